Background: an optimization exercise with open tools, aiming at small area. Do not read the settings as production practice. Where RTL was checked, it was by simulation tests only, not by an equivalence proof against the original. Runs are listed by start time; runs that overlapped did not see each other's results, and the first one shown may already differ from the original design. Not every run is shown, and edits may drop behaviour that the tests do not exercise. For run 3, only the layout was checked, not whether the RTL still works.

**flow/config.mk**
```make
export PLATFORM = sky130hd
export DESIGN_NAME = v_top
export DESIGN_NICKNAME = v_top
export VERILOG_FILES = /design/flow/design.v
export SDC_FILE = /design/flow/constraint.sdc
export NUM_CORES = 8
export LEC_CHECK = 0
export CAP_MARGIN = 20
export CORE_MARGIN = 2
export CORE_UTILIZATION = 40
export SLEW_MARGIN = 20
```
**flow/constraint.sdc**
```tcl
create_clock -name core_clock -period 12.0 [get_ports {hclk}]
set_input_delay 2.4000 -clock core_clock [delete_from_list [all_inputs] [get_ports {hclk}]]
set_output_delay 2.4000 -clock core_clock [all_outputs]
set_load 0.01 [all_outputs]
```
**flow/design.v**
```verilog
package ahb_lite;
  parameter [1:0] AHB_IDLE   = 2'b00,
                  AHB_BUSY   = 2'b01,
                  AHB_NONSEQ = 2'b10,
                  AHB_SEQ    = 2'b11;
  parameter [2:0] AHB_B8    = 3'b000,
                  AHB_B16   = 3'b001,
                  AHB_B32   = 3'b010,
                  AHB_B64   = 3'b011,
                  AHB_B128  = 3'b100, 
                  AHB_B256  = 3'b101, 
                  AHB_B512  = 3'b110,
                  AHB_B1024 = 3'b111,
                  AHB_BYTE  = AHB_B8,
                  AHB_HWORD = AHB_B16,
                  AHB_WORD  = AHB_B32,
                  AHB_DWORD = AHB_B64;
  parameter [2:0] AHB_SINGLE = 3'b000,
                  AHB_INCR   = 3'b001,
                  AHB_WRAP4  = 3'b010,
                  AHB_INCR4  = 3'b011,
                  AHB_WRAP8  = 3'b100,
                  AHB_INCR8  = 3'b101,
                  AHB_WRAP16 = 3'b110,
                  AHB_INCR16 = 3'b111;
  parameter [3:0] AHB_OPCODE         = 4'b0000,
                  AHB_DATA           = 4'b0001,
                  AHB_USER           = 4'b0000,
                  AHB_PRIVILEGED     = 4'b0010,
                  AHB_NON_BUFFERABLE = 4'b0000,
                  AHB_BUFFERABLE     = 4'b0100,
                  AHB_NON_CACHEABLE  = 4'b0000,
                  AHB_CACHEABLE      = 4'b1000;
  parameter       AHB_OKAY  = 1'b0,
                  AHB_ERROR = 1'b1;
endpackage
module v_arbiter #(
  parameter CH = 8)
(
  input  logic [CH-1:0] r_i,
  input  logic [CH-1:0][1:0] p_i,
  output logic [$clog2(CH)-1:0] c_o,
  output logic ready);
  always_comb begin c_o = '0;
    for (int j=0; j<4; j++)
      for (int i=0; i<CH; i++) 
         if (r_i[CH-i-1] & p_i[CH-i-1]==j) 
            c_o = CH-i-1;
  end
  assign ready = |r_i;
endmodule
module v_rux #(
  parameter CHANNEL_NUM = 8,
  parameter REQUEST_WIDTH = 16)
(
  input  logic [CHANNEL_NUM-1:0][$clog2(REQUEST_WIDTH)-1:0] rmux_i,
  input  logic [CHANNEL_NUM-1:0][$clog2(REQUEST_WIDTH)-1:0] wmux_i,
  input  logic [REQUEST_WIDTH-1:0] rreq_i,
  input  logic [REQUEST_WIDTH-1:0] wreq_i,
  output logic [REQUEST_WIDTH-1:0] rack_o,
  output logic [REQUEST_WIDTH-1:0] wack_o,
  output logic [CHANNEL_NUM-1:0] ch_rreq_o,
  output logic [CHANNEL_NUM-1:0] ch_wreq_o, 
  input  logic [CHANNEL_NUM-1:0] ch_rack_i,
  input  logic [CHANNEL_NUM-1:0] ch_wack_i); 
  logic [REQUEST_WIDTH-1:0][CHANNEL_NUM-1:0] m_rack;
  logic [REQUEST_WIDTH-1:0][CHANNEL_NUM-1:0] m_wack;
  genvar i,j;
  generate 
    for (i=0; i <CHANNEL_NUM; i++) begin: ireq_gen
      assign ch_rreq_o[i] = rreq_i[rmux_i[i]];
      assign ch_wreq_o[i] = wreq_i[wmux_i[i]];
    end 
    for (i=0; i <CHANNEL_NUM; i++) begin: mack_ch_gen
      for (j=0; j<REQUEST_WIDTH; j++) begin: mack_rq_gen
        assign m_rack[j][i] = rmux_i[i]==j ? ch_rack_i[i] : '0;
        assign m_wack[j][i] = wmux_i[i]==j ? ch_wack_i[i] : '0;
    end end 
    for (j=0; j<REQUEST_WIDTH; j++) begin: oack_rq_gen
      assign rack_o[j] = |m_rack[j];
      assign wack_o[j] = |m_wack[j];
    end 
  endgenerate
endmodule
module v_fifo #(
  parameter DATA_WIDTH = 32,
  parameter BUFFER_SIZE = 2,
  parameter HEAD = 2)
(
  input  logic  clk,
  input  logic  areset,
  input  logic [DATA_WIDTH-1:0]  data_i,
  input  logic                   read_i,
  input  logic                   write_i,
  output logic [DATA_WIDTH-1:0]  data_o);
  logic [DATA_WIDTH-1:0] memory [BUFFER_SIZE];
  logic [$clog2(BUFFER_SIZE)-1:0] num, num_next;
  logic [$clog2(BUFFER_SIZE)-1:0] read_ptr, write_ptr;
  logic [$clog2(BUFFER_SIZE)-1:0] read_ptr_next, write_ptr_next;
  logic full_next, empty_next, ready_next;
  logic full_o,empty_o,ready_o;
  always @(posedge clk or negedge areset)
    if (~areset) begin
      num <= '0;
      read_ptr <= '0;
      write_ptr <= '0;
      full_o <= '0;
      empty_o <= '1;
      ready_o <= '1;
    end
    else begin
      num <= num_next;
      read_ptr <= read_ptr_next;
      write_ptr <= write_ptr_next;
      full_o <= full_next;
      empty_o <= empty_next;
      ready_o <= ready_next;
    end
  always @(posedge clk or negedge areset)
    if (~areset) begin
      for (int i=0; i<BUFFER_SIZE; i++)
        memory[i] <= '0;
    end
    else if ((~read_i & write_i & ~full_o) | (read_i & write_i))
      memory[write_ptr] <= data_i;
  always_comb begin data_o = memory[read_ptr];
    if (read_i & ~write_i & ~empty_o) begin
      read_ptr_next = inc_pointer(read_ptr);
      write_ptr_next = write_ptr;
      full_next = '0;
      empty_next = (read_ptr_next == write_ptr);
      num_next = num-1;
    end
    else if (~read_i & write_i & ~full_o) begin
      read_ptr_next = read_ptr;
      write_ptr_next = inc_pointer(write_ptr);
      full_next = (write_ptr_next == read_ptr);
      empty_next = '0; 
      num_next = num+1;
    end
    else if (read_i & write_i & ~empty_o) begin
      read_ptr_next = inc_pointer(read_ptr);      
      write_ptr_next = inc_pointer(write_ptr);
      full_next = full_o;       
      empty_next = empty_o; 
      num_next = num;
    end
    else begin
      read_ptr_next = read_ptr;      
      write_ptr_next = write_ptr;
      full_next = full_o;       
      empty_next = empty_o; 
      num_next = num;      
    end  
  end
  always_comb begin
    if (num > num_next & num < HEAD) 
      ready_next = '1;
    else if (num < num_next & num_next > BUFFER_SIZE - HEAD) 
      ready_next = '0; 
    else ready_next = ready_o;  
  end
  function automatic logic [$clog2(BUFFER_SIZE)-1:0] inc_pointer(
    input logic [$clog2(BUFFER_SIZE)-1:0] pointer);
    inc_pointer = (pointer == BUFFER_SIZE-1) ? '0 : pointer + 1'b1;
  endfunction
endmodule
module v_ch_fifo #(
  parameter BUFFER_SIZE = 2)
(
  input  logic  clk,
  input  logic  areset,
  input  logic  en,
  input  logic [31:0] data_i,
  input  logic        read_i,
  input  logic        write_i,
  output logic [31:0] data_o,
  input  logic  [1:0] size_i,
  input  logic  [1:0] offset_i);
  logic [3:0] rd_en;
  logic [3:0] wr_en;
  logic [3:0][7:0] wr_data;
  logic [3:0][7:0] rd_data;
  logic [3:0][7:0] data_to_buffer;
  logic [3:0][7:0] data_from_buffer;
  logic [1:0] w_count, r_count;
  logic [2:0] n_lanes;
  genvar i;
  generate for (i=0; i<4; i++) begin : data_gen
    assign wr_data[i] = data_i[8*(i+1)-1:8*i];
    always @(posedge clk or negedge areset)
      if (~areset) data_o[8*(i+1)-1:8*i] <= '0;
      else if (en & read_i) 
        data_o[8*(i+1)-1:8*i] <= rd_data[i];
  end endgenerate
  always @(posedge clk or negedge areset)
    if (~areset) begin
      r_count <= '0;
      w_count <= '0;
    end
    else begin
      if (read_i) r_count <= r_count+2**size_i;
      if (write_i) w_count <= w_count+2**size_i;  
    end 
  always_comb
    case (size_i)
      2'd0:    n_lanes = 3'd1;
      2'd1:    n_lanes = 3'd2;
      2'd2:    n_lanes = 3'd4;
      default: n_lanes = 3'd0;
    endcase
  always_comb begin  
    rd_data = '0;
    rd_en = '0;
    wr_en = '0;
    data_to_buffer = '0;
    for (int k=0; k<4; k++)
      if (k < n_lanes) begin
        wr_en[2'(w_count+k)] = write_i;
        data_to_buffer[2'(w_count+k)] = wr_data[2'(offset_i+k)];
        rd_en[2'(r_count+k)] = read_i;
        rd_data[2'(offset_i+k)] = data_from_buffer[2'(r_count+k)];
      end
  end
  generate for (i =0; i<4; i++) begin : byte_fifos
    v_fifo #(8,BUFFER_SIZE)
    byte_fifo (
      .clk(clk),
      .areset(areset),
      .data_i(data_to_buffer[i]),
      .read_i(rd_en[i]),
      .write_i(wr_en[i]),
      .data_o(data_from_buffer[i]));  
  end endgenerate
endmodule
module v_channel #(
  parameter BUFFER_SIZE = 4)
(
  input  logic        clk,
  input  logic        areset,
  input  logic        en,
  input  logic        ch_enable_i,
  input  logic        ch_rd_mode_i, 
  input  logic        ch_wr_mode_i,
  input  logic        ch_rd_incr_i,  
  input  logic        ch_wr_incr_i,
  input  logic  [1:0] ch_rd_size_i,  
  input  logic  [1:0] ch_wr_size_i, 
  input  logic  [2:0] ch_rd_bsize_i,  
  input  logic  [2:0] ch_wr_bsize_i,  
  input  logic        ch_rack_en_i,  
  input  logic        ch_wack_en_i,
  input  logic [31:0] ch_data_len_i, 
  input  logic [31:0] ch_rd_addr_i,   
  input  logic [31:0] ch_wr_addr_i,
  input  logic        read_request_i,
  input  logic        write_request_i,
  input  logic        i_last_i,
  input  logic        i_last_write_i,
  input  logic        i_next_i,
  input  logic        i_resp_i,
  output logic        rush_read_o,
  output logic        rush_write_o,
  output logic [31:0] i_rd_addr_o,
  output logic [31:0] i_wr_addr_o, 
  output logic  [$clog2(4*BUFFER_SIZE):0] i_lenght_o,
  output logic  [1:0] i_size_o,
  output logic        i_incr_o,   
  output logic        i_mode_o,
  output logic        i_flow_o,
  output logic [31:0] i_rd_data_o, 
  input  logic [31:0] i_wr_data_i,
  input  logic  [1:0] i_buf_size_i,
  input  logic  [1:0] i_buf_offset_i,
  input  logic        i_read_i,
  input  logic        i_write_i,
  output logic        ch_error_o,
  output logic        ch_bus_error_o, 
  output logic        ch_interrupt_o,  
  input  logic        ch_rreq_i,
  input  logic        ch_wreq_i,
  output logic        ch_rack_o,
  output logic        ch_wack_o,
  output logic        ready);
  typedef enum {
    IDLE,
    READ,
    WRITE,
    WAIT_ACK_READ,
    WAIT_LAST_READ,
    WAIT_ACK_WRITE,
    WAIT_LAST_WRITE,
    LAST,
    BUS_ERROR} fsm_state;
  fsm_state state;
  logic [31:0] r_count, w_count;
  logic [32:0] l_count;
  assign rush_read_o = state == READ;
  assign rush_write_o = state == WRITE;
  always @(posedge clk or negedge areset)
    if (~areset) begin
      state <= IDLE;
      i_rd_addr_o <= '0;
      i_wr_addr_o <= '0;
      i_lenght_o <= '0;
      i_size_o <= '0;
      i_mode_o <= '0; 
      i_incr_o <= '0;
      r_count <= '0; 
      w_count <= '0;
      l_count <= '0;
      ch_bus_error_o <= '0;
      ch_interrupt_o <= '0;
    end
    else case (state)
      IDLE: begin 
        if (ch_enable_i) begin 
          state <= READ;
          i_rd_addr_o <= ch_rd_addr_i;
          i_wr_addr_o <= ch_wr_addr_i;
          i_incr_o <= ch_rd_incr_i;
          i_mode_o <= '0;
          i_size_o <= ch_rd_size_i; 
          i_lenght_o <= 2**ch_rd_bsize_i;
        end 
      end
      READ: begin
        if (i_resp_i) state <= BUS_ERROR;
        else begin
          if (i_next_i) begin
            r_count <= r_count + 2**ch_rd_bsize_i;
            i_rd_addr_o <= ch_rd_incr_i ? 
            i_rd_addr_o + 2**ch_rd_bsize_i : i_rd_addr_o; 
            if (ch_wr_bsize_i>=ch_rd_bsize_i) begin
              if (r_count>=2**ch_wr_bsize_i-2**ch_rd_bsize_i) begin
                if (ch_rack_en_i & ~ch_rd_mode_i) 
                  state <= WAIT_LAST_READ;
                else state <= WRITE;
                i_incr_o <= ch_wr_incr_i;
                i_mode_o <= '1;
                i_size_o <= ch_wr_size_i;
                i_lenght_o <= 2**ch_wr_bsize_i;
              end
              else if (ch_rack_en_i & ~ch_rd_mode_i)
                state <= WAIT_LAST_READ;
            end
            else begin
              if (ch_rack_en_i & ~ch_rd_mode_i) 
                state <= WAIT_LAST_READ;
              else state <= WRITE;
              i_incr_o <= ch_wr_incr_i;
              i_mode_o <= '1;
              i_size_o <= ch_wr_size_i;
              i_lenght_o <= 2**ch_wr_bsize_i;
            end 
          end 
        end   
      end    
      WAIT_LAST_READ: begin
        if (i_resp_i) state <= BUS_ERROR;
        if (i_last_i) begin
          state <= WAIT_ACK_READ;
        end
      end
      WAIT_ACK_READ: begin
        if (i_next_i) state <= BUS_ERROR;
        if (~ch_rreq_i) begin
          if (ch_wr_bsize_i>=ch_rd_bsize_i)
            if (r_count>=2**ch_wr_bsize_i) begin
              state <= WRITE;
            end 
            else state <= READ;
          else begin
            state <= WRITE;
          end
        end 
      end
      WRITE: begin
        if (i_resp_i) state <= BUS_ERROR;
        else begin
          if (i_next_i) begin
            if (l_count ==  ch_data_len_i-2**ch_wr_bsize_i+1) 
              state <= LAST;
            else begin
              i_wr_addr_o <= ch_wr_incr_i ? 
              i_wr_addr_o + 2**ch_wr_bsize_i : i_wr_addr_o;  
              i_mode_o <= '1;
              i_size_o <= ch_wr_size_i;
              i_incr_o <= ch_wr_incr_i;
              w_count <= w_count + 2**ch_wr_bsize_i;
              l_count <= l_count + 2**ch_wr_bsize_i;
              i_lenght_o <= 2**ch_wr_bsize_i;
              if (ch_wack_en_i & ~ch_wr_mode_i) begin
                state <= WAIT_LAST_WRITE;
                i_mode_o <= '0;
              end
              else if (w_count >= r_count-2**ch_wr_bsize_i | w_count >= r_count) begin
                  state <= READ;
                  r_count <= '0;
                  w_count <= '0;
                  i_mode_o <= '0;
                  i_size_o <= ch_rd_size_i;
                  i_incr_o <= ch_rd_incr_i; 
                  i_lenght_o <= 2**ch_rd_bsize_i;
              end 
            end
          end  
        end
      end
      WAIT_LAST_WRITE: begin
        if (i_resp_i) state <= BUS_ERROR;
        if (i_last_write_i) begin
          state <= WAIT_ACK_WRITE;
        end 
      end
      WAIT_ACK_WRITE: begin
        if (i_resp_i) state <= BUS_ERROR;
        if (~ch_wreq_i) begin       
          if (l_count == ch_data_len_i+1)
            state <= LAST;
          else begin
            if (w_count >= r_count) begin
              state <= READ;
              r_count <= '0;
              w_count <= '0;
              i_mode_o <= '0;
              i_size_o <= ch_rd_size_i;
              i_incr_o <= ch_rd_incr_i; 
              i_lenght_o <= 2**ch_rd_bsize_i;
            end
            else begin
              state <= WRITE;
              i_mode_o <= '1;
            end
          end  
        end
      end
      LAST: begin
        if (i_resp_i) state <= BUS_ERROR;
        if (i_last_write_i) begin
          ch_interrupt_o <= '1;
          state <= IDLE;
        end
      end 
      BUS_ERROR: begin
        ch_bus_error_o <= '1;
        state <= IDLE;
      end  
    endcase
  v_ch_fifo #(
    BUFFER_SIZE)
  channel_fifo (
    .clk(clk),
    .areset(areset),
    .en(en),
    .data_i(i_wr_data_i),
    .read_i(i_read_i),
    .write_i(i_write_i),
    .data_o(i_rd_data_o),
    .size_i(i_buf_size_i),
    .offset_i(i_buf_offset_i));  
  assign ch_rack_o = state == WAIT_LAST_READ ? i_last_i : '0;
  assign ch_wack_o = (state == WAIT_LAST_WRITE | state == LAST )? i_last_write_i : '0;
  assign ready = state == IDLE;
  assign ch_error_o = state == BUS_ERROR;
endmodule
module v_engine #(
  parameter CHANNEL_NUM  = 4,
  parameter REQUEST_LINE = 4,
  parameter BUFFER_SIZE  = 4)
(
  input  logic clk,
  input  logic areset,
  input  logic cg_te,
  input  logic [CHANNEL_NUM-1:0]       ch_enable_i, 
  input  logic [CHANNEL_NUM-1:0] [1:0] ch_prior_i,
  input  logic [CHANNEL_NUM-1:0]       ch_rd_mode_i, 
  input  logic [CHANNEL_NUM-1:0]       ch_wr_mode_i,
  input  logic [CHANNEL_NUM-1:0]       ch_rd_incr_i,  
  input  logic [CHANNEL_NUM-1:0]       ch_wr_incr_i,
  input  logic [CHANNEL_NUM-1:0] [1:0] ch_rd_size_i,  
  input  logic [CHANNEL_NUM-1:0] [1:0] ch_wr_size_i, 
  input  logic [CHANNEL_NUM-1:0] [2:0] ch_rd_bsize_i,  
  input  logic [CHANNEL_NUM-1:0] [2:0] ch_wr_bsize_i, 
  input  logic [CHANNEL_NUM-1:0]
      [$clog2(REQUEST_LINE)-1:0]       ch_rreq_sel_i, 
  input  logic [CHANNEL_NUM-1:0]
      [$clog2(REQUEST_LINE)-1:0]       ch_wreq_sel_i,
  input  logic [CHANNEL_NUM-1:0]       ch_rack_en_i,  
  input  logic [CHANNEL_NUM-1:0]       ch_wack_en_i,
  input  logic [CHANNEL_NUM-1:0][31:0] ch_data_len_i, 
  input  logic [CHANNEL_NUM-1:0][31:0] ch_rd_addr_i,   
  input  logic [CHANNEL_NUM-1:0][31:0] ch_wr_addr_i,
  output logic [CHANNEL_NUM-1:0]       ch_ready_o,
  output logic [CHANNEL_NUM-1:0]       ch_bus_error_o, 
  output logic                         grq_o,
  output logic [CHANNEL_NUM-1:0]       irq_o,  
  input  logic [REQUEST_LINE-1:0]      rreq_i,
  input  logic [REQUEST_LINE-1:0]      wreq_i,
  output logic [REQUEST_LINE-1:0]      rack_o,
  output logic [REQUEST_LINE-1:0]      wack_o,   
  input  logic                         i_next_i,
  input  logic                         i_last_i,
  input  logic                         i_last_write_i,
  input  logic                         i_resp_i,  
  output logic                         i_valid_o,  
  output logic                  [31:0] i_rd_addr_o,
  output logic                  [31:0] i_wr_addr_o, 
  output logic [$clog2(4*BUFFER_SIZE):0] i_lenght_o,
  output logic                   [1:0] i_size_o,
  output logic                         i_incr_o,
  output logic                         i_mode_o,
  input  logic                         i_ready_i,
  input  logic                         i_hready_i,
  output logic                  [31:0] i_rd_data_o, 
  input  logic                  [31:0] i_wr_data_i,
  input  logic                   [1:0] i_buf_size_i,
  input  logic                   [1:0] i_buf_offset_i,
  input  logic                         i_read_i,
  input  logic                         i_write_i,
  output logic                         race,
  output logic                         ready);
  logic [CHANNEL_NUM-1:0]      rreq;
  logic [CHANNEL_NUM-1:0]      wreq;
  logic [CHANNEL_NUM-1:0]       rack;
  logic [CHANNEL_NUM-1:0]       wack;
  logic [CHANNEL_NUM-1:0][31:0] i_rd_addr;
  logic [CHANNEL_NUM-1:0][31:0] i_wr_addr; 
  logic [CHANNEL_NUM-1:0][$clog2(4*BUFFER_SIZE):0] i_lenght;
  logic [CHANNEL_NUM-1:0] [1:0] i_size;
  logic [CHANNEL_NUM-1:0]       i_incr;
  logic [CHANNEL_NUM-1:0]       i_mode;
  logic [CHANNEL_NUM-1:0][31:0] i_rd_data; 
  logic [CHANNEL_NUM-1:0]       rush_read;
  logic [CHANNEL_NUM-1:0]       rush_write;
  logic [CHANNEL_NUM-1:0]       read_request;
  logic [CHANNEL_NUM-1:0]       write_request;
  logic [$clog2(CHANNEL_NUM)-1:0] read_channel;
  logic [$clog2(CHANNEL_NUM)-1:0] write_channel;
  logic [CHANNEL_NUM-1:0]         channel_error;
  logic [$clog2(CHANNEL_NUM)-1:0] channel_select;
  logic [$clog2(CHANNEL_NUM)-1:0] channel_select_next;
  logic [$clog2(CHANNEL_NUM)-1:0] channel_select_last;
  logic [$clog2(CHANNEL_NUM)-1:0] channel_select_last_write;
  logic race_i;
  logic channel_init;
  logic read_ready_from_arbiter;
  logic write_ready_from_arbiter; 
  typedef enum {
    IDLE,
    WAIT_REQUEST,
    HANDLING_REQUEST} fsm_state;
  fsm_state state;
  assign channel_select = 
    write_ready_from_arbiter ? 
    write_channel : read_channel;
  always @(posedge clk) if (|ch_enable_i) begin
    if (channel_init) channel_select_next <= channel_select;
    if (channel_init) channel_select_last <= channel_select;
    if (channel_init) channel_select_last_write <= channel_select;
    if (race)
      if (i_last_i | i_valid_o) channel_select_next <= channel_select;
    if (i_next_i) channel_select_last <= channel_select_next;
    if (i_last_write_i) channel_select_last_write <= channel_select_next;
  end
  assign race = race_i & (state != IDLE); 
  assign race_i = write_ready_from_arbiter | read_ready_from_arbiter;
  always @(posedge clk or negedge areset)
    if (~areset) begin
      state <= IDLE;
      channel_init <= '0;
      i_valid_o <= '0;
      grq_o <= '0;
    end 
    else case (state)
      IDLE: begin
        grq_o <= '0;
        if (|ch_enable_i) begin
          state <=  WAIT_REQUEST;
          channel_init <= '1;
        end
      end
      WAIT_REQUEST: begin
        channel_init <= '0;
        if (|ch_enable_i) begin
          if (race_i & i_ready_i) begin
            channel_init <= '0;
            i_valid_o <= '1;
            state <= HANDLING_REQUEST;
          end
        end else begin
          grq_o <= '1;
          state <= IDLE;
        end 
      end
      HANDLING_REQUEST: begin
        i_valid_o <= '0;
        if (|ch_enable_i) begin 
          if (i_hready_i) begin  
            if (i_resp_i) state <= IDLE;
            else if (~race_i)
              state <=  WAIT_REQUEST;
          end  
        end 
        else if (i_ready_i) begin
          grq_o <= '1;
          state <= IDLE;
        end 
      end
    endcase
  genvar i;
  generate for (i=0; i<CHANNEL_NUM; i++) begin : channels
    v_channel #(BUFFER_SIZE)
    v_channel (
      .clk(clk),
      .areset(areset & ch_enable_i[i]),
      .en(ch_enable_i[i] | cg_te),
      .ch_enable_i(ch_enable_i[i]),
      .ch_rd_mode_i(ch_rd_mode_i[i]), 
      .ch_wr_mode_i(ch_wr_mode_i[i]),
      .ch_rd_incr_i(ch_rd_incr_i[i]),  
      .ch_wr_incr_i(ch_wr_incr_i[i]),
      .ch_rd_size_i(ch_rd_size_i[i]),  
      .ch_wr_size_i(ch_wr_size_i[i]),  
      .ch_rd_bsize_i(ch_rd_bsize_i[i]),  
      .ch_wr_bsize_i(ch_wr_bsize_i[i]), 
      .ch_rack_en_i(ch_rack_en_i[i]),  
      .ch_wack_en_i(ch_wack_en_i[i]),
      .ch_data_len_i(ch_data_len_i[i]), 
      .ch_rd_addr_i(ch_rd_addr_i[i]),   
      .ch_wr_addr_i(ch_wr_addr_i[i]),
      .read_request_i(read_request[i]),
      .write_request_i(write_request[i]),
      .i_last_i(i_last_i & i==channel_select_next),
      .i_last_write_i(i_last_write_i),
      .i_next_i(i_next_i & i==channel_select_next),
      .i_resp_i(i_resp_i & i==channel_select_last),
      .rush_read_o(rush_read[i]),
      .rush_write_o(rush_write[i]),
      .i_rd_addr_o(i_rd_addr[i]),
      .i_wr_addr_o(i_wr_addr[i]), 
      .i_lenght_o(i_lenght[i]),
      .i_size_o(i_size[i]),
      .i_incr_o(i_incr[i]),
      .i_mode_o(i_mode[i]),
      .i_rd_data_o(i_rd_data[i]), 
      .i_wr_data_i(i_wr_data_i),
      .i_buf_size_i(i_buf_size_i),
      .i_buf_offset_i(i_buf_offset_i),
      .i_read_i(i_read_i & i==channel_select_next),
      .i_write_i(i_write_i & i==channel_select_next),
      .ch_interrupt_o(irq_o[i]),
      .ch_rreq_i(rreq[i]),
      .ch_wreq_i(wreq[i]),
      .ch_rack_o(rack[i]),
      .ch_wack_o(wack[i]),
      .ch_error_o(channel_error[i]), 
      .ch_bus_error_o(ch_bus_error_o[i]),         
      .ready(ch_ready_o[i]));
  end endgenerate
  assign i_rd_data_o = i_rd_data[channel_select_last];
  assign i_rd_addr_o = i_rd_addr[channel_select];
  assign i_wr_addr_o = i_wr_addr[channel_select];
  assign i_lenght_o = i_lenght[channel_select];
  assign i_size_o = i_size[channel_select];
  assign i_incr_o = i_incr[channel_select];
  assign i_mode_o = i_mode[channel_select];
  v_arbiter #(CHANNEL_NUM)
  read_arbiter (
    .r_i(read_request & ch_enable_i),
    .p_i(ch_prior_i), 
    .c_o(read_channel),
    .ready(read_ready_from_arbiter));
  v_arbiter #(CHANNEL_NUM)
  write_arbiter (
    .r_i(write_request & ch_enable_i),
    .p_i(ch_prior_i),
    .c_o(write_channel),
    .ready(write_ready_from_arbiter));
  v_rux #(CHANNEL_NUM, REQUEST_LINE)
  v_rux (
    .rmux_i(ch_rreq_sel_i),
    .wmux_i(ch_wreq_sel_i),
    .rreq_i(rreq_i),
    .wreq_i(wreq_i),
    .wack_o(wack_o),
    .rack_o(rack_o),
    .ch_rreq_o(rreq),
    .ch_wreq_o(wreq), 
    .ch_rack_i(rack),
    .ch_wack_i(wack)); 
  logic [CHANNEL_NUM-1:0] req_mask;
  always_comb begin
    read_request = '0;
    write_request = '0; 
    req_mask = '0;
    for (int i=0; i<CHANNEL_NUM; i++) begin
      req_mask[i] = i_last_i & (channel_select_next==i);  
      read_request[i] = rreq[i] & rush_read[i] & ~req_mask[i]; 
      write_request[i] = wreq[i] & rush_write[i] & ~req_mask[i]; 
      if (ch_rd_mode_i[i]) read_request[i] = rush_read[i] & ~req_mask[i];
      if (ch_wr_mode_i[i]) write_request[i] = rush_write[i] & ~req_mask[i];
  end end
  assign ready = state == IDLE;
endmodule
module v_control #(
  parameter CHANNEL_NUM   = 8,
  parameter REQUEST_LINE  = 4,
  parameter AHB_ADDR_SIZE = 32,
  parameter AHB_DATA_SIZE = 32)
(
  input  logic clk,
  input  logic areset,
  input  logic     [AHB_ADDR_SIZE-1:0] c_ad_i,
  input  logic                         c_we_i,
  input  logic                         c_cs_i,
  input  logic     [AHB_DATA_SIZE-1:0] c_wd_i,
  output logic     [AHB_DATA_SIZE-1:0] c_rd_o,
  output logic [CHANNEL_NUM-1:0]       ch_enable_o, 
  output logic [CHANNEL_NUM-1:0] [1:0] ch_prior_o,
  output logic [CHANNEL_NUM-1:0]       ch_rd_mode_o, 
  output logic [CHANNEL_NUM-1:0]       ch_wr_mode_o,
  output logic [CHANNEL_NUM-1:0]       ch_rd_incr_o,  
  output logic [CHANNEL_NUM-1:0]       ch_wr_incr_o,
  output logic [CHANNEL_NUM-1:0] [1:0] ch_rd_size_o,  
  output logic [CHANNEL_NUM-1:0] [1:0] ch_wr_size_o, 
  output logic [CHANNEL_NUM-1:0] [2:0] ch_rd_bsize_o,  
  output logic [CHANNEL_NUM-1:0] [2:0] ch_wr_bsize_o, 
  output logic [CHANNEL_NUM-1:0]
      [$clog2(REQUEST_LINE)-1:0]       ch_rreq_sel_o, 
  output logic [CHANNEL_NUM-1:0]
      [$clog2(REQUEST_LINE)-1:0]       ch_wreq_sel_o,
  output logic [CHANNEL_NUM-1:0]       ch_rack_en_o,  
  output logic [CHANNEL_NUM-1:0]       ch_wack_en_o,
  output logic [CHANNEL_NUM-1:0][31:0] ch_data_len_o, 
  output logic [CHANNEL_NUM-1:0][31:0] ch_rd_addr_o,   
  output logic [CHANNEL_NUM-1:0][31:0] ch_wr_addr_o,
  input  logic [CHANNEL_NUM-1:0]       ch_ready_i,
  output logic                         erq_o,
  output logic                         grq_o,
  output logic [CHANNEL_NUM-1:0]       irq_o,
  input  logic [CHANNEL_NUM-1:0]       ch_bus_errors_i,
  input  logic [CHANNEL_NUM-1:0]       ch_interrupt_i,  
  input  logic                         ch_g_interrupt_i);
  logic      grq_en, irq_en, erq_en;
  logic [CHANNEL_NUM-1:0] bus_error;
  logic [CHANNEL_NUM-1:0] ch_irq_ena;
  always @(posedge clk or negedge areset)
    if (~areset) begin
      erq_o         <= '0;
      grq_o         <= '0;
      irq_o         <= '0; 
      erq_en        <= '1;
      grq_en        <= '1;
      irq_en        <= '0; 
      bus_error     <= '0;
      ch_enable_o   <= '0;
      ch_prior_o    <= '0;
      ch_rd_mode_o  <= '0;
      ch_wr_mode_o  <= '0;
      ch_rd_incr_o  <= '0;  
      ch_wr_incr_o  <= '0;
      ch_rd_size_o  <= '0;  
      ch_wr_size_o  <= '0; 
      ch_rd_bsize_o <= '0;  
      ch_wr_bsize_o <= '0; 
      ch_rreq_sel_o <= '0;
      ch_wreq_sel_o <= '0;
      ch_rack_en_o  <= '0;
      ch_wack_en_o  <= '0;
      ch_irq_ena    <= '0;
    end
    else begin    
        for (int i=0; i <CHANNEL_NUM; i++) begin 
          if (ch_bus_errors_i[i]) begin
            bus_error[i] <= '1;
            if (erq_en) erq_o <= '1;
          end
          if (ch_interrupt_i[i]| 
              ch_bus_errors_i[i]) ch_enable_o[i] <= '0;
          if (ch_interrupt_i[i]&ch_irq_ena[i]) irq_o[i] <= '1;
          if (c_cs_i & c_we_i) begin
            for (int i=0; i <CHANNEL_NUM; i++) begin
              if (c_ad_i == 16*i+12) begin
                {ch_irq_ena[i],
                 ch_wack_en_o[i], 
                 ch_rack_en_o[i],
                 ch_wreq_sel_o[i],
                 ch_rreq_sel_o[i], 
                 ch_wr_bsize_o[i], 
                 ch_rd_bsize_o[i], 
                 ch_wr_size_o[i], 
                 ch_rd_size_o[i], 
                 ch_wr_incr_o[i],  
                 ch_rd_incr_o[i],  
                 ch_wr_mode_o[i],  
                 ch_rd_mode_o[i], 
                 ch_prior_o[i]}   
                 <= c_wd_i[AHB_DATA_SIZE-1:1];  
                if (c_wd_i[0])
                  if (ch_ready_i[i]) begin
                    ch_enable_o[i] <= '1;
                    {bus_error[i]} <= '0;
                  end 
                  else ch_enable_o[i] <= '0; 
                else ch_enable_o[i] <= '0;
              end  
              if (c_ad_i == 16*CHANNEL_NUM+0)
                if (c_wd_i[i] == '1) irq_o[i] <= '0;      
            end
          end
        end
        if (ch_g_interrupt_i & grq_en) grq_o <= '1;  
        if (c_cs_i & c_we_i) begin
          if (c_ad_i == 16*CHANNEL_NUM) begin  
            if (c_wd_i[CHANNEL_NUM+0] == '1 & 
                c_wd_i[CHANNEL_NUM+1] == '1) {grq_o,erq_o} <= '0;            
            if (c_wd_i[CHANNEL_NUM+0] == '1) grq_o  <= '0;            
            if (c_wd_i[CHANNEL_NUM+1] == '1) erq_o  <= '0;
            if (c_wd_i[CHANNEL_NUM+2] == '0) grq_en <= '0;
            if (c_wd_i[CHANNEL_NUM+2] == '1) grq_en <= '1; 
            if (c_wd_i[CHANNEL_NUM+3] == '0) erq_en <= '0;
            if (c_wd_i[CHANNEL_NUM+3] == '1) erq_en <= '1; 
            if (c_wd_i[CHANNEL_NUM+2] == '0&
                   c_wd_i[CHANNEL_NUM+3] == '0) {grq_en,erq_en} <= '0;
            if (c_wd_i[CHANNEL_NUM+2] == '1&
                   c_wd_i[CHANNEL_NUM+3] == '1) {grq_en,erq_en} <= '1;
          end     
        end         
      end
  always @(posedge clk)
    if (areset & c_cs_i & c_we_i)
      for (int i=0; i <CHANNEL_NUM; i++) begin
        if (c_ad_i == 16*i+0) 
          {ch_wr_addr_o[i]} <= c_wd_i;
        if (c_ad_i == 16*i+4) 
          {ch_rd_addr_o[i]} <= c_wd_i;
        if (c_ad_i == 16*i+8) 
          {ch_data_len_o[i]} <= c_wd_i;
      end
  always_comb begin c_rd_o = '0;
    if (c_cs_i & ~c_we_i) if (c_ad_i == 16*CHANNEL_NUM)    
      c_rd_o =  {{(AHB_DATA_SIZE-3*CHANNEL_NUM){1'b0}},bus_error,irq_o,ch_ready_i}; end
endmodule
import ahb_lite::*;
module v_ahb_slave #(
  parameter AHB_SLAVE_VOL = 64,
  parameter AHB_ADDR_SIZE = 32,
  parameter AHB_DATA_SIZE = 32)
(
  input  logic                     hclk,
  input  logic                     hresetn,
  input  logic                     s_hsel_i,
  input  logic [AHB_ADDR_SIZE-1:0] s_haddr_i,
  input  logic [AHB_DATA_SIZE-1:0] s_hwdata_i,
  output logic [AHB_DATA_SIZE-1:0] s_hrdata_o,
  input  logic                     s_hwrite_i,
  input  logic               [2:0] s_hsize_i,
  input  logic               [2:0] s_hburst_i,
  input  logic               [3:0] s_hprot_i,
  input  logic               [1:0] s_htrans_i,
  input  logic                     s_hmastlock_i ,
  output logic                     s_hreadyout_o, 
  input  logic                     s_hready_i, 
  output logic                     s_hresp_o,
  output logic [AHB_ADDR_SIZE-1:0] c_ad_o,
  output logic                     c_we_o,
  output logic                     c_cs_o,
  output logic [AHB_DATA_SIZE-1:0] c_wd_o,
  input  logic [AHB_DATA_SIZE-1:0] c_rd_i,
  input  logic                     flow_ready_i);
  localparam LAW = $clog2(AHB_SLAVE_VOL);
  logic we;
  logic [AHB_DATA_SIZE-1:0] data;
  logic [LAW-1:0] waddr;
  assign data = s_hwdata_i[AHB_DATA_SIZE-1:0];
  always @(posedge hclk)
    if (s_hready_i & s_hsel_i & (s_htrans_i != AHB_BUSY) & (s_htrans_i != AHB_IDLE)) begin
      we <= s_hwrite_i;
      waddr <= s_haddr_i[LAW-1:0];
    end
  assign c_ad_o = waddr;
  assign c_we_o = we;
  assign c_wd_o = data;
  assign s_hrdata_o = {c_rd_i};
  typedef enum logic [0:0] {IDLE, ERROR} fsm_state;
  fsm_state state;
  always @(posedge hclk or negedge hresetn) 
    if (~hresetn) begin 
      state <= IDLE;
      s_hreadyout_o <= '1;
      s_hresp_o <= AHB_OKAY;
      c_cs_o <= '0;
    end
    else case (state)
      IDLE: begin
        s_hresp_o <= AHB_OKAY;
        s_hreadyout_o <= '1;
        c_cs_o <= '0;
        if (s_hsel_i & s_htrans_i[1] & s_hready_i) begin
          c_cs_o <= '1;
          if (s_hsize_i!=AHB_WORD) begin
            c_cs_o <= '0;
            state <= ERROR;
            s_hresp_o <= AHB_ERROR;
            s_hreadyout_o <= '0;
          end
        end          
      end
      ERROR: begin
        c_cs_o <= '0;
        s_hreadyout_o <= '1;
        state <= IDLE;
      end
    endcase
endmodule
import ahb_lite::*;
module v_ahb_master #(
  parameter AHB_ADDR_SIZE  = 32,
  parameter AHB_DATA_SIZE  = 32,
  parameter BUFFER_SIZE = 4) 
(
  input  logic                     hclk,
  input  logic                     hresetn,
  output logic                     m_hsel_o,
  output logic [AHB_ADDR_SIZE-1:0] m_haddr_o,
  output logic [AHB_DATA_SIZE-1:0] m_hwdata_o,
  input  logic [AHB_DATA_SIZE-1:0] m_hrdata_i,
  output logic                     m_hwrite_o,
  output logic               [2:0] m_hsize_o,
  output logic               [2:0] m_hburst_o,
  output logic               [3:0] m_hprot_o,
  output logic               [1:0] m_htrans_o,
  output logic                     m_hmastlock_o ,
  input  logic                     m_hready_i, 
  input  logic                     m_hresp_i,
  output logic                     i_last_o,
  output logic                     i_last_write_o,
  output logic                     i_next_o,
  input  logic                     i_valid_i,   
  input  logic              [31:0] i_rd_addr_i,
  input  logic              [31:0] i_wr_addr_i, 
  input  logic [$clog2(4*BUFFER_SIZE):0] i_lenght_i,
  input  logic               [1:0] i_size_i,
  input  logic                     i_incr_i,
  input  logic                     i_mode_i,
  input  logic              [31:0] i_rd_data_i, 
  output logic              [31:0] i_wr_data_o,
  output logic               [1:0] i_buf_size_o,
  output logic               [1:0] i_buf_offset_o,
  output logic                     i_read_o,
  output logic                     i_write_o,
  input  logic                     channel_enable, 
  input  logic                     race,
  output logic                     ready);
  assign m_hprot_o = '0;
  assign m_hburst_o = '0;
  assign m_hmastlock_o = '0;
  logic write_last_f, i_last_write;
  assign i_last_write_o = write_last_f | i_last_write; 
  typedef enum {
    IDLE,
    READ_INIT,
    READ_NEXT,
    WRITE_INIT,
    WRITE_NEXT, 
    WAIT_LAST} fsm_state;
  fsm_state state;
  logic       t_incr_s;
  logic [$clog2(4*BUFFER_SIZE):0] t_count;
  logic [$clog2(4*BUFFER_SIZE):0] t_lenght_s;
  logic m_hsel_a;
  always_comb begin
    i_next_o = '0;
    if (m_hready_i) begin
      if (state == READ_INIT) i_next_o = '1;
      if (state == WRITE_INIT) i_next_o = '1;
    end
  end
  always @(posedge hclk or negedge hresetn)
    if (~hresetn) begin
      state <= IDLE;
      m_haddr_o <= '0;
      m_hsel_a <= '0;
      m_htrans_o <= AHB_IDLE;
      m_hsize_o <= '0;
      m_hwrite_o <= '0;
      t_count <= '0;
      t_incr_s <= '0;
      t_lenght_s <= '0; 
      write_last_f <= '0;
    end
    else case (state)
      IDLE: begin
        if (m_hresp_i) begin
          state <= IDLE;
          m_haddr_o <= '0;
          m_hsel_a <= '0;
          m_htrans_o <= AHB_IDLE;
          m_hsize_o <= '0;
          m_hwrite_o <= '0;
          write_last_f <= '0;
        end 
        else begin
          if (i_valid_i & channel_enable) begin 
            if (i_mode_i) begin
              state <= WRITE_INIT;
              m_htrans_o <= AHB_NONSEQ;
              m_hsel_a <= '1;
              m_hwrite_o <= '1;
              m_haddr_o <= i_wr_addr_i;
              m_hsize_o <= i_size_i; 
              t_count <= '0;
              t_incr_s <= i_incr_i;
              t_lenght_s <= i_lenght_i; 
            end
            else begin
              state <= READ_INIT;  
              m_htrans_o <= AHB_NONSEQ;
              m_hsel_a <= '1;
              m_haddr_o <= i_rd_addr_i;
              m_hsize_o <= i_size_i; 
              t_count <= '0;
              t_incr_s <= i_incr_i;
              t_lenght_s <= i_lenght_i; 
            end  
          end
        end
      end
      READ_INIT: begin
        write_last_f <= '0;
        if (m_hresp_i) begin
          state <= IDLE;
          m_haddr_o <= '0;
          m_hsel_a <= '0;
          m_htrans_o <= AHB_IDLE;
          m_hsize_o <= '0;
          m_hwrite_o <= '0;
        end 
        else if (m_hready_i) begin
          state <= READ_NEXT;
          if (t_lenght_s>2**m_hsize_o)
            m_haddr_o <= t_incr_s? m_haddr_o+2**m_hsize_o: m_haddr_o;
          if (t_lenght_s == 2**m_hsize_o) m_hsel_a <= '0;
        end
      end 
      READ_NEXT: begin
        if (m_hresp_i) begin
          state <= IDLE;
          m_haddr_o <= '0;
          m_hsel_a <= '0;
          m_htrans_o <= AHB_IDLE;
          m_hsize_o <= '0;
          m_hwrite_o <= '0;
        end 
        else if (m_hready_i) begin
          if (t_count < t_lenght_s-2**m_hsize_o) begin    
            t_count <= t_count+2**m_hsize_o; 
            if (t_count < t_lenght_s-2*2**m_hsize_o) begin   
              m_haddr_o <= t_incr_s ? t_count < t_lenght_s-2*2**m_hsize_o ? 
              m_haddr_o+2**m_hsize_o: m_haddr_o : m_haddr_o;
            end 
            else begin
              m_hsel_a<='0;
              m_htrans_o<=AHB_IDLE; 
            end
          end
          else begin
            m_hsel_a<='0;
            m_htrans_o<=AHB_IDLE;  
            if (race) begin
              if (i_mode_i) begin
                state <= WRITE_INIT;
                m_htrans_o <= AHB_NONSEQ;
                m_hsel_a <= '1;
                m_hwrite_o <= '1;
                m_haddr_o <= i_wr_addr_i;
                m_hsize_o <= i_size_i; 
                t_count <= '0;
                t_incr_s <= i_incr_i;
                t_lenght_s <= i_lenght_i; 
              end
              else begin
                state <= READ_INIT;
                m_htrans_o <= AHB_NONSEQ;
                m_hsel_a <= '1;
                m_haddr_o <= i_rd_addr_i;
                m_hsize_o <= i_size_i; 
                t_count <= '0;
                t_incr_s <= i_incr_i;
                t_lenght_s <= i_lenght_i; 
              end
            end else state <= IDLE;
          end        
        end
      end
      WRITE_INIT: begin
        write_last_f <= '0;
        if (m_hresp_i) begin
          state <= IDLE;
          m_haddr_o <= '0;
          m_hsel_a <= '0;
          m_htrans_o <= AHB_IDLE;
          m_hsize_o <= '0;
          m_hwrite_o <= '0;
        end 
        else 
          if (m_hready_i) begin
            state <= WRITE_NEXT;
            if (t_lenght_s>2**m_hsize_o) begin
              m_haddr_o <= t_incr_s? 
              m_haddr_o+2**m_hsize_o: m_haddr_o;
              t_count <= t_count+2**m_hsize_o;
            end 
            if (t_lenght_s == 2**m_hsize_o) begin
              m_hsel_a <= '0;
              m_hwrite_o <= '0;
            end  
          end
      end
      WRITE_NEXT: begin
        if (m_hresp_i) begin
          state <= IDLE;
          m_haddr_o <= '0;
          m_hsel_a <= '0;
          m_htrans_o <= AHB_IDLE;
          m_hsize_o <= '0;
          m_hwrite_o <= '0;
        end 
        else if (m_hready_i) begin
          if (t_count < t_lenght_s-2**m_hsize_o) begin    
            t_count <= t_count+2**m_hsize_o; 
            m_haddr_o <= t_incr_s ? 
            m_haddr_o+2**m_hsize_o : m_haddr_o;
          end
          else begin
            m_hsel_a<='0;
            m_hwrite_o<='0;
            m_htrans_o<=AHB_IDLE;  
            if (race) begin
              if (i_mode_i) begin
                write_last_f <= '1;
                state <= WRITE_INIT;
                m_htrans_o <= AHB_NONSEQ;
                m_hsel_a <= '1;
                m_hwrite_o <= '1;
                m_haddr_o <= i_wr_addr_i;
                m_hsize_o <= i_size_i; 
                t_count <= '0;
                t_incr_s <= i_incr_i;
                t_lenght_s <= i_lenght_i; 
              end
              else begin
                write_last_f <= '1;
                state <= READ_INIT;  
                m_htrans_o <= AHB_NONSEQ;
                m_hsel_a <= '1;
                m_haddr_o <= i_rd_addr_i;
                m_hsize_o <= i_size_i; 
                t_count <= '0;
                t_incr_s <= i_incr_i;
                t_lenght_s <= i_lenght_i; 
              end
            end
            else state <= WAIT_LAST;
          end
        end
      end
      WAIT_LAST: begin
        if (m_hready_i) state <= IDLE;
      end
    endcase
  assign m_hsel_o = channel_enable ? m_hsel_a : '0;
  logic [1:0] i_buf_size_s;
  logic [1:0] i_buf_offset_s;
  always @(posedge hclk)
    if (m_hsel_a & m_hready_i)
      i_buf_offset_s <= m_haddr_o;
  assign i_buf_size_o = m_hsize_o;
  always @(posedge hclk or negedge hresetn)
    if (~hresetn) i_buf_size_s <= '0;
    else if (m_hsel_a & m_hwrite_o & m_hready_i) i_buf_size_s <= i_buf_size_o;
  assign i_buf_offset_o = i_write_o ? i_buf_offset_s : m_haddr_o;
  always_comb begin
    i_wr_data_o = '0;
    i_write_o = '0;
    i_read_o = '0;
    i_last_o = '0;
    i_last_write = '0;
    m_hwdata_o = '0;
    if (state == READ_NEXT & m_hready_i) begin
      i_write_o = '1;
      if (t_count == t_lenght_s-2**m_hsize_o) 
        i_last_o = '1;
      case (m_hsize_o) 
        0: case (i_buf_offset_s[1:0])
             0: i_wr_data_o[7:0] = m_hrdata_i[7:0]; 
             1: i_wr_data_o[15:8] = m_hrdata_i[15:8];
             2: i_wr_data_o[23:16] = m_hrdata_i[23:16];
             3: i_wr_data_o[31:24] = m_hrdata_i[31:24];
           endcase
        1: case (i_buf_offset_s[1])
             0: i_wr_data_o[15:0] = m_hrdata_i[15:0]; 
             1: i_wr_data_o[31:16] = m_hrdata_i[31:16];
           endcase
        2: i_wr_data_o = m_hrdata_i;
      endcase
    end
    if ((state == WRITE_NEXT | state == WRITE_INIT) 
        & m_hready_i & m_hsel_a) i_read_o = '1;
    if (state == WRITE_NEXT & m_hready_i) begin
      if (t_count == t_lenght_s-2**m_hsize_o) 
        i_last_o = '1;
    end
    if (state == WAIT_LAST & m_hready_i) begin
      if (t_count == t_lenght_s-2**m_hsize_o) 
        i_last_write = '1;
    end
    case (i_buf_size_s) 
      0: case (i_buf_offset_s[1:0])
           0: m_hwdata_o[7:0] = i_rd_data_i[7:0]; 
           1: m_hwdata_o[15:8] = i_rd_data_i[15:8];
           2: m_hwdata_o[23:16] = i_rd_data_i[23:16];
           3: m_hwdata_o[31:24] = i_rd_data_i[31:24];
         endcase
      1: case (i_buf_offset_s[1])
           0: m_hwdata_o[15:0] = i_rd_data_i[15:0];
           1: m_hwdata_o[31:16] = i_rd_data_i[31:16];
         endcase
      2: m_hwdata_o = i_rd_data_i;
    endcase
  end
  assign ready = state == IDLE;
endmodule
module v_top #(
  parameter CHANNEL_NUM    = 8,
  parameter REQUEST_LINE   = 16,
  parameter CHANNEL_DEPTH  = 4,
  parameter AHB_ADDR_SIZE  = 32,
  parameter AHB_DATA_SIZE  = 32) 
(
  input  logic                     hclk,
  input  logic                     hresetn,
  input  logic                     cg_te,
  output logic                     m_hsel_o,
  output logic [AHB_ADDR_SIZE-1:0] m_haddr_o,
  output logic [AHB_DATA_SIZE-1:0] m_hwdata_o,
  input  logic [AHB_DATA_SIZE-1:0] m_hrdata_i,
  output logic                     m_hwrite_o,
  output logic               [2:0] m_hsize_o,
  output logic               [2:0] m_hburst_o,
  output logic               [3:0] m_hprot_o,
  output logic               [1:0] m_htrans_o,
  output logic                     m_hmastlock_o,
  input  logic                     m_hready_i, 
  input  logic                     m_hresp_i,
  input  logic                     s_hsel_i,
  input  logic [AHB_ADDR_SIZE-1:0] s_haddr_i,
  input  logic [AHB_DATA_SIZE-1:0] s_hwdata_i,
  output logic [AHB_DATA_SIZE-1:0] s_hrdata_o,
  input  logic                     s_hwrite_i,
  input  logic               [2:0] s_hsize_i,
  input  logic               [2:0] s_hburst_i,
  input  logic               [3:0] s_hprot_i,
  input  logic               [1:0] s_htrans_i,
  input  logic                     s_hmastlock_i ,
  output logic                     s_hreadyout_o, 
  input  logic                     s_hready_i, 
  output logic                     s_hresp_o,
  output logic                     grq_o,
  output logic                     erq_o, 
  output logic   [CHANNEL_NUM-1:0] irq_o,  
  input  logic  [REQUEST_LINE-1:0] rreq_i,
  input  logic  [REQUEST_LINE-1:0] wreq_i,
  output logic  [REQUEST_LINE-1:0] rack_o,
  output logic  [REQUEST_LINE-1:0] wack_o,
  output logic                     ready);
  logic                         channel_race;
  logic [CHANNEL_NUM-1:0]       ch_enable; 
  logic [CHANNEL_NUM-1:0] [1:0] ch_prior;
  logic [CHANNEL_NUM-1:0]       ch_rd_mode; 
  logic [CHANNEL_NUM-1:0]       ch_wr_mode;
  logic [CHANNEL_NUM-1:0]       ch_rd_incr;  
  logic [CHANNEL_NUM-1:0]       ch_wr_incr;
  logic [CHANNEL_NUM-1:0] [1:0] ch_rd_size;  
  logic [CHANNEL_NUM-1:0] [1:0] ch_wr_size; 
  logic [CHANNEL_NUM-1:0] [2:0] ch_rd_bsize;  
  logic [CHANNEL_NUM-1:0] [2:0] ch_wr_bsize;  
  logic [CHANNEL_NUM-1:0]
  [$clog2(REQUEST_LINE)-1:0]    ch_rreq_sel;
  logic [CHANNEL_NUM-1:0]
  [$clog2(REQUEST_LINE)-1:0]    ch_wreq_sel;
  logic [CHANNEL_NUM-1:0]       ch_rack_en;  
  logic [CHANNEL_NUM-1:0]       ch_wack_en;
  logic [CHANNEL_NUM-1:0][31:0] ch_data_len; 
  logic [CHANNEL_NUM-1:0][31:0] ch_rd_addr;   
  logic [CHANNEL_NUM-1:0][31:0] ch_wr_addr;
  logic [CHANNEL_NUM-1:0]       ch_ready;
  logic [CHANNEL_NUM-1:0]       ch_bus_error;
  logic [CHANNEL_NUM-1:0]       ch_irq;
  logic                         ch_grq;
  logic                         i_next;
  logic                         i_last;
  logic                         i_last_write;
  logic                         i_valid;  
  logic                  [31:0] i_rd_addr;
  logic                  [31:0] i_wr_addr; 
  logic [$clog2(4*CHANNEL_DEPTH):0] i_lenght;
  logic                   [1:0] i_size;
  logic                         i_incr;  
  logic                         i_mode;
  logic                  [31:0] i_wr_data; 
  logic                  [31:0] i_rd_data;
  logic                   [1:0] i_buf_size;
  logic                   [1:0] i_buf_offset;
  logic                         i_read;
  logic                         i_write;
  logic                   [8:0] c_ad;
  logic                         c_we, 
                                c_cs;
  logic     [AHB_DATA_SIZE-1:0] c_wd, 
                                c_rd;
  logic ready_from_master, ready_from_engine;
  v_ahb_slave #(16*(CHANNEL_NUM+1),9,AHB_DATA_SIZE)
  v_ahb_slave (
    .hclk(hclk),
    .hresetn(hresetn),
    .s_hsel_i(s_hsel_i),
    .s_haddr_i(s_haddr_i),
    .s_hwdata_i(s_hwdata_i),
    .s_hrdata_o(s_hrdata_o),
    .s_hwrite_i(s_hwrite_i),
    .s_hsize_i(s_hsize_i),
    .s_hburst_i(s_hburst_i),
    .s_hprot_i(s_hprot_i),
    .s_htrans_i(s_htrans_i),
    .s_hmastlock_i(s_hmastlock_i),
    .s_hreadyout_o(s_hreadyout_o), 
    .s_hready_i(s_hready_i), 
    .s_hresp_o(s_hresp_o),
    .c_ad_o(c_ad),
    .c_we_o(c_we),
    .c_cs_o(c_cs),
    .c_wd_o(c_wd),
    .c_rd_i(c_rd),
    .flow_ready_i());
  v_control #(
    CHANNEL_NUM,
    REQUEST_LINE,
    AHB_ADDR_SIZE,
    AHB_DATA_SIZE)
  v_control(
    .clk(hclk),
    .areset(hresetn),
    .c_ad_i(c_ad),
    .c_we_i(c_we),
    .c_cs_i(c_cs),
    .c_wd_i(c_wd),
    .c_rd_o(c_rd),
    .ch_enable_o(ch_enable), 
    .ch_prior_o(ch_prior),
    .ch_rd_mode_o(ch_rd_mode), 
    .ch_wr_mode_o(ch_wr_mode),
    .ch_rd_incr_o(ch_rd_incr),  
    .ch_wr_incr_o(ch_wr_incr),
    .ch_rd_size_o(ch_rd_size),  
    .ch_wr_size_o(ch_wr_size), 
    .ch_rd_bsize_o(ch_rd_bsize),  
    .ch_wr_bsize_o(ch_wr_bsize),
    .ch_rreq_sel_o(ch_rreq_sel),
    .ch_wreq_sel_o(ch_wreq_sel),
    .ch_rack_en_o(ch_rack_en),  
    .ch_wack_en_o(ch_wack_en),
    .ch_data_len_o(ch_data_len), 
    .ch_rd_addr_o(ch_rd_addr),   
    .ch_wr_addr_o(ch_wr_addr),
    .ch_ready_i(ch_ready),
    .erq_o(erq_o),
    .grq_o(grq_o),
    .irq_o(irq_o),
    .ch_bus_errors_i(ch_bus_error),
    .ch_interrupt_i(ch_irq),
    .ch_g_interrupt_i(ch_grq));
  v_engine #(
    CHANNEL_NUM,
    REQUEST_LINE,
    CHANNEL_DEPTH)
  v_engine (
    .clk(hclk),
    .areset(hresetn),
    .cg_te(cg_te),
    .ch_enable_i(ch_enable), 
    .ch_prior_i(ch_prior),
    .ch_rd_mode_i(ch_rd_mode), 
    .ch_wr_mode_i(ch_wr_mode),
    .ch_rd_incr_i(ch_rd_incr),  
    .ch_wr_incr_i(ch_wr_incr),
    .ch_rd_size_i(ch_rd_size),  
    .ch_wr_size_i(ch_wr_size), 
    .ch_rd_bsize_i(ch_rd_bsize),  
    .ch_wr_bsize_i(ch_wr_bsize),  
    .ch_rreq_sel_i(ch_rreq_sel),
    .ch_wreq_sel_i(ch_wreq_sel),
    .ch_rack_en_i(ch_rack_en),  
    .ch_wack_en_i(ch_wack_en),
    .ch_data_len_i(ch_data_len), 
    .ch_rd_addr_i(ch_rd_addr),   
    .ch_wr_addr_i(ch_wr_addr),
    .ch_ready_o(ch_ready),
    .ch_bus_error_o(ch_bus_error),      
    .grq_o(ch_grq),
    .irq_o(ch_irq),  
    .rreq_i(rreq_i),
    .wreq_i(wreq_i),
    .rack_o(rack_o),
    .wack_o(wack_o),
    .i_next_i(i_next),
    .i_last_i(i_last),
    .i_last_write_i(i_last_write),
    .i_valid_o(i_valid),  
    .i_rd_addr_o(i_rd_addr),
    .i_wr_addr_o(i_wr_addr), 
    .i_lenght_o(i_lenght),
    .i_size_o(i_size),
    .i_incr_o(i_incr),
    .i_mode_o(i_mode),
    .i_hready_i(m_hready_i),
    .i_ready_i(ready_from_master),
    .i_rd_data_o(i_rd_data), 
    .i_wr_data_i(i_wr_data),
    .i_buf_size_i(i_buf_size),
    .i_buf_offset_i(i_buf_offset),
    .i_read_i(i_read),
    .i_write_i(i_write),
    .i_resp_i(m_hresp_i),
    .race(channel_race), 
    .ready(ready_from_engine));
  v_ahb_master #(
    AHB_ADDR_SIZE,
    AHB_DATA_SIZE,
    CHANNEL_DEPTH) 
  v_ahb_master (
    .hclk(hclk),
    .hresetn(hresetn),
    .m_hsel_o(m_hsel_o),
    .m_haddr_o(m_haddr_o),
    .m_hwdata_o(m_hwdata_o),
    .m_hrdata_i(m_hrdata_i),
    .m_hwrite_o(m_hwrite_o),
    .m_hsize_o(m_hsize_o),
    .m_hburst_o(m_hburst_o),
    .m_hprot_o(m_hprot_o),
    .m_htrans_o(m_htrans_o),
    .m_hmastlock_o(m_hmastlock_o),
    .m_hready_i(m_hready_i), 
    .m_hresp_i(m_hresp_i),
    .i_next_o(i_next),
    .i_last_o(i_last),
    .i_last_write_o(i_last_write),
    .i_valid_i(i_valid),  
    .i_rd_addr_i(i_rd_addr),
    .i_wr_addr_i(i_wr_addr), 
    .i_lenght_i(i_lenght),
    .i_size_i(i_size),
    .i_incr_i(i_incr),
    .i_mode_i(i_mode),
    .i_rd_data_i(i_rd_data), 
    .i_wr_data_o(i_wr_data),
    .i_buf_size_o(i_buf_size),
    .i_buf_offset_o(i_buf_offset),
    .i_read_o(i_read),
    .i_write_o(i_write),
    .channel_enable(|ch_enable), 
    .race(channel_race),
    .ready(ready_from_master));
  assign ready = &ch_ready &ready_from_master &ready_from_engine;
endmodule
```
**flow/run.sh**
```bash
#!/bin/bash
# synth_recipe.tcl (not shown) runs the flow's synth.tcl, then flattens the netlist and writes it again
# the make line also repeats each setting of config.mk as NAME=value (left out here)
make -C /OpenROAD-flow-scripts/flow DESIGN_CONFIG=/design/flow/config.mk WORK_HOME=/design/flow/orfs CLKGATE_MAP_FILE= SYNTH_SCRIPT=/design/flow/synth_recipe.tcl finish
```
==> run notes, run 1 <==
* **cell with the most instances after synthesis** dfrtp_1
* **result of the run** complete, no violations
* **start-to-end type of the worst setup path** flop to output port
* **Final setup violation count** 0
* **clock slew at the register clock pins of the worst setup and hold paths** 0.06 ns
* **cells along the critical path** inv_1, ha_4, ha_1, inv_1, fa_1, a21o_1, a21oi_1, ha_1, ha_1, nand4_1, or4_1, o21bai_1, buf_4, nor2_1, nand3_1, nor3_1, inv_1, o31ai_1, a221oi_1, o311ai_0, clkdlybuf4s50_1
* **library cell occupying the most area in the post-synthesis netlist** dfrtp_1
* **number of vias in the routed layout** 261000
* **slew of the pin with the lowest slew margin** 1.33 ns
* **WP data arrival** 8.63 ns
* **final estimated routing congestion in global placement** 1.03
* **number of global-route vias before repair** 245000
* **share of cells above drive strength 1** 0.0775
* **sinks on the clock net** 4228
* **Pins Over Slew Limit** 0
* **reg-to-reg setup timing slack** 2.05 ns
* **maximum number of buffers from clock root to sink** 4
* **number of top-level pins** 305
* **insertion delay to the later sink of the worst-skew pair** 1.12 ns
* **number of synthesized register bits** 4228
* **Mapped Cells** 32100
* **capturing element type of the critical path** output port
* **Worst R2R Start** v_ahb_master.m_hsize_o[0]
* **width of the die** 855 um
* **worst flop-to-flop path endpoint** v_ahb_master.m_haddr_o[30]
* **startpoint types** flop
* **clock tree from TritonCTS** yes
* **final standard cell utilization of the core** 0.444
* **worst hold slack** 0.368 ns
* **TritonCTS buffer count** 523
* **Hold Crit Endpoint** v_engine.channels[1].v_channel.state[16]
* **first-pass GRT wire length** 1730 mm
* **WL per Instance** 29.0 um
* **EDFF count, synth** 785
* **share of synthesized flip-flops with an asynchronous set or reset** 0.814
* **Routed Wire Length** 1210 mm
* **half-perimeter wire length of the detailed placement result** 876 mm
* **Rel. slew slack** 0.107
* **leading register cell type out of synthesis** dfrtp_1
* **count of warnings emitted by yosys** 11
* **global router's overall resource usage** 0.318
* **number of distinct standard cells referenced by the synthesized netlist** 125
* **final hold violations** 0
* **Synth top area share** 0.294
* **buffer cell driving the clock tree root** clkbuf_16
* **most instantiated cells after synthesis** dfrtp_1, nand2_1, a21oi_1
* **Synth Cell Area** 290000 um2
* **Routed Antenna Nets** 0
* **pin count of the biggest net entering global routing** 158
* **aggregate global routing overflow** 0
* **critical path data required time** 9.60 ns
* **Layout Cell Area excl Fill** 321000 um2
* **Final Critical Period** 11.03 ns
* **drc violations** 0
* **largest stage delay on the critical path** 0.83 ns
* **Post-layout nets** 33900
* **f_max** 90.6 MHz
* **CTS Hold Buffers Added** 0
* **via density per instance** 6.26
* **drt pass-1 iters** 14
* **CTS H-tree lvls** 6
* **worst-path cell with the longest stage delay** nor3_1
* **CP max FO** 6
* **cells resized by post-CTS repair** 0
* **Floorplan Core Area** 722000 um2
* **critical hold path startpoint** v_engine.channels[1].v_channel.state[16]
* **part of the Yosys area used for sequential elements** 0.379
* **setup repair after global routing missed its margin** no
* **cell area after placement** 302000 um2
* **hold depth** 0
* **postcts setup bufs** 0
* **cells taking the most area after synthesis** dfrtp_1, ha_1, edfxtp_1, a21oi_1, nand2_1
* **Initial Util** 0.401
* **DIE HEIGHT** 855 um
* **Max-cap violations** 0
* **floorplan die area** 731000 um2
* **r2r worst-path depth** 25
* **worst clock skew on the final layout** 0.0558 ns
* **number of port buffers** 253
* **classification of the worst-slack hold path** flop to flop
* **share of the clock period used by the worst path** 0.919
* **number of antenna violations at the first check in global routing** 129
* **placement row count** 312
* **mean instance size in the synthesized netlist** 9.02 um2
* **relative area change from synthesis to final layout** 10.7%
* **DRT iter0 DRCs** 33500
[worst max-delay path, delay by kind of cell, from the launching register on]
family	cells	cell delay (ns)
compound gates	6	1.11
fa+ha+maj	5	1.66
buf+inv	5	1.37
flops	1	0.46
simple gates	5	2.92
[per-layer routing]
metal | GRT usage | share of wire | vias up
met5 | 0.00400 | 0.00035 | -
met2 | 0.475 | 0.43 | 13800
met1 | 0.404 | 0.39 | 128000
li1 | - | - | 116000
met3 | 0.0849 | 0.10 | 3433
met4 | 0.213 | 0.078 | 35
[cell families (layout without fill, tap and decap cells)]
| kind of cell | count (synthesis) | after routing | synth area share |
|---|---|---|---|
| AO/OA/AOI/OAI | 8894 | 8894 | 0.194 |
| XOR/XNOR | 1743 | 1743 | 0.0527 |
| adder cells (fa/ha/maj) | 2235 | 2235 | 0.0985 |
| buffers and inverters | 3550 | 3366 | 0.0472 |
| flip-flops | 4228 | 4228 | 0.379 |
| multiplexers | 1733 | 1733 | 0.0681 |
| other | 1 | 185 | 0.0000129 |
| AND/OR/NAND/NOR | 9712 | 9712 | 0.160 |
[layout by cell type, fill, tap and decap left out, types with 736 or more instances in the layout]
master    synthesis  layout
mux2i_1        1104    1086
inv_1          1628    1627
dfrtp_1        3408    3408
edfxtp_1        785     785
xnor2_1        1259    1259
nand2_1        3004    2994
o21ai_0        2175    2170
nor2_1         2397    2333
nand3_1         857     854
ha_1           2156    2148
a21oi_1        2453    2446
o22ai_1         738     736
[cell type report]
| type | count | area, um2 |
|---|---|---|
| Sequential cell | 4228 | 110000 |
| Multi-Input combinational cell | 24300 | 168000 |
| Antenna cell | 167 | 418 |
| Clock buffer | 727 | 15000 |
| Inverter | 1643 | 6170 |
| Clock inverter | 217 | 2850 |
| Fill cell | 69400 | 401000 |
| Timing Repair Buffer | 779 | 6740 |
| Tap cell | 9577 | 12000 |
[worst max path at each step]
stage                                          from                                            end
after floorplan                             hresetn  v_engine.channels[4].v_channel.ch_bus_error_o
after global placement                   m_hready_i                                      rack_o[0]
after detailed placement                 m_hready_i                     v_ahb_master.m_haddr_o[28]
after CTS                 v_ahb_master.m_hsize_o[0]                                      rack_o[0]
after global routing      v_ahb_master.m_hsize_o[0]                                      rack_o[0]
final                     v_ahb_master.m_hsize_o[0]                                      rack_o[0]
[per-stage QoR]
stage          setup TNS, ns  setup slack [ns]  instances
2_1_floorplan       -4814.90             -3.10      32100
3_3_place_gp               0              1.96      40500
3_5_place_dp               0              1.92      40500
4_1_cts                    0              1.10      41500
5_1_grt                    0             0.943      41500
6_report                   0             0.967      41700
Power of run 1 is not shown: the default activity estimate is doubtful for this run.
==> run 2: changes to the inputs <==
--- a/flow/design.v
+++ b/flow/design.v
@@ -59,3 +59,2 @@
   input  logic [REQUEST_WIDTH-1:0] wreq_i,
-  output logic [REQUEST_WIDTH-1:0] rack_o,
   output logic [REQUEST_WIDTH-1:0] wack_o,
@@ -63,180 +62,58 @@
   output logic [CHANNEL_NUM-1:0] ch_wreq_o, 
-  input  logic [CHANNEL_NUM-1:0] ch_rack_i,
   input  logic [CHANNEL_NUM-1:0] ch_wack_i); 
-  logic [REQUEST_WIDTH-1:0][CHANNEL_NUM-1:0] m_rack;
-  logic [REQUEST_WIDTH-1:0][CHANNEL_NUM-1:0] m_wack;
-  genvar i,j;
-  generate 
-    for (i=0; i <CHANNEL_NUM; i++) begin: ireq_gen
-      assign ch_rreq_o[i] = rreq_i[rmux_i[i]];
-      assign ch_wreq_o[i] = wreq_i[wmux_i[i]];
-    end 
-    for (i=0; i <CHANNEL_NUM; i++) begin: mack_ch_gen
-      for (j=0; j<REQUEST_WIDTH; j++) begin: mack_rq_gen
-        assign m_rack[j][i] = rmux_i[i]==j ? ch_rack_i[i] : '0;
-        assign m_wack[j][i] = wmux_i[i]==j ? ch_wack_i[i] : '0;
-    end end 
-    for (j=0; j<REQUEST_WIDTH; j++) begin: oack_rq_gen
-      assign rack_o[j] = |m_rack[j];
-      assign wack_o[j] = |m_wack[j];
-    end 
-  endgenerate
+  always_comb begin
+    wack_o = '0;
+    for (int i=0; i<CHANNEL_NUM; i++) begin
+      ch_rreq_o[i] = rreq_i[rmux_i[i]];
+      ch_wreq_o[i] = wreq_i[wmux_i[i]];
+      if (ch_wack_i[i]) wack_o[wmux_i[i]] = 1'b1;
+    end
+  end
 endmodule
-module v_fifo #(
-  parameter DATA_WIDTH = 32,
-  parameter BUFFER_SIZE = 2,
-  parameter HEAD = 2)
-(
-  input  logic  clk,
-  input  logic  areset,
-  input  logic [DATA_WIDTH-1:0]  data_i,
-  input  logic                   read_i,
-  input  logic                   write_i,
-  output logic [DATA_WIDTH-1:0]  data_o);
-  logic [DATA_WIDTH-1:0] memory [BUFFER_SIZE];
-  logic [$clog2(BUFFER_SIZE)-1:0] num, num_next;
-  logic [$clog2(BUFFER_SIZE)-1:0] read_ptr, write_ptr;
-  logic [$clog2(BUFFER_SIZE)-1:0] read_ptr_next, write_ptr_next;
-  logic full_next, empty_next, ready_next;
-  logic full_o,empty_o,ready_o;
+module v_fifo (
+  input  logic       clk,
+  input  logic       areset,
+  input  logic [7:0] data_i,
+  input  logic       read_i,
+  input  logic       write_i,
+  output logic [7:0] data_o,
+  output logic       valid_o);
+  logic [7:0] memory [4];
+  logic [1:0] read_ptr, write_ptr;
+  logic full, empty, wrapped;
+  logic do_write, do_read;
+  assign do_write = write_i & ~full;
+  assign do_read  = read_i & ~empty;
   always @(posedge clk or negedge areset)
     if (~areset) begin
-      num <= '0;
       read_ptr <= '0;
       write_ptr <= '0;
-      full_o <= '0;
-      empty_o <= '1;
-      ready_o <= '1;
+      full <= '0;
+      empty <= '1;
+      wrapped <= '0;
     end
     else begin
-      num <= num_next;
-      read_ptr <= read_ptr_next;
-      write_ptr <= write_ptr_next;
-      full_o <= full_next;
-      empty_o <= empty_next;
-      ready_o <= ready_next;
-    end
-  always @(posedge clk or negedge areset)
-    if (~areset) begin
-      for (int i=0; i<BUFFER_SIZE; i++)
-        memory[i] <= '0;
-    end
-    else if ((~read_i & write_i & ~full_o) | (read_i & write_i))
-      memory[write_ptr] <= data_i;
-  always_comb begin data_o = memory[read_ptr];
-    if (read_i & ~write_i & ~empty_o) begin
-      read_ptr_next = inc_pointer(read_ptr);
-      write_ptr_next = write_ptr;
-      full_next = '0;
-      empty_next = (read_ptr_next == write_ptr);
-      num_next = num-1;
-    end
-    else if (~read_i & write_i & ~full_o) begin
-      read_ptr_next = read_ptr;
-      write_ptr_next = inc_pointer(write_ptr);
-      full_next = (write_ptr_next == read_ptr);
-      empty_next = '0; 
-      num_next = num+1;
-    end
-    else if (read_i & write_i & ~empty_o) begin
-      read_ptr_next = inc_pointer(read_ptr);      
-      write_ptr_next = inc_pointer(write_ptr);
-      full_next = full_o;       
-      empty_next = empty_o; 
-      num_next = num;
+      if (do_write) begin
+        write_ptr <= write_ptr + 2'd1;
+        full <= (2'(write_ptr + 2'd1) == read_ptr);
+        empty <= '0;
+        if (write_ptr == 2'd3) wrapped <= '1;
+      end
+      if (do_read) begin
+        read_ptr <= read_ptr + 2'd1;
+        empty <= (2'(read_ptr + 2'd1) == write_ptr);
+        full <= '0;
+      end
     end
-    else begin
-      read_ptr_next = read_ptr;      
-      write_ptr_next = write_ptr;
-      full_next = full_o;       
-      empty_next = empty_o; 
-      num_next = num;      
-    end  
-  end
-  always_comb begin
-    if (num > num_next & num < HEAD) 
-      ready_next = '1;
-    else if (num < num_next & num_next > BUFFER_SIZE - HEAD) 
-      ready_next = '0; 
-    else ready_next = ready_o;  
-  end
-  function automatic logic [$clog2(BUFFER_SIZE)-1:0] inc_pointer(
-    input logic [$clog2(BUFFER_SIZE)-1:0] pointer);
-    inc_pointer = (pointer == BUFFER_SIZE-1) ? '0 : pointer + 1'b1;
-  endfunction
-endmodule
-module v_ch_fifo #(
-  parameter BUFFER_SIZE = 2)
-(
-  input  logic  clk,
-  input  logic  areset,
-  input  logic  en,
-  input  logic [31:0] data_i,
-  input  logic        read_i,
-  input  logic        write_i,
-  output logic [31:0] data_o,
-  input  logic  [1:0] size_i,
-  input  logic  [1:0] offset_i);
-  logic [3:0] rd_en;
-  logic [3:0] wr_en;
-  logic [3:0][7:0] wr_data;
-  logic [3:0][7:0] rd_data;
-  logic [3:0][7:0] data_to_buffer;
-  logic [3:0][7:0] data_from_buffer;
-  logic [1:0] w_count, r_count;
-  logic [2:0] n_lanes;
   genvar i;
-  generate for (i=0; i<4; i++) begin : data_gen
-    assign wr_data[i] = data_i[8*(i+1)-1:8*i];
-    always @(posedge clk or negedge areset)
-      if (~areset) data_o[8*(i+1)-1:8*i] <= '0;
-      else if (en & read_i) 
-        data_o[8*(i+1)-1:8*i] <= rd_data[i];
-  end endgenerate
-  always @(posedge clk or negedge areset)
-    if (~areset) begin
-      r_count <= '0;
-      w_count <= '0;
-    end
-    else begin
-      if (read_i) r_count <= r_count+2**size_i;
-      if (write_i) w_count <= w_count+2**size_i;  
-    end 
-  always_comb
-    case (size_i)
-      2'd0:    n_lanes = 3'd1;
-      2'd1:    n_lanes = 3'd2;
-      2'd2:    n_lanes = 3'd4;
-      default: n_lanes = 3'd0;
-    endcase
-  always_comb begin  
-    rd_data = '0;
-    rd_en = '0;
-    wr_en = '0;
-    data_to_buffer = '0;
-    for (int k=0; k<4; k++)
-      if (k < n_lanes) begin
-        wr_en[2'(w_count+k)] = write_i;
-        data_to_buffer[2'(w_count+k)] = wr_data[2'(offset_i+k)];
-        rd_en[2'(r_count+k)] = read_i;
-        rd_data[2'(offset_i+k)] = data_from_buffer[2'(r_count+k)];
-      end
-  end
-  generate for (i =0; i<4; i++) begin : byte_fifos
-    v_fifo #(8,BUFFER_SIZE)
-    byte_fifo (
-      .clk(clk),
-      .areset(areset),
-      .data_i(data_to_buffer[i]),
-      .read_i(rd_en[i]),
-      .write_i(wr_en[i]),
-      .data_o(data_from_buffer[i]));  
+  generate for (i=0; i<4; i++) begin : mem
+    always @(posedge clk)
+      if (do_write & write_ptr == i) memory[i] <= data_i;
   end endgenerate
+  assign valid_o = wrapped | ~empty;
+  assign data_o = memory[read_ptr];
 endmodule
-module v_channel #(
-  parameter BUFFER_SIZE = 4)
-(
+module v_channel (
   input  logic        clk,
   input  logic        areset,
-  input  logic        en,
   input  logic        ch_enable_i,
@@ -255,4 +132,3 @@
   input  logic [31:0] ch_wr_addr_i,
-  input  logic        read_request_i,
-  input  logic        write_request_i,
+  input  logic        sel_i,
   input  logic        i_last_i,
@@ -261,2 +137,13 @@
   input  logic        i_resp_i,
+  input  logic [31:0] g_rd_addr_next_i,
+  input  logic [31:0] g_wr_addr_next_i,
+  input  logic [32:0] g_l_next_i,
+  input  logic        g_l_last_i,
+  input  logic  [7:0] g_r_next_i,
+  input  logic  [7:0] g_w_next_i,
+  input  logic        g_w_done_i,
+  input  logic        g_r_full_i,
+  input  logic        g_wb_ge_rb_i,
+  input  logic  [1:0] g_fr_next_i,
+  input  logic  [1:0] g_fw_next_i,
   output logic        rush_read_o,
@@ -265,3 +152,3 @@
   output logic [31:0] i_wr_addr_o, 
-  output logic  [$clog2(4*BUFFER_SIZE):0] i_lenght_o,
+  output logic  [4:0] i_lenght_o,
   output logic  [1:0] i_size_o,
@@ -269,10 +156,14 @@
   output logic        i_mode_o,
-  output logic        i_flow_o,
-  output logic [31:0] i_rd_data_o, 
-  input  logic [31:0] i_wr_data_i,
-  input  logic  [1:0] i_buf_size_i,
-  input  logic  [1:0] i_buf_offset_i,
+  output logic  [7:0] r_count_o,
+  output logic  [7:0] w_count_o,
+  output logic [32:0] l_count_o,
   input  logic        i_read_i,
   input  logic        i_write_i,
-  output logic        ch_error_o,
+  input  logic  [3:0] g_rd_lanes_i,
+  input  logic  [3:0] g_wr_lanes_i,
+  input  logic [31:0] g_wr_data_i,
+  output logic  [1:0] f_r_count_o,
+  output logic  [1:0] f_w_count_o,
+  output logic [31:0] f_data_o,
+  output logic  [3:0] f_valid_o,
   output logic        ch_bus_error_o, 
@@ -281,6 +172,6 @@
   input  logic        ch_wreq_i,
-  output logic        ch_rack_o,
-  output logic        ch_wack_o,
+  output logic        rack_state_o,
+  output logic        wack_state_o,
   output logic        ready);
-  typedef enum {
+  typedef enum logic [3:0] {
     IDLE,
@@ -295,4 +186,15 @@
   fsm_state state;
-  logic [31:0] r_count, w_count;
-  logic [32:0] l_count;
+  logic  [7:0] r_count, w_count;
+  logic [32:0] l_m;
+  logic  [4:0] rb_len, wb_len;
+  logic  [7:0] wb;
+  logic        next, last;
+  assign next = i_next_i & sel_i;
+  assign last = i_last_i & sel_i;
+  assign rb_len = 5'(8'd1 << ch_rd_bsize_i);
+  assign wb_len = 5'(8'd1 << ch_wr_bsize_i);
+  assign wb = 8'd1 << ch_wr_bsize_i;
+  assign r_count_o = r_count;
+  assign w_count_o = w_count;
+  assign l_count_o = l_m;
   assign rush_read_o = state == READ;
@@ -310,3 +212,3 @@
       w_count <= '0;
-      l_count <= '0;
+      l_m <= '1;
       ch_bus_error_o <= '0;
@@ -323,3 +225,3 @@
           i_size_o <= ch_rd_size_i; 
-          i_lenght_o <= 2**ch_rd_bsize_i;
+          i_lenght_o <= rb_len;
         end 
@@ -328,30 +230,16 @@
         if (i_resp_i) state <= BUS_ERROR;
-        else begin
-          if (i_next_i) begin
-            r_count <= r_count + 2**ch_rd_bsize_i;
-            i_rd_addr_o <= ch_rd_incr_i ? 
-            i_rd_addr_o + 2**ch_rd_bsize_i : i_rd_addr_o; 
-            if (ch_wr_bsize_i>=ch_rd_bsize_i) begin
-              if (r_count>=2**ch_wr_bsize_i-2**ch_rd_bsize_i) begin
-                if (ch_rack_en_i & ~ch_rd_mode_i) 
-                  state <= WAIT_LAST_READ;
-                else state <= WRITE;
-                i_incr_o <= ch_wr_incr_i;
-                i_mode_o <= '1;
-                i_size_o <= ch_wr_size_i;
-                i_lenght_o <= 2**ch_wr_bsize_i;
-              end
-              else if (ch_rack_en_i & ~ch_rd_mode_i)
-                state <= WAIT_LAST_READ;
-            end
-            else begin
-              if (ch_rack_en_i & ~ch_rd_mode_i) 
-                state <= WAIT_LAST_READ;
-              else state <= WRITE;
-              i_incr_o <= ch_wr_incr_i;
-              i_mode_o <= '1;
-              i_size_o <= ch_wr_size_i;
-              i_lenght_o <= 2**ch_wr_bsize_i;
-            end 
-          end 
+        else if (next) begin
+          r_count <= g_r_next_i;
+          if (ch_rd_incr_i) i_rd_addr_o <= g_rd_addr_next_i;
+          if (~g_wb_ge_rb_i | g_r_full_i) begin
+            if (ch_rack_en_i & ~ch_rd_mode_i) 
+              state <= WAIT_LAST_READ;
+            else state <= WRITE;
+            i_incr_o <= ch_wr_incr_i;
+            i_mode_o <= '1;
+            i_size_o <= ch_wr_size_i;
+            i_lenght_o <= wb_len;
+          end
+          else if (ch_rack_en_i & ~ch_rd_mode_i)
+            state <= WAIT_LAST_READ;
         end   
@@ -360,17 +248,11 @@
         if (i_resp_i) state <= BUS_ERROR;
-        if (i_last_i) begin
-          state <= WAIT_ACK_READ;
-        end
+        if (last) state <= WAIT_ACK_READ;
       end
       WAIT_ACK_READ: begin
-        if (i_next_i) state <= BUS_ERROR;
+        if (next) state <= BUS_ERROR;
         if (~ch_rreq_i) begin
-          if (ch_wr_bsize_i>=ch_rd_bsize_i)
-            if (r_count>=2**ch_wr_bsize_i) begin
-              state <= WRITE;
-            end 
-            else state <= READ;
-          else begin
+          if (ch_wr_bsize_i >= ch_rd_bsize_i && {1'b0, r_count} < {1'b0, wb})
+            state <= READ;
+          else
             state <= WRITE;
-          end
         end 
@@ -379,30 +261,27 @@
         if (i_resp_i) state <= BUS_ERROR;
-        else begin
-          if (i_next_i) begin
-            if (l_count ==  ch_data_len_i-2**ch_wr_bsize_i+1) 
-              state <= LAST;
-            else begin
-              i_wr_addr_o <= ch_wr_incr_i ? 
-              i_wr_addr_o + 2**ch_wr_bsize_i : i_wr_addr_o;  
-              i_mode_o <= '1;
-              i_size_o <= ch_wr_size_i;
-              i_incr_o <= ch_wr_incr_i;
-              w_count <= w_count + 2**ch_wr_bsize_i;
-              l_count <= l_count + 2**ch_wr_bsize_i;
-              i_lenght_o <= 2**ch_wr_bsize_i;
-              if (ch_wack_en_i & ~ch_wr_mode_i) begin
-                state <= WAIT_LAST_WRITE;
-                i_mode_o <= '0;
-              end
-              else if (w_count >= r_count-2**ch_wr_bsize_i | w_count >= r_count) begin
-                  state <= READ;
-                  r_count <= '0;
-                  w_count <= '0;
-                  i_mode_o <= '0;
-                  i_size_o <= ch_rd_size_i;
-                  i_incr_o <= ch_rd_incr_i; 
-                  i_lenght_o <= 2**ch_rd_bsize_i;
-              end 
+        else if (next) begin
+          if (g_l_last_i) 
+            state <= LAST;
+          else begin
+            if (ch_wr_incr_i) i_wr_addr_o <= g_wr_addr_next_i;
+            i_mode_o <= '1;
+            i_size_o <= ch_wr_size_i;
+            i_incr_o <= ch_wr_incr_i;
+            w_count <= g_w_next_i;
+            l_m <= g_l_next_i;
+            i_lenght_o <= wb_len;
+            if (ch_wack_en_i & ~ch_wr_mode_i) begin
+              state <= WAIT_LAST_WRITE;
+              i_mode_o <= '0;
             end
-          end  
+            else if (g_w_done_i) begin
+              state <= READ;
+              r_count <= '0;
+              w_count <= '0;
+              i_mode_o <= '0;
+              i_size_o <= ch_rd_size_i;
+              i_incr_o <= ch_rd_incr_i; 
+              i_lenght_o <= rb_len;
+            end 
+          end
         end
@@ -411,5 +290,3 @@
         if (i_resp_i) state <= BUS_ERROR;
-        if (i_last_write_i) begin
-          state <= WAIT_ACK_WRITE;
-        end 
+        if (i_last_write_i) state <= WAIT_ACK_WRITE;
       end
@@ -418,19 +295,17 @@
         if (~ch_wreq_i) begin       
-          if (l_count == ch_data_len_i+1)
+          if (l_m == {1'b0, ch_data_len_i})
             state <= LAST;
+          else if (w_count >= r_count) begin
+            state <= READ;
+            r_count <= '0;
+            w_count <= '0;
+            i_mode_o <= '0;
+            i_size_o <= ch_rd_size_i;
+            i_incr_o <= ch_rd_incr_i; 
+            i_lenght_o <= rb_len;
+          end
           else begin
-            if (w_count >= r_count) begin
-              state <= READ;
-              r_count <= '0;
-              w_count <= '0;
-              i_mode_o <= '0;
-              i_size_o <= ch_rd_size_i;
-              i_incr_o <= ch_rd_incr_i; 
-              i_lenght_o <= 2**ch_rd_bsize_i;
-            end
-            else begin
-              state <= WRITE;
-              i_mode_o <= '1;
-            end
-          end  
+            state <= WRITE;
+            i_mode_o <= '1;
+          end
         end
@@ -448,23 +323,37 @@
       end  
+      default: ;
     endcase
-  v_ch_fifo #(
-    BUFFER_SIZE)
-  channel_fifo (
-    .clk(clk),
-    .areset(areset),
-    .en(en),
-    .data_i(i_wr_data_i),
-    .read_i(i_read_i),
-    .write_i(i_write_i),
-    .data_o(i_rd_data_o),
-    .size_i(i_buf_size_i),
-    .offset_i(i_buf_offset_i));  
-  assign ch_rack_o = state == WAIT_LAST_READ ? i_last_i : '0;
-  assign ch_wack_o = (state == WAIT_LAST_WRITE | state == LAST )? i_last_write_i : '0;
+  assign rack_state_o = state == WAIT_LAST_READ;
+  assign wack_state_o = state == WAIT_LAST_WRITE | state == LAST;
   assign ready = state == IDLE;
-  assign ch_error_o = state == BUS_ERROR;
+  logic [1:0] f_r_count, f_w_count;
+  logic rd, wr;
+  assign rd = i_read_i & sel_i;
+  assign wr = i_write_i & sel_i;
+  assign f_r_count_o = f_r_count;
+  assign f_w_count_o = f_w_count;
+  always @(posedge clk or negedge areset)
+    if (~areset) begin
+      f_r_count <= '0;
+      f_w_count <= '0;
+    end
+    else begin
+      if (rd) f_r_count <= g_fr_next_i;
+      if (wr) f_w_count <= g_fw_next_i;
+    end 
+  genvar i;
+  generate for (i=0; i<4; i++) begin : byte_fifos
+    v_fifo byte_fifo (
+      .clk(clk),
+      .areset(areset),
+      .data_i(g_wr_data_i[8*i+:8]),
+      .read_i(rd & g_rd_lanes_i[i]),
+      .write_i(wr & g_wr_lanes_i[i]),
+      .data_o(f_data_o[8*i+:8]),
+      .valid_o(f_valid_o[i]));
+  end endgenerate
 endmodule
 module v_engine #(
-  parameter CHANNEL_NUM  = 4,
-  parameter REQUEST_LINE = 4,
+  parameter CHANNEL_NUM  = 8,
+  parameter REQUEST_LINE = 16,
   parameter BUFFER_SIZE  = 4)
@@ -522,9 +411,10 @@
   output logic                         ready);
+  localparam CW = $clog2(CHANNEL_NUM);
   logic [CHANNEL_NUM-1:0]      rreq;
   logic [CHANNEL_NUM-1:0]      wreq;
-  logic [CHANNEL_NUM-1:0]       rack;
-  logic [CHANNEL_NUM-1:0]       wack;
+  logic [CHANNEL_NUM-1:0]      rack_state;
+  logic [CHANNEL_NUM-1:0]      wack_state;
   logic [CHANNEL_NUM-1:0][31:0] i_rd_addr;
   logic [CHANNEL_NUM-1:0][31:0] i_wr_addr; 
-  logic [CHANNEL_NUM-1:0][$clog2(4*BUFFER_SIZE):0] i_lenght;
+  logic [CHANNEL_NUM-1:0][4:0]  i_lenght;
   logic [CHANNEL_NUM-1:0] [1:0] i_size;
@@ -532,3 +422,9 @@
   logic [CHANNEL_NUM-1:0]       i_mode;
-  logic [CHANNEL_NUM-1:0][31:0] i_rd_data; 
+  logic [CHANNEL_NUM-1:0] [7:0] r_count;
+  logic [CHANNEL_NUM-1:0] [7:0] w_count;
+  logic [CHANNEL_NUM-1:0][32:0] l_count;
+  logic [CHANNEL_NUM-1:0] [1:0] f_r_count;
+  logic [CHANNEL_NUM-1:0] [1:0] f_w_count;
+  logic [CHANNEL_NUM-1:0][31:0] f_data;
+  logic [CHANNEL_NUM-1:0] [3:0] f_valid;
   logic [CHANNEL_NUM-1:0]       rush_read;
@@ -537,9 +433,9 @@
   logic [CHANNEL_NUM-1:0]       write_request;
-  logic [$clog2(CHANNEL_NUM)-1:0] read_channel;
-  logic [$clog2(CHANNEL_NUM)-1:0] write_channel;
-  logic [CHANNEL_NUM-1:0]         channel_error;
-  logic [$clog2(CHANNEL_NUM)-1:0] channel_select;
-  logic [$clog2(CHANNEL_NUM)-1:0] channel_select_next;
-  logic [$clog2(CHANNEL_NUM)-1:0] channel_select_last;
-  logic [$clog2(CHANNEL_NUM)-1:0] channel_select_last_write;
+  logic [CW-1:0] read_channel;
+  logic [CW-1:0] write_channel;
+  logic [CW-1:0] channel_select;
+  logic [CW-1:0] channel_select_next;
+  logic [CW-1:0] channel_select_last;
+  logic [CW-1:0] channel_select_last_write;
+  logic [CHANNEL_NUM-1:0] sel;
   logic race_i;
@@ -548,3 +444,3 @@
   logic write_ready_from_arbiter; 
-  typedef enum {
+  typedef enum logic [1:0] {
     IDLE,
@@ -609,10 +505,100 @@
       end
+      default: ;
+    endcase
+  always_comb
+    for (int i=0; i<CHANNEL_NUM; i++) sel[i] = channel_select_next == i;
+  logic [31:0] g_rd_addr, g_wr_addr, g_len;
+  logic [32:0] g_l;
+  logic  [7:0] g_r, g_w;
+  logic  [2:0] g_rbs, g_wbs;
+  logic  [1:0] g_fr, g_fw;
+  logic [31:0] g_fdata;
+  logic  [3:0] g_fvalid;
+  always_comb begin
+    g_rd_addr = '0; g_wr_addr = '0; g_len = '0; g_l = '0; g_r = '0; g_w = '0;
+    g_rbs = '0; g_wbs = '0; g_fr = '0; g_fw = '0; g_fdata = '0; g_fvalid = '0;
+    for (int i=0; i<CHANNEL_NUM; i++) if (sel[i]) begin
+      g_rd_addr = g_rd_addr | i_rd_addr[i];
+      g_wr_addr = g_wr_addr | i_wr_addr[i];
+      g_len     = g_len     | ch_data_len_i[i];
+      g_l       = g_l       | l_count[i];
+      g_r       = g_r       | r_count[i];
+      g_w       = g_w       | w_count[i];
+      g_rbs     = g_rbs     | ch_rd_bsize_i[i];
+      g_wbs     = g_wbs     | ch_wr_bsize_i[i];
+      g_fr      = g_fr      | f_r_count[i];
+      g_fw      = g_fw      | f_w_count[i];
+      g_fdata   = g_fdata   | f_data[i];
+      g_fvalid  = g_fvalid  | f_valid[i];
+    end
+  end
+  logic  [7:0] g_rb, g_wb;
+  logic [31:0] g_rd_addr_next, g_wr_addr_next;
+  logic [32:0] g_l_next;
+  logic        g_l_last;
+  logic  [7:0] g_r_next, g_w_next;
+  logic        g_w_done, g_r_full, g_wb_ge_rb;
+  assign g_rb = 8'd1 << g_rbs;
+  assign g_wb = 8'd1 << g_wbs;
+  assign g_rd_addr_next = g_rd_addr + 32'(g_rb);
+  assign g_wr_addr_next = g_wr_addr + 32'(g_wb);
+  assign g_l_next = g_l + 33'(g_wb);
+  assign g_l_last = g_l_next == {1'b0, g_len};
+  assign g_r_next = g_r + g_rb;
+  assign g_w_next = g_w + g_wb;
+  assign g_wb_ge_rb = g_wbs >= g_rbs;
+  assign g_r_full = {1'b0, g_r} >= {1'b0, g_wb} - {1'b0, g_rb};
+  assign g_w_done = ({1'b0, g_r} >= {1'b0, g_wb}) ? ({1'b0, g_w} + {1'b0, g_wb} >= {1'b0, g_r})
+                                                  : (g_w >= g_r);
+  logic [3:0] lane_mask;
+  logic [1:0] lane_step;
+  logic [1:0] w_rot, r_rot;
+  logic [3:0] g_rd_lanes, g_wr_lanes;
+  logic [3:0][7:0] g_wr_data, wr_bytes;
+  logic [1:0] g_fr_next, g_fw_next;
+  always_comb
+    case (i_buf_size_i)
+      2'd0:    begin lane_mask = 4'b0001; lane_step = 2'd1; end
+      2'd1:    begin lane_mask = 4'b0011; lane_step = 2'd2; end
+      2'd2:    begin lane_mask = 4'b1111; lane_step = 2'd0; end
+      default: begin lane_mask = 4'b0000; lane_step = 2'd0; end
     endcase
+  assign wr_bytes = i_wr_data_i;
+  assign w_rot = 2'(i_buf_offset_i - g_fw);
+  assign r_rot = 2'(g_fr - i_buf_offset_i);
+  assign g_fr_next = 2'(g_fr + lane_step);
+  assign g_fw_next = 2'(g_fw + lane_step);
+  always_comb
+    for (int j=0; j<4; j++) begin
+      g_wr_lanes[j] = lane_mask[2'(j - g_fw)];
+      g_rd_lanes[j] = lane_mask[2'(j - g_fr)];
+      g_wr_data[j] = wr_bytes[2'(j + w_rot)];
+    end
+  logic [31:0] d_data;
+  logic [CW-1:0] d_owner;
+  logic d_valid;
+  always @(posedge clk or negedge areset)
+    if (~areset) begin
+      d_valid <= '0;
+    end
+    else if (i_read_i) begin
+      d_valid <= ch_enable_i[channel_select_next];
+    end
+    else if (~ch_enable_i[d_owner]) begin
+      d_valid <= '0;
+    end
+  always @(posedge clk)
+    if (i_read_i) begin
+      d_owner <= channel_select_next;
+      for (int j=0; j<4; j++)
+        d_data[8*j+:8] <= (lane_mask[2'(j - i_buf_offset_i)] & g_fvalid[2'(j + r_rot)]) ?
+                          g_fdata[8*(2'(j + r_rot))+:8] : 8'd0;
+    end
+  assign i_rd_data_o = (d_valid & ch_enable_i[d_owner] & d_owner == channel_select_last) ?
+                       d_data : '0;
   genvar i;
   generate for (i=0; i<CHANNEL_NUM; i++) begin : channels
-    v_channel #(BUFFER_SIZE)
-    v_channel (
+    v_channel v_channel (
       .clk(clk),
       .areset(areset & ch_enable_i[i]),
-      .en(ch_enable_i[i] | cg_te),
       .ch_enable_i(ch_enable_i[i]),
@@ -631,8 +617,18 @@
       .ch_wr_addr_i(ch_wr_addr_i[i]),
-      .read_request_i(read_request[i]),
-      .write_request_i(write_request[i]),
-      .i_last_i(i_last_i & i==channel_select_next),
+      .sel_i(sel[i]),
+      .i_last_i(i_last_i),
       .i_last_write_i(i_last_write_i),
-      .i_next_i(i_next_i & i==channel_select_next),
+      .i_next_i(i_next_i),
       .i_resp_i(i_resp_i & i==channel_select_last),
+      .g_rd_addr_next_i(g_rd_addr_next),
+      .g_wr_addr_next_i(g_wr_addr_next),
+      .g_l_next_i(g_l_next),
+      .g_l_last_i(g_l_last),
+      .g_r_next_i(g_r_next),
+      .g_w_next_i(g_w_next),
+      .g_w_done_i(g_w_done),
+      .g_r_full_i(g_r_full),
+      .g_wb_ge_rb_i(g_wb_ge_rb),
+      .g_fr_next_i(g_fr_next),
+      .g_fw_next_i(g_fw_next),
       .rush_read_o(rush_read[i]),
@@ -645,8 +641,15 @@
       .i_mode_o(i_mode[i]),
-      .i_rd_data_o(i_rd_data[i]), 
-      .i_wr_data_i(i_wr_data_i),
-      .i_buf_size_i(i_buf_size_i),
-      .i_buf_offset_i(i_buf_offset_i),
-      .i_read_i(i_read_i & i==channel_select_next),
-      .i_write_i(i_write_i & i==channel_select_next),
+      .r_count_o(r_count[i]),
+      .w_count_o(w_count[i]),
+      .l_count_o(l_count[i]),
+      .i_read_i(i_read_i),
+      .i_write_i(i_write_i),
+      .g_rd_lanes_i(g_rd_lanes),
+      .g_wr_lanes_i(g_wr_lanes),
+      .g_wr_data_i(g_wr_data),
+      .f_r_count_o(f_r_count[i]),
+      .f_w_count_o(f_w_count[i]),
+      .f_data_o(f_data[i]),
+      .f_valid_o(f_valid[i]),
+      .ch_bus_error_o(ch_bus_error_o[i]),
       .ch_interrupt_o(irq_o[i]),
@@ -654,9 +657,6 @@
       .ch_wreq_i(wreq[i]),
-      .ch_rack_o(rack[i]),
-      .ch_wack_o(wack[i]),
-      .ch_error_o(channel_error[i]), 
-      .ch_bus_error_o(ch_bus_error_o[i]),         
+      .rack_state_o(rack_state[i]),
+      .wack_state_o(wack_state[i]),
       .ready(ch_ready_o[i]));
   end endgenerate
-  assign i_rd_data_o = i_rd_data[channel_select_last];
   assign i_rd_addr_o = i_rd_addr[channel_select];
@@ -686,7 +686,14 @@
     .wack_o(wack_o),
-    .rack_o(rack_o),
     .ch_rreq_o(rreq),
     .ch_wreq_o(wreq), 
-    .ch_rack_i(rack),
-    .ch_wack_i(wack)); 
+    .ch_wack_i(wack_state & {CHANNEL_NUM{i_last_write_i}})); 
+  logic [$clog2(REQUEST_LINE)-1:0] g_rsel;
+  always_comb begin
+    g_rsel = '0;
+    for (int i=0; i<CHANNEL_NUM; i++) if (sel[i]) g_rsel = g_rsel | ch_rreq_sel_i[i];
+  end
+  always_comb begin
+    rack_o = '0;
+    if (i_last_i & |(rack_state & sel)) rack_o[g_rsel] = 1'b1;
+  end
   logic [CHANNEL_NUM-1:0] req_mask;
@@ -697,3 +704,3 @@
     for (int i=0; i<CHANNEL_NUM; i++) begin
-      req_mask[i] = i_last_i & (channel_select_next==i);  
+      req_mask[i] = i_last_i & sel[i];  
       read_request[i] = rreq[i] & rush_read[i] & ~req_mask[i]; 
@@ -757,16 +764,2 @@
       ch_enable_o   <= '0;
-      ch_prior_o    <= '0;
-      ch_rd_mode_o  <= '0;
-      ch_wr_mode_o  <= '0;
-      ch_rd_incr_o  <= '0;  
-      ch_wr_incr_o  <= '0;
-      ch_rd_size_o  <= '0;  
-      ch_wr_size_o  <= '0; 
-      ch_rd_bsize_o <= '0;  
-      ch_wr_bsize_o <= '0; 
-      ch_rreq_sel_o <= '0;
-      ch_wreq_sel_o <= '0;
-      ch_rack_en_o  <= '0;
-      ch_wack_en_o  <= '0;
-      ch_irq_ena    <= '0;
     end
@@ -784,17 +777,2 @@
               if (c_ad_i == 16*i+12) begin
-                {ch_irq_ena[i],
-                 ch_wack_en_o[i], 
-                 ch_rack_en_o[i],
-                 ch_wreq_sel_o[i],
-                 ch_rreq_sel_o[i], 
-                 ch_wr_bsize_o[i], 
-                 ch_rd_bsize_o[i], 
-                 ch_wr_size_o[i], 
-                 ch_rd_size_o[i], 
-                 ch_wr_incr_o[i],  
-                 ch_rd_incr_o[i],  
-                 ch_wr_mode_o[i],  
-                 ch_rd_mode_o[i], 
-                 ch_prior_o[i]}   
-                 <= c_wd_i[AHB_DATA_SIZE-1:1];  
                 if (c_wd_i[0])
@@ -831,2 +809,21 @@
   always @(posedge clk)
+    if (c_cs_i & c_we_i)
+      for (int i=0; i <CHANNEL_NUM; i++)
+        if (c_ad_i == 16*i+12)
+          {ch_irq_ena[i],
+           ch_wack_en_o[i], 
+           ch_rack_en_o[i],
+           ch_wreq_sel_o[i],
+           ch_rreq_sel_o[i], 
+           ch_wr_bsize_o[i], 
+           ch_rd_bsize_o[i], 
+           ch_wr_size_o[i], 
+           ch_rd_size_o[i], 
+           ch_wr_incr_o[i],  
+           ch_rd_incr_o[i],  
+           ch_wr_mode_o[i],  
+           ch_rd_mode_o[i], 
+           ch_prior_o[i]}   
+           <= c_wd_i[AHB_DATA_SIZE-1:1];  
+  always @(posedge clk)
     if (areset & c_cs_i & c_we_i)
==> run notes, run 2 <==
* **setup repair after global routing missed its margin** no
* **classification of the worst-slack hold path** flop to flop
* **clock slew at the register clock pins of the worst setup and hold paths** 0.06 ns, about the same
* **via density per instance** 6.24, -0.32%
* **Mapped Cells** 14900, -54%
* **placement row count** 239, -23%
* **DRT iter0 DRCs** 18500, -45%
* **worst clock skew on the final layout** 0.0642 ns, +0.00836 ns
* **WL per Instance** 32.4 um, +12%
* **count of warnings emitted by yosys** 11, unchanged
* **DIE HEIGHT** 657 um, -23%
* **slew of the pin with the lowest slew margin** 1.29 ns, -0.0396 ns
* **Final Critical Period** 10.59 ns, -0.447 ns
* **CTS Hold Buffers Added** 0, unchanged
* **share of cells above drive strength 1** 0.153, +0.0759
* **met1 capacity usage during global routing** 0.394, -0.00931
* **number of antenna violations at the first check in global routing** 49, -62%
* **clock tree from TritonCTS** yes
* **f_max** 94.5 MHz, +4.2%
* **final estimated routing congestion in global placement** 1.01, -2.3%
* **final hold violations** 0, unchanged
* **global router's overall resource usage** 0.305, -0.0134
* **TritonCTS buffer count** 371, -29%
* **largest register by flop count** v_engine.channels.v_channel.byte_fifos.byte_fifo.memory
* **number of port buffers** 252, -0.40%
* **Pins Over Slew Limit** 0, unchanged
* **CP Buf/Inv Count** 4, -1
* **Final setup violation count** 0, unchanged
* **mean instance size in the synthesized netlist** 11.5 um2, +27%
* **EDFF count, synth** 2060, +160%
* **crit-path leading delay family** simple AND/OR/NAND/NOR gates
* **Synth Cell Area** 171000 um2, -41%
* **Routed Wire Length** 680 mm, -44%
* **most instantiated cells after synthesis** edfxtp_1, nand2_1, nor2_1
* **Worst R2R Start** v_engine.channel_select_next[0]
* **cells taking the most area after synthesis** edfxtp_1, dfrtp_1, mux2_2, dfstp_2, ha_1
* **Initial Util** 0.402, +0.00105
* **aggregate global routing overflow** 0, unchanged
* **worst flop-to-flop path endpoint** v_engine.channels[2].v_channel.w_count[5]
* **Floorplan Core Area** 424000 um2, -41%
* **startpoint types** flop
* **max reg flops** 1024
* **buffer cell driving the clock tree root** clkbuf_16
* **Total Neg Setup Slack** 0 ns, unchanged
* **sinks on the clock net** 3432, -19%
* **r2r worst-path depth** 24, -4.0%
* **commonest non-fill, non-tap cell in the layout** edfxtp_1
* **hold depth** 1, +1
* **first-pass GRT wire length** 948 mm, -45%
* **most frequent cells in the layout** edfxtp_1, nand2_1, nor2_1
* **CP max FO** 36, +30
* **share of the clock period used by the worst path** 0.882, -0.0372
* **Rel. slew slack** 0.138, +0.0314
* **cell with the most instances after synthesis** edfxtp_1
* **maximum number of buffers from clock root to sink** 4, unchanged
* **worst hold slack** 0.458 ns, +0.0899 ns
* **registers with the most flip-flops** v_engine.channels.v_channel.byte_fifos.byte_fifo.memory: 1024 flops, v_engine.channels.v_channel.l_m: 264 flops
* **start-to-end type of the worst setup path** flop to flop
* **Max-cap violations** 0, unchanged
* **floorplan die area** 432000 um2, -41%
* **cells resized by post-CTS repair** 0, unchanged
* **number of top-level pins** 305, unchanged
* **fillcell total** 38800, -44%
* **pin count of the biggest net entering global routing** 140, -11%
* **part of the Yosys area used for sequential elements** 0.566, +0.187
* **critical path data required time** 12.88 ns, +3.28 ns
* **Layout Cell Area excl Fill** 193000 um2, -40%
* **worst-path cell with the longest stage delay** nor2_1
* **CTS H-tree lvls** 5, -1
* **WP data arrival** 11.46 ns, +2.83 ns
* **Post-layout nets** 15700, -54%
* **largest stage delay on the critical path** 0.97 ns, +0.14 ns
* **leading register cell type out of synthesis** edfxtp_1
* **insertion delay to the later sink of the worst-skew pair** 1.01 ns, -0.11 ns
* **share of synthesized flip-flops with an asynchronous set or reset** 0.400, -0.415
* **width of the die** 657 um, -23%
* **result of the run** complete, no violations
* **reg-to-reg setup timing slack** 1.41 ns, -0.64 ns
* **Routed Antenna Nets** 0, unchanged
* **number of distinct standard cells referenced by the synthesized netlist** 127, +1.6%
* **postcts setup bufs** 0, unchanged
* **library cell occupying the most area in the post-synthesis netlist** edfxtp_1
* **GR Util met3** 0.0840, -0.000859
* **Global Route met2 Usage** 0.463, -0.0119
* **capturing element type of the critical path** flop
* **relative area change from synthesis to final layout** 12.9%
* **drt pass-1 iters** 9, -5
* **busiest metal layer after global routing** met2
* **cell area after placement** 180000 um2, -40%
* **Synth top area share** 0.362, +0.0679
* **number of synthesized register bits** 3432, -19%
* **number of global-route vias before repair** 125000, -49%
* **half-perimeter wire length of the detailed placement result** 450 mm, -49%
* **drc violations** 0, unchanged
* **cells along the critical path** buf_4, and3_4, a22oi_1, and4_1, inv_1, nand2_1, nor2_1, ha_1, a21oi_1, o21bai_1, a21oi_1, o21bai_1, a21oi_1, nand4bb_1, xor2_1, xor2_1, nor4_1, nand4_1, nor3_4, buf_4, nor3_4, buf_4, o21ai_2, mux2_2
* **number of vias in the routed layout** 131000, -50%
-- run 2: cell count changes after synthesis, sizes merged, moves of 559 or more --
cell / before / now
dfrtp: 3408 / 1073
nand2: 3004 / 1367
ha: 2156 / 555
a21oi: 2453 / 981
o21ai: 2235 / 910
edfxtp: 785 / 2060
inv: 1639 / 440
nor2: 2400 / 1249
xnor2: 1259 / 337
clkbuf: 1586 / 674
mux2i: 1112 / 257
a21o: 670 / 59
nand3: 857 / 291
o22ai: 739 / 180
-- run 2: kinds of logic after synthesis --
logic type | after synthesis | share of synthesized area
compound gates | 3602 | 0.137
xor+xnor | 596 | 0.0307
simple gates | 4246 | 0.117
other cells | 1 | 0.0000220
mux | 1081 | 0.0760
buf+inv | 1357 | 0.0321
flops | 3432 | 0.566
fa+ha+maj | 566 | 0.0420
-- run 2: cell type report --
cell class	instances	area [um2]	area share
Clock inverter	179	1890	0.00982
Tap cell	5663	7090	0.0368
Multi-Input combinational cell	10100	69900	0.363
Sequential cell	3432	96600	0.501
Antenna cell	31	77.6	0.000403
Clock buffer	510	10400	0.0538
Timing Repair Buffer	585	5110	0.0265
Inverter	441	1660	0.00859
-- run 2: worst max-delay path by stage --
stage	startpoint	end	slack, ns	cells past startpoint
6_report	v_engine.channel_select_next[0]	v_engine.channels[2].v_channel.w_count[5]	1.41	24
4_1_cts	v_ahb_master.m_hsize_o[1]	v_ahb_master.m_haddr_o[28]	1.92	25
2_1_floorplan	v_engine.channel_select_next[0]	v_engine.channels[3].v_channel.w_count[0]	3.38	38
3_5_place_dp	m_hready_i	v_ahb_master.m_haddr_o[28]	1.62	18
3_3_place_gp	m_hready_i	v_ahb_master.m_haddr_o[3]	1.57	16
5_1_grt	v_ahb_master.m_hsize_o[1]	v_ahb_master.m_haddr_o[29]	1.35	26
-- run 2: metal layers --
layer  share of wire  vias up
met2            0.44     7738
li1                -    55400
met1            0.39    65700
met3            0.11     1799
met5         0.00034        -
met4           0.063       36
-- run 2: per-stage QoR --
step / worst slack [ns] / std cells / util
after floorplan: 3.38 / 14900 / -
after global placement: 1.57 / 20200 / 0.425
after detailed placement: 1.62 / 20200 / 0.425
after CTS: 1.92 / 20900 / 0.454
after global routing: 1.35 / 20900 / 0.454
final: 1.41 / 21000 / 0.454
Power of run 2 is not shown: the default activity estimate is doubtful for this run.
==> run 3: changes to the inputs <==
--- a/flow/design.v
+++ b/flow/design.v
@@ -63,10 +63,16 @@
   input  logic [CHANNEL_NUM-1:0] ch_wack_i); 
-  always_comb begin
-    wack_o = '0;
-    for (int i=0; i<CHANNEL_NUM; i++) begin
-      ch_rreq_o[i] = rreq_i[rmux_i[i]];
-      ch_wreq_o[i] = wreq_i[wmux_i[i]];
-      if (ch_wack_i[i]) wack_o[wmux_i[i]] = 1'b1;
-    end
-  end
+  genvar i, j;
+  generate 
+    for (i=0; i <CHANNEL_NUM; i++) begin: ireq_gen
+      assign ch_rreq_o[i] = rreq_i[rmux_i[i]];
+      assign ch_wreq_o[i] = wreq_i[wmux_i[i]];
+    end 
+    for (j=0; j<REQUEST_WIDTH; j++) begin: oack_gen
+      logic [CHANNEL_NUM-1:0] hit;
+      for (i=0; i <CHANNEL_NUM; i++) begin: ch_gen
+        assign hit[i] = ch_wack_i[i] & (wmux_i[i] == j);
+      end
+      assign wack_o[j] = |hit;
+    end 
+  endgenerate
 endmodule
@@ -78,2 +84,3 @@
   input  logic       write_i,
+  input  logic       sel_i,
   output logic [7:0] data_o,
@@ -82,3 +89,7 @@
   logic [1:0] read_ptr, write_ptr;
-  logic full, empty, wrapped;
+  logic last_write, wrapped;
+  logic same, full, empty;
+  assign same  = read_ptr == write_ptr;
+  assign full  = same & last_write;
+  assign empty = same & ~last_write;
   logic do_write, do_read;
@@ -90,4 +101,3 @@
       write_ptr <= '0;
-      full <= '0;
-      empty <= '1;
+      last_write <= '0;
       wrapped <= '0;
@@ -96,11 +106,9 @@
       if (do_write) begin
-        write_ptr <= write_ptr + 2'd1;
-        full <= (2'(write_ptr + 2'd1) == read_ptr);
-        empty <= '0;
-        if (write_ptr == 2'd3) wrapped <= '1;
+        write_ptr <= {write_ptr[0], ~write_ptr[1]};
+        last_write <= '1;
+        if (write_ptr == 2'b10) wrapped <= '1;
       end
       if (do_read) begin
-        read_ptr <= read_ptr + 2'd1;
-        empty <= (2'(read_ptr + 2'd1) == write_ptr);
-        full <= '0;
+        read_ptr <= {read_ptr[0], ~read_ptr[1]};
+        last_write <= '0;
       end
@@ -113,3 +121,7 @@
   assign valid_o = wrapped | ~empty;
-  assign data_o = memory[read_ptr];
+  always_comb begin
+    data_o = '0;
+    for (int e=0; e<4; e++)
+      if (sel_i & read_ptr == e) data_o = data_o | memory[e];
+  end
 endmodule
@@ -137,8 +149,7 @@
   input  logic        i_resp_i,
-  input  logic [31:0] g_rd_addr_next_i,
-  input  logic [31:0] g_wr_addr_next_i,
+  input  logic [31:0] g_addr_next_i,
   input  logic [32:0] g_l_next_i,
   input  logic        g_l_last_i,
-  input  logic  [7:0] g_r_next_i,
-  input  logic  [7:0] g_w_next_i,
+  input  logic  [8:0] g_d_next_i,
+  input  logic        g_r_ge_wb_next_i,
   input  logic        g_w_done_i,
@@ -152,3 +163,3 @@
   output logic [31:0] i_wr_addr_o, 
-  output logic  [4:0] i_lenght_o,
+  output logic  [2:0] i_bsize_o,
   output logic  [1:0] i_size_o,
@@ -156,4 +167,4 @@
   output logic        i_mode_o,
-  output logic  [7:0] r_count_o,
-  output logic  [7:0] w_count_o,
+  output logic  [8:0] d_count_o,
+  output logic        r_ge_wb_o,
   output logic [32:0] l_count_o,
@@ -174,2 +185,3 @@
   output logic        wack_state_o,
+  output logic        loaded_o,
   output logic        ready);
@@ -186,15 +198,16 @@
   fsm_state state;
-  logic  [7:0] r_count, w_count;
+  logic  [8:0] d_count;
+  logic        r_ge_wb;
   logic [32:0] l_m;
-  logic  [4:0] rb_len, wb_len;
   logic  [7:0] wb;
-  logic        next, last;
+  logic        next, last, fresh, start;
   assign next = i_next_i & sel_i;
   assign last = i_last_i & sel_i;
-  assign rb_len = 5'(8'd1 << ch_rd_bsize_i);
-  assign wb_len = 5'(8'd1 << ch_wr_bsize_i);
+  assign fresh = ~ch_interrupt_o & ~ch_bus_error_o;
+  assign start = state == IDLE & ch_enable_i;
   assign wb = 8'd1 << ch_wr_bsize_i;
-  assign r_count_o = r_count;
-  assign w_count_o = w_count;
+  assign d_count_o = d_count;
+  assign r_ge_wb_o = r_ge_wb;
   assign l_count_o = l_m;
+  assign loaded_o = state != IDLE | ~fresh;
   assign rush_read_o = state == READ;
@@ -204,11 +217,2 @@
       state <= IDLE;
-      i_rd_addr_o <= '0;
-      i_wr_addr_o <= '0;
-      i_lenght_o <= '0;
-      i_size_o <= '0;
-      i_mode_o <= '0; 
-      i_incr_o <= '0;
-      r_count <= '0; 
-      w_count <= '0;
-      l_m <= '1;
       ch_bus_error_o <= '0;
@@ -217,13 +221,4 @@
     else case (state)
-      IDLE: begin 
-        if (ch_enable_i) begin 
-          state <= READ;
-          i_rd_addr_o <= ch_rd_addr_i;
-          i_wr_addr_o <= ch_wr_addr_i;
-          i_incr_o <= ch_rd_incr_i;
-          i_mode_o <= '0;
-          i_size_o <= ch_rd_size_i; 
-          i_lenght_o <= rb_len;
-        end 
-      end
+      IDLE: 
+        if (ch_enable_i) state <= READ;
       READ: begin
@@ -231,4 +226,2 @@
         else if (next) begin
-          r_count <= g_r_next_i;
-          if (ch_rd_incr_i) i_rd_addr_o <= g_rd_addr_next_i;
           if (~g_wb_ge_rb_i | g_r_full_i) begin
@@ -237,6 +230,2 @@
             else state <= WRITE;
-            i_incr_o <= ch_wr_incr_i;
-            i_mode_o <= '1;
-            i_size_o <= ch_wr_size_i;
-            i_lenght_o <= wb_len;
           end
@@ -253,3 +242,3 @@
         if (~ch_rreq_i) begin
-          if (ch_wr_bsize_i >= ch_rd_bsize_i && {1'b0, r_count} < {1'b0, wb})
+          if (ch_wr_bsize_i >= ch_rd_bsize_i && ~r_ge_wb)
             state <= READ;
@@ -264,24 +253,6 @@
             state <= LAST;
-          else begin
-            if (ch_wr_incr_i) i_wr_addr_o <= g_wr_addr_next_i;
-            i_mode_o <= '1;
-            i_size_o <= ch_wr_size_i;
-            i_incr_o <= ch_wr_incr_i;
-            w_count <= g_w_next_i;
-            l_m <= g_l_next_i;
-            i_lenght_o <= wb_len;
-            if (ch_wack_en_i & ~ch_wr_mode_i) begin
-              state <= WAIT_LAST_WRITE;
-              i_mode_o <= '0;
-            end
-            else if (g_w_done_i) begin
-              state <= READ;
-              r_count <= '0;
-              w_count <= '0;
-              i_mode_o <= '0;
-              i_size_o <= ch_rd_size_i;
-              i_incr_o <= ch_rd_incr_i; 
-              i_lenght_o <= rb_len;
-            end 
-          end
+          else if (ch_wack_en_i & ~ch_wr_mode_i)
+            state <= WAIT_LAST_WRITE;
+          else if (g_w_done_i)
+            state <= READ;
         end
@@ -297,15 +268,6 @@
             state <= LAST;
-          else if (w_count >= r_count) begin
+          else if (w_ge_r)
             state <= READ;
-            r_count <= '0;
-            w_count <= '0;
-            i_mode_o <= '0;
-            i_size_o <= ch_rd_size_i;
-            i_incr_o <= ch_rd_incr_i; 
-            i_lenght_o <= rb_len;
-          end
-          else begin
+          else
             state <= WRITE;
-            i_mode_o <= '1;
-          end
         end
@@ -325,2 +287,46 @@
     endcase
+  logic rd_next, wr_next, wr_last, to_read_w, to_read_a, ack_w, to_write_r;
+  logic w_ge_r;
+  assign w_ge_r = d_count[8] | d_count == '0;
+  assign rd_next   = state == READ & ~i_resp_i & next;
+  assign wr_next   = state == WRITE & ~i_resp_i & next;
+  assign wr_last   = wr_next & g_l_last_i;
+  assign to_read_w = wr_next & ~g_l_last_i & ~(ch_wack_en_i & ~ch_wr_mode_i) & g_w_done_i;
+  assign ack_w     = state == WAIT_ACK_WRITE & ~ch_wreq_i & l_m != {1'b0, ch_data_len_i};
+  assign to_read_a = ack_w & w_ge_r;
+  assign to_write_r = rd_next & (~g_wb_ge_rb_i | g_r_full_i);
+  always @(posedge clk) begin
+    if (start) begin
+      i_rd_addr_o <= ch_rd_addr_i;
+      i_wr_addr_o <= ch_wr_addr_i;
+    end
+    if (rd_next & ch_rd_incr_i) i_rd_addr_o <= g_addr_next_i;
+    if (wr_next & ~g_l_last_i & ch_wr_incr_i) i_wr_addr_o <= g_addr_next_i;
+    if (start) l_m <= '1;
+    if (wr_next & ~g_l_last_i) l_m <= g_l_next_i;
+    if (rd_next) begin
+      d_count <= g_d_next_i;
+      r_ge_wb <= g_r_ge_wb_next_i;
+    end
+    if (wr_next & ~g_l_last_i) d_count <= g_d_next_i;
+    if (start | to_read_w | to_read_a) begin
+      d_count <= '0;
+      r_ge_wb <= '0;
+    end
+    if (start | to_read_w | to_read_a) begin
+      i_incr_o <= ch_rd_incr_i;
+      i_size_o <= ch_rd_size_i; 
+      i_bsize_o <= ch_rd_bsize_i;
+    end
+    if (to_write_r | (wr_next & ~g_l_last_i & ~to_read_w)) begin
+      i_incr_o <= ch_wr_incr_i;
+      i_size_o <= ch_wr_size_i;
+      i_bsize_o <= ch_wr_bsize_i;
+    end
+    if (start | to_read_w | to_read_a | (wr_next & ~g_l_last_i & ch_wack_en_i & ~ch_wr_mode_i))
+      i_mode_o <= '0;
+    if (to_write_r | (wr_next & ~g_l_last_i & ~(ch_wack_en_i & ~ch_wr_mode_i) & ~g_w_done_i) |
+        (ack_w & ~w_ge_r))
+      i_mode_o <= '1;
+  end
   assign rack_state_o = state == WAIT_LAST_READ;
@@ -351,2 +357,3 @@
       .write_i(wr & g_wr_lanes_i[i]),
+      .sel_i(sel_i),
       .data_o(f_data_o[8*i+:8]),
@@ -418,3 +425,4 @@
   logic [CHANNEL_NUM-1:0][31:0] i_wr_addr; 
-  logic [CHANNEL_NUM-1:0][4:0]  i_lenght;
+  logic [CHANNEL_NUM-1:0][2:0]  i_bsize;
+  logic [CHANNEL_NUM-1:0]       loaded;
   logic [CHANNEL_NUM-1:0] [1:0] i_size;
@@ -422,4 +430,4 @@
   logic [CHANNEL_NUM-1:0]       i_mode;
-  logic [CHANNEL_NUM-1:0] [7:0] r_count;
-  logic [CHANNEL_NUM-1:0] [7:0] w_count;
+  logic [CHANNEL_NUM-1:0] [8:0] d_count;
+  logic [CHANNEL_NUM-1:0]       r_ge_wb;
   logic [CHANNEL_NUM-1:0][32:0] l_count;
@@ -509,5 +517,6 @@
     for (int i=0; i<CHANNEL_NUM; i++) sel[i] = channel_select_next == i;
-  logic [31:0] g_rd_addr, g_wr_addr, g_len;
+  logic [31:0] g_addr, g_len;
   logic [32:0] g_l;
-  logic  [7:0] g_r, g_w;
+  logic  [8:0] g_d;
+  logic        g_read, g_rge;
   logic  [2:0] g_rbs, g_wbs;
@@ -517,11 +526,12 @@
   always_comb begin
-    g_rd_addr = '0; g_wr_addr = '0; g_len = '0; g_l = '0; g_r = '0; g_w = '0;
+    g_addr = '0; g_len = '0; g_l = '0; g_d = '0; g_read = '0; g_rge = '0;
     g_rbs = '0; g_wbs = '0; g_fr = '0; g_fw = '0; g_fdata = '0; g_fvalid = '0;
+    for (int i=0; i<CHANNEL_NUM; i++) g_fdata = g_fdata | f_data[i];
     for (int i=0; i<CHANNEL_NUM; i++) if (sel[i]) begin
-      g_rd_addr = g_rd_addr | i_rd_addr[i];
-      g_wr_addr = g_wr_addr | i_wr_addr[i];
+      g_addr    = g_addr    | (rush_read[i] ? i_rd_addr[i] : i_wr_addr[i]);
+      g_read    = g_read    | rush_read[i];
       g_len     = g_len     | ch_data_len_i[i];
       g_l       = g_l       | l_count[i];
-      g_r       = g_r       | r_count[i];
-      g_w       = g_w       | w_count[i];
+      g_d       = g_d       | d_count[i];
+      g_rge     = g_rge     | r_ge_wb[i];
       g_rbs     = g_rbs     | ch_rd_bsize_i[i];
@@ -530,3 +540,2 @@
       g_fw      = g_fw      | f_w_count[i];
-      g_fdata   = g_fdata   | f_data[i];
       g_fvalid  = g_fvalid  | f_valid[i];
@@ -535,19 +544,18 @@
   logic  [7:0] g_rb, g_wb;
-  logic [31:0] g_rd_addr_next, g_wr_addr_next;
+  logic [31:0] g_addr_next;
   logic [32:0] g_l_next;
   logic        g_l_last;
-  logic  [7:0] g_r_next, g_w_next;
-  logic        g_w_done, g_r_full, g_wb_ge_rb;
+  logic  [8:0] g_d_next, g_r_next;
+  logic        g_w_done, g_r_full, g_wb_ge_rb, g_rge_next;
   assign g_rb = 8'd1 << g_rbs;
   assign g_wb = 8'd1 << g_wbs;
-  assign g_rd_addr_next = g_rd_addr + 32'(g_rb);
-  assign g_wr_addr_next = g_wr_addr + 32'(g_wb);
+  assign g_addr_next = g_addr + 32'(g_read ? g_rb : g_wb);
   assign g_l_next = g_l + 33'(g_wb);
   assign g_l_last = g_l_next == {1'b0, g_len};
-  assign g_r_next = g_r + g_rb;
-  assign g_w_next = g_w + g_wb;
+  assign g_r_next = g_d + {1'b0, g_rb};
+  assign g_d_next = g_read ? g_r_next : g_d - {1'b0, g_wb};
+  assign g_rge_next = g_r_next >= {1'b0, g_wb};
   assign g_wb_ge_rb = g_wbs >= g_rbs;
-  assign g_r_full = {1'b0, g_r} >= {1'b0, g_wb} - {1'b0, g_rb};
-  assign g_w_done = ({1'b0, g_r} >= {1'b0, g_wb}) ? ({1'b0, g_w} + {1'b0, g_wb} >= {1'b0, g_r})
-                                                  : (g_w >= g_r);
+  assign g_r_full = g_d >= {1'b0, g_wb} - {1'b0, g_rb};
+  assign g_w_done = g_rge ? ($signed(g_d) <= $signed({1'b0, g_wb})) : ($signed(g_d) <= 0);
   logic [3:0] lane_mask;
@@ -576,2 +584,10 @@
     end
+  logic [3:0] hw_mask;
+  always_comb
+    case (i_buf_size_i)
+      2'd0:    hw_mask = 4'b0001 << i_buf_offset_i;
+      2'd1:    hw_mask = i_buf_offset_i[1] ? 4'b1100 : 4'b0011;
+      2'd2:    hw_mask = 4'b1111;
+      default: hw_mask = 4'b0000;
+    endcase
   logic [31:0] d_data;
@@ -593,3 +609,3 @@
       for (int j=0; j<4; j++)
-        d_data[8*j+:8] <= (lane_mask[2'(j - i_buf_offset_i)] & g_fvalid[2'(j + r_rot)]) ?
+        d_data[8*j+:8] <= (lane_mask[2'(j - i_buf_offset_i)] & hw_mask[j] & g_fvalid[2'(j + r_rot)]) ?
                           g_fdata[8*(2'(j + r_rot))+:8] : 8'd0;
@@ -622,8 +638,7 @@
       .i_resp_i(i_resp_i & i==channel_select_last),
-      .g_rd_addr_next_i(g_rd_addr_next),
-      .g_wr_addr_next_i(g_wr_addr_next),
+      .g_addr_next_i(g_addr_next),
       .g_l_next_i(g_l_next),
       .g_l_last_i(g_l_last),
-      .g_r_next_i(g_r_next),
-      .g_w_next_i(g_w_next),
+      .g_d_next_i(g_d_next),
+      .g_r_ge_wb_next_i(g_rge_next),
       .g_w_done_i(g_w_done),
@@ -637,3 +652,3 @@
       .i_wr_addr_o(i_wr_addr[i]), 
-      .i_lenght_o(i_lenght[i]),
+      .i_bsize_o(i_bsize[i]),
       .i_size_o(i_size[i]),
@@ -641,4 +656,4 @@
       .i_mode_o(i_mode[i]),
-      .r_count_o(r_count[i]),
-      .w_count_o(w_count[i]),
+      .d_count_o(d_count[i]),
+      .r_ge_wb_o(r_ge_wb[i]),
       .l_count_o(l_count[i]),
@@ -659,10 +674,14 @@
       .wack_state_o(wack_state[i]),
+      .loaded_o(loaded[i]),
       .ready(ch_ready_o[i]));
   end endgenerate
-  assign i_rd_addr_o = i_rd_addr[channel_select];
-  assign i_wr_addr_o = i_wr_addr[channel_select];
-  assign i_lenght_o = i_lenght[channel_select];
-  assign i_size_o = i_size[channel_select];
-  assign i_incr_o = i_incr[channel_select];
-  assign i_mode_o = i_mode[channel_select];
+  logic cs_loaded;
+  assign cs_loaded = loaded[channel_select];
+  assign i_rd_addr_o = ~cs_loaded ? '0 :
+                       i_mode[channel_select] ? i_wr_addr[channel_select] : i_rd_addr[channel_select];
+  assign i_wr_addr_o = i_rd_addr_o;
+  assign i_lenght_o = cs_loaded ? 5'(8'd1 << i_bsize[channel_select]) : '0;
+  assign i_size_o = cs_loaded ? i_size[channel_select] : '0;
+  assign i_incr_o = cs_loaded & i_incr[channel_select];
+  assign i_mode_o = cs_loaded & i_mode[channel_select];
   v_arbiter #(CHANNEL_NUM)
@@ -1170,3 +1189,2 @@
   assign m_hsel_o = channel_enable ? m_hsel_a : '0;
-  logic [1:0] i_buf_size_s;
   logic [1:0] i_buf_offset_s;
@@ -1176,5 +1194,2 @@
   assign i_buf_size_o = m_hsize_o;
-  always @(posedge hclk or negedge hresetn)
-    if (~hresetn) i_buf_size_s <= '0;
-    else if (m_hsel_a & m_hwrite_o & m_hready_i) i_buf_size_s <= i_buf_size_o;
   assign i_buf_offset_o = i_write_o ? i_buf_offset_s : m_haddr_o;
@@ -1215,15 +1230,3 @@
     end
-    case (i_buf_size_s) 
-      0: case (i_buf_offset_s[1:0])
-           0: m_hwdata_o[7:0] = i_rd_data_i[7:0]; 
-           1: m_hwdata_o[15:8] = i_rd_data_i[15:8];
-           2: m_hwdata_o[23:16] = i_rd_data_i[23:16];
-           3: m_hwdata_o[31:24] = i_rd_data_i[31:24];
-         endcase
-      1: case (i_buf_offset_s[1])
-           0: m_hwdata_o[15:0] = i_rd_data_i[15:0];
-           1: m_hwdata_o[31:16] = i_rd_data_i[31:16];
-         endcase
-      2: m_hwdata_o = i_rd_data_i;
-    endcase
+    m_hwdata_o = i_rd_data_i;
   end
--- a/flow/config.mk
+++ b/flow/config.mk
@@ -10,2 +10,3 @@
 export CORE_UTILIZATION = 40
+export CTS_BUF_LIST = sky130_fd_sc_hd__clkbuf_4
 export SLEW_MARGIN = 20
==> run notes, run 3 <==
* **cell with the most instances after synthesis** edfxtp_1
* **Max-cap violations** 0, unchanged
* **Pins Over Slew Limit** 0, unchanged
* **classification of the worst-slack hold path** flop to flop
* **Crit path top cell by count** ha_1
* **buffer cell driving the clock tree root** clkbuf_4
* **placement row count** 228, -4.6%
* **Worst R2R Start** v_engine.channel_select_next[0]
* **share of the clock period used by the worst path** 0.932, +0.0495
* **start-to-end type of the worst setup path** flop to output port
* **sinks on the clock net** 3334, -2.9%
* **Final setup violation count** 0, unchanged
* **DIE HEIGHT** 627 um, -4.6%
* **share of synthesized flip-flops with an asynchronous set or reset** 0.109, -0.291
* **clock slew at the register clock pins of the worst setup and hold paths** 0.07 ns, about the same
* **Initial Util** 0.402, about the same
* **most instantiated cells after synthesis** edfxtp_1, nand2_1, nor2_1
* **final standard cell utilization of the core** 0.461, +0.00676
* **worst flop-to-flop path endpoint** v_engine.channels[5].v_channel.i_wr_addr_o[23]
* **cells resized by post-CTS repair** 0, unchanged
* **floorplan die area** 393000 um2, -9.1%
* **via density per instance** 6.39, +2.4%
* **drt pass-1 iters** 6, -3
* **worst-path cell with the longest stage delay** ha_1
* **drc violations** 0, unchanged
* **r2r worst-path depth** 23, -4.2%
* **capture point of the critical path** wack_o[9]
* **CP max FO** 28, -22%
* **CTS Hold Buffers Added** 0, unchanged
* **number of vias in the routed layout** 120000, -8.1%
* **insertion delay to the later sink of the worst-skew pair** 1.79 ns, +0.78 ns
* **result of the run** complete, no violations
* **half-perimeter wire length of the detailed placement result** 432 mm, -4.0%
* **DRT iter0 DRCs** 18500, -0.11%
* **WP data arrival** 8.78 ns, -2.68 ns
* **capturing element type of the critical path** output port
* **startpoint types** flop
* **commonest non-fill, non-tap cell in the layout** edfxtp_1
* **EDFF count, synth** 2884, +40%
* **max reg flops** 1024, unchanged
* **critical hold path startpoint** v_ahb_slave.state
* **cells taking the most area after synthesis** edfxtp_1, dfrtp_1, mux2_2, mux2i_1, nand2_1
* **leading register cell type out of synthesis** edfxtp_1
* **TritonCTS buffer count** 863, +130%
* **Total Neg Setup Slack** 0 ns, unchanged
* **Rel. slew slack** 0.114, -0.0239
* **cells along the critical path** ha_1, clkinv_1, ha_1, a21oi_1, inv_1, a21oi_1, ha_1, ha_1, nand2_1, nor3_1, a41oi_2, buf_4, nor2_1, nand3_1, o22ai_1, a2111oi_0, o21ai_0, clkdlybuf4s50_1
* **most frequent cells in the layout** edfxtp_1, clkbuf_4, nand2_1
* **setup repair after global routing missed its margin** no
* **slew of the pin with the lowest slew margin** 1.32 ns, +0.0285 ns
* **registers with the most flip-flops** v_engine.channels.v_channel.byte_fifos.byte_fifo.memory: 1024 flops, v_engine.channels.v_channel.l_m: 264 flops
* **Floorplan Core Area** 386000 um2, -9.0%
* **mean instance size in the synthesized netlist** 13.0 um2, +13%
* **number of distinct standard cells referenced by the synthesized netlist** 103, -19%
* **WL per Instance** 35.3 um, +8.8%
* **Post-layout nets** 13200, -16%
* **Routed Antenna Nets** 0, unchanged
* **number of synthesized register bits** 3334, -2.9%
* **relative area change from synthesis to final layout** 14.7%
* **Routed Wire Length** 663 mm, -2.4%
* **first-pass GRT wire length** 899 mm, -5.1%
* **largest register by flop count** v_engine.channels.v_channel.byte_fifos.byte_fifo.memory
* **share of cells above drive strength 1** 0.219, +0.0653
* **largest stage delay on the critical path** 0.72 ns, -0.25 ns
* **number of top-level pins** 305, unchanged
* **final estimated routing congestion in global placement** 0.991, -1.7%
* **critical path data required time** 9.60 ns, -3.28 ns
* **number of port buffers** 252, unchanged
* **number of antenna violations at the first check in global routing** 51, +4.1%
* **f_max** 89.4 MHz, -5.3%
* **clock tree from TritonCTS** yes
* **Mapped Cells** 11900, -20%
* **library cell occupying the most area in the post-synthesis netlist** edfxtp_1
* **Synth top area share** 0.558, +0.196
* **launch point of the worst path** v_ahb_master.m_hsize_o[1]
* **aggregate global routing overflow** 0, unchanged
* **Synth Cell Area** 155000 um2, -9.1%
* **number of global-route vias before repair** 115000, -7.4%
* **CTS H-tree lvls** 6, +1
* **part of the Yosys area used for sequential elements** 0.628, +0.0624
* **Final Critical Period** 11.18 ns, +0.594 ns
* **worst clock skew on the final layout** 0.213 ns, +0.148 ns
* **pin count of the biggest net entering global routing** 89, -36%
* **final hold violations** 0, unchanged
* **global router's overall resource usage** 0.328, +0.0229
* **width of the die** 627 um, -4.6%
* **maximum number of buffers from clock root to sink** 4, unchanged
* **count of warnings emitted by yosys** 10, -1
* **reg-to-reg setup timing slack** 1.81 ns, +0.40 ns
* **postcts setup bufs** 0, unchanged
run 3: cell type report:
class | count | area [um2]
Antenna cell | 45 | 113
Clock buffer | 1302 | 9770
Clock inverter | 242 | 1410
Fill cell | 34700 | 208000
Inverter | 224 | 841
Multi-Input combinational cell | 7774 | 55800
Sequential cell | 3334 | 97400
Tap cell | 5175 | 6470
Timing Repair Buffer | 699 | 6000
run 3: worst min path at each step:
stage,end,slack (ns),cells past startpoint
finish,v_ahb_slave.c_cs_o,0.46,1
global route,flop,0.48,1
CTS,v_ahb_slave.c_cs_o,0.46,1
detailed placement,v_ahb_slave.c_cs_o,0.45,1
global placement,flop,0.45,1
floorplan,v_engine.d_owner[2],0.42,0
run 3: worst max-delay path, delay by kind of cell, from the launching register on:
family,cells,cell delay [ns]
flops,1,0.53
compound gates,6,1.15
fa+ha+maj,4,1.79
simple gates,4,1.88
buf+inv,4,1.66
run 3: per-layer routing:
metal	share of wire	GRT usage	vias to the layer above	wire (um)
met4	0.076	0.211	28	50200
met1	0.36	0.407	59700	239000
met2	0.44	0.502	9446	292000
met3	0.12	0.0919	2190	81900
met5	0.00028	0	-	188
li1	-	-	48700	-
run 3: metrics by stage:
step	cell area, um2	setup slack, ns	hold WS, ns	cells
6_report	178000	0.820	0.465	18800
2_1_floorplan	155000	1.87	0.424	11900
4_1_cts	178000	0.815	0.461	18700
3_3_place_gp	166000	2.09	0.451	17200
3_5_place_dp	166000	1.99	0.450	17200
5_1_grt	178000	0.300	0.484	18800
run 3: kinds of logic (layout without fill, tap and decap cells):
| kind of cell | after synthesis | in the layout | share of synthesized area |
|---|---|---|---|
| adder cells (fa/ha/maj) | 138 | 138 | 0.0116 |
| flip-flops | 3334 | 3334 | 0.628 |
| AO/OA/AOI/OAI | 2442 | 2442 | 0.109 |
| buffers and inverters | 834 | 2467 | 0.0216 |
| other | 1 | 63 | 0.0000242 |
| XOR/XNOR | 458 | 458 | 0.0266 |
| multiplexers | 1290 | 1290 | 0.0955 |
| AND/OR/NAND/NOR | 3428 | 3428 | 0.107 |
Power of run 3 is not shown: the default activity estimate is doubtful for this run.
==> run 4: changes to the inputs <==
--- a/flow/design.v
+++ b/flow/design.v
@@ -559,3 +559,3 @@
   assign g_r_full = g_d >= {1'b0, g_wb} - {1'b0, g_rb};
-  assign g_w_done = g_rge ? ($signed(g_d) <= $signed({1'b0, g_wb})) : ($signed(g_d) <= 0);
+  assign g_w_done = g_d[8] | (g_rge ? g_d[7:0] <= g_wb : g_d[7:0] == '0);
   logic [3:0] lane_mask;
--- a/flow/config.mk
+++ b/flow/config.mk
@@ -10,3 +10,2 @@
 export CORE_UTILIZATION = 40
-export CTS_BUF_LIST = sky130_fd_sc_hd__clkbuf_4
 export SLEW_MARGIN = 20
==> run notes, run 4 <==
* **result of the run** complete, no violations
* **aggregate global routing overflow** 0, unchanged
* **registers with the most flip-flops** v_engine.channels.v_channel.byte_fifos.byte_fifo.memory: 1024 flops, v_engine.channels.v_channel.l_m: 264 flops
* **clock slew at the register clock pins of the worst setup and hold paths** 0.06 ns, about the same
* **Max-cap violations** 0, unchanged
* **Total Neg Setup Slack** 0 ns, unchanged
* **DRT iter0 DRCs** 17100, -7.4%
* **drc violations** 0, unchanged
* **leading register cell type out of synthesis** edfxtp_1
* **Rel. slew slack** 0.135, +0.0210
* **number of antenna violations at the first check in global routing** 37, -27%
* **sinks on the clock net** 3334, unchanged
* **placement row count** 229, +0.44%
* **postcts setup bufs** 0, unchanged
* **floorplan die area** 395000 um2, +0.48%
* **startpoint types** flop
* **Synth Cell Area** 156000 um2, +0.48%
* **cells resized by post-CTS repair** 0, unchanged
* **buffer cell driving the clock tree root** clkbuf_16
* **reg-to-reg setup timing slack** 2.25 ns, +0.44 ns
* **CTS Hold Buffers Added** 0, unchanged
* **capture point of the critical path** wack_o[0]
* **maximum number of buffers from clock root to sink** 4, unchanged
* **f_max** 100 MHz, +12%
* **worst clock skew on the final layout** 0.118 ns, -0.0948 ns
* **most instantiated cells after synthesis** edfxtp_1, nand2_1, nor2_1
* **number of global-route vias before repair** 109000, -5.6%
* **Pins Over Slew Limit** 0, unchanged
* **share of synthesized flip-flops with an asynchronous set or reset** 0.109, unchanged
* **final estimated routing congestion in global placement** 0.950, -4.2%
* **largest register by flop count** v_engine.channels.v_channel.byte_fifos.byte_fifo.memory
* **start-to-end type of the worst setup path** flop to output port
* **slew of the pin with the lowest slew margin** 1.29 ns, -0.0301 ns
* **WP data arrival** 7.59 ns, -1.19 ns
* **number of port buffers** 252, unchanged
* **global router's overall resource usage** 0.308, -0.0193
* **max reg flops** 1024, unchanged
* **first-pass GRT wire length** 860 mm, -4.3%
* **CTS H-tree lvls** 5, -1
* **library cell occupying the most area in the post-synthesis netlist** edfxtp_1
* **Routed Antenna Nets** 0, unchanged
* **TritonCTS buffer count** 363, -58%
* **insertion delay to the later sink of the worst-skew pair** 1.03 ns, -0.76 ns
* **EDFF count, synth** 2884, unchanged
* **width of the die** 628 um, +0.24%
* **part of the Yosys area used for sequential elements** 0.625, -0.00301
* **cells along the critical path** inv_1, ha_1, ha_1, inv_1, fa_1, a21o_1, a21oi_1, ha_1, ha_1, and4b_1, nand4_1, nor2_1, a31o_2, buf_4, and3_1, or3b_2, nor3_1, a221oi_1, nand3_1, clkdlybuf4s50_1
* **Final setup violation count** 0, unchanged
* **pin count of the biggest net entering global routing** 88, -1.1%
* **commonest non-fill, non-tap cell in the layout** edfxtp_1
* **fillcell total** 34400, -0.71%
* **classification of the worst-slack hold path** flop to flop
* **most frequent cells in the layout** edfxtp_1, nand2_1, mux2i_1
* **number of distinct standard cells referenced by the synthesized netlist** 134, +30%
* **Synth top area share** 0.556, -0.00268
* **count of warnings emitted by yosys** 10, unchanged
* **DIE HEIGHT** 628 um, +0.24%
* **r2r worst-path depth** 26, +13%
* **Crit path top cell by count** ha_1
* **number of synthesized register bits** 3334, unchanged
* **via density per instance** 6.37, -0.30%
* **cell with the most instances after synthesis** edfxtp_1
* **relative area change from synthesis to final layout** 14.2%
* **capturing element type of the critical path** output port
* **Floorplan Core Area** 389000 um2, +0.66%
* **number of vias in the routed layout** 114000, -5.3%
* **share of the clock period used by the worst path** 0.832, -0.0993
* **launch point of the worst path** v_ahb_master.m_hsize_o[0]
* **mean instance size in the synthesized netlist** 13.1 um2, +0.36%
* **CP max FO** 13, -54%
* **Final Critical Period** 9.99 ns, -1.19 ns
* **largest stage delay on the critical path** 0.62 ns, -0.10 ns
* **worst-path cell with the longest stage delay** ha_1
* **cells taking the most area after synthesis** edfxtp_1, dfrtp_1, mux2i_1, mux2_2, nand2_1
* **half-perimeter wire length of the detailed placement result** 418 mm, -3.3%
* **clock tree from TritonCTS** yes
* **WL per Instance** 35.3 um, +0.11%
* **drt pass-1 iters** 6, unchanged
* **number of top-level pins** 305, unchanged
* **Initial Util** 0.401, -0.000717
* **final standard cell utilization of the core** 0.458, -0.00257
* **setup repair after global routing missed its margin** no
* **Worst R2R Start** v_engine.channel_select_next[0]
* **critical path data required time** 9.60 ns, about the same
* **Post-layout nets** 12600, -4.3%
* **Routed Wire Length** 630 mm, -5.0%
* **share of cells above drive strength 1** 0.156, -0.0624
* **final hold violations** 0, unchanged
* **Mapped Cells** 11900, +0.12%
* **worst flop-to-flop path endpoint** v_engine.channels[3].v_channel.i_wr_addr_o[1]
## run 4: layout make-up
cell class	count	area [um2]	area share
Inverter	221	831	0.00467
Clock inverter	191	1830	0.0103
Clock buffer	476	9870	0.0554
Timing Repair Buffer	636	5380	0.0302
Tap cell	5197	6500	0.0365
Sequential cell	3334	97400	0.547
Multi-Input combinational cell	7772	56200	0.315
Antenna cell	17	42.5	0.000239
## run 4: layer usage
| layer | wire length, um | global-route usage |
|---|---|---|
| met5 | 133 | 0 |
| met4 | 40700 | 0.168 |
| met3 | 68200 | 0.0680 |
| met2 | 287000 | 0.486 |
| met1 | 235000 | 0.396 |
## run 4: how the worst min path moves through the flow
stage / slack (ns) / to / cells past startpoint / startpoint
2_1_floorplan: 0.43 / flop / 2 / flop
3_3_place_gp: 0.44 / flop / 1 / flop
3_5_place_dp: 0.44 / flop / 1 / flop
4_1_cts: 0.46 / flop / 1 / flop
5_1_grt: 0.48 / flop / 1 / flop
6_report: 0.46 / flop / 1 / flop
## run 4: cells by family (layout without fill, tap and decap cells)
group           count (synthesis)  count (layout)  synth area share
simple gates                 3507            3507             0.109
flops                        3334            3334             0.625
compound gates               2329            2329             0.105
mux                          1328            1328            0.0999
buf+inv                       850            1524            0.0236
xor+xnor                      451             451            0.0263
fa+ha+maj                     139             139            0.0116
other cells                     1              35         0.0000241
## run 4: stage by stage
step	hold slack [ns]	cells	setup WS, ns	instance area [um2]
finish	0.460	17800	2.01	178000
CTS	0.460	17800	2.05	178000
global route	0.482	17800	1.73	178000
floorplan	0.428	12000	2.19	156000
global placement	0.443	17200	2.55	166000
detailed placement	0.444	17200	2.50	166000
## run 4: worst max-delay path, delay by kind of cell, from the launching register on
kind	cells	cell delay (ns)
AOI/OAI and AO/OA	4	0.94
adders and majority gates	5	1.93
DFF	1	0.46
buffers and inverters	4	1.08
and+or+nand+nor	7	2.25
Power of run 4 is not shown: the default activity estimate is doubtful for this run.
==> run 5: changes to the inputs <==
--- a/flow/config.mk
+++ b/flow/config.mk
@@ -9,3 +9,3 @@
 export CORE_MARGIN = 2
-export CORE_UTILIZATION = 40
+export CORE_UTILIZATION = 65
 export SLEW_MARGIN = 20
==> run notes, run 5 <==
* **CP max FO** 25, +12
* **Crit path top cell by count** buf_4
* **most frequent cells in the layout** edfxtp_1, nand2_1, mux2i_1
* **first-pass GRT wire length** 824 mm, -4.2%
* **leading register cell type out of synthesis** edfxtp_1
* **pin count of the biggest net entering global routing** 96, +9.1%
* **setup repair after global routing missed its margin** no
* **number of global-route vias before repair** 113000, +3.9%
* **start-to-end type of the worst setup path** flop to flop
* **registers with the most flip-flops** v_engine.channels.v_channel.byte_fifos.byte_fifo.memory: 1024 flops, v_engine.channels.v_channel.l_m: 264 flops
* **Routed Antenna Nets** 0, unchanged
* **placement row count** 179, -22%
* **largest register by flop count** v_engine.channels.v_channel.byte_fifos.byte_fifo.memory
* **number of port buffers** 252, unchanged
* **number of top-level pins** 305, unchanged
* **commonest non-fill, non-tap cell in the layout** edfxtp_1
* **maximum number of buffers from clock root to sink** 4, unchanged
* **Post-layout nets** 12600, -0.38%
* **cells resized by post-CTS repair** 0, unchanged
* **number of antenna violations at the first check in global routing** 32, -14%
* **insertion delay to the later sink of the worst-skew pair** 1.02 ns, about the same
* **worst flop-to-flop path endpoint** v_engine.channels[3].v_channel.i_wr_addr_o[1]
* **r2r worst-path depth** 25, -3.8%
* **Routed Wire Length** 597 mm, -5.3%
* **final hold violations** 0, unchanged
* **capturing element type of the critical path** flop
* **final estimated routing congestion in global placement** 1.05, +10%
* **DRT iter0 DRCs** 20800, +22%
* **TritonCTS buffer count** 348, -4.1%
* **hold depth** 1, unchanged
* **postcts setup bufs** 0, unchanged
* **half-perimeter wire length of the detailed placement result** 380 mm, -9.0%
* **Initial Util** 0.655, +0.254
* **floorplan die area** 244000 um2, -38%
* **mean instance size in the synthesized netlist** 13.1 um2, unchanged
* **Synth top area share** 0.556, unchanged
* **slew of the pin with the lowest slew margin** 1.29 ns, +0.00244 ns
* **Final setup violation count** 0, unchanged
* **CTS Hold Buffers Added** 0, unchanged
* **width of the die** 494 um, -21%
* **WL per Instance** 38.0 um, +7.4%
* **sinks on the clock net** 3334, unchanged
* **part of the Yosys area used for sequential elements** 0.625, unchanged
* **drc violations** 0, unchanged
* **classification of the worst-slack hold path** flop to flop
* **Max-cap violations** 0, unchanged
* **cells taking the most area after synthesis** edfxtp_1, dfrtp_1, mux2i_1, mux2_2, nand2_1
* **clock slew at the register clock pins of the worst setup and hold paths** 0.06 ns, about the same
* **count of placed standard cells including taps** 15100, -12%
* **result of the run** complete, no violations
* **number of synthesized register bits** 3334, unchanged
* **fillcell total** 15100, -56%
* **count of warnings emitted by yosys** 10, unchanged
* **Floorplan Core Area** 238000 um2, -39%
* **launch point of the worst path** v_engine.channel_select_next[2]
* **EDFF count, synth** 2884, unchanged
* **worst-path cell with the longest stage delay** edfxtp_1
* **CTS H-tree lvls** 5, unchanged
* **Final Critical Period** 10.43 ns, +0.445 ns
* **clock tree from TritonCTS** yes
* **library cell occupying the most area in the post-synthesis netlist** edfxtp_1
* **f_max** 95.8 MHz, -4.3%
* **number of vias in the routed layout** 118000, +3.7%
* **Total Neg Setup Slack** 0 ns, unchanged
* **via density per instance** 7.49, +18%
* **global router's overall resource usage** 0.482, +0.174
* **Mapped Cells** 11900, unchanged
* **WP data arrival** 11.15 ns, +3.56 ns
* **number of distinct standard cells referenced by the synthesized netlist** 134, unchanged
* **aggregate global routing overflow** 0, unchanged
* **DIE HEIGHT** 494 um, -21%
* **largest stage delay on the critical path** 1.18 ns, +0.56 ns
* **buffer cell driving the clock tree root** clkbuf_16
* **drt pass-1 iters** 10, +4
* **Rel. slew slack** 0.116, -0.0191
* **Post-Layout Cell Count** 15700, -12%
* **relative area change from synthesis to final layout** 11.9%
* **max reg flops** 1024, unchanged
* **reg-to-reg setup timing slack** 1.57 ns, -0.68 ns
* **share of the clock period used by the worst path** 0.869, +0.0371
* **share of cells above drive strength 1** 0.151, -0.00494
* **most instantiated cells after synthesis** edfxtp_1, nand2_1, nor2_1
* **startpoint types** flop
* **cell with the most instances after synthesis** edfxtp_1
* **Pins Over Slew Limit** 0, unchanged
* **share of synthesized flip-flops with an asynchronous set or reset** 0.109, unchanged
* **worst clock skew on the final layout** 0.102 ns, -0.0158 ns
* **Worst R2R Start** v_engine.channel_select_next[2]
* **Synth Cell Area** 156000 um2, unchanged
* **critical path data required time** 12.71 ns, +3.11 ns
## run 5: critical path, delay by kind of cell, from the launching register on
kind	cells	cell delay [ns]
buffers and inverters	5	1.90
XOR/XNOR	1	0.67
adder cells (fa/ha/maj)	2	0.66
AND/OR/NAND/NOR	9	3.30
flip-flops	1	1.18
multiplexers	2	0.75
AO/OA/AOI/OAI	6	1.61
## run 5: cell type report
cell class / count / area, um2 / area share
Tap cell: 3167 / 3960 / 0.0227
Antenna cell: 23 / 57.6 / 0.000330
Clock inverter: 183 / 1600 / 0.00917
Clock buffer: 434 / 9240 / 0.0530
Multi-Input combinational cell: 7772 / 56100 / 0.322
Timing Repair Buffer: 603 / 5170 / 0.0296
Inverter: 221 / 831 / 0.00476
Sequential cell: 3334 / 97400 / 0.559
## run 5: stage by stage
step	cell area, um2	hold slack (ns)	utilization	setup slack, ns
final	174000	0.463	0.733	1.57
after global routing	174000	0.485	0.732	1.57
after CTS	174000	0.465	0.731	2.11
after detailed placement	163000	0.451	0.686	2.25
after global placement	163000	0.447	0.685	2.36
after floorplan	156000	0.428	-	2.19
## run 5: cells by family after synthesis
group | count (synthesis) | share of synthesized area
and+or+nand+nor | 3507 | 0.109
adders and majority gates | 139 | 0.0116
muxes | 1328 | 0.0999
buffers and inverters | 850 | 0.0236
AOI/OAI and AO/OA | 2329 | 0.105
other | 1 | 0.0000241
DFF | 3334 | 0.625
xor gates and xnor gates | 451 | 0.0263
## run 5: metal layers
metal  vias up  global-route usage  wire [um]  share of wire
li1      46600                   -          -              -
met1     57200               0.595     192000           0.32
met2     11100               0.716     258000           0.43
met3      2899               0.157      91900           0.15
met4        14               0.354      55200          0.092
met5         -                   0         99        0.00017
## run 5: worst max-delay path by stage
| stage | to | depth (start not counted) |
|---|---|---|
| finish | v_engine.channels[3].v_channel.i_wr_addr_o[1] | 25 |
| global route | v_engine.channels[6].v_channel.i_bsize_o[2] | 27 |
| CTS | wack_o[0] | 17 |
| detailed placement | v_engine.channels[6].v_channel.i_size_o[0] | 27 |
| global placement | v_engine.channels[3].v_channel.i_wr_addr_o[0] | 24 |
| floorplan | v_engine.channels[1].v_channel.l_m[0] | 39 |
Power of run 5 is not shown: the default activity estimate is doubtful for this run.
==> run 6: changes to the inputs <==
==> flow/flow/run.sh (new file) <==
#!/bin/bash
# The standard layout (standard.sh), with clock tree synthesis told not to
# add dummy loads. make's output goes to standard.log; ORFS keeps each step's
# log under orfs/logs.
set -euo pipefail
export CTS_ARGS="-sink_clustering_enable -repair_clock_nets -dont_use_dummy_load"
bash standard.sh > standard.log 2>&1
==> flow/standard.sh (new file) <==
#!/bin/bash
# synth_recipe.tcl (not shown) runs the flow's synth.tcl, then flattens the netlist and writes it again
# the make line also repeats each setting of config.mk as NAME=value (left out here)
make -C /OpenROAD-flow-scripts/flow DESIGN_CONFIG=/design/flow/config.mk WORK_HOME=/design/flow/orfs CLKGATE_MAP_FILE= SYNTH_SCRIPT=/design/flow/synth_recipe.tcl "${@:-finish}"
--- a/flow/config.mk
+++ b/flow/config.mk
@@ -9,3 +9,3 @@
 export CORE_MARGIN = 2
-export CORE_UTILIZATION = 65
+export CORE_UTILIZATION = 40
 export SLEW_MARGIN = 20
removed: flow/run.sh
==> run notes, run 6 <==
* **result of the run** complete, no violations
* **number of global-route vias before repair** 108000, -4.2%
* **Routed Wire Length** 629 mm, +5.4%
* **final estimated routing congestion in global placement** 0.950, -9.1%
* **largest stage delay on the critical path** 0.62 ns, -0.56 ns
* **worst-path cell with the longest stage delay** ha_1
* **critical hold path startpoint** v_control.ch_rd_addr_o[8]
* **via density per instance** 6.45, -14%
* **half-perimeter wire length of the detailed placement result** 418 mm, +9.9%
* **Routed Antenna Nets** 0, unchanged
* **Synth Cell Area** 156000 um2, unchanged
* **largest register by flop count** v_engine.channels.v_channel.byte_fifos.byte_fifo.memory
* **count of placed standard cells including taps** 17200, +14%
* **cell with the most instances after synthesis** edfxtp_1
* **sinks on the clock net** 3334, unchanged
* **EDFF count, synth** 2884, unchanged
* **worst hold slack** 0.453 ns, -0.00987 ns
* **Multi-input gate area** 56200 um2, +0.12%
* **critical path data required time** 9.60 ns, -3.11 ns
* **start-to-end type of the worst setup path** flop to output port
* **capturing element type of the critical path** output port
* **capture point of the critical path** wack_o[0]
* **width of the die** 628 um, +27%
* **Total Neg Setup Slack** 0 ns, unchanged
* **CTS Hold Buffers Added** 0, unchanged
* **share of cells above drive strength 1** 0.147, -0.00443
* **Final Critical Period** 9.94 ns, -0.494 ns
* **CP max FO** 13, -48%
* **part of the Yosys area used for sequential elements** 0.625, unchanged
* **number of synthesized register bits** 3334, unchanged
* **final hold violations** 0, unchanged
* **DIE HEIGHT** 628 um, +27%
* **CTS H-tree lvls** 5, unchanged
* **fillcell total** 34600, +130%
* **Mapped Cells** 11900, unchanged
* **WL per Instance** 35.9 um, -5.5%
* **number of vias in the routed layout** 113000, -4.0%
* **r2r worst-path depth** 26, +4.0%
* **classification of the worst-slack hold path** flop to flop
* **cells along the critical path** inv_1, ha_1, ha_1, inv_1, fa_1, a21o_1, a21oi_1, ha_1, ha_1, and4b_1, nand4_1, nor2_1, a31o_2, buf_4, and3_1, or3b_2, nor3_1, a221oi_1, nand3_1, clkdlybuf4s50_1
* **placement row count** 229, +28%
* **commonest non-fill, non-tap cell in the layout** edfxtp_1
* **TritonCTS buffer count** 363, +4.3%
* **cells taking the most area after synthesis** edfxtp_1, dfrtp_1, mux2i_1, mux2_2, nand2_1
* **share of the clock period used by the worst path** 0.828, -0.0412
* **registers with the most flip-flops** v_engine.channels.v_channel.byte_fifos.byte_fifo.memory: 1024 flops, v_engine.channels.v_channel.l_m: 264 flops
* **aggregate global routing overflow** 0, unchanged
* **DRT iter0 DRCs** 17100, -18%
* **Initial Util** 0.401, -0.254
* **Floorplan Core Area** 389000 um2, +63%
* **sequential standard cell area** 97400 um2, unchanged
* **leading register cell type out of synthesis** edfxtp_1
* **worst flop-to-flop path endpoint** v_engine.channels[3].v_channel.i_wr_addr_o[1]
* **clock slew at the register clock pins of the worst setup and hold paths** 0.06 ns, about the same
* **clock tree from TritonCTS** yes
* **WP data arrival** 7.54 ns, -3.61 ns
* **slew of the pin with the lowest slew margin** 1.26 ns, -0.0338 ns
* **startpoint types** flop
* **share of synthesized flip-flops with an asynchronous set or reset** 0.109, unchanged
* **drt pass-1 iters** 8, -2
* **library cell occupying the most area in the post-synthesis netlist** edfxtp_1
* **number of port buffers** 252, unchanged
* **count of warnings emitted by yosys** 10, unchanged
* **setup repair after global routing missed its margin** no
* **maximum number of buffers from clock root to sink** 4, unchanged
* **Post-layout nets** 12600, +0.38%
* **worst clock skew on the final layout** 0.124 ns, +0.0221 ns
* **f_max** 101 MHz, +5.0%
* **CP Buf/Inv Count** 4, -1
* **Synth top area share** 0.556, unchanged
* **global router's overall resource usage** 0.308, -0.174
* **number of top-level pins** 305, unchanged
* **mean instance size in the synthesized netlist** 13.1 um2, unchanged
* **launch point of the worst path** v_ahb_master.m_hsize_o[0]
* **crit-path leading delay family** simple AND/OR/NAND/NOR gates
* **relative area change from synthesis to final layout** 12.6%
* **floorplan die area** 395000 um2, +62%
* **most instantiated cells after synthesis** edfxtp_1, nand2_1, nor2_1
* **postcts setup bufs** 0, unchanged
* **Max-cap violations** 0, unchanged
* **Worst path depth** 20, -20%
* **cells resized by post-CTS repair** 0, unchanged
* **number of antenna violations at the first check in global routing** 39, +22%
* **Final setup violation count** 0, unchanged
* **Crit path top cell by count** ha_1
* **pin count of the biggest net entering global routing** 88, -8.3%
* **Worst R2R Start** v_engine.channel_select_next[0]
* **Post-Layout Cell Count** 17500, +11%
* **number of distinct standard cells referenced by the synthesized netlist** 134, unchanged
* **Rel. slew slack** 0.156, +0.0402
* **buffer cell driving the clock tree root** clkbuf_16
* **reg-to-reg setup timing slack** 2.26 ns, +0.69 ns
* **Pins Over Slew Limit** 0, unchanged
* **max reg flops** 1024, unchanged
* **drc violations** 0, unchanged
* **most frequent cells in the layout** edfxtp_1, nand2_1, mux2i_1
* **insertion delay to the later sink of the worst-skew pair** 1.01 ns, about the same
* **first-pass GRT wire length** 858 mm, +4.1%
[run 6: layout make-up]
cell class              instances  share of cell area
inverters                     221             0.00474
repair buffers                636              0.0307
well taps                    5197              0.0371
diodes                         16            0.000228
flip-flops and latches       3334               0.555
clock buffers                 363              0.0518
multi-input cells            7772               0.320
[run 6: worst min-delay path by stage]
| stage | end | slack (ns) | depth (start not counted) |
|---|---|---|---|
| finish | v_engine.channels[0].v_channel.i_rd_addr_o[8] | 0.45 | 2 |
| global route | flop | 0.48 | 1 |
| CTS | flop | 0.46 | 1 |
| detailed placement | flop | 0.44 | 1 |
| global placement | flop | 0.44 | 1 |
| floorplan | flop | 0.43 | 2 |
[run 6: routing by layer]
metal / track usage / wire [um] / vias up
met5: 0 / 110 / -
met4: 0.166 / 40000 / 16
li1: - / - / 46400
met2: 0.487 / 287000 / 7523
met3: 0.0668 / 69000 / 1653
met1: 0.395 / 234000 / 57500
[run 6: logic make-up after synthesis]
group / Yosys count / share of synthesized area
AO/OA/AOI/OAI: 2329 / 0.105
XOR/XNOR: 451 / 0.0263
multiplexers: 1328 / 0.0999
buffers and inverters: 850 / 0.0236
AND/OR/NAND/NOR: 3507 / 0.109
flip-flops: 3334 / 0.625
other: 1 / 0.0000241
adder cells (fa/ha/maj): 139 / 0.0116
[run 6: per-stage QoR]
step	util	area (um2)	setup WS, ns
6_report	0.452	175000	2.06
3_5_place_dp	0.428	166000	2.50
3_3_place_gp	0.427	166000	2.55
2_1_floorplan	-	156000	2.19
4_1_cts	0.451	175000	2.07
5_1_grt	0.451	175000	1.76
[run 6: tightest hold or removal path, stage by stage (launching register included)]
cell and delay [ns]:
edfxtp_1 0.32, nand2_1 0.04, o21ai_0 0.05
Power of run 6 is not shown: the default activity estimate is doubtful for this run.
==> run 7: changes to the inputs <==
==> flow/flow/run.sh (replaced) <==
#!/bin/bash
# The standard layout (standard.sh), with clock tree synthesis told not to
# add dummy loads and given its buffer and sink clustering. make's output goes
# to standard.log; ORFS keeps each step's log under orfs/logs.
set -euo pipefail
export CTS_ARGS="-sink_clustering_enable -repair_clock_nets -dont_use_dummy_load -buf_list sky130_fd_sc_hd__clkbuf_8 -sink_clustering_size 12 -sink_clustering_max_diameter 80"
bash standard.sh > standard.log 2>&1
--- a/flow/config.mk
+++ b/flow/config.mk
@@ -9,3 +9,3 @@
 export CORE_MARGIN = 2
-export CORE_UTILIZATION = 40
+export CORE_UTILIZATION = 65
 export SLEW_MARGIN = 20
==> run notes, run 7 <==
* **result of the run** complete, no violations
* **pin count of the biggest net entering global routing** 96, +9.1%
* **count of warnings emitted by yosys** 10, unchanged
* **WP data arrival** 11.13 ns, +3.59 ns
* **share of synthesized flip-flops with an asynchronous set or reset** 0.109, unchanged
* **post-placement setup slack** 2.25 ns, -0.255 ns
* **number of vias in the routed layout** 116000, +2.4%
* **share of cells above drive strength 1** 0.142, -0.00497
* **clock slew at the register clock pins of the worst setup and hold paths** 0.08 ns, +0.02 ns
* **sequential standard cell area** 97400 um2, unchanged
* **postcts setup bufs** 0, unchanged
* **start-to-end type of the worst setup path** flop to flop
* **part of the Yosys area used for sequential elements** 0.625, unchanged
* **EDFF count, synth** 2884, unchanged
* **worst clock skew on the final layout** 0.121 ns, -0.00362 ns
* **max reg flops** 1024, unchanged
* **startpoint types** flop
* **Worst R2R Start** v_engine.channel_select_next[2]
* **drc violations** 0, unchanged
* **share of the clock period used by the worst path** 0.863, +0.0352
* **placement row count** 179, -22%
* **worst hold slack** 0.472 ns, +0.0185 ns
* **setup repair after global routing missed its margin** no
* **number of antenna violations at the first check in global routing** 34, -13%
* **critical path data required time** 12.77 ns, +3.17 ns
* **slew of the pin with the lowest slew margin** 1.23 ns, -0.0206 ns
* **classification of the worst-slack hold path** flop to flop
* **library cell occupying the most area in the post-synthesis netlist** edfxtp_1
* **CP max FO** 40, +27
* **global router's overall resource usage** 0.475, +0.167
* **Initial Util** 0.655, +0.254
* **Synth Cell Area** 156000 um2, unchanged
* **f_max** 96.5 MHz, -4.1%
* **Max-cap violations** 0, unchanged
* **width of the die** 494 um, -21%
* **Mapped Cells** 11900, unchanged
* **TritonCTS buffer count** 329, -9.4%
* **via density per instance** 7.50, +16%
* **capturing element type of the critical path** flop
* **number of top-level pins** 305, unchanged
* **cells resized by post-CTS repair** 0, unchanged
* **DRT iter0 DRCs** 20800, +22%
* **most instantiated cells after synthesis** edfxtp_1, nand2_1, nor2_1
* **clock tree from TritonCTS** yes
* **number of synthesized register bits** 3334, unchanged
* **most frequent cells in the layout** edfxtp_1, nand2_1, mux2i_1
* **WL per Instance** 38.0 um, +5.8%
* **launch point of the worst path** v_engine.channel_select_next[2]
* **cells taking the most area after synthesis** edfxtp_1, dfrtp_1, mux2i_1, mux2_2, nand2_1
* **Floorplan Core Area** 238000 um2, -39%
* **insertion delay to the later sink of the worst-skew pair** 1.17 ns, +0.16 ns
* **Post-layout nets** 12500, -0.55%
* **mean instance size in the synthesized netlist** 13.1 um2, unchanged
* **fillcell total** 16100, -54%
* **first-pass GRT wire length** 811 mm, -5.5%
* **buffer cell driving the clock tree root** clkbuf_8
* **leading register cell type out of synthesis** edfxtp_1
* **Synth top area share** 0.556, unchanged
* **drt pass-1 iters** 9, +1
* **aggregate global routing overflow** 0, unchanged
* **worst-case setup margin in the final layout** 1.64 ns, -0.422 ns
* **half-perimeter wire length of the detailed placement result** 380 mm, -9.0%
* **final hold violations** 0, unchanged
* **number of distinct standard cells referenced by the synthesized netlist** 134, unchanged
* **relative area change from synthesis to final layout** 7.84%
* **Rel. slew slack** 0.153, -0.00285
* **Final Critical Period** 10.36 ns, +0.422 ns
* **maximum number of buffers from clock root to sink** 4, unchanged
* **cell with the most instances after synthesis** edfxtp_1
* **Multi-input gate area** 56100 um2, -0.12%
* **number of global-route vias before repair** 111000, +2.5%
* **CTS H-tree lvls** 5, unchanged
* **Final setup violation count** 0, unchanged
* **Routed Antenna Nets** 0, unchanged
* **registers with the most flip-flops** v_engine.channels.v_channel.byte_fifos.byte_fifo.memory: 1024 flops, v_engine.channels.v_channel.l_m: 264 flops
* **number of port buffers** 252, unchanged
* **DIE HEIGHT** 494 um, -21%
* **sinks on the clock net** 3334, unchanged
* **commonest non-fill, non-tap cell in the layout** edfxtp_1
* **largest register by flop count** v_engine.channels.v_channel.byte_fifos.byte_fifo.memory
* **floorplan die area** 244000 um2, -38%
* **Routed Wire Length** 587 mm, -6.8%
* **count of placed standard cells including taps** 15100, -12%
* **Total Neg Setup Slack** 0 ns, unchanged
* **final estimated routing congestion in global placement** 1.05, +10%
* **Post-Layout Cell Count** 15500, -12%
* **Pins Over Slew Limit** 0, unchanged
* **CTS Hold Buffers Added** 0, unchanged
## run 7: final cells by class
| type | instances | area share |
|---|---|---|
| Clock buffer | 329 | 0.0269 |
| Sequential cell | 3334 | 0.580 |
| Multi-Input combinational cell | 7772 | 0.334 |
| Antenna cell | 26 | 0.000387 |
| Inverter | 221 | 0.00494 |
| Timing Repair Buffer | 601 | 0.0306 |
| Tap cell | 3167 | 0.0236 |
## run 7: worst max-delay path, stage by stage (launching register included)
cell	delay [ns]
edfxtp_1	1.19
buf_4	0.56
nor3b_4	0.09
buf_4	0.30
a221oi_1	0.57
nand2_1	0.15
inv_1	0.27
ha_1	0.23
inv_1	0.07
fa_1	0.42
nor2b_1	0.13
o21ai_0	0.11
a21oi_1	0.21
o21a_1	0.36
o2111ai_2	0.37
nor4_1	0.60
xor2_1	0.69
o2111ai_1	0.26
nand4b_1	0.24
and4bb_2	0.86
buf_4	0.44
nor4_4	0.08
buf_4	0.39
nand2_1	0.17
nand3_1	0.51
a211o_1	0.68
## run 7: worst paths after layout
check,to,slack (ns),depth (start not counted)
worst max-delay path,v_engine.channels[6].v_channel.i_bsize_o[0],1.64,25
worst min-delay path,flop,0.47,1
max in group asynchronous,async pin,8.61,3
worst max register to register,v_engine.channels[6].v_channel.i_bsize_o[0],1.64,25
min in group asynchronous,v_engine.channels[0].v_channel.ch_bus_error_o,0.66,1
worst min register to register,flop,0.47,1
## run 7: per-layer routing
metal / global-route usage / share of wire / vias up
met5: 0.00822 / 0.00064 / -
met4: 0.339 / 0.089 / 20
met3: 0.159 / 0.15 / 2682
met2: 0.700 / 0.43 / 10700
met1: 0.590 / 0.32 / 56300
li1: - / - / 46200
## run 7: metrics by stage
step	util	instance area [um2]
after global placement	0.685	163000
after detailed placement	0.686	163000
after global routing	0.706	168000
after CTS	0.705	168000
after floorplan	-	156000
final	0.706	168000
## run 7: logic make-up (layout without fill, tap and decap cells)
| family | Yosys count | count (layout) | share of synthesized area |
|---|---|---|---|
| adder cells (fa/ha/maj) | 139 | 139 | 0.0116 |
| AND/OR/NAND/NOR | 3507 | 3507 | 0.109 |
| multiplexers | 1328 | 1328 | 0.0999 |
| buffers and inverters | 850 | 1151 | 0.0236 |
| AO/OA/AOI/OAI | 2329 | 2329 | 0.105 |
| XOR/XNOR | 451 | 451 | 0.0263 |
| other | 1 | 44 | 0.0000241 |
| flip-flops | 3334 | 3334 | 0.625 |
Power of run 7 is not shown: the default activity estimate is doubtful for this run.
==> run 8: changes to the inputs <==
==> flow/flow/run.sh (replaced) <==
#!/bin/bash
# The standard layout (standard.sh), with clock tree synthesis told not to
# add dummy loads and given its buffer and sink clustering. make's output goes
# to standard.log; ORFS keeps each step's log under orfs/logs.
set -euo pipefail
export CTS_ARGS="-sink_clustering_enable -repair_clock_nets -dont_use_dummy_load -buf_list sky130_fd_sc_hd__clkbuf_16 -sink_clustering_size 24 -sink_clustering_max_diameter 120"
bash standard.sh > standard.log 2>&1
==> run notes, run 8 <==
* **hold depth** 1, unchanged
* **insertion delay to the later sink of the worst-skew pair** 0.92 ns, -0.25 ns
* **number of top-level pins** 305, unchanged
* **buffer cell driving the clock tree root** clkbuf_16
* **most instantiated cells after synthesis** edfxtp_1, nand2_1, nor2_1
* **f_max** 96.4 MHz, -0.11%
* **sinks on the clock net** 3334, unchanged
* **cells resized by post-CTS repair** 0, unchanged
* **WL per Instance** 38.3 um, +0.94%
* **Initial Util** 0.655, unchanged
* **placement row count** 179, unchanged
* **final estimated routing congestion in global placement** 1.05, unchanged
* **Post-layout nets** 12400, -1.4%
* **DIE HEIGHT** 494 um, unchanged
* **Routed Antenna Nets** 0, unchanged
* **clock slew at the register clock pins of the worst setup and hold paths** 0.10 ns, +0.02 ns
* **most frequent cells in the layout** edfxtp_1, nand2_1, mux2i_1
* **worst flop-to-flop path endpoint** v_engine.channels[6].v_channel.i_bsize_o[1]
* **Floorplan Core Area** 238000 um2, unchanged
* **Worst R2R Start** v_engine.channel_select_next[2]
* **share of synthesized flip-flops with an asynchronous set or reset** 0.109, unchanged
* **Synth Cell Area** 156000 um2, unchanged
* **post-placement setup slack** 2.25 ns, unchanged
* **maximum number of buffers from clock root to sink** 3, -1
* **Routed Wire Length** 585 mm, -0.23%
* **registers with the most flip-flops** v_engine.channels.v_channel.byte_fifos.byte_fifo.memory: 1024 flops, v_engine.channels.v_channel.l_m: 264 flops
* **via density per instance** 7.54, +0.56%
* **result of the run** complete, no violations
* **pin count of the biggest net entering global routing** 96, unchanged
* **share of cells above drive strength 1** 0.130, -0.0124
* **DRT iter0 DRCs** 20800, +0.13%
* **EDFF count, synth** 2884, unchanged
* **part of the Yosys area used for sequential elements** 0.625, unchanged
* **number of vias in the routed layout** 115000, -0.61%
* **share of the clock period used by the worst path** 0.864, +0.000989
* **met1 capacity usage during global routing** 0.588, -0.00196
* **cell with the most instances after synthesis** edfxtp_1
* **CP max FO** 40, unchanged
* **Final Critical Period** 10.37 ns, +0.0119 ns
* **Pins Over Slew Limit** 0, unchanged
* **CTS Hold Buffers Added** 0, unchanged
* **reg-to-reg setup timing slack** 1.63 ns, about the same
* **setup repair after global routing missed its margin** no
* **worst-case setup margin in the final layout** 1.63 ns, -0.0119 ns
* **Final setup violation count** 0, unchanged
* **CTS H-tree lvls** 4, -1
* **postcts setup bufs** 0, unchanged
* **count of placed standard cells including taps** 15100, unchanged
* **number of distinct standard cells referenced by the synthesized netlist** 134, unchanged
* **WP data arrival** 10.94 ns, -0.19 ns
* **relative area change from synthesis to final layout** 7.42%
* **final standard cell utilization of the core** 0.703, -0.00275
* **leading register cell type out of synthesis** edfxtp_1
* **final hold violations** 0, unchanged
* **Total Neg Setup Slack** 0 ns, unchanged
* **count of warnings emitted by yosys** 10, unchanged
* **first-pass GRT wire length** 807 mm, -0.43%
* **largest register by flop count** v_engine.channels.v_channel.byte_fifos.byte_fifo.memory
* **number of port buffers** 252, unchanged
* **global router's overall resource usage** 0.473, -0.00168
* **floorplan die area** 244000 um2, unchanged
* **slew of the pin with the lowest slew margin** 1.32 ns, +0.0814 ns
* **library cell occupying the most area in the post-synthesis netlist** edfxtp_1
* **start-to-end type of the worst setup path** flop to flop
* **Post-Layout Cell Count** 15300, -1.2%
* **fillcell total** 16100, +0.031%
* **busiest metal layer after global routing** met2
* **drt pass-1 iters** 10, +1
* **classification of the worst-slack hold path** flop to flop
* **Synth top area share** 0.556, unchanged
* **capturing element type of the critical path** flop
* **Rel. slew slack** 0.105, -0.0481
* **max reg flops** 1024, unchanged
* **Max-cap violations** 0, unchanged
* **drc violations** 0, unchanged
* **commonest non-fill, non-tap cell in the layout** edfxtp_1
* **half-perimeter wire length of the detailed placement result** 380 mm, unchanged
* **number of antenna violations at the first check in global routing** 36, +5.9%
* **clock tree from TritonCTS** yes
* **cells taking the most area after synthesis** edfxtp_1, dfrtp_1, mux2i_1, mux2_2, nand2_1
* **Mapped Cells** 11900, unchanged
* **Global Route met2 Usage** 0.702, +0.00150
* **worst clock skew on the final layout** 0.0879 ns, -0.0326 ns
* **number of global-route vias before repair** 110000, -0.97%
* **mean instance size in the synthesized netlist** 13.1 um2, unchanged
* **aggregate global routing overflow** 0, unchanged
* **width of the die** 494 um, unchanged
* **startpoint types** flop
* **r2r worst-path depth** 27, +8.0%
* **TritonCTS buffer count** 156, -53%
* **number of synthesized register bits** 3334, unchanged
* **critical path data required time** 12.56 ns, -0.21 ns
* **GR Util met3** 0.153, -0.00593
-- run 8: worst max-delay path by stage --
| stage | start | endpoint | slack (ns) | cells past startpoint |
|---|---|---|---|---|
| 6_report | v_engine.channel_select_next[2] | v_engine.channels[6].v_channel.i_bsize_o[1] | 1.63 | 27 |
| 2_1_floorplan | v_engine.channel_select_next[0] | v_engine.channels[1].v_channel.l_m[0] | 2.19 | 39 |
| 3_5_place_dp | v_engine.channel_select_next[2] | v_engine.channels[6].v_channel.i_size_o[0] | 2.25 | 27 |
| 4_1_cts | v_ahb_master.m_hsize_o[1] | wack_o[0] | 2.17 | 17 |
| 5_1_grt | v_engine.channel_select_next[2] | v_engine.channels[6].v_channel.i_bsize_o[0] | 1.57 | 27 |
| 3_3_place_gp | v_engine.channel_select_next[2] | v_engine.channels[3].v_channel.i_wr_addr_o[0] | 2.36 | 24 |
-- run 8: critical path, cell delays in order, from the launching register on --
cell       delay [ns]
edfxtp_1         1.18
buf_4            0.45
nor2b_4          0.06
buf_4            0.25
a221oi_1         0.34
o21ai_0          0.29
nor2_1           0.20
nand2_1          0.10
inv_1            0.27
ha_1             0.23
inv_1            0.07
fa_1             0.42
nor2b_1          0.13
o21ai_0          0.12
a21oi_1          0.21
o21a_1           0.36
o2111ai_2        0.39
nor4_1           0.61
xor2_1           0.68
o2111ai_1        0.26
nand4b_1         0.24
and4bb_2         0.88
buf_4            0.44
nor4_4           0.08
buf_4            0.41
nand2_1          0.18
nand3_1          0.50
a211o_1          0.66
-- run 8: stage by stage --
step	instance area [um2]	hold WS, ns
floorplan	156000	0.428
global placement	163000	0.447
detailed placement	163000	0.451
CTS	167000	0.474
global route	167000	0.493
finish	167000	0.475
-- run 8: kinds of logic (layout without fill, tap and decap cells) --
kind of cell             count (synthesis)  in the layout  share of synthesized area
AND/OR/NAND/NOR                       3507           3507                      0.109
flip-flops                            3334           3334                      0.625
AO/OA/AOI/OAI                         2329           2329                      0.105
multiplexers                          1328           1328                     0.0999
buffers and inverters                  850            978                     0.0236
XOR/XNOR                               451            451                     0.0263
adder cells (fa/ha/maj)                139            139                     0.0116
other                                    1             37                  0.0000241
-- run 8: metal layers --
layer  up-vias  share of wire
li1      45900              -
met1     56200           0.32
met2     10500           0.44
met3      2565           0.15
met4        32          0.089
met5         -        0.00058
-- run 8: final cells by class --
cell class | instances | area (um2) | share of cell area
flip-flops and latches | 3334 | 97400 | 0.582
multi-input cells | 7772 | 56100 | 0.335
repair buffers | 601 | 5140 | 0.0307
well taps | 3167 | 3960 | 0.0237
clock buffers | 156 | 3900 | 0.0233
inverters | 221 | 831 | 0.00496
diodes | 19 | 47.5 | 0.000284
Power of run 8 is not shown: the default activity estimate is doubtful for this run.
==> run 9: changes to the inputs <==
==> flow/flow/run.sh (replaced) <==
#!/bin/bash
# Layout flow: the standard flow (standard.sh) with these changes.
#  2. Clock tree synthesis adds no dummy loads, and uses clkbuf_8 buffers on
#     sink clusters of 12.
#  3. The buffers that placement puts on every input and output port are
#     buf_2 cells.
# Each tool's output goes to a log file of its own in this folder.
set -uo pipefail
R=orfs/results/sky130hd/v_top/base
YOSYS=$FLOW_HOME/../tools/install/yosys/bin/yosys
YABC=$FLOW_HOME/../tools/install/yosys/bin/yosys-abc
LIB=$FLOW_HOME/platforms/sky130hd/lib/sky130_fd_sc_hd__tt_025C_1v80.lib
export BUFFER_PORTS_ARGS="-buffer_cell sky130_fd_sc_hd__buf_2"
export CTS_ARGS="-sink_clustering_enable -repair_clock_nets -dont_use_dummy_load -buf_list sky130_fd_sc_hd__clkbuf_8 -sink_clustering_size 12 -sink_clustering_max_diameter 80"

bash standard.sh synth > synth.log 2>&1 || exit 1
cp $R/1_2_yosys.v standard_netlist.v

DU=""
for c in probe_p_8 probec_p_8 lpflow_bleeder_1 lpflow_clkbufkapwr_1 lpflow_clkbufkapwr_16 \
  lpflow_clkbufkapwr_2 lpflow_clkbufkapwr_4 lpflow_clkbufkapwr_8 lpflow_clkinvkapwr_1 \
  lpflow_clkinvkapwr_16 lpflow_clkinvkapwr_2 lpflow_clkinvkapwr_4 lpflow_clkinvkapwr_8 \
  lpflow_decapkapwr_12 lpflow_decapkapwr_3 lpflow_decapkapwr_4 lpflow_decapkapwr_6 \
  lpflow_decapkapwr_8 lpflow_inputiso0n_1 lpflow_inputiso0p_1 lpflow_inputiso1n_1 \
  lpflow_inputiso1p_1 lpflow_inputisolatch_1 lpflow_isobufsrc_1 lpflow_isobufsrc_16 \
  lpflow_isobufsrc_2 lpflow_isobufsrc_4 lpflow_isobufsrc_8 lpflow_isobufsrckapwr_16 \
  lpflow_lsbuf_lh_hl_isowell_tap_1 lpflow_lsbuf_lh_hl_isowell_tap_2 \
  lpflow_lsbuf_lh_hl_isowell_tap_4 lpflow_lsbuf_lh_isowell_4 lpflow_lsbuf_lh_isowell_tap_1 \
  lpflow_lsbuf_lh_isowell_tap_2 lpflow_lsbuf_lh_isowell_tap_4; do
  DU="$DU -dont_use sky130_fd_sc_hd__$c"
done

cat > remap.ys <<EOT
read_liberty -ignore_miss_func $LIB
read_verilog standard_netlist.v
hierarchy -top v_top
setattr -mod -set keep_hierarchy 1 sky130_fd_sc_hd__df* sky130_fd_sc_hd__edf* sky130_fd_sc_hd__sdf* sky130_fd_sc_hd__sedf* sky130_fd_sc_hd__dl*
flatten
blackbox sky130_fd_sc_hd__*
delete t:\$scopeinfo
opt -purge
abc -script flow/area.abc -liberty $LIB $DU
opt_clean -purge
setundef -zero
hilomap -singleton -hicell sky130_fd_sc_hd__conb_1 HI -locell sky130_fd_sc_hd__conb_1 LO
insbuf -buf sky130_fd_sc_hd__buf_4 A X
splitnets
opt_clean -purge
stat -liberty $LIB
write_verilog -noattr -noexpr -nohex -nodec remapped_netlist.v
EOT
$YOSYS -s remap.ys > remap.log 2>&1

ok=0
if [[ -s remapped_netlist.v ]]; then
  python3 flow/cutff.py standard_netlist.v gold_cut.v > cut.log 2>&1 &&
  python3 flow/cutff.py remapped_netlist.v gate_cut.v >> cut.log 2>&1 &&
  cat > equiv.ys <<EOT &&
read_liberty -ignore_miss_func $LIB
read_verilog gold_cut.v
rename v_top gold
read_verilog gate_cut.v
rename v_top gate
hierarchy -check
flatten gold gate
delete t:\$scopeinfo
opt_clean
miter -equiv -flatten gold gate miter
hierarchy -top miter
opt -fast
techmap
aigmap
write_aiger miter.aig
EOT
  $YOSYS -s equiv.ys > equiv.log 2>&1 &&
  $YABC -c "read_aiger miter.aig; strash; iprove" > iprove.log 2>&1 &&
  grep -q "UNSATISFIABLE" iprove.log && ok=1
fi
if [[ $ok == 1 ]]; then
  echo "remapped netlist proven equal; using it" > remap_result.log
  cp remapped_netlist.v $R/1_2_yosys.v
else
  echo "remapped netlist not proven equal; using the standard netlist" > remap_result.log
fi
rm -f gold_cut.v gate_cut.v miter.aig

bash standard.sh > standard.log 2>&1
==> flow/flow/area.abc (new file) <==
&get -n
&st
&deepsyn -T 120
&dch -f
&nf -a -R 1000
&st
&syn2
&dch -f
&nf -a -R 1000
&put
topo
==> flow/flow/cutff.py (new file) <==
#!/usr/bin/env python3
"""Cut the flip-flops out of a mapped netlist: each flip-flop's Q becomes a top
input and each of its input pins a top output, named after the instance, so two
netlists with the same flip-flops can be compared as combinational logic."""
import re, sys
src, dst = sys.argv[1], sys.argv[2]
t = open(src).read()
m = re.search(r'module\s+v_top\s*\((.*?)\);', t, re.S)
body_start = m.end()
end = t.index('endmodule', body_start)
body = t[body_start:end]
inst_re = re.compile(r'\n(\s*)(sky130_fd_sc_hd__\w+)\s+(\\\S+|\S+)\s*\((.*?)\);', re.S)
newports = []
decls = []
assigns = []
def ident(s):
    s = re.sub(r'[^A-Za-z0-9_]', '_', s)
    return s
out = []
pos = 0
for mm in inst_re.finditer(body):
    cell, name, pins = mm.group(2), mm.group(3), mm.group(4)
    if not re.match(r'sky130_fd_sc_hd__(df|edf|sdf|sedf|dl)', cell):
        continue
    out.append(body[pos:mm.start()])
    pos = mm.end()
    base = ident(name.lstrip('\\'))
    for p, n in re.findall(r'\.(\w+)\(([^()]*)\)', pins):
        n = n.strip()
        if not n:
            continue
        if p in ('Q', 'Q_N'):
            pn = 'q__' + base + '__' + p
            newports.append(pn); decls.append(f'  input {pn};')
            assigns.append(f'  assign {n} = {pn};')
        else:
            pn = 'd__' + base + '__' + p
            newports.append(pn); decls.append(f'  output {pn};')
            assigns.append(f'  assign {pn} = {n} ;')
out.append(body[pos:])
ports = m.group(1).strip()
res = t[:m.start()] + 'module v_top(' + ports + ', ' + ', '.join(newports) + ');\n' + \
      '\n'.join(decls) + '\n' + ''.join(out) + '\n'.join(assigns) + '\n' + t[end:]
open(dst, 'w').write(res)
--- a/flow/config.mk
+++ b/flow/config.mk
@@ -9,3 +9,3 @@
 export CORE_MARGIN = 2
-export CORE_UTILIZATION = 65
+export CORE_UTILIZATION = 55
 export SLEW_MARGIN = 20
==> run notes, run 9 <==
* **slew of the pin with the lowest slew margin** 1.33 ns, +0.0146 ns
* **Post-layout nets** 12300, -0.23%
* **Layout Cell Area excl Fill** 158000 um2, -5.7%
* **drt pass-1 iters** 14, +4
* **start-to-end type of the worst setup path** flop to flop
* **WL per Instance** 40.1 um, +4.7%
* **Final setup violation count** 0, unchanged
* **max reg flops** 1024, unchanged
* **placement row count** 186, +3.9%
* **postcts setup bufs** 0, unchanged
* **final hold violations** 0, unchanged
* **Routed Antenna Nets** 0, unchanged
* **number of port buffers** 252, unchanged
* **final estimated routing congestion in global placement** 1.08, +3.4%
* **cells resized by post-CTS repair** 0, unchanged
* **maximum number of buffers from clock root to sink** 4, +1
* **startpoint types** flop
* **CP max FO** 35, -13%
* **result of the run** complete, no violations
* **clock slew at the register clock pins of the worst setup and hold paths** 0.08 ns, -0.02 ns
* **r2r worst-path depth** 39, +44%
* **Synth Cell Area** 142000 um2, -8.7%
* **insertion delay to the later sink of the worst-skew pair** 1.05 ns, +0.13 ns
* **worst flop-to-flop path endpoint** v_engine.channels[6].v_channel.l_m[3]
* **worst-path cell with the longest stage delay** edfxtp_1
* **capture point of the critical path** v_engine.channels[6].v_channel.l_m[3]
* **aggregate global routing overflow** 0, unchanged
* **capturing element type of the critical path** flop
* **Rel. slew slack** 0.0952, -0.00990
* **most frequent cells in the layout** edfxtp_1, nand2_1, nor2_1
* **CTS H-tree lvls** 5, +1
* **Max-cap violations** 0, unchanged
* **pin count of the biggest net entering global routing** 66, -31%
* **drc violations** 0, unchanged
* **cell area after placement** 153000 um2, -6.3%
* **TritonCTS buffer count** 324, +110%
* **first-pass GRT wire length** 849 mm, +5.2%
* **Pins Over Slew Limit** 0, unchanged
* **WP data arrival** 11.92 ns, +0.98 ns
* **setup repair after global routing missed its margin** no
* **CTS Hold Buffers Added** 0, unchanged
* **number of top-level pins** 305, unchanged
* **relative area change from synthesis to final layout** 10.9%
* **number of global-route vias before repair** 108000, -2.1%
* **Routed Wire Length** 628 mm, +7.2%
* **Mapped Cells** 11100, -6.8%
* **final standard cell utilization of the core** 0.614, -0.0890
* **via density per instance** 7.42, -1.6%
* **Final Critical Period** 11.30 ns, +0.931 ns
* **share of cells above drive strength 1** 0.116, -0.0135
* **sinks on the clock net** 3334, unchanged
* **buffer cell driving the clock tree root** clkbuf_8
* **worst clock skew on the final layout** 0.123 ns, +0.0355 ns
* **mean instance size in the synthesized netlist** 12.8 um2, -2.0%
* **clock tree from TritonCTS** yes
* **Floorplan Core Area** 257000 um2, +7.9%
* **f_max** 88.5 MHz, -8.2%
* **Worst R2R Start** v_engine.channel_select_next[2]
* **DIE HEIGHT** 513 um, +3.8%
* **number of antenna violations at the first check in global routing** 60, +67%
* **number of vias in the routed layout** 116000, +0.84%
* **share of the clock period used by the worst path** 0.942, +0.0776
* **launch point of the worst path** v_engine.channel_select_next[2]
* **DRT iter0 DRCs** 24100, +16%
* **width of the die** 513 um, +3.8%
* **critical path data required time** 12.62 ns, +0.06 ns
* **reg-to-reg setup timing slack** 0.70 ns, -0.93 ns
* **Initial Util** 0.554, -0.101
* **commonest non-fill, non-tap cell in the layout** edfxtp_1
* **registers with the most flip-flops** v_engine.channels.v_channel.byte_fifos.byte_fifo.memory: 1024 flops, v_engine.channels.v_channel.l_m: 264 flops
* **half-perimeter wire length of the detailed placement result** 423 mm, +11%
* **largest stage delay on the critical path** 0.88 ns, -0.30 ns
* **largest register by flop count** v_engine.channels.v_channel.byte_fifos.byte_fifo.memory
* **global router's overall resource usage** 0.467, -0.00588
* **count of warnings emitted by yosys** 10, unchanged
* **floorplan die area** 263000 um2, +7.8%
* **classification of the worst-slack hold path** flop to async pin
* **Crit path top cell by count** buf_4
## run 9: cell type report
type | instances | area, um2
Sequential cell | 3334 | 97400
Inverter | 372 | 1400
Timing Repair Buffer | 793 | 5530
Fill cell | 20100 | 99100
Multi-Input combinational cell | 7372 | 44600
Tap cell | 3384 | 4230
Antenna cell | 62 | 155
Clock buffer | 324 | 4460
## run 9: worst min path at each step
| stage | startpoint | to | slack, ns | cells past startpoint |
|---|---|---|---|---|
| detailed placement | v_control.ch_enable_o[5] | v_engine.channels[5].v_channel.ch_bus_error_o | 0.41 | 2 |
| global route | v_control.ch_enable_o[5] | v_engine.channels[5].v_channel.state[2] | 0.38 | 2 |
| global placement | v_control.ch_enable_o[5] | v_engine.channels[5].v_channel.ch_bus_error_o | 0.41 | 2 |
| floorplan | v_ahb_slave.state | v_ahb_slave.c_cs_o | 0.43 | 1 |
| CTS | v_control.ch_enable_o[1] | v_engine.channels[1].v_channel.state[3] | 0.36 | 2 |
| finish | v_control.ch_enable_o[5] | v_engine.channels[5].v_channel.state[0] | 0.37 | 2 |
## run 9: per-stage QoR
| step | hold slack, ns | worst slack, ns | setup TNS, ns | instances |
|---|---|---|---|---|
| after floorplan | 0.433 | -0.0435 | -1.24 | 11100 |
| after global placement | 0.408 | 0.832 | 0 | 15200 |
| after CTS | 0.363 | 1.16 | 0 | 15600 |
| final | 0.369 | 0.696 | 0 | 15600 |
| after global routing | 0.376 | 0.675 | 0 | 15600 |
| after detailed placement | 0.414 | 0.817 | 0 | 15300 |
## run 9: critical path: cells and delay by family (launching register included)
| family | cells | cell delay [ns] |
|---|---|---|
| buffers and inverters | 6 | 2.05 |
| XOR/XNOR | 1 | 0.21 |
| flip-flops | 1 | 0.88 |
| AO/OA/AOI/OAI | 7 | 1.97 |
| adder cells (fa/ha/maj) | 2 | 0.69 |
| AND/OR/NAND/NOR | 23 | 4.93 |
## run 9: per-layer routing
layer	global-route usage	part of all wire
met2	0.674	0.42
met4	0.325	0.087
met1	0.595	0.33
met5	0	0.00029
met3	0.159	0.16
Power of run 9 is not shown: the default activity estimate is doubtful for this run.
==> run 10: changes to the inputs <==
==> flow/flow/area.abc (replaced) <==
&get -n
&st
&deepsyn -T 300
&dch -f
&nf -a -R 1000
&st
&syn2
&dch -f
&nf -a -R 1000
&put
topo
--- a/flow/config.mk
+++ b/flow/config.mk
@@ -10,2 +10,3 @@
 export CORE_UTILIZATION = 55
+export SETUP_SLACK_MARGIN = 0.4
 export SLEW_MARGIN = 20
==> run notes, run 10 <==
* **via density per instance** 7.53, +1.4%
* **Pins Over Slew Limit** 0, unchanged
* **sinks on the clock net** 3334, unchanged
* **first-pass GRT wire length** 886 mm, +4.3%
* **largest register by flop count** v_engine.channels.v_channel.byte_fifos.byte_fifo.memory
* **start-to-end type of the worst setup path** flop to flop
* **Final setup violation count** 0, unchanged
* **CTS H-tree lvls** 5, unchanged
* **global router's overall resource usage** 0.491, +0.0237
* **WP data arrival** 11.73 ns, -0.19 ns
* **Post-layout nets** 12400, +0.38%
* **clock tree from TritonCTS** yes
* **floorplan die area** 263000 um2, about the same
* **critical path data required time** 12.84 ns, +0.22 ns
* **Initial Util** 0.553, about the same
* **startpoint types** flop
* **clock slew at the register clock pins of the worst setup and hold paths** 0.09 ns, about the same
* **half-perimeter wire length of the detailed placement result** 447 mm, +5.8%
* **most frequent cells in the layout** edfxtp_1, nand2_1, nor2_1
* **number of antenna violations at the first check in global routing** 70, +17%
* **postcts setup bufs** 0, unchanged
* **drc violations** 0, unchanged
* **width of the die** 513 um, about the same
* **relative area change from synthesis to final layout** 11.2%
* **commonest non-fill, non-tap cell in the layout** edfxtp_1
* **share of the clock period used by the worst path** 0.908, -0.0341
* **Crit path top cell by count** nand2b_1
* **f_max** 91.8 MHz, +3.8%
* **result of the run** complete, no violations
* **placement row count** 186, unchanged
* **CTS Hold Buffers Added** 0, unchanged
* **count of warnings emitted by yosys** 10, unchanged
* **drt pass-1 iters** 14, unchanged
* **number of vias in the routed layout** 118000, +1.6%
* **classification of the worst-slack hold path** flop to flop
* **setup repair after global routing missed its margin** no
* **insertion delay to the later sink of the worst-skew pair** 1.15 ns, +0.10 ns
* **Routed Wire Length** 661 mm, +5.3%
* **CP max FO** 16, -54%
* **Max-cap violations** 0, unchanged
* **WL per Instance** 42.1 um, +5.0%
* **Total Neg Setup Slack** 0 ns, unchanged
* **final estimated routing congestion in global placement** 1.08, about the same
* **Synth Cell Area** 142000 um2, about the same
* **DRT iter0 DRCs** 26000, +7.7%
* **worst clock skew on the final layout** 0.0942 ns, -0.0292 ns
* **buffer cell driving the clock tree root** clkbuf_8
* **Routed Antenna Nets** 0, unchanged
* **final hold violations** 0, unchanged
* **maximum number of buffers from clock root to sink** 4, unchanged
* **Mapped Cells** 11100, +0.20%
* **number of port buffers** 252, unchanged
* **worst-path cell with the longest stage delay** or3_1
* **aggregate global routing overflow** 0, unchanged
* **number of top-level pins** 305, unchanged
* **Final Critical Period** 10.89 ns, -0.409 ns
* **max reg flops** 1024, unchanged
* **DIE HEIGHT** 513 um, about the same
* **number of global-route vias before repair** 110000, +1.7%
* **slew of the pin with the lowest slew margin** 1.31 ns, -0.0160 ns
* **Rel. slew slack** 0.123, +0.0282
* **cells resized by post-CTS repair** 0, unchanged
* **TritonCTS buffer count** 319, -1.5%
* **fillcell total** 20200, +0.41%
* **largest stage delay on the critical path** 0.80 ns, -0.08 ns
* **mean instance size in the synthesized netlist** 12.8 um2, -0.15%
* **pin count of the biggest net entering global routing** 66, unchanged
* **share of cells above drive strength 1** 0.115, -0.00151
* **capturing element type of the critical path** flop
* **registers with the most flip-flops** v_engine.channels.v_channel.byte_fifos.byte_fifo.memory: 1024 flops, v_engine.channels.v_channel.l_m: 264 flops
* **Floorplan Core Area** 257000 um2, about the same
## run 10: stage by stage
stage	utilization	hold slack [ns]	cell area [um2]	instances	setup WS (ns)
after global placement	0.597	0.446	153000	15300	1.16
after global routing	0.615	0.490	158000	15700	1.03
final	0.615	0.475	158000	15700	1.11
after floorplan	-	0.433	142000	11200	0.309
after detailed placement	0.597	0.457	154000	15300	1.02
after CTS	0.614	0.455	158000	15600	1.86
## run 10: path summary, 6_finish.rpt
kind / startpoint / end / slack, ns / depth (start not counted)
worst max-delay path: v_engine.channels[4].v_channel.state[3] / v_engine.channels[7].v_channel.i_rd_addr_o[31] / 1.11 / 42
worst min-delay path: flop / flop / 0.47 / 1
worst max register to register: v_engine.channels[4].v_channel.state[3] / v_engine.channels[7].v_channel.i_rd_addr_o[31] / 1.11 / 42
worst min register to register: flop / flop / 0.47 / 1
max in group asynchronous: hresetn / async pin / 8.28 / 4
min in group asynchronous: v_control.ch_enable_o[7] / v_engine.channels[7].v_channel.state[0] / 0.51 / 1
## run 10: area by class of cell
| class | count | area, um2 | share of cell area |
|---|---|---|---|
| diodes | 51 | 128 | 0.000806 |
| clock buffers | 319 | 4390 | 0.0277 |
| inverters | 415 | 1560 | 0.00984 |
| multi-input cells | 7351 | 44200 | 0.280 |
| flip-flops and latches | 3334 | 97400 | 0.616 |
| well taps | 3384 | 4230 | 0.0268 |
| repair buffers | 823 | 6270 | 0.0396 |
## run 10: critical path: cells and delay by family, from the launching register on
family / cells / cell delay, ns
AOI/OAI and AO/OA: 8 / 1.94
xor gates and xnor gates: 1 / 0.14
adders and majority gates: 1 / 0.20
buffers and inverters: 4 / 0.79
DFF: 1 / 0.66
and+or+nand+nor: 28 / 6.84
## run 10: per-layer routing
layer	GRT usage	routed length, um
met1	0.607	213000
met2	0.691	269000
met3	0.193	112000
met4	0.377	66600
met5	0.00493	370
Power of run 10 is not shown: the default activity estimate is doubtful for this run.
==> run 11: changes to the inputs <==
==> flow/flow/area.abc (replaced) <==
&get -n
&st
&deepsyn -T 120
&dch -f
&nf -a -R 1000
&st
&syn2
&dch -f
&nf -a -R 1000
&put
topo
==> run notes, run 11 <==
* **result of the run** complete, no violations
* **Mapped Cells** 11200, +0.43%
* **pin count of the biggest net entering global routing** 77, +17%
* **Post-layout nets** 12400, unchanged
* **maximum number of buffers from clock root to sink** 4, unchanged
* **share of cells above drive strength 1** 0.114, -0.00106
* **Rel. slew slack** 0.0579, -0.0656
* **classification of the worst-slack hold path** flop to async pin
* **clock tree from TritonCTS** yes
* **CTS H-tree lvls** 5, unchanged
* **width of the die** 514 um, +0.21%
* **share of the clock period used by the worst path** 0.938, +0.0300
* **first-pass GRT wire length** 850 mm, -4.0%
* **number of top-level pins** 305, unchanged
* **most frequent cells in the layout** edfxtp_1, nand2_1, nor2_1
* **fillcell total** 20100, -0.35%
* **floorplan die area** 264000 um2, +0.42%
* **crit-path leading delay family** simple AND/OR/NAND/NOR gates
* **half-perimeter wire length of the detailed placement result** 426 mm, -4.7%
* **Final Critical Period** 11.26 ns, +0.360 ns
* **DRT iter0 DRCs** 23800, -8.4%
* **largest register by flop count** v_engine.channels.v_channel.byte_fifos.byte_fifo.memory
* **via density per instance** 7.41, -1.5%
* **DIE HEIGHT** 514 um, +0.21%
* **final estimated routing congestion in global placement** 1.10, +1.7%
* **largest stage delay on the critical path** 0.55 ns, -0.25 ns
* **WL per Instance** 40.2 um, -4.6%
* **critical path data required time** 12.83 ns, about the same
* **drc violations** 0, unchanged
* **drt pass-1 iters** 13, -1
* **sinks on the clock net** 3334, unchanged
* **clock slew at the register clock pins of the worst setup and hold paths** 0.09 ns, about the same
* **commonest non-fill, non-tap cell in the layout** edfxtp_1
* **final hold violations** 0, unchanged
* **number of antenna violations at the first check in global routing** 41, -41%
* **TritonCTS buffer count** 319, unchanged
* **registers with the most flip-flops** v_engine.channels.v_channel.byte_fifos.byte_fifo.memory: 1024 flops, v_engine.channels.v_channel.l_m: 264 flops
* **aggregate global routing overflow** 0, unchanged
* **mean instance size in the synthesized netlist** 12.8 um2, about the same
* **Pins Over Slew Limit** 0, unchanged
* **number of vias in the routed layout** 116000, -1.5%
* **worst-path cell with the longest stage delay** a221oi_2
* **Routed Antenna Nets** 0, unchanged
* **insertion delay to the later sink of the worst-skew pair** 1.19 ns, +0.04 ns
* **Initial Util** 0.552, -0.00164
* **WP data arrival** 12.08 ns, +0.35 ns
* **count of warnings emitted by yosys** 10, unchanged
* **worst clock skew on the final layout** 0.177 ns, +0.0829 ns
* **number of global-route vias before repair** 107000, -2.4%
* **startpoint types** flop
* **Final setup violation count** 0, unchanged
* **f_max** 88.8 MHz, -3.2%
* **Crit path top cell by count** nand2b_1
* **CP Buf/Inv Count** 5, +1
* **relative area change from synthesis to final layout** 10.7%
* **placement row count** 187, +0.54%
* **Max-cap violations** 0, unchanged
* **buffer cell driving the clock tree root** clkbuf_8
* **start-to-end type of the worst setup path** flop to flop
* **slew of the pin with the lowest slew margin** 1.40 ns, +0.0836 ns
* **global router's overall resource usage** 0.467, -0.0242
* **Total Neg Setup Slack** 0 ns, unchanged
* **Routed Wire Length** 631 mm, -4.5%
* **CP max FO** 76, +60
* **Synth Cell Area** 143000 um2, +0.42%
* **capturing element type of the critical path** flop
* **reg-to-reg setup timing slack** 0.74 ns, -0.36 ns
* **number of port buffers** 252, unchanged
* **setup repair after global routing missed its margin** no
* **Floorplan Core Area** 259000 um2, +0.72%
* **max reg flops** 1024, unchanged
## run 11: cell count changes in the layout (fill, tap and decap cells not counted), sizes merged, moves of 14 or more
cell	change
nand2b	-14
clkinv	+33
nor2	+17
a21oi	+63
a222oi	-43
a22o	+16
mux2i	+55
nand3	+19
o21ai	-34
buf	-51
nand2	-71
and4	-20
xor2	+24
a22oi	+28
## run 11: final cells by class
type / count / area [um2] / area share
antenna: 48 / 120 / 0.000759
timing repair buffer: 774 / 5430 / 0.0343
multi-input combinational: 7366 / 45000 / 0.284
tap: 3402 / 4260 / 0.0269
sequential: 3334 / 97400 / 0.616
inverter: 449 / 1690 / 0.0106
clock buffer: 319 / 4390 / 0.0277
## run 11: repair_timing
item / 4_1_cts / 5_1_grt
buffers inserted: 0 / 7
hold buffers: 0 / 0
setup endpoints to repair: 0 / 702
resized for setup: 0 / 10
## run 11: worst paths after layout
kind | from | end | cells after the start
worst max-delay path | v_engine.channel_select_next[1] | v_engine.channels[5].v_channel.i_rd_addr_o[31] | 45
worst min-delay path | v_control.ch_enable_o[7] | v_engine.channels[7].v_channel.state[0] | 1
worst max register to register | v_engine.channel_select_next[1] | v_engine.channels[5].v_channel.i_rd_addr_o[31] | 45
worst min register to register | v_control.ch_enable_o[7] | v_engine.channels[7].v_channel.state[0] | 1
max in group asynchronous | hresetn | v_engine.channels[6].v_channel.f_w_count[1] | 4
min in group core_clock | v_control.ch_rd_size_o[14] | v_engine.channels[7].v_channel.i_size_o[0] | 1
## run 11: routing by layer
metal / part of all wire / global-route usage
met2: 0.42 / 0.668
met4: 0.090 / 0.337
met1: 0.33 / 0.594
met5: 0.00042 / 0
met3: 0.16 / 0.158
## run 11: metrics by stage
step | std cells | utilization | hold WS, ns | worst slack [ns] | cell area (um2)
detailed placement | 15300 | 0.592 | 0.454 | 0.858 | 153000
global placement | 15300 | 0.592 | 0.449 | 0.979 | 153000
CTS | 15600 | 0.609 | 0.430 | 0.704 | 158000
floorplan | 11200 | - | 0.433 | 0.455 | 143000
global route | 15700 | 0.611 | 0.468 | 0.471 | 158000
finish | 15700 | 0.611 | 0.459 | 0.745 | 158000
Power of run 11 is not shown: the default activity estimate is doubtful for this run.
==> run 12: changes to the inputs <==
--- a/flow/config.mk
+++ b/flow/config.mk
@@ -10,2 +10,3 @@
 export CORE_UTILIZATION = 55
+export GPL_TIMING_DRIVEN = 0
 export SETUP_SLACK_MARGIN = 0.4
==> run notes, run 12 <==
* **largest register by flop count** v_engine.channels.v_channel.byte_fifos.byte_fifo.memory
* **drc violations** 0, unchanged
* **TritonCTS buffer count** 332, +4.1%
* **max reg flops** 1024, unchanged
* **Hold Crit Endpoint** v_engine.channels[5].v_channel.i_rd_addr_o[13]
* **final estimated routing congestion in global placement** 1.07, -2.9%
* **mean instance size in the synthesized netlist** 12.8 um2, unchanged
* **Routed Antenna Nets** 0, unchanged
* **registers with the most flip-flops** v_engine.channels.v_channel.byte_fifos.byte_fifo.memory: 1024 flops, v_engine.channels.v_channel.l_m: 264 flops
* **first-pass GRT wire length** 869 mm, +2.1%
* **count of warnings emitted by yosys** 10, unchanged
* **commonest non-fill, non-tap cell in the layout** edfxtp_1
* **pin count of the biggest net entering global routing** 67, -13%
* **setup repair after global routing missed its margin** yes
* **WL per Instance** 41.1 um, +2.1%
* **number of antenna violations at the first check in global routing** 51, +24%
* **clock tree from TritonCTS** yes
* **number of top-level pins** 305, unchanged
* **capturing element type of the critical path** flop
* **post-placement setup slack** -2.57 ns, -3.43 ns
* **floorplan die area** 264000 um2, unchanged
* **half-perimeter wire length of the detailed placement result** 453 mm, +6.3%
* **Crit path top cell by count** nor2_1
* **Post-Layout Cell Count** 15700, +0.22%
* **width of the die** 514 um, unchanged
* **hold depth** 2
* **share of the clock period used by the worst path** 0.971, +0.0326
* **classification of the worst-slack hold path** flop to flop
* **clock slew at the register clock pins of the worst setup and hold paths** 0.08 ns, about the same
* **Rel. slew slack** 0.0429, -0.0150
* **sinks on the clock net** 3334, unchanged
* **worst flop-to-flop path endpoint** v_engine.channels[0].v_channel.i_wr_addr_o[22]
* **share of cells above drive strength 1** 0.135, +0.0217
* **buffer cell driving the clock tree root** clkbuf_8
* **number of vias in the routed layout** 118000, +1.2%
* **maximum number of buffers from clock root to sink** 4, unchanged
* **DRT iter0 DRCs** 22500, -5.4%
* **reg-to-reg setup timing slack** 0.35 ns, -0.39 ns
* **critical path data required time** 12.73 ns, -0.10 ns
* **critical hold path startpoint** v_control.ch_rd_addr_o[173]
* **worst-case setup margin in the final layout** 0.354 ns, -0.391 ns
* **Final setup violation count** 0, unchanged
* **count of placed standard cells including taps** 15300, -0.22%
* **start-to-end type of the worst setup path** flop to flop
* **worst hold slack** 0.467 ns, +0.00827 ns
* **Mapped Cells** 11200, unchanged
* **placement row count** 187, unchanged
* **Synth Cell Area** 143000 um2, unchanged
* **drt pass-1 iters** 14, +1
* **Worst R2R Start** v_engine.channel_select_next[2]
* **result of the run** complete, no violations
* **via density per instance** 7.48, +0.93%
* **Floorplan Core Area** 259000 um2, unchanged
* **worst clock skew on the final layout** 0.134 ns, -0.0433 ns
* **Max-cap violations** 0, unchanged
* **WP data arrival** 12.38 ns, +0.30 ns
* **Routed Wire Length** 646 mm, +2.4%
* **final hold violations** 0, unchanged
* **Post-layout nets** 12400, +0.29%
* **aggregate global routing overflow** 0, unchanged
* **global router's overall resource usage** 0.478, +0.0111
* **most frequent cells in the layout** edfxtp_1, nand2_1, nor2_1
* **Final Critical Period** 11.65 ns, +0.391 ns
* **r2r worst-path depth** 39, -13%
* **f_max** 85.9 MHz, -3.4%
* **startpoint types** flop
* **DIE HEIGHT** 514 um, unchanged
* **insertion delay to the later sink of the worst-skew pair** 1.15 ns, -0.04 ns
* **slew of the pin with the lowest slew margin** 1.43 ns, +0.0339 ns
* **number of global-route vias before repair** 109000, +2.2%
* **CP max FO** 66, -13%
* **fillcell total** 19600, -2.8%
* **CTS H-tree lvls** 5, unchanged
* **largest stage delay on the critical path** 0.65 ns, +0.10 ns
* **Initial Util** 0.552, unchanged
* **Pins Over Slew Limit** 0, unchanged
* **worst-path cell with the longest stage delay** nor4_4
* **number of port buffers** 252, unchanged
* **relative area change from synthesis to final layout** 14.5%
## run 12: layout make-up
| class | count | area, um2 | share of cell area |
|---|---|---|---|
| Timing Repair Buffer | 723 | 8550 | 0.0522 |
| Tap cell | 3402 | 4260 | 0.0260 |
| Antenna cell | 47 | 118 | 0.000719 |
| Sequential cell | 3334 | 97400 | 0.595 |
| Buffer | 61 | 458 | 0.00280 |
| Inverter | 449 | 1700 | 0.0104 |
| Multi-Input combinational cell | 7379 | 46600 | 0.285 |
| Clock buffer | 332 | 4570 | 0.0279 |
## run 12: through the flow
| stage | utilization | cell area, um2 | setup TNS, ns |
|---|---|---|---|
| 2_1_floorplan | - | 143000 | 0 |
| 3_3_place_gp | 0.574 | 149000 | - |
| 3_5_place_dp | 0.608 | 158000 | -570.03 |
| 4_1_cts | 0.628 | 163000 | 0 |
| 5_1_grt | 0.632 | 164000 | 0 |
| 6_report | 0.632 | 164000 | 0 |
## run 12: critical path, delay by kind of cell (launching register included)
family,cells,cell delay [ns]
flops,1,0.48
simple gates,26,7.46
xor+xnor,2,0.74
compound gates,6,1.43
fa+ha+maj,1,0.29
buf+inv,4,0.70
## run 12: metal layers
layer	global-route usage	up-vias	share of wire	wire length, um
met5	0.00164	-	0.00053	344
met4	0.351	32	0.095	61600
met3	0.178	2996	0.16	100000
met2	0.694	11400	0.42	272000
met1	0.585	57100	0.33	211000
li1	-	46100	-	-
## run 12: worst max-delay path by stage
| stage | to | startpoint | slack, ns | depth (start not counted) |
|---|---|---|---|---|
| finish | v_engine.channels[0].v_channel.i_wr_addr_o[22] | v_engine.channel_select_next[2] | 0.35 | 39 |
| global route | v_engine.channels[0].v_channel.i_wr_addr_o[2] | v_engine.channel_select_next[0] | 0.28 | 41 |
| CTS | v_engine.channels[6].v_channel.i_wr_addr_o[9] | v_engine.channel_select_next[0] | 0.40 | 44 |
| detailed placement | v_engine.channels[5].v_channel.i_rd_addr_o[31] | v_engine.channel_select_next[2] | -2.57 | 43 |
| global placement | v_engine.channels[5].v_channel.i_wr_addr_o[24] | v_engine.channel_select_next[2] | -13.94 | 35 |
| floorplan | v_engine.channels[1].v_channel.d_count[8] | v_engine.channel_select_next[2] | 0.45 | 40 |
## run 12: repair_timing
item / 4_1_cts / 5_1_grt
cloned: 9 / 5
endpoints found under the setup margin: 1188 / 1007
pin swaps: 18 / 15
gates resized for setup: 58 / 51
hold buffers: 0 / 0
buffers inserted: 23 / 31
Power of run 12 is not shown: the default activity estimate is doubtful for this run.
==> run 13: changes to the inputs <==
--- a/flow/design.v
+++ b/flow/design.v
@@ -305,3 +305,3 @@
     if (start) l_m <= '1;
-    if (wr_next & ~g_l_last_i) l_m <= g_l_next_i;
+    if (wr_next) l_m <= g_l_next_i;
     if (rd_next) begin
@@ -310,3 +310,3 @@
     end
-    if (wr_next & ~g_l_last_i) d_count <= g_d_next_i;
+    if (wr_next) d_count <= g_d_next_i;
     if (start | to_read_w | to_read_a) begin
@@ -320,3 +320,3 @@
     end
-    if (to_write_r | (wr_next & ~g_l_last_i & ~to_read_w)) begin
+    if (to_write_r) begin
       i_incr_o <= ch_wr_incr_i;
@@ -327,4 +327,3 @@
       i_mode_o <= '0;
-    if (to_write_r | (wr_next & ~g_l_last_i & ~(ch_wack_en_i & ~ch_wr_mode_i) & ~g_w_done_i) |
-        (ack_w & ~w_ge_r))
+    if (to_write_r | (ack_w & ~w_ge_r))
       i_mode_o <= '1;
@@ -460,2 +459,8 @@
     write_channel : read_channel;
+  logic [CHANNEL_NUM-1:0] cs_oh;
+  always_comb
+    for (int i=0; i<CHANNEL_NUM; i++) cs_oh[i] = channel_select == i;
+  always @(posedge clk) if (|ch_enable_i) begin
+    if (channel_init | race & (i_last_i | i_valid_o)) sel <= cs_oh;
+  end
   always @(posedge clk) if (|ch_enable_i) begin
@@ -515,4 +520,2 @@
     endcase
-  always_comb
-    for (int i=0; i<CHANNEL_NUM; i++) sel[i] = channel_select_next == i;
   logic [31:0] g_addr, g_len;
--- a/flow/config.mk
+++ b/flow/config.mk
@@ -10,3 +10,2 @@
 export CORE_UTILIZATION = 55
-export GPL_TIMING_DRIVEN = 0
 export SETUP_SLACK_MARGIN = 0.4
==> run notes, run 13 <==
* **clock slew at the register clock pins of the worst setup and hold paths** 0.08 ns, about the same
* **cell area after placement** 152000 um2, -3.8%
* **capturing element type of the critical path** flop
* **drc violations** 0, unchanged
* **number of antenna violations at the first check in global routing** 47, -7.8%
* **mean instance size in the synthesized netlist** 12.9 um2, +1.4%
* **r2r worst-path depth** 36, -7.7%
* **Worst R2R Start** v_engine.sel[7]
* **final estimated routing congestion in global placement** 1.08, +1.5%
* **drt pass-1 iters** 14, unchanged
* **capture point of the critical path** v_engine.channels[3].v_channel.i_rd_addr_o[31]
* **f_max** 87.5 MHz, +2.0%
* **slew of the pin with the lowest slew margin** 1.33 ns, -0.104 ns
* **Initial Util** 0.552, +0.000654
* **Crit path top cell by count** nand3_1
* **number of top-level pins** 305, unchanged
* **half-perimeter wire length of the detailed placement result** 401 mm, -12%
* **max reg flops** 1024, unchanged
* **DRT iter0 DRCs** 24100, +7.2%
* **insertion delay to the later sink of the worst-skew pair** 1.22 ns, +0.07 ns
* **Final Critical Period** 11.42 ns, -0.223 ns
* **TritonCTS buffer count** 331, -0.30%
* **worst flop-to-flop path endpoint** v_engine.channels[3].v_channel.i_rd_addr_o[31]
* **Synth Cell Area** 142000 um2, -0.87%
* **CTS Hold Buffers Added** 0, unchanged
* **number of vias in the routed layout** 113000, -3.6%
* **CTS H-tree lvls** 5, unchanged
* **clock tree from TritonCTS** yes
* **WP data arrival** 12.30 ns, -0.08 ns
* **Rel. slew slack** 0.115, +0.0717
* **critical path data required time** 12.88 ns, +0.15 ns
* **Total Neg Setup Slack** 0 ns, unchanged
* **Routed Wire Length** 607 mm, -6.1%
* **final hold violations** 0, unchanged
* **global router's overall resource usage** 0.453, -0.0252
* **worst-path cell with the longest stage delay** nor2b_4
* **aggregate global routing overflow** 0, unchanged
* **number of global-route vias before repair** 106000, -3.5%
* **CP max FO** 41, -38%
* **WL per Instance** 39.5 um, -3.8%
* **sinks on the clock net** 3342, +0.24%
* **reg-to-reg setup timing slack** 0.58 ns, +0.22 ns
* **Max-cap violations** 0, unchanged
* **floorplan die area** 262000 um2, -0.86%
* **pin count of the biggest net entering global routing** 66, -1.5%
* **first-pass GRT wire length** 825 mm, -5.0%
* **largest register by flop count** v_engine.channels.v_channel.byte_fifos.byte_fifo.memory
* **share of the clock period used by the worst path** 0.952, -0.0186
* **via density per instance** 7.39, -1.2%
* **result of the run** complete, no violations
* **width of the die** 512 um, -0.43%
* **startpoint types** flop
* **fillcell total** 19800, +1.4%
* **relative area change from synthesis to final layout** 10.4%
* **registers with the most flip-flops** v_engine.channels.v_channel.byte_fifos.byte_fifo.memory: 1024 flops, v_engine.channels.v_channel.l_m: 264 flops
* **buffer cell driving the clock tree root** clkbuf_8
* **DIE HEIGHT** 512 um, -0.43%
* **Final setup violation count** 0, unchanged
* **Floorplan Core Area** 256000 um2, -0.98%
* **start-to-end type of the worst setup path** flop to flop
* **largest stage delay on the critical path** 0.81 ns, +0.16 ns
* **placement row count** 186, -0.53%
* **classification of the worst-slack hold path** flop to flop
* **Routed Antenna Nets** 0, unchanged
* **count of warnings emitted by yosys** 10, unchanged
* **setup repair after global routing missed its margin** no
* **number of port buffers** 252, unchanged
* **worst clock skew on the final layout** 0.186 ns, +0.0520 ns
* **launch point of the worst path** v_engine.sel[7]
* **commonest non-fill, non-tap cell in the layout** edfxtp_1
* **Pins Over Slew Limit** 0, unchanged
* **most frequent cells in the layout** edfxtp_1, nand2_1, nor2_1
* **hold depth** 1, -1
* **Layout Cell Area excl Fill** 156000 um2, -4.4%
* **Mapped Cells** 10900, -2.2%
* **share of cells above drive strength 1** 0.108, -0.0276
* **Post-layout nets** 12100, -2.7%
* **maximum number of buffers from clock root to sink** 4, unchanged
[run 13: worst min path at each step]
| stage | slack, ns | startpoint | end |
|---|---|---|---|
| global placement | 0.45 | v_ahb_slave.state | v_ahb_slave.c_cs_o |
| detailed placement | 0.46 | flop | flop |
| floorplan | 0.43 | v_ahb_slave.state | v_ahb_slave.c_cs_o |
| CTS | 0.48 | flop | flop |
| global route | 0.50 | flop | flop |
| finish | 0.48 | flop | flop |
[run 13: timing repair]
item | 4_1_cts | 5_1_grt
hold endpoints to repair | 0 | 0
resized for setup | 0 | 3
buffers inserted | 0 | 1
setup endpoints to repair | 0 | 60
[run 13: cell type report]
type,instances,area (um2),area share
clock buffers,331,4560,0.0291
well taps,3384,4230,0.0271
multi-input cells,7156,43300,0.277
inverters,400,1500,0.00960
flip-flops and latches,3342,97700,0.624
diodes,27,67.6,0.000432
repair buffers,713,5090,0.0326
[run 13: metrics by stage]
step | utilization | hold slack [ns] | setup slack, ns | instances
4_1_cts | 0.609 | 0.479 | 0.974 | 15300
5_1_grt | 0.610 | 0.498 | 0.419 | 15300
3_3_place_gp | 0.591 | 0.451 | 0.942 | 15000
6_report | 0.610 | 0.478 | 0.577 | 15400
3_5_place_dp | 0.591 | 0.460 | 1.02 | 15000
2_1_floorplan | - | 0.433 | 0.584 | 11000
[run 13: worst max-delay path, delay by kind of cell, from the launching register on]
kind | cells | cell delay [ns]
AOI/OAI and AO/OA | 8 | 2.29
adders and majority gates | 2 | 0.73
and+or+nand+nor | 22 | 6.02
DFF | 1 | 0.57
xor gates and xnor gates | 1 | 0.33
buffers and inverters | 3 | 1.20
[run 13: layer usage]
metal,vias to the layer above,share of wire,global-route usage
met5,-,0.00026,0.00110
met4,24,0.081,0.284
met3,2453,0.16,0.153
met2,10900,0.42,0.658
met1,54900,0.34,0.585
li1,45100,-,-
Power of run 13 is not shown: the default activity estimate is doubtful for this run.
==> run 14: changes to the inputs <==
--- a/flow/flow/run.sh
+++ b/flow/flow/run.sh
@@ -3,5 +3,5 @@
 #  2. Clock tree synthesis adds no dummy loads, and uses clkbuf_8 buffers on
-#     sink clusters of 12.
+#     sink clusters of 14.
 #  3. The buffers that placement puts on every input and output port are
-#     buf_2 cells.
+#     buf_1 cells.
 # Each tool's output goes to a log file of its own in this folder.
@@ -12,4 +12,4 @@
 LIB=$FLOW_HOME/platforms/sky130hd/lib/sky130_fd_sc_hd__tt_025C_1v80.lib
-export BUFFER_PORTS_ARGS="-buffer_cell sky130_fd_sc_hd__buf_2"
-export CTS_ARGS="-sink_clustering_enable -repair_clock_nets -dont_use_dummy_load -buf_list sky130_fd_sc_hd__clkbuf_8 -sink_clustering_size 12 -sink_clustering_max_diameter 80"
+export BUFFER_PORTS_ARGS="-buffer_cell sky130_fd_sc_hd__buf_1"
+export CTS_ARGS="-sink_clustering_enable -repair_clock_nets -dont_use_dummy_load -buf_list sky130_fd_sc_hd__clkbuf_8 -sink_clustering_size 14 -sink_clustering_max_diameter 60"
 
==> run notes, run 14 <==
* **buffer cell driving the clock tree root** clkbuf_8
* **number of global-route vias before repair** 105000, -0.54%
* **Synth Cell Area** 142000 um2, unchanged
* **worst clock skew on the final layout** 0.168 ns, -0.0181 ns
* **relative area change from synthesis to final layout** 9.79%
* **registers with the most flip-flops** v_engine.channels.v_channel.byte_fifos.byte_fifo.memory: 1024 flops, v_engine.channels.v_channel.l_m: 264 flops
* **Mapped Cells** 10900, unchanged
* **half-perimeter wire length of the detailed placement result** 396 mm, -1.2%
* **max reg flops** 1024, unchanged
* **Final Critical Period** 11.35 ns, -0.0700 ns
* **number of vias in the routed layout** 113000, -0.33%
* **global router's overall resource usage** 0.449, -0.00380
* **CP max FO** 15, -63%
* **result of the run** complete, no violations
* **setup repair after global routing missed its margin** no
* **maximum number of buffers from clock root to sink** 4, unchanged
* **via density per instance** 7.39, about the same
* **Final setup violation count** 0, unchanged
* **count of warnings emitted by yosys** 10, unchanged
* **fillcell total** 20000, +1.1%
* **clock slew at the register clock pins of the worst setup and hold paths** 0.09 ns, about the same
* **met1 capacity usage during global routing** 0.583, -0.00176
* **Routed Wire Length** 602 mm, -0.83%
* **drc violations** 0, unchanged
* **worst-path cell with the longest stage delay** edfxtp_1
* **f_max** 88.1 MHz, +0.62%
* **GR Util met3** 0.154, +0.000953
* **Pins Over Slew Limit** 0, unchanged
* **Post-layout nets** 12000, -0.39%
* **slew of the pin with the lowest slew margin** 1.32 ns, -0.00990 ns
* **critical path data required time** 13.03 ns, +0.15 ns
* **CTS H-tree lvls** 5, unchanged
* **first-pass GRT wire length** 820 mm, -0.71%
* **number of antenna violations at the first check in global routing** 36, -23%
* **width of the die** 512 um, unchanged
* **Global Route met2 Usage** 0.650, -0.00868
* **share of cells above drive strength 1** 0.0857, -0.0219
* **final hold violations** 0, unchanged
* **share of the clock period used by the worst path** 0.946, -0.00583
* **largest stage delay on the critical path** 0.82 ns, about the same
* **Floorplan Core Area** 256000 um2, unchanged
* **commonest non-fill, non-tap cell in the layout** edfxtp_1
* **classification of the worst-slack hold path** flop to flop
* **startpoint types** flop
* **TritonCTS buffer count** 306, -7.6%
* **most frequent cells in the layout** edfxtp_1, nand2_1, nor2_1
* **DRT iter0 DRCs** 24600, +1.8%
* **hold depth** 2, +1
* **clock tree from TritonCTS** yes
* **number of top-level pins** 305, unchanged
* **Initial Util** 0.552, unchanged
* **number of port buffers** 252, unchanged
* **mean instance size in the synthesized netlist** 12.9 um2, unchanged
* **start-to-end type of the worst setup path** flop to flop
* **WL per Instance** 39.3 um, -0.48%
* **floorplan die area** 262000 um2, unchanged
* **final estimated routing congestion in global placement** 1.07, -1.5%
* **aggregate global routing overflow** 0, unchanged
* **r2r worst-path depth** 38, +5.6%
* **postcts setup bufs** 0, unchanged
* **largest register by flop count** v_engine.channels.v_channel.byte_fifos.byte_fifo.memory
* **capturing element type of the critical path** flop
* **insertion delay to the later sink of the worst-skew pair** 1.19 ns, -0.03 ns
* **placement row count** 186, unchanged
* **pin count of the biggest net entering global routing** 68, +3.0%
* **Total Neg Setup Slack** 0 ns, unchanged
* **WP data arrival** 12.38 ns, +0.08 ns
* **DIE HEIGHT** 512 um, unchanged
* **sinks on the clock net** 3342, unchanged
* **drt pass-1 iters** 13, -1
* **busiest metal layer after global routing** met2
* **Multi-input gate area** 43400 um2, +0.13%
* **sequential standard cell area** 97700 um2, unchanged
* **Max-cap violations** 0, unchanged
* **Routed Antenna Nets** 0, unchanged
* **Rel. slew slack** 0.121, +0.00660
run 14: final cells by class:
class	instances	area share
flip-flops and latches	3342	0.628
inverters	400	0.00965
repair buffers	691	0.0291
multi-input cells	7156	0.279
clock buffers	306	0.0271
diodes	20	0.000322
well taps	3384	0.0272
run 14: worst paths after layout:
kind,start,to,slack [ns]
setup / recovery,v_engine.sel[3],v_engine.channels[7].v_channel.d_count[3],0.65
hold / removal,v_control.ch_rd_addr_o[209],v_engine.channels[6].v_channel.i_rd_addr_o[17],0.47
setup reg to reg,v_engine.sel[3],v_engine.channels[7].v_channel.d_count[3],0.65
hold reg to reg,v_control.ch_rd_addr_o[209],v_engine.channels[6].v_channel.i_rd_addr_o[17],0.47
max in group asynchronous,hresetn,v_engine.channels[1].v_channel.ch_interrupt_o,8.63
min in group asynchronous,v_control.ch_enable_o[5],v_engine.channels[5].v_channel.ch_interrupt_o,0.57
run 14: per-layer routing:
metal,vias up,part of all wire
li1,45000,-
met1,54700,0.34
met4,20,0.080
met2,11000,0.42
met3,2394,0.16
met5,-,0.00022
run 14: critical path: cells and delay by family (launching register included):
family	cells	cell delay (ns)
and+or+nand+nor	22	6.24
DFF	1	0.82
buffers and inverters	6	1.01
xor gates and xnor gates	2	0.29
adders and majority gates	2	0.83
AOI/OAI and AO/OA	6	2.05
run 14: through the flow:
stage | hold WS [ns] | utilization | cell area, um2 | instances | worst slack (ns)
after floorplan | 0.433 | - | 142000 | 11000 | 0.584
after CTS | 0.462 | 0.605 | 155000 | 15300 | 0.771
after detailed placement | 0.460 | 0.589 | 151000 | 15000 | 0.800
after global routing | 0.491 | 0.606 | 156000 | 15300 | 0.406
after global placement | 0.447 | 0.589 | 151000 | 15000 | 1.04
final | 0.469 | 0.607 | 156000 | 15300 | 0.647
run 14: timing repair:
action                     CTS  global route
gates resized for setup      0             7
setup endpoints to repair    0            70
hold buffers                 0             0
Power of run 14 is not shown: the default activity estimate is doubtful for this run.
==> run 15: changes to the inputs <==
--- a/flow/config.mk
+++ b/flow/config.mk
@@ -9,3 +9,3 @@
 export CORE_MARGIN = 2
-export CORE_UTILIZATION = 55
+export CORE_UTILIZATION = 62
 export SETUP_SLACK_MARGIN = 0.4
==> run notes, run 15 <==
* **maximum number of buffers from clock root to sink** 4, unchanged
* **CP Buf/Inv Count** 3, -3
* **number of antenna violations at the first check in global routing** 47, +31%
* **startpoint types** flop
* **DRT iter0 DRCs** 27800, +13%
* **CTS H-tree lvls** 5, unchanged
* **setup repair after global routing missed its margin** no
* **relative area change from synthesis to final layout** 9.41%
* **buffer cell driving the clock tree root** clkbuf_8
* **Worst R2R Start** v_engine.sel[1]
* **clock tree from TritonCTS** yes
* **via density per instance** 7.96, +7.7%
* **Pins Over Slew Limit** 0, unchanged
* **count of warnings emitted by yosys** 10, unchanged
* **WP data arrival** 12.20 ns, -0.18 ns
* **Mapped Cells** 10900, unchanged
* **Final Critical Period** 11.34 ns, -0.0139 ns
* **placement row count** 175, -5.9%
* **Max-cap violations** 0, unchanged
* **final hold violations** 0, unchanged
* **WL per Instance** 41.4 um, +5.2%
* **Synth Cell Area** 142000 um2, unchanged
* **worst flop-to-flop path endpoint** v_engine.channels[3].v_channel.i_rd_addr_o[31]
* **r2r worst-path depth** 37, -2.6%
* **commonest non-fill, non-tap cell in the layout** edfxtp_1
* **clock slew at the register clock pins of the worst setup and hold paths** 0.10 ns, about the same
* **result of the run** complete, no violations
* **start-to-end type of the worst setup path** flop to flop
* **aggregate global routing overflow** 0, unchanged
* **worst-path cell with the longest stage delay** buf_4
* **half-perimeter wire length of the detailed placement result** 402 mm, +1.4%
* **drt pass-1 iters** 22, +9
* **classification of the worst-slack hold path** flop to flop
* **registers with the most flip-flops** v_engine.channels.v_channel.byte_fifos.byte_fifo.memory: 1024 flops, v_engine.channels.v_channel.l_m: 264 flops
* **Routed Wire Length** 617 mm, +2.6%
* **floorplan die area** 232000 um2, -11%
* **fillcell total** 15300, -24%
* **share of the clock period used by the worst path** 0.945, -0.00116
* **Total Neg Setup Slack** 0 ns, unchanged
* **slew of the pin with the lowest slew margin** 1.29 ns, -0.0261 ns
* **Initial Util** 0.623, +0.0709
* **number of top-level pins** 305, unchanged
* **global router's overall resource usage** 0.520, +0.0710
* **capturing element type of the critical path** flop
* **reg-to-reg setup timing slack** 0.66 ns, about the same
* **share of cells above drive strength 1** 0.0846, -0.00107
* **most frequent cells in the layout** edfxtp_1, nand2_1, nor2_1
* **sinks on the clock net** 3342, unchanged
* **worst clock skew on the final layout** 0.170 ns, +0.00277 ns
* **crit-path leading delay family** simple AND/OR/NAND/NOR gates
* **Floorplan Core Area** 227000 um2, -11%
* **insertion delay to the later sink of the worst-skew pair** 1.23 ns, +0.04 ns
* **pin count of the biggest net entering global routing** 66, -2.9%
* **CP max FO** 42, +27
* **number of port buffers** 252, unchanged
* **largest register by flop count** v_engine.channels.v_channel.byte_fifos.byte_fifo.memory
* **launch point of the worst path** v_engine.sel[1]
* **final estimated routing congestion in global placement** 1.06, -0.76%
* **number of vias in the routed layout** 119000, +5.1%
* **capture point of the critical path** v_engine.channels[3].v_channel.i_rd_addr_o[31]
* **DIE HEIGHT** 482 um, -5.8%
* **Final setup violation count** 0, unchanged
* **TritonCTS buffer count** 304, -0.65%
* **Post-layout nets** 12000, -0.12%
* **first-pass GRT wire length** 838 mm, +2.2%
* **largest stage delay on the critical path** 0.69 ns, -0.13 ns
* **drc violations** 0, unchanged
* **width of the die** 482 um, -5.8%
* **f_max** 88.2 MHz, +0.12%
* **mean instance size in the synthesized netlist** 12.9 um2, unchanged
* **max reg flops** 1024, unchanged
* **Routed Antenna Nets** 0, unchanged
* **Rel. slew slack** 0.139, +0.0174
* **number of global-route vias before repair** 112000, +6.8%
* **critical path data required time** 12.86 ns, -0.17 ns
* **Worst path depth** 37, -2.6%
-- run 15: repair_timing --
item	CTS	global route
gates resized for setup	0	6
hold endpoints to repair	0	0
setup buffers	0	4
endpoints found under the setup margin	0	391
hold buffers	0	0
-- run 15: how the worst min path moves through the flow --
| stage | start | end | slack, ns | cells past startpoint |
|---|---|---|---|---|
| 6_report | v_control.ch_rd_size_o[7] | v_engine.channels[3].v_channel.i_size_o[1] | 0.48 | 1 |
| 5_1_grt | flop | flop | 0.50 | 1 |
| 4_1_cts | flop | flop | 0.48 | 1 |
| 3_5_place_dp | flop | flop | 0.46 | 1 |
| 3_3_place_gp | flop | flop | 0.45 | 1 |
| 2_1_floorplan | v_ahb_slave.state | v_ahb_slave.c_cs_o | 0.43 | 1 |
-- run 15: stage by stage --
step,utilization,setup slack (ns),hold slack (ns),area [um2],instances
after floorplan,-,0.584,0.433,142000,11000
after global placement,0.661,0.847,0.453,150000,14600
after detailed placement,0.662,0.464,0.459,150000,14600
after CTS,0.680,0.911,0.483,155000,14900
after global routing,0.682,0.423,0.497,155000,14900
final,0.682,0.661,0.478,155000,14900
-- run 15: final cells by class --
type	count	area, um2	share of cell area
Antenna cell	39	97.6	0.000630
Clock buffer	304	4180	0.0270
Multi-Input combinational cell	7156	43300	0.279
Inverter	400	1500	0.00969
Sequential cell	3342	97700	0.630
Tap cell	3009	3760	0.0243
Timing Repair Buffer	678	4490	0.0289
-- run 15: metal layers --
layer | routed length (um) | vias up | GRT usage
met1 | 185000 | 55600 | 0.627
li1 | - | 45000 | -
met5 | 415 | - | 0.00551
met2 | 249000 | 14000 | 0.730
met4 | 67000 | 38 | 0.405
met3 | 116000 | 4082 | 0.230
Power of run 15 is not shown: the default activity estimate is doubtful for this run.
==> run 16: changes to the inputs <==
--- a/flow/config.mk
+++ b/flow/config.mk
@@ -9,3 +9,4 @@
 export CORE_MARGIN = 2
-export CORE_UTILIZATION = 62
+export CORE_UTILIZATION = 55
+export PLACE_DENSITY = 0.72
 export SETUP_SLACK_MARGIN = 0.4
==> run notes, run 16 <==
* **result of the run** complete, no violations
* **Floorplan Core Area** 256000 um2, +13%
* **largest register by flop count** v_engine.channels.v_channel.byte_fifos.byte_fifo.memory
* **commonest non-fill, non-tap cell in the layout** edfxtp_1
* **number of global-route vias before repair** 106000, -5.8%
* **maximum number of buffers from clock root to sink** 4, unchanged
* **relative area change from synthesis to final layout** 10.0%
* **placement row count** 186, +6.3%
* **classification of the worst-slack hold path** flop to async pin
* **clock slew at the register clock pins of the worst setup and hold paths** 0.09 ns, about the same
* **start-to-end type of the worst setup path** flop to flop
* **r2r worst-path depth** 37, unchanged
* **Routed Antenna Nets** 0, unchanged
* **half-perimeter wire length of the detailed placement result** 399 mm, -0.74%
* **buffer cell driving the clock tree root** clkbuf_8
* **most frequent cells in the layout** edfxtp_1, nand2_1, nor2_1
* **Pins Over Slew Limit** 0, unchanged
* **f_max** 88.8 MHz, +0.67%
* **critical path data required time** 12.84 ns, -0.02 ns
* **largest stage delay on the critical path** 0.65 ns, -0.04 ns
* **slew of the pin with the lowest slew margin** 1.29 ns, -0.00592 ns
* **number of port buffers** 252, unchanged
* **CTS Hold Buffers Added** 0, unchanged
* **WL per Instance** 39.5 um, -4.5%
* **Routed Wire Length** 606 mm, -1.9%
* **pin count of the biggest net entering global routing** 95, +44%
* **Worst R2R Start** v_engine.channels[3].v_channel.state[1]
* **aggregate global routing overflow** 0, unchanged
* **final hold violations** 0, unchanged
* **drt pass-1 iters** 22, unchanged
* **first-pass GRT wire length** 823 mm, -1.7%
* **global router's overall resource usage** 0.451, -0.0693
* **capturing element type of the critical path** flop
* **startpoint types** flop
* **worst hold slack** 0.477 ns, -0.000480 ns
* **max reg flops** 1024, unchanged
* **final estimated routing congestion in global placement** 1.04, -2.2%
* **share of the clock period used by the worst path** 0.939, -0.00626
* **DRT iter0 DRCs** 23600, -15%
* **registers with the most flip-flops** v_engine.channels.v_channel.byte_fifos.byte_fifo.memory: 1024 flops, v_engine.channels.v_channel.l_m: 264 flops
* **Rel. slew slack** 0.143, +0.00395
* **clock tree from TritonCTS** yes
* **floorplan die area** 262000 um2, +13%
* **TritonCTS buffer count** 308, +1.3%
* **number of vias in the routed layout** 113000, -4.6%
* **sinks on the clock net** 3342, unchanged
* **count of warnings emitted by yosys** 10, unchanged
* **reg-to-reg setup timing slack** 0.74 ns, +0.08 ns
* **Initial Util** 0.552, -0.0709
* **CTS H-tree lvls** 5, unchanged
* **insertion delay to the later sink of the worst-skew pair** 1.19 ns, -0.04 ns
* **Max-cap violations** 0, unchanged
* **fillcell total** 19900, +30%
* **Final setup violation count** 0, unchanged
* **Total Neg Setup Slack** 0 ns, unchanged
* **share of cells above drive strength 1** 0.0872, +0.00265
* **setup repair after global routing missed its margin** no
* **number of top-level pins** 305, unchanged
* **number of antenna violations at the first check in global routing** 33, -30%
* **worst-path cell with the longest stage delay** dfrtp_1
* **width of the die** 512 um, +6.1%
* **drc violations** 0, unchanged
* **DIE HEIGHT** 512 um, +6.1%
* **Crit path top cell by count** nand2b_1
* **Final Critical Period** 11.26 ns, -0.0751 ns
* **mean instance size in the synthesized netlist** 12.9 um2, unchanged
* **Synth Cell Area** 142000 um2, unchanged
* **Mapped Cells** 10900, unchanged
* **worst clock skew on the final layout** 0.160 ns, -0.0107 ns
* **worst flop-to-flop path endpoint** v_engine.channels[2].v_channel.i_rd_addr_o[31]
* **CP max FO** 17, -60%
* **Post-layout nets** 12100, +0.33%
* **WP data arrival** 12.10 ns, -0.10 ns
* **via density per instance** 7.40, -7.1%
## run 16: cell types whose count changed in the layout (fill, tap and decap cells not counted), sizes merged
cell    before  now
buf        650  683
clkbuf     332  339
diode       39   22
## run 16: routing by layer
| metal | part of all wire | up-vias | GRT usage |
|---|---|---|---|
| li1 | - | 45100 | - |
| met1 | 0.33 | 55100 | 0.573 |
| met2 | 0.43 | 10700 | 0.669 |
| met3 | 0.15 | 2424 | 0.138 |
| met4 | 0.086 | 18 | 0.300 |
| met5 | 0.00029 | - | 0 |
## run 16: through the flow
step / util / instance area [um2] / cells / setup slack, ns
final: 0.608 / 156000 / 15300 / 0.736
after global routing: 0.608 / 156000 / 15300 / 0.387
after CTS: 0.607 / 156000 / 15300 / 0.671
after detailed placement: 0.590 / 151000 / 15000 / 0.731
after global placement: 0.590 / 151000 / 15000 / 0.907
after floorplan: - / 142000 / 11000 / 0.584
## run 16: timing repair
item,in CTS,in global routing
resized for setup,0,3
endpoints found under the setup margin,0,69
buffers inserted,0,0
## run 16: worst max-delay path, delay by kind of cell (launching register included)
family          cells  cell delay, ns
compound gates      8            2.41
xor+xnor            1            0.32
fa+ha+maj           2            0.73
buf+inv             1            0.33
flops               1            0.65
simple gates       25            6.49
## run 16: how the worst max path moves through the flow
| stage | startpoint | endpoint | slack, ns | cells past startpoint |
|---|---|---|---|---|
| after floorplan | v_engine.sel[4] | v_engine.channels[7].v_channel.i_wr_addr_o[0] | 0.58 | 36 |
| after global placement | wreq_i[12] | v_ahb_master.m_haddr_o[30] | 0.91 | 38 |
| after detailed placement | v_engine.channels[3].v_channel.state[1] | v_engine.channels[2].v_channel.i_rd_addr_o[31] | 0.73 | 37 |
| after CTS | v_engine.channels[3].v_channel.state[1] | v_engine.channels[2].v_channel.i_rd_addr_o[31] | 0.67 | 37 |
| after global routing | v_engine.channels[3].v_channel.state[1] | v_engine.channels[2].v_channel.i_rd_addr_o[31] | 0.39 | 37 |
| final | v_engine.channels[3].v_channel.state[1] | v_engine.channels[2].v_channel.i_rd_addr_o[31] | 0.74 | 37 |
## run 16: cell type report
type                            instances  area (um2)  share of cell area
Clock buffer                          308        4240              0.0272
Antenna cell                           22        55.1            0.000353
Multi-Input combinational cell       7156       43300               0.278
Timing Repair Buffer                  714        4880              0.0313
Sequential cell                      3342       97700               0.627
Tap cell                             3384        4230              0.0272
Inverter                              400        1500             0.00963
Power of run 16 is not shown: the default activity estimate is doubtful for this run.
==> run 17: changes to the inputs <==
==> flow/flow/area.abc (replaced) <==
&get -n
&st
&deepsyn -T 400
&dch -f
&nf -a -R 1000
&st
&syn2
&dch -f
&nf -a -R 1000
&put
topo
--- a/flow/config.mk
+++ b/flow/config.mk
@@ -10,3 +10,2 @@
 export CORE_UTILIZATION = 55
-export PLACE_DENSITY = 0.72
 export SETUP_SLACK_MARGIN = 0.4
==> run notes, run 17 <==
* **number of vias in the routed layout** 113000, +0.037%
* **number of top-level pins** 305, unchanged
* **clock slew at the register clock pins of the worst setup and hold paths** 0.10 ns, about the same
* **share of the clock period used by the worst path** 0.939, about the same
* **DIE HEIGHT** 511 um, about the same
* **reg-to-reg setup timing slack** 0.73 ns, about the same
* **clock tree from TritonCTS** yes
* **critical hold path startpoint** v_control.ch_rd_addr_o[79]
* **CP max FO** 17, unchanged
* **classification of the worst-slack hold path** flop to flop
* **Initial Util** 0.552, about the same
* **maximum number of buffers from clock root to sink** 4, unchanged
* **insertion delay to the later sink of the worst-skew pair** 1.20 ns, about the same
* **floorplan die area** 261000 um2, -0.15%
* **worst-path cell with the longest stage delay** nor3_1
* **TritonCTS buffer count** 308, unchanged
* **f_max** 88.7 MHz, about the same
* **buffer cell driving the clock tree root** clkbuf_8
* **DRT iter0 DRCs** 25000, +5.9%
* **pin count of the biggest net entering global routing** 66, -31%
* **mean instance size in the synthesized netlist** 13.1 um2, +0.99%
* **final hold violations** 0, unchanged
* **most frequent cells in the layout** edfxtp_1, nand2_1, o21ai_0
* **WL per Instance** 40.0 um, +1.3%
* **max reg flops** 1024, unchanged
* **Post-layout nets** 12000, -0.55%
* **launch point of the worst path** v_engine.sel[2]
* **Total Neg Setup Slack** 0 ns, unchanged
* **drt pass-1 iters** 14, -36%
* **startpoint types** flop
* **CTS Hold Buffers Added** 0, unchanged
* **first-pass GRT wire length** 830 mm, +0.89%
* **Final setup violation count** 0, unchanged
* **Floorplan Core Area** 256000 um2, about the same
* **placement row count** 186, unchanged
* **worst hold slack** 0.436 ns, -0.0414 ns
* **Synth Cell Area** 141000 um2, -0.16%
* **relative area change from synthesis to final layout** 10.4%
* **sinks on the clock net** 3342, unchanged
* **WP data arrival** 12.12 ns, +0.02 ns
* **count of warnings emitted by yosys** 10, unchanged
* **critical path data required time** 12.84 ns, about the same
* **Pins Over Slew Limit** 0, unchanged
* **half-perimeter wire length of the detailed placement result** 405 mm, +1.6%
* **share of cells above drive strength 1** 0.0920, +0.00470
* **fillcell total** 19800, -0.29%
* **number of port buffers** 252, unchanged
* **commonest non-fill, non-tap cell in the layout** edfxtp_1
* **count of placed standard cells including taps** 14900, -0.47%
* **Max-cap violations** 0, unchanged
* **Multi-input gate area** 43100 um2, -0.42%
* **global router's overall resource usage** 0.456, +0.00590
* **Mapped Cells** 10800, -1.1%
* **registers with the most flip-flops** v_engine.channels.v_channel.byte_fifos.byte_fifo.memory: 1024 flops, v_engine.channels.v_channel.l_m: 264 flops
* **Routed Antenna Nets** 0, unchanged
* **largest register by flop count** v_engine.channels.v_channel.byte_fifos.byte_fifo.memory
* **drc violations** 0, unchanged
* **sequential standard cell area** 97700 um2, unchanged
* **Rel. slew slack** 0.0746, -0.0679
* **Worst R2R Start** v_engine.sel[2]
* **via density per instance** 7.43, +0.47%
* **CTS H-tree lvls** 5, unchanged
* **Routed Wire Length** 611 mm, +0.85%
* **result of the run** complete, no violations
* **worst clock skew on the final layout** 0.185 ns, +0.0251 ns
* **aggregate global routing overflow** 0, unchanged
* **number of global-route vias before repair** 106000, +0.16%
* **capturing element type of the critical path** flop
* **Final Critical Period** 11.27 ns, +0.00942 ns
* **number of antenna violations at the first check in global routing** 30, -9.1%
* **setup repair after global routing missed its margin** no
* **largest stage delay on the critical path** 0.77 ns, +0.12 ns
* **slew of the pin with the lowest slew margin** 1.39 ns, +0.102 ns
* **width of the die** 511 um, about the same
* **Post-Layout Cell Count** 15300, -0.43%
* **final estimated routing congestion in global placement** 1.05, +1.5%
* **start-to-end type of the worst setup path** flop to flop
-- run 17: metrics by stage --
step	instance area, um2	worst slack (ns)	util
final	156000	0.726	0.610
after CTS	156000	0.908	0.609
after floorplan	142000	0.399	-
after detailed placement	152000	0.272	0.592
after global routing	156000	0.431	0.610
after global placement	152000	0.352	0.592
-- run 17: layout make-up --
class / instances / share of cell area
multi-input cells: 7052 / 0.276
well taps: 3384 / 0.0271
inverters: 380 / 0.00915
repair buffers: 772 / 0.0351
diodes: 22 / 0.000352
flip-flops and latches: 3342 / 0.625
clock buffers: 308 / 0.0271
-- run 17: timing repair --
item | in CTS | in global routing
buffers inserted | 0 | 2
hold endpoints to repair | 0 | 0
endpoints found under the setup margin | 0 | 4
gates resized for setup | 0 | 2
-- run 17: routing by layer --
metal	part of all wire	vias to the layer above	wire, um	global-route usage
li1	-	44900	-	-
met1	0.34	54900	205000	0.589
met2	0.42	11100	256000	0.662
met3	0.16	2495	99600	0.162
met4	0.082	16	50200	0.281
met5	0.00022	-	137	0
-- run 17: worst paths after layout --
check | cells after the start | endpoint
setup / recovery | 41 | v_engine.channels[5].v_channel.i_wr_addr_o[30]
hold / removal | 2 | v_engine.channels[2].v_channel.i_rd_addr_o[15]
setup reg to reg | 41 | v_engine.channels[5].v_channel.i_wr_addr_o[30]
hold reg to reg | 2 | v_engine.channels[2].v_channel.i_rd_addr_o[15]
max in group asynchronous | 5 | async pin
min in group asynchronous | 2 | async pin
-- run 17: worst max-delay path: cells and delay by family (launching register included) --
family | cells | cell delay, ns
AND/OR/NAND/NOR | 25 | 6.54
buffers and inverters | 9 | 1.85
AO/OA/AOI/OAI | 5 | 1.31
flip-flops | 1 | 0.61
adder cells (fa/ha/maj) | 1 | 0.41
XOR/XNOR | 1 | 0.22
Power of run 17 is not shown: the default activity estimate is doubtful for this run.
==> run 18: changes to the inputs <==
--- a/flow/flow/run.sh
+++ b/flow/flow/run.sh
@@ -13,3 +13,3 @@
 export BUFFER_PORTS_ARGS="-buffer_cell sky130_fd_sc_hd__buf_1"
-export CTS_ARGS="-sink_clustering_enable -repair_clock_nets -dont_use_dummy_load -buf_list sky130_fd_sc_hd__clkbuf_8 -sink_clustering_size 14 -sink_clustering_max_diameter 60"
+export CTS_ARGS="-sink_clustering_enable -repair_clock_nets -dont_use_dummy_load -buf_list sky130_fd_sc_hd__clkbuf_8 -sink_clustering_buffer sky130_fd_sc_hd__clkbuf_4 -sink_clustering_size 7 -sink_clustering_max_diameter 40"
 
==> flow/flow/area.abc (replaced) <==
&get -n
&st
&deepsyn -T 120
&dch -f
&nf -a -R 1000
&st
&syn2
&dch -f
&nf -a -R 1000
&put
topo
==> run notes, run 18 <==
* **drt pass-1 iters** 14, unchanged
* **final hold violations** 0, unchanged
* **CTS H-tree lvls** 6, +1
* **placement row count** 186, unchanged
* **Synth Cell Area** 142000 um2, +0.16%
* **most frequent cells in the layout** edfxtp_1, nand2_1, nor2_1
* **clock tree from TritonCTS** yes
* **Final setup violation count** 0, unchanged
* **Pins Over Slew Limit** 0, unchanged
* **number of global-route vias before repair** 107000, +1.2%
* **reasons for failing layout checks** antenna rules
* **DIE HEIGHT** 512 um, about the same
* **pin count of the biggest net entering global routing** 68, +3.0%
* **Floorplan Core Area** 256000 um2, about the same
* **cell area after placement** 151000 um2, -0.41%
* **global router's overall resource usage** 0.451, -0.00549
* **width of the die** 512 um, about the same
* **Crit path top cell by count** nand3_1
* **Mapped Cells** 10900, +1.1%
* **mean instance size in the synthesized netlist** 12.9 um2, -0.98%
* **number of top-level pins** 305, unchanged
* **Max-cap violations** 0, unchanged
* **setup repair after global routing missed its margin** no
* **WP data arrival** 12.19 ns, +0.07 ns
* **TritonCTS buffer count** 592, +92%
* **Rel. slew slack** 0.110, +0.0354
* **number of vias in the routed layout** 115000, +1.2%
* **critical path data required time** 12.75 ns, -0.09 ns
* **Global Route met2 Usage** 0.651, -0.0110
* **capturing element type of the critical path** flop
* **Post-layout nets** 12300, +2.8%
* **slew of the pin with the lowest slew margin** 1.34 ns, -0.0531 ns
* **startpoint types** flop
* **final standard cell utilization of the core** 0.610, about the same
* **drc violations** 0, unchanged
* **largest register by flop count** v_engine.channels.v_channel.byte_fifos.byte_fifo.memory
* **half-perimeter wire length of the detailed placement result** 396 mm, -2.3%
* **share of cells above drive strength 1** 0.108, +0.0158
* **worst clock skew on the final layout** 0.158 ns, -0.0268 ns
* **sinks on the clock net** 3342, unchanged
* **buffer cell driving the clock tree root** clkbuf_8
* **WL per Instance** 38.8 um, -3.1%
* **CTS Hold Buffers Added** 0, unchanged
* **f_max** 87.4 MHz, -1.4%
* **final estimated routing congestion in global placement** 1.07, +1.5%
* **Layout Cell Area excl Fill** 156000 um2, about the same
* **registers with the most flip-flops** v_engine.channels.v_channel.byte_fifos.byte_fifo.memory: 1024 flops, v_engine.channels.v_channel.l_m: 264 flops
* **largest stage delay on the critical path** 0.55 ns, -0.22 ns
* **commonest non-fill, non-tap cell in the layout** edfxtp_1
* **classification of the worst-slack hold path** flop to flop
* **number of antenna violations at the first check in global routing** 40, +33%
* **floorplan die area** 262000 um2, +0.15%
* **count of warnings emitted by yosys** 10, unchanged
* **Initial Util** 0.552, about the same
* **result of the run** failed layout checks
* **max reg flops** 1024, unchanged
* **Routed Wire Length** 605 mm, -0.92%
* **insertion delay to the later sink of the worst-skew pair** 1.13 ns, -0.07 ns
* **busiest metal layer after global routing** met2
* **Routed Antenna Nets** 1, +1
* **share of the clock period used by the worst path** 0.953, +0.0135
* **relative area change from synthesis to final layout** 10.4%, about the same
* **clock slew at the register clock pins of the worst setup and hold paths** 0.09 ns, about the same
* **met1 capacity usage during global routing** 0.582, -0.00698
* **GR Util met3** 0.161, -0.000219
* **maximum number of buffers from clock root to sink** 4, unchanged
* **worst-path cell with the longest stage delay** edfxtp_1
* **via density per instance** 7.35, -1.1%
* **CP max FO** 38, +21
* **number of port buffers** 252, unchanged
* **start-to-end type of the worst setup path** flop to flop
* **aggregate global routing overflow** 0, unchanged
* **worst hold slack** 0.468 ns, +0.0325 ns
* **DRT iter0 DRCs** 23800, -4.5%
* **Final Critical Period** 11.44 ns, +0.162 ns
* **Total Neg Setup Slack** 0 ns, unchanged
* **first-pass GRT wire length** 826 mm, -0.54%
## run 18: what timing repair did
action / CTS / global route
setup buffers: 0 / 4
endpoints found under the setup margin: 0 / 81
gates resized for setup: 0 / 8
## run 18: critical path, delay by kind of cell (launching register included)
family | cells | cell delay (ns)
flip-flops | 1 | 0.55
AND/OR/NAND/NOR | 22 | 5.81
AO/OA/AOI/OAI | 9 | 2.21
adder cells (fa/ha/maj) | 2 | 0.74
buffers and inverters | 4 | 1.41
XOR/XNOR | 1 | 0.34
## run 18: cell type report
type	instances	area (um2)
antenna	31	77.6
clock buffer	592	4900
fill	20100	100000
inverter	400	1500
multi-input combinational	7156	43400
sequential	3342	97700
tap	3384	4230
timing repair buffer	699	4610
## run 18: path summary, 6_finish.rpt
path | start | endpoint | slack [ns] | depth (start not counted)
worst max register to register | v_engine.sel[4] | v_engine.channels[0].v_channel.i_rd_addr_o[31] | 0.56 | 38
max in group asynchronous | hresetn | v_engine.channels[1].v_channel.ch_interrupt_o | 8.53 | 3
worst min register to register | v_ahb_slave.state | v_ahb_slave.c_cs_o | 0.47 | 1
min in group asynchronous | v_control.ch_enable_o[2] | v_engine.channels[2].v_channel.state[1] | 0.60 | 2
worst min-delay path | v_ahb_slave.state | v_ahb_slave.c_cs_o | 0.47 | 1
worst max-delay path | v_engine.sel[4] | v_engine.channels[0].v_channel.i_rd_addr_o[31] | 0.56 | 38
## run 18: routing by layer
| layer | share of wire | up-vias |
|---|---|---|
| met3 | 0.16 | 2534 |
| met5 | 0.00034 | - |
| met4 | 0.079 | 28 |
| met1 | 0.34 | 55300 |
| met2 | 0.42 | 11100 |
| li1 | - | 45800 |
## run 18: metrics by stage
stage	worst slack, ns	cells
5_1_grt	0.431	15600
6_report	0.564	15600
2_1_floorplan	0.584	11000
3_3_place_gp	1.04	15000
3_5_place_dp	0.800	15000
4_1_cts	0.717	15600
Power of run 18 is not shown: the default activity estimate is doubtful for this run.

-- afterwards: timing with drivers on the ports --
The flow's constraints put no driver on any port. The routed layouts listed below were extracted and timed again, unchanged, in two steps.
Step 1, drivers: a clkbuf_16 drives hclk and a buf_2 each remaining input, both assumed.
Step 2 also shifts input and output timing later by t, the mid clock arrival at the registers, as if the neighbouring blocks saw the same clock.
a / b / c = ideal / step 1 / step 2; a / b = the first two.
| run | t (ns) | setup WS [ns] | latest minus earliest clock arrival (ns) | pins driven straight from the clock port |
|---|---|---|---|---|
| run 1 | 1.245 | 0.967 / 0.823 / 1.351 | 0.073 / 0.074 | 1 |
| run 2 | 1.096 | 1.414 / 1.414 / 0.889 | 0.066 / 0.066 | 1 |
| run 3 | 1.796 | 0.820 / 0.712 / 1.504 | 0.213 / 0.213 | 1 |
| run 4 | 1.067 | 2.012 / 1.906 / 2.244 | 0.129 / 0.129 | 1 |
| run 5 | 1.092 | 1.567 / 1.567 / 1.567 | 0.124 / 0.124 | 1 |
| run 6 | 1.039 | 2.061 / 1.957 / 2.164 | 0.148 / 0.148 | 1 |
| run 7 | 1.213 | 1.639 / 1.639 / 1.639 | 0.135 / 0.135 | 1 |
| run 8 | 0.980 | 1.627 / 1.627 / 1.627 | 0.096 / 0.096 | 1 |
| run 9 | 1.122 | 0.696 / 0.696 / 0.333 | 0.155 / 0.154 | 1 |
| run 10 | 1.224 | 1.105 / 1.105 / 0.489 | 0.099 / 0.099 | 1 |
| run 11 | 1.208 | 0.745 / 0.745 / 0.745 | 0.177 / 0.177 | 1 |
| run 12 | 1.196 | 0.354 / 0.354 / -0.383 | 0.143 / 0.143 | 1 |
| run 13 | 1.228 | 0.577 / 0.577 / 0.577 | 0.186 / 0.186 | 1 |
| run 14 | 1.207 | 0.647 / 0.647 / 0.507 | 0.172 / 0.172 | 1 |
| run 15 | 1.239 | 0.661 / 0.661 / -0.143 | 0.172 / 0.172 | 1 |
| run 16 | 1.226 | 0.736 / 0.736 / 0.434 | 0.173 / 0.172 | 1 |
| run 17 | 1.215 | 0.726 / 0.726 / -0.367 | 0.184 / 0.185 | 1 |
| run 18 | 1.146 | 0.564 / 0.564 / 0.310 | 0.172 / 0.172 | 1 |
Met with ideal ports but missed after step 2: setup timing in run 12, run 15 and run 17. For run 17, which loses most, drivers alone change the setup slack by 0.000 ns; drivers and shift together by -1.093 ns.
